This design comes from an exercise in tuning for small area on the open sky130 flow, not from production work.
RTL that was checked went through simulation tests only; none was proved equivalent to the original.
The runs stand in the order in which they began. Some may have run side by side, so a run need not build on the results above it, and the first need not be the original design.
Some runs may be left out. An edit can pass the tests and still lose a function that they never use.
Only the layout flow was run in runs 2 to 4, 8 and 9; the RTL was not checked for function there.
The clock port is modelled as an ideal driver; clocking choices that lean on that would not hold on a real chip.
Power and IR drop assume default switching activity.

### flow/design.v
module button_pulse(clk, reset, button_in, button_out);
	input clk, reset;
	input button_in;
	output button_out;
	reg D0, D1;
	always @(posedge clk or posedge reset) begin
		if (reset) begin D0 <= 0; D1 <= 0; end
		else begin D0 <= button_in; D1 <= D0; end
	end
	assign button_out = ~D0 & D1;
endmodule
module converter(bin, bcd1, bcd0);
	input [4:0] bin;
	output [3:0] bcd1, bcd0;
	reg [3:0] bcd1, bcd0;	
        always @(bin) begin
           if (bin < 10) begin bcd1 = 10; bcd0 = bin; end
           else if (bin < 20) begin bcd1 = 1; bcd0 = bin + 6; end
           else begin bcd1 = 2; bcd0 = bin + 12; end
        end
endmodule
module counterN(clk, reset, clr, enable, qout, tc);
    parameter N=24, M=5;
    input clk, reset;
    input clr;
    input enable;
    output [M-1:0] qout;
    output tc;
    reg [M-1:0] qout;
    assign tc = (qout==N-1) & enable;
    always @(posedge clk or posedge reset) begin
        if (reset) qout <= 0;
        else if (clr) qout <= 0;
        else if (enable) begin
            if (qout==N-1) qout <= 0;
            else qout <= qout + 1;
        end
    end
endmodule
module led(data, led);
	input [3:0] data;
   output [6:0] led;
	reg [6:0]led;
    always  @(data) begin
		case (data)
			0: led=7'b100_0000;
			1: led=7'b111_1001;
			2: led=7'b010_0100;
			3: led=7'b011_0000;
			4: led=7'b001_1001;
			5: led=7'b001_0010;
			6: led=7'b000_0010;
			7: led=7'b111_1000;
			8: led=7'b000_0000;
			9: led=7'b001_0000;
			default: led = 7'b111_1111;
		endcase
   	end
endmodule
module statemachine(set_clock, alarm_set_clock, inc_hour, inc_min, stop, stop_start, stop_reset, B0, B1, clk, reset);
	input	B0, B1, clk, reset;
	output	set_clock, alarm_set_clock, inc_hour, inc_min, stop, stop_start, stop_reset;
	reg		[3:0] state;
	reg		[3:0] next_state;
	parameter  S0 = 0, S10 = 1, S11 = 3, S12 = 2, S20 = 6, S21 = 4, S22 = 5, S30 = 7, S31 = 15, S32 = 14;
	always @* begin
		next_state = state;
		case (state)
			S0: if (B0) next_state = S10;			
				else if (B1) next_state = S30;
			S10: if (B0) next_state = S20;		
		  	     else if (B1) next_state = S11;
			S11: if (B1) next_state = S12;			
			S12: if (B1) next_state = S10;			
			S20: if (B0) next_state = S0;			
			     else if (B1) next_state = S21;
			S21: if (B1) next_state = S22;		
			S22: if (B1) next_state = S20;	
			S30: if (B0) next_state = S31;		
				 else if (B1) next_state = S0;
			S31: if (B0) next_state = S32;
			S32: if (B0) next_state = S30;
				 else if (B1) next_state = S0;
			default: next_state = S0;
		endcase
	end
	always @(posedge clk or posedge reset)begin
		if(reset) state <= S0;
		else state <= next_state;
	end
	assign set_clock = (state == S10 || state == S11 || state == S12);
	assign alarm_set_clock = (state == S20 || state == S21 || state == S22);
	assign inc_hour = (state == S11 || state == S21) && B0;
	assign inc_min = (state == S12 || state == S22) && B0;
	assign stop = (state == S30 || state == S31 || state == S32);
	assign stop_start = (state == S31);
	assign stop_reset = (state == S30) || (next_state == S30);
endmodule
module project(clk, reset, button1, button0, led5, led4, led3, led2, led1, led0, alarmon, what);
	input clk, reset, button1, button0;
	output [6:0] led5, led4, led3, led2, led1, led0, alarmon, what;
	reg [3:0] num0, num1, num2, num3, num4, num5;
	reg [6:0] alarmon, what;
	wire B1, B0, inc_hour, inc_min, stop, stop_start, stop_reset;
	wire set_clock, alarm_set_clock;
	wire [3:0] h1, h10;
	wire [4:0] hour_out;
	wire en_clock, en_sec, en_sec10, en_min, en_min10, en_hour;
	wire tc, tc_sec, tc_sec10, tc_min, tc_min10;
	wire [3:0] sec, min, hour1, hour10;
	wire [2:0] sec10, min10;
	wire [4:0] hour;
	button_pulse b0 (clk, ~reset, button0, B0);		
	button_pulse b1 (clk, ~reset, button1, B1);		
	statemachine st (set_clock, alarm_set_clock, inc_hour, inc_min, stop, stop_start, stop_reset, B0, B1, clk, ~reset);
	counterN #(1000,10) u0 (clk, ~reset, 1'b0, en_clock,  , tc);   
	counterN #(10,4) u1 (clk, ~reset, 1'b0, en_sec, sec, tc_sec);
    counterN #(6,3)  u2 (clk, ~reset, 1'b0, en_sec10, sec10, tc_sec10);
    counterN #(10,4) u3 (clk, ~reset, 1'b0, en_min, min, tc_min);
    counterN #(6,3)  u4 (clk, ~reset, 1'b0, en_min10, min10, tc_min10);
    counterN #(24,5) u5 (clk, ~reset, 1'b0, en_hour, hour, );
	assign en_clock = (set_clock) ? 1'b0 : 1;
	assign en_sec = (set_clock) ? 1'b0 : tc;             
	assign en_sec10 = tc_sec;
	assign en_min = (set_clock) ? inc_min : tc_sec10;       
	assign en_min10 = tc_min;
	assign en_hour = (set_clock) ? inc_hour : tc_min10;     
	wire  alarm_en_clock, alarm_en_sec, alarm_en_sec10, alarm_en_min, alarm_en_min10, alarm_en_hour;
	wire  alarm_tc, alarm_tc_sec, alarm_tc_sec10, alarm_tc_min, alarm_tc_min10;
	assign alarm_tc = 1'b0;
	assign alarm_tc_sec = 1'b0;
	assign alarm_tc_sec10 = 1'b0;
	wire  [3:0] alarm_sec, alarm_min;
	wire  [2:0] alarm_sec10, alarm_min10;
	wire  [4:0] alarm_hour;
    counterN #(10,4) u6 (clk, ~reset, 1'b0, alarm_en_min, alarm_min, alarm_tc_min);
    counterN #(6,3)  u7 (clk, ~reset, 1'b0, alarm_en_min10, alarm_min10, alarm_tc_min10);
    counterN #(24,5) u8 (clk, ~reset, 1'b0, alarm_en_hour, alarm_hour, );
	assign alarm_en_clock = (alarm_set_clock) ? 1'b0 : 1;
	assign alarm_en_sec = (alarm_set_clock) ? 1'b0 : alarm_tc;
	assign alarm_en_sec10 = alarm_tc_sec;
	assign alarm_en_min = (alarm_set_clock) ? inc_min : alarm_tc_sec10;
	assign alarm_en_min10 = alarm_tc_min;
	assign alarm_en_hour = (alarm_set_clock) ? inc_hour : alarm_tc_min10;
	wire stop_en_clock, stop_en_msec, stop_en_msec10, stop_en_sec, stop_en_sec10, stop_en_min, stop_en_min10;
	wire stop_tc, stop_tc_msec, stop_tc_msec10, stop_tc_sec, stop_tc_sec10, stop_tc_min, stop_tc_min10;
	wire [3:0] stop_msec, stop_msec10, stop_sec, stop_min;
	wire [2:0] stop_sec10, stop_min10;
	 counterN #(10,4) u10 (clk, 1'b0, stop_reset, stop_en_clock,  , stop_tc);
	 counterN #(10,4) u11 (clk, 1'b0, stop_reset, stop_en_msec, stop_msec, stop_tc_msec);
	 counterN #(10,4) u12 (clk, 1'b0, stop_reset, stop_en_msec10, stop_msec10, stop_tc_msec10);
	 counterN #(10,4) u13 (clk, 1'b0, stop_reset, stop_en_sec, stop_sec, stop_tc_sec);
    counterN #(6,3)  u14 (clk, 1'b0, stop_reset, stop_en_sec10, stop_sec10, stop_tc_sec10);
    counterN #(10,4) u15 (clk, 1'b0, stop_reset, stop_en_min, stop_min, stop_tc_min);
    counterN #(6,3)  u16 (clk, 1'b0, stop_reset, stop_en_min10, stop_min10, stop_tc_min10);
	assign stop_en_clock = (stop) ? 1 : 1'b0;
	assign stop_en_msec = (stop_start) ? stop_tc : 1'b0;
	assign stop_en_msec10 = stop_tc_msec;
	assign stop_en_sec = stop_tc_msec10;
	assign stop_en_sec10 = stop_tc_sec;
	assign stop_en_min = stop_tc_sec10;
	assign stop_en_min10 = stop_tc_min;
	assign hour_out = (alarm_set_clock) ? alarm_hour : hour;	
	converter h0 (hour_out, h10, h1);
	always @* begin
		if (alarm_set_clock) begin	
			num5 = h10;
			num4 = h1;
			num3 = {1'b0, alarm_min10};
			num2 = alarm_min;
			num1 = 1'b0;
			num0 = 1'b0;
			what =7'b000_1000;
		end
		else if (stop) begin
			num5 = stop_min10;
			num4 = stop_min;
			num3 = stop_sec10;
			num2 = stop_sec;
			num1 = stop_msec10;
			num0 = stop_msec;
			what =7'b111_1111;
		end
		else begin
			num5 = h10;
			num4 = h1;
			num3 = {1'b0, min10};
			num2 = min;
			num1 = {1'b0, sec10};
			num0 = sec;
			what =7'b111_1111;
		end
	end
	led u31 (num0, led0);
	led u32 (num1, led1);
	led u33 (num2, led2);
	led u34 (num3, led3);
	led u35 (num4, led4);
	led u36 (num5, led5);
	always@ * begin
		if(alarm_hour == hour && alarm_min10 == min10 && alarm_min == min)
		alarmon =7'b000_1000;
		else
		alarmon =7'b111_1111; 
	end                                 
endmodule
### flow/run.sh
#!/bin/bash
# synth_recipe.tcl (not shown) runs the flow's synth.tcl, then flattens the netlist and writes it again
# the make line also repeats each setting of config.mk as NAME=value (left out here)
make -C /OpenROAD-flow-scripts/flow DESIGN_CONFIG=/design/flow/config.mk WORK_HOME=/design/flow/orfs CLKGATE_MAP_FILE= SYNTH_SCRIPT=/design/flow/synth_recipe.tcl finish
### flow/config.mk
export PLATFORM = sky130hd
export DESIGN_NAME = project
export DESIGN_NICKNAME = project
export VERILOG_FILES = /design/flow/design.v
export SDC_FILE = /design/flow/constraint.sdc
export NUM_CORES = 4
export LEC_CHECK = 0
export CAP_MARGIN = 20
export CORE_MARGIN = 2
export CORE_UTILIZATION = 40
export SLEW_MARGIN = 20
### flow/constraint.sdc
create_clock -name core_clock -period 10.0 [get_ports {clk}]
set_input_delay 2.0000 -clock core_clock [delete_from_list [all_inputs] [get_ports {clk}]]
set_output_delay 2.0000 -clock core_clock [all_outputs]
set_load 0.01 [all_outputs]
==> flow_summary.ini, run 1 <==
[grt]
grtUsageTotal_pct = 16.6
antenna_found_initial = 0
grt_max_degree = 50
grt_pass1_vias = 4229
grt_pass1_wl_mm = 19.7
overflow = 0

[cts]
clock_sinks = 75
cts_setup_buffers = 0
cts_buffers = 9
insertion_delay_ns = 0.33
cts_resized = 0
h-tree-depth = 3
clk_pin_slew_worst_paths_ns = 0.05
cts_buffer_depth = 2
postCtsHoldBufs = 0
cts_tree = yes
root_buffer = clkbuf_16

[sta]
maxSlewViolCount = 0
rsz0062_at_grt = false
slew_headroom_pct = 31.1
fin_crit_sh_pct = 73.6
hold_ws_ns = 0.394
fin_crit_ns = 7.36
layout_setup_ws_ns = 2.64
finalClockSkew_ns = 0.00736
tns_ns = 0
tightest_slew_ns = 1.02
setup_viol = 0
hold_viol_final = 0
max_freq_mhz = 136

[setup_path]
cp_top_family = compound AO/OA/AOI/OAI gates
path_cells = nand2b_4 -> a21oi_4 -> inv_2 -> mux2i_1 -> ha_1 -> or3b_2 -> o2111ai_1 -> o31ai_1 -> xor2_1 -> mux2i_1 -> ha_1 -> inv_1 -> nor4_1 -> o221ai_1 -> clkdlybuf4s50_1
crit_slowest_cell = dfrtp_1
cp_data_required_time_ns = 8.00
critical_path_buf_inv_count = 3
crit_fanout = 28
path_class = reg2out
endpoint_kind = output pin
cp-start-kind = flop
arrival_ns = 5.36
cpPeakStageDelay_ns = 0.71

[final_layout]
multiInputGateArea_sq_mm = 0.00337
nFillCells = 1287
syn_to_final_growth_pct = 15.7
finalNetCount = 738
seqCellArea_sq_mm = 0.00175
drive_gt1_share_pct = 6.06
finalNonFillerCells = 886
diodes = 0
fin_util_pct = 47.5

[synthesis]
synth_cells = 676
synth_cell_types = 69
synth_edf_count = 0
yosys.cell_count.top_type = nand2_1
yosys_warnings = 9
ys_seq_elements = 75
synthesis.area_sq_mm = 0.00544
synth_area_leaders = dfrtp_1, dfxtp_1, ha_1
synth_top_area_share_pct = 22.5
syn_avg_cell_area_sq_um = 8.04
ys_top_cells_by_count = nand2_1, nor2_1, a21oi_1, dfrtp_1, o21ai_0
ys_async_sr_fraction_pct = 65.3
ys_seq_area_share_pct = 32.1
synth_flop_cell = dfrtp_1
synth_top_area_cell = dfrtp_1

[run]
maxCapViolCount = 0

[floorplanning]
initial_core_util_pct = 41.1
rows = 42
dieArea_sq_mm = 0.0145
io_pins = 60
die_x_um = 121
die_y_um = 121
core_sq_mm = 0.0132

[pwr]
peakVddDrop_uv = 107
power.density_mw_per_mm2 = 255
p_leak_nw = 2.73

[route]
met1_length_mm = 5.61
via_per_inst = 5.28
route.detailed.drc = 0
wirelength_mm = 12.0
postRouteAntennaNets = 0
wl_met3_um = 417
drt_iter0_markers = 194
via_count = 4675
drt-pass1-iter-count = 5
wl_per_cell_um = 13.5
wl_met2_mm = 5.86
top_layer = met4

[place]
dp_hpwl_mm = 8.77
port_buffers = 57
dp_cells = 870
gp_congestion = 0.840
place_ws_ns = 3.01

[run_status]
status = complete, no violations

[hold_path]
min-delay-path-class = reg2reg
metal layers:
| metal | track usage [%] | up-vias |
|---|---|---|
| li1 | - | 2389 |
| met1 | 20.9 | 2188 |
| met2 | 28.8 | 92 |
| met3 | 2.64 | 6 |
| met4 | 5.38 | 0 |
| met5 | 0 | - |
final timing paths:
path,to,slack (ns),cells past startpoint,from
max,led4[3],2.64,15,st.state[2]$_DFF_PN0_
min,b1.D1$_DFF_PN0_,0.39,0,b1.D0$_DFF_PN0_
max reg2reg,u5.qout[3]$_DFFE_PN0P_,6.96,7,st.state[1]$_DFF_PN0_
min reg2reg,b1.D1$_DFF_PN0_,0.39,0,b1.D0$_DFF_PN0_
max in group asynchronous,u3.qout[0]$_DFFE_PN0N_,7.80,2,reset
min in group asynchronous,u0.qout[8]$_DFFE_PN0N_,1.77,2,reset
worst register-to-register path, stage by stage (launching register included):
cell	delay (ns)
dfrtp_1	0.62
or2_4	0.38
a2111oi_4	0.66
a31o_1	0.27
and2_1	0.32
a31o_4	0.24
nand4_1	0.12
mux2_4	0.31
cell families after synthesis:
kind of cell,synth area share [%]
other cells,0.0690
fa+ha+maj,6.67
compound gates,17.5
buf+inv,6.14
flops,32.1
simple gates,25.3
mux,5.43
xor+xnor,6.76
state kept, by name, indices dropped and copies added (netlist names), 4 cells and up:
register / count
u12.qout: 4
u1.qout: 4
u8.qout: 5
u15.qout: 4
u13.qout: 4
u11.qout: 4
u0.qout: 10
u5.qout: 5
u6.qout: 4
u10.qout: 4
u3.qout: 4
st.state: 4
metrics by stage:
step                total power [mW]  cell area, sq um
floorplan                      0.998              5440
global placement                1.30              6020
detailed placement              1.32              6020
CTS                             1.62              6290
global route                    1.73              6290
finish                          1.61              6290
placed cells by master (no fill, tap or decap), types with 4 or more instances in the layout:
master           instances
a211oi_1                 4
a21o_1                   7
a21oi_1                 58
and2_1                   7
clkbuf_16                9
clkdlybuf4s50_1         56
dfrtp_1                 49
dfxtp_1                 26
ha_1                    29
inv_1                   28
mux2_2                   7
mux2i_1                 19
nand2_1                 82
nand2b_1                17
nand3_1                 16
nand3b_1                 5
nand4_1                  7
nor2_1                  70
nor2b_1                 19
nor3_1                  13
nor3b_1                  4
nor4_1                   8
o211ai_1                 7
o21ai_0                 43
o22ai_1                  4
or2_2                    6
xnor2_1                 18
xor2_1                  24
power breakdown:
part	leakage [nW]	total (mW)	internal, mW	switching (mW)
registers	0.852	0.447	0.349	0.0980
clock network	0.129	0.291	0.167	0.124
logic	1.75	0.868	0.422	0.446
area by class of cell:
class | instances | share of cell area (%)
tap | 176 | 3.50
multi-input combinational | 530 | 53.5
inverter | 29 | 1.73
clock inverter | 5 | 0.497
timing repair buffer | 60 | 9.34
clock buffer | 11 | 3.70
sequential | 75 | 27.8
==> inputs of run 2 (changes only) <==
==> flow/design.v (replaced) <==
module project(clk, reset, button1, button0, led5, led4, led3, led2, led1, led0, alarmon, what);
	input clk, reset, button1, button0;
	output [6:0] led5, led4, led3, led2, led1, led0, alarmon, what;
	function [6:0] seg;
		input [3:0] d;
		case (d)
			0: seg = 7'b100_0000;
			1: seg = 7'b111_1001;
			2: seg = 7'b010_0100;
			3: seg = 7'b011_0000;
			4: seg = 7'b001_1001;
			5: seg = 7'b001_0010;
			6: seg = 7'b000_0010;
			7: seg = 7'b111_1000;
			8: seg = 7'b000_0000;
			9: seg = 7'b001_0000;
			default: seg = 7'b111_1111;
		endcase
	endfunction
	function [3:0] n10;
		input [3:0] q;
		input en;
		n10 = q ^ {en & q[0] & (q[3] | q[1] & q[2]), en & q[0] & q[1], en & q[0] & ~q[3], en};
	endfunction
	function [2:0] n6;
		input [2:0] q;
		input en;
		n6 = q ^ {en & q[0] & (q[1] | q[2]), en & q[0] & ~q[2], en};
	endfunction
	function [4:0] n24;
		input [4:0] q;
		input en;
		reg c3;
		begin
			c3 = en & q[0] & q[1] & q[2];
			n24 = q ^ {c3 & (q[3] | q[4]), c3 & ~q[4], en & q[0] & q[1], en & q[0], en};
		end
	endfunction
	function [9:0] n1000;
		input [9:0] q;
		input en;
		reg [9:0] c;
		reg e;
		integer i;
		begin
			c[0] = en;
			for (i = 1; i < 10; i = i + 1) c[i] = c[i-1] & q[i-1];
			e = c[3] & q[9] & q[8] & q[7] & q[6] & q[5];
			n1000 = q ^ {c[9:5] | {5{e}}, c[4], c[3] & ~e, c[2:0]};
		end
	endfunction
	reg b0d0, b0d1, b1d0, b1d1;
	always @(posedge clk or negedge reset)
		if (!reset) begin b0d0 <= 0; b0d1 <= 0; b1d0 <= 0; b1d1 <= 0; end
		else begin b0d0 <= button0; b0d1 <= b0d0; b1d0 <= button1; b1d1 <= b1d0; end
	wire B0 = b0d1 & ~b0d0;
	wire B1 = b1d1 & ~b1d0;
	reg [1:0] mode, sub;
	always @(posedge clk or negedge reset)
		if (!reset) begin mode <= 0; sub <= 0; end
		else case (mode)
			0: if (B0) mode <= 1; else if (B1) mode <= 3;
			1, 2: if (sub == 0) begin
					if (B0) mode <= (mode == 1) ? 2'd2 : 2'd0;
					else if (B1) sub <= 1;
				end else if (B1) sub <= (sub == 1) ? 2'd2 : 2'd0;
			3: case (sub)
					0: if (B0) sub <= 1; else if (B1) mode <= 0;
					1: if (B0) sub <= 2;
					default: if (B0) sub <= 0; else if (B1) begin mode <= 0; sub <= 0; end
				endcase
		endcase
	wire set_clock = (mode == 1);
	wire alarm_set = (mode == 2);
	wire stop = (mode == 3);
	wire inc_hour = B0 & (sub == 1);
	wire inc_min = B0 & (sub == 2);
	reg [9:0] div;
	reg [3:0] sec, min;
	reg [2:0] sec10, min10;
	reg [4:0] hour;
	wire run = ~set_clock;
	wire div_end = &{div[9:5], div[2:0]};
	wire tick = run & div_end;
	wire sec_end = sec[3] & sec[0];
	wire sec10_end = sec10[2] & sec10[0];
	wire min_end = min[3] & min[0];
	wire min10_end = min10[2] & min10[0];
	wire hour_end = hour[4] & hour[2] & hour[1] & hour[0];
	wire en_min = set_clock ? inc_min : (tick & sec_end & sec10_end);
	wire en_hour = set_clock ? inc_hour : (en_min & min_end & min10_end);
	always @(posedge clk or negedge reset)
		if (!reset) begin div <= 0; sec <= 0; sec10 <= 0; min <= 0; min10 <= 0; hour <= 0; end
		else begin
			div <= n1000(div, run);
			sec <= n10(sec, tick);
			sec10 <= n6(sec10, tick & sec_end);
			min <= n10(min, en_min);
			min10 <= n6(min10, en_min & min_end);
			hour <= n24(hour, en_hour);
		end
	reg [3:0] amin;
	reg [2:0] amin10;
	reg [4:0] ahour;
	wire amin_end = amin[3] & amin[0];
	wire amin10_end = amin10[2] & amin10[0];
	wire ahour_end = ahour[4] & ahour[2] & ahour[1] & ahour[0];
	always @(posedge clk or negedge reset)
		if (!reset) begin amin <= 0; amin10 <= 0; ahour <= 0; end
		else begin
			amin <= n10(amin, alarm_set & inc_min);
			amin10 <= n6(amin10, alarm_set & inc_min & amin_end);
			ahour <= n24(ahour, alarm_set & inc_hour);
		end
	reg [3:0] sdiv, sms, sms10, ssec, smin;
	reg [2:0] ssec10, smin10;
	wire sclr = ~((stop & sub == 1) | (stop & sub == 2 & ~B0));
	wire sdiv_end = sdiv[3] & sdiv[0];
	wire e0 = stop & (sub == 1) & sdiv_end;
	wire e1 = e0 & sms[3] & sms[0];
	wire e2 = e1 & sms10[3] & sms10[0];
	wire e3 = e2 & ssec[3] & ssec[0];
	wire e4 = e3 & ssec10[2] & ssec10[0];
	wire e5 = e4 & smin[3] & smin[0];
	always @(posedge clk)
		if (sclr) begin sdiv <= 0; sms <= 0; sms10 <= 0; ssec <= 0; ssec10 <= 0; smin <= 0; smin10 <= 0; end
		else begin
			sdiv <= n10(sdiv, 1'b1);
			sms <= n10(sms, e0);
			sms10 <= n10(sms10, e1);
			ssec <= n10(ssec, e2);
			ssec10 <= n6(ssec10, e3);
			smin <= n10(smin, e4);
			smin10 <= n6(smin10, e5);
		end
	wire [4:0] hsel = alarm_set ? ahour : hour;
	wire [3:0] h10 = (hsel < 10) ? 4'd10 : (hsel < 20) ? 4'd1 : 4'd2;
	wire [3:0] h1 = (hsel < 10) ? hsel[3:0] : (hsel < 20) ? hsel[3:0] + 4'd6 : hsel[3:0] + 4'd12;
	reg [3:0] n0, n1, n2, n3, n4, n5;
	always @* begin
		if (alarm_set) begin
			n5 = h10; n4 = h1; n3 = {1'b0, amin10}; n2 = amin; n1 = 0; n0 = 0;
		end else if (stop) begin
			n5 = {1'b0, smin10}; n4 = smin; n3 = {1'b0, ssec10}; n2 = ssec; n1 = sms10; n0 = sms;
		end else begin
			n5 = h10; n4 = h1; n3 = {1'b0, min10}; n2 = min; n1 = {1'b0, sec10}; n0 = sec;
		end
	end
	assign led0 = seg(n0);
	assign led1 = seg(n1);
	assign led2 = seg(n2);
	assign led3 = seg(n3);
	assign led4 = seg(n4);
	assign led5 = seg(n5);
	assign what = alarm_set ? 7'b000_1000 : 7'b111_1111;
	wire match = (ahour == hour) & (amin10 == min10) & (amin == min);
	assign alarmon = match ? 7'b000_1000 : 7'b111_1111;
endmodule
==> flow/flow/run.sh (new file) <==
#!/bin/bash
# Standard layout, with single-drive buffers on the ports.
set -euo pipefail
export BUFFER_PORTS_ARGS="-buffer_cell sky130_fd_sc_hd__buf_1"
bash standard.sh > standard_flow.log 2>&1
==> flow/standard.sh (new file) <==
#!/bin/bash
# synth_recipe.tcl (not shown) runs the flow's synth.tcl, then flattens the netlist and writes it again
# the make line also repeats each setting of config.mk as NAME=value (left out here)
make -C /OpenROAD-flow-scripts/flow DESIGN_CONFIG=/design/flow/config.mk WORK_HOME=/design/flow/orfs CLKGATE_MAP_FILE= SYNTH_SCRIPT=/design/flow/synth_recipe.tcl "${@:-finish}"
--- a/flow/config.mk
+++ b/flow/config.mk
@@ -5,7 +5,10 @@
 export SDC_FILE = /design/flow/constraint.sdc
 export NUM_CORES = 4
 export LEC_CHECK = 0
+export ABC_AREA = 1
 export CAP_MARGIN = 20
 export CORE_MARGIN = 2
 export CORE_UTILIZATION = 40
+export CTS_BUF_LIST = sky130_fd_sc_hd__clkbuf_4 sky130_fd_sc_hd__clkbuf_8
+export CTS_CLUSTER_SIZE = 30
 export SLEW_MARGIN = 20
removed: flow/run.sh
==> flow_summary.ini, run 2 <==
[synthesis]
ys_async_sr_fraction_pct = 65.3
yosys.cell_count.top_type = nand2_1
yosys_warnings = 1
synth_top_area_cell = dfrtp_1
synth_top_area_share_pct = 25.1
ys_seq_area_share_pct = 35.7
synth_cell_types = 32
synth_area_leaders = dfrtp_1, ha_1, dfxtp_1
synth_edf_count = 0
ys_seq_elements = 75
synthesis.area_sq_mm = 0.00489
synth_flop_cell = dfrtp_1
synth_cells = 659
syn_avg_cell_area_sq_um = 7.43
ys_top_cells_by_count = nand2_1, inv_1, nor2_1, ha_1, o21ai_0

[route]
route.detailed.drc = 0
drt_iter0_markers = 152
wirelength_mm = 9.48
drt-pass1-iter-count = 4
via_count = 4186
via_per_inst = 4.86
postRouteAntennaNets = 0
wl_per_cell_um = 11.0

[sta]
hold_viol_final = 0
layout_setup_ws_ns = 4.66
fin_crit_ns = 5.34
maxSlewViolCount = 0
slew_headroom_pct = 55.2
tns_ns = 0
setup_viol = 0
tightest_slew_ns = 0.671
rsz0062_at_grt = false
fin_crit_sh_pct = 53.4
finalClockSkew_ns = 0.00639
max_freq_mhz = 187

[floorplanning]
die_x_um = 115
rows = 40
core_sq_mm = 0.0120
io_pins = 60
initial_core_util_pct = 40.9
die_y_um = 115
dieArea_sq_mm = 0.0131

[place]
port_buffers = 57
dp_hpwl_mm = 7.30
dp_cells = 846
gp_congestion = 0.798
place_ws_ns = 5.04

[cts]
insertion_delay_ns = 0.34
clock_sinks = 75
clk_pin_slew_worst_paths_ns = 0.07
cts_resized = 0
cts_tree = yes
h-tree-depth = 3
root_buffer = clkbuf_8
postCtsHoldBufs = 0
cts_buffers = 9
cts_setup_buffers = 0
cts_buffer_depth = 2

[hold_path]
min_to = b1d1$_DFF_PN0_
min-delay-path-class = reg2reg
min_delay_path_depth = 0
hp-start = b1d0$_DFF_PN0_

[final_layout]
diodes = 0
seqCellArea_sq_mm = 0.00175
largest_reg_flops = 10
layout_common_cells = nand2_1, inv_1, nor2_1
drive_gt1_share_pct = 5.17
nFillCells = 1200
top_register = div
final_common_cell = nand2_1
multiInputGateArea_sq_mm = 0.00265
finalNetCount = 772
syn_to_final_growth_pct = 10.0
finalNonFillerCells = 862
top_regs = div (10), ahour (5), hour (5)

[grt]
antenna_found_initial = 0
grtUsageTotal_pct = 15.3
grt_pass1_vias = 3821
overflow = 0
grt_max_degree = 50
grt_pass1_wl_mm = 16.2

[setup_path]
path_cells = inv_1 -> ha_1 -> buf_4 -> o21ai_0 -> inv_1 -> ha_1 -> inv_1 -> nand3_1 -> nand2_1 -> nand2_1 -> nand2_1 -> nand3_1 -> nand2_1 -> inv_1 -> ha_1 -> nand3_1 -> nand3_1 -> nand2_1 -> buf_1
arrival_ns = 3.34
cp_data_required_time_ns = 8.00
cp-start-kind = flop
endpoint_kind = output pin
crit_path_frequent_cell = nand2_1
critical_path_buf_inv_count = 6
ff2ff_path_depth = 12
reg2reg_from = mode[1]$_DFFE_PN0P_
regToRegSetupSlack_ns = 6.89
cp_top_family = simple AND/OR/NAND/NOR gates
path_class = reg2out
cpPeakStageDelay_ns = 0.40
r2r-end = smin10[1]$_SDFF_PN0_
crit_fanout = 23
crit_slowest_cell = dfrtp_1

[run]
maxCapViolCount = 0

[run_status]
status = complete, no violations

[pwr]
peakVddDrop_uv = 119
power.density_mw_per_mm2 = 254
p_leak_nw = 2.68
[run 2: worst max-delay path by stage]
stage	from	endpoint	slack [ns]	cells past startpoint
floorplan	mode[0]$_DFFE_PN0P_	led5[1]	5.42	14
global placement	mode[0]$_DFFE_PN0P_	led4[5]	5.20	19
detailed placement	mode[0]$_DFFE_PN0P_	led4[5]	5.04	19
CTS	mode[0]$_DFFE_PN0P_	led4[5]	4.65	19
global route	mode[0]$_DFFE_PN0P_	led4[5]	4.33	19
finish	mode[0]$_DFFE_PN0P_	led4[5]	4.66	19
[run 2: metrics by stage]
stage | util, % | instance area, sq um | hold WS, ns | power (mW)
finish | 45.0 | 5390 | 0.379 | 1.37
global route | 45.0 | 5390 | 0.394 | 1.52
CTS | 45.0 | 5380 | 0.383 | 1.39
detailed placement | 43.3 | 5180 | 0.365 | 1.15
global placement | 43.3 | 5180 | 0.359 | 1.14
floorplan | - | 4900 | 0.354 | 0.967
[run 2: layout make-up]
cell class                 instances  share of cell area (%)
clock buffer                      13                    2.86
clock inverter                     3                   0.743
inverter                         102                    7.11
multi-input combinational        463                    49.2
sequential                        75                    32.4
tap                              147                    3.42
timing repair buffer              59                    4.28
[run 2: worst register-to-register path, cell delays in order (launching register included)]
cell and delay (ns):
dfrtp_1 0.40, ha_1 0.56, inv_2 0.28, nor2_1 0.28, inv_1 0.11, nor2_1 0.15, nand2_1 0.09, nor2_1 0.18
nand3_1 0.16, nor4_1 0.28, ha_1 0.26, nand3_1 0.09, nor3b_1 0.14
[run 2: cells by family after synthesis]
| family | Yosys count | share of synthesized area (%) |
|---|---|---|
| simple gates | 275 | 23.5 |
| buf+inv | 122 | 10.5 |
| compound gates | 106 | 11.5 |
| flops | 75 | 35.7 |
| fa+ha+maj | 58 | 14.8 |
| xor+xnor | 22 | 3.94 |
| other cells | 1 | 0.0766 |
[run 2: power breakdown]
part | internal (mW) | switching [mW]
Sequential | 0.342 | 0.0345
Combinational | 0.251 | 0.508
Clock | 0.126 | 0.106
Total | 0.719 | 0.648
[run 2: layer usage]
layer	wire length [um]	track usage, %	part of all wire [%]	vias up
li1	-	-	-	2185
met1	4550	18.6	48	1918
met2	4430	26.7	47	68
met3	337	3.44	3.6	15
met4	149	5.04	1.6	0
met5	0	0	0	-
==> inputs of run 3 (changes only) <==
==> flow/flow/run.sh (replaced) <==
#!/bin/bash
# Standard layout, with an area-oriented ABC script and no half-adder extraction in synthesis,
# single-drive buffers on the ports and a small clock tree.
set -euo pipefail
{ cat flow/overrides.tcl; cat synth_recipe.tcl; } > own_synth.tcl
export OWN_ABC_SCRIPT=$PWD/flow/area.abc
export BUFFER_PORTS_ARGS="-buffer_cell sky130_fd_sc_hd__buf_1"
export CTS_ARGS="-sink_clustering_enable -repair_clock_nets -root_buf sky130_fd_sc_hd__clkbuf_8 -buf_list sky130_fd_sc_hd__clkbuf_8 -sink_clustering_size 40 -sink_clustering_max_diameter 300"
bash standard.sh SYNTH_SCRIPT=$PWD/own_synth.tcl > standard_flow.log 2>&1
==> flow/flow/area.abc (new file) <==
strash
&get -n
&fraig -x
&put
scorr
dc2
strash
&get -n
&dch -f
&nf -R 1000
&put
topo
==> flow/flow/overrides.tcl (new file) <==
proc extract_fa {args} { puts "own flow: no adder extraction" }
proc abc {args} {
  set i [lsearch -exact $args -script]
  if {$i >= 0} { set args [lreplace $args $i [expr {$i + 1}] -script $::env(OWN_ABC_SCRIPT)] }
  yosys abc {*}$args
}
==> flow/config.mk (replaced) <==
export PLATFORM = sky130hd
export DESIGN_NAME = project
export DESIGN_NICKNAME = project
export VERILOG_FILES = /design/flow/design.v
export SDC_FILE = /design/flow/constraint.sdc
export NUM_CORES = 4
export LEC_CHECK = 0
export CAP_MARGIN = 20
export CORE_MARGIN = 2
export CORE_UTILIZATION = 40
export SLEW_MARGIN = 20
==> flow_summary.ini, run 3 <==
[floorplanning]
io_pins = 60
rows = 36
dieArea_sq_mm = 0.0107
die_x_um = 104
die_y_um = 104
initial_core_util_pct = 40.8
core_sq_mm = 0.00973

[place]
dp_cells = 645
port_buffers = 57
dp_hpwl_mm = 6.50
place_ws_ns = 3.59
gp_congestion = 0.778

[hold_path]
min_delay_path_depth = 0
min_to = b1d1$_DFF_PN0_
min-delay-path-class = reg2reg
hp-start = b1d0$_DFF_PN0_

[final_layout]
layout_common_cells = nand2_1, buf_1, nor2_1
drive_gt1_share_pct = 3.79
diodes = 0
finalNonFillerCells = 661
syn_to_final_growth_pct = 13.3
top_regs = div (10), ahour (5), hour (5)
largest_reg_flops = 10
finalNetCount = 527
nFillCells = 967
top_register = div
final_common_cell = nand2_1

[synthesis]
syn_avg_cell_area_sq_um = 8.58
ys_async_sr_fraction_pct = 65.3
ys_top_cells_by_count = nand2_1, nor2_1, dfrtp_1, a21oi_1, dfxtp_1
yosys_warnings = 1
synth_top_area_cell = dfrtp_1
synth_flop_cell = dfrtp_1
yosys.cell_count.top_type = nand2_1
synth_edf_count = 0
synth_top_area_share_pct = 30.9
ys_seq_area_share_pct = 44.0
synth_cell_types = 41
synth_area_leaders = dfrtp_1, dfxtp_1, xnor2_1
synthesis.area_sq_mm = 0.00397
synth_cells = 463
ys_seq_elements = 75

[setup_path]
r2r-end = hour[3]$_DFF_PN0_
path_cells = clkinv_1 -> nor2_1 -> clkinv_1 -> mux2i_1 -> a21oi_1 -> nor2b_1 -> o22ai_1 -> xor2_1 -> a21oi_1 -> nor2_1 -> or2_0 -> o21ai_0 -> buf_1
path_class = reg2out
endpoint_kind = output pin
crit_slowest_cell = dfrtp_1
cp-start-kind = flop
arrival_ns = 4.77
critical_path_buf_inv_count = 3
crit_start = mode[1]$_DFFE_PN0P_
cp_data_required_time_ns = 8.00
cp_top_family = simple AND/OR/NAND/NOR gates
crit_fanout = 15
ff2ff_path_depth = 15
cpPeakStageDelay_ns = 0.62
regToRegSetupSlack_ns = 5.58
reg2reg_from = mode[1]$_DFFE_PN0P_

[sta]
hold_ws_ns = 0.377
tns_ns = 0
layout_setup_ws_ns = 3.23
fin_crit_ns = 6.77
tightest_slew_ns = 0.760
setup_viol = 0
maxSlewViolCount = 0
slew_headroom_pct = 49.3
max_freq_mhz = 148
hold_viol_final = 0
fin_crit_sh_pct = 67.7
finalClockSkew_ns = 0.0166
rsz0062_at_grt = false

[route]
route.detailed.drc = 0
via_count = 3458
drt_iter0_markers = 182
wirelength_mm = 9.04
drt-pass1-iter-count = 4
wl_per_cell_um = 13.7
postRouteAntennaNets = 0
via_per_inst = 5.23

[pwr]
comb_power_share_pct = 50.9
seq_power_share_pct = 31.0
internal-power_mw = 0.729
total_power_mw = 1.35
power.share.clock_pct = 18.1
switchingPower_mw = 0.620
p_leak_nw = 1.95
power.density_mw_per_mm2 = 300
peakVddDrop_uv = 421
p_sw_share_pct = 46.0

[cts]
clk_pin_slew_worst_paths_ns = 0.08
cts_buffer_depth = 2
root_buffer = clkbuf_8
h-tree-depth = 3
clock_sinks = 75
postCtsHoldBufs = 0
cts_tree = yes
cts_buffers = 9
cts_resized = 0
cts_setup_buffers = 0
insertion_delay_ns = 0.35

[grt]
grtUsageTotal_pct = 17.3
grt_max_degree = 50
grt_pass1_wl_mm = 15.4
grt_pass1_vias = 3188
antenna_found_initial = 0
overflow = 0

[run_status]
status = complete, no violations

[run]
maxCapViolCount = 0
[run 3: layout make-up]
| cell class | instances | area, sq um | share of cell area (%) |
|---|---|---|---|
| well taps | 133 | 166 | 3.70 |
| flip-flops and latches | 75 | 1750 | 38.8 |
| repair buffers | 60 | 238 | 5.28 |
| clock inverters | 6 | 71.3 | 1.58 |
| multi-input cells | 368 | 2110 | 46.8 |
| inverters | 9 | 33.8 | 0.751 |
| clock buffers | 10 | 138 | 3.06 |
[run 3: power by group through the flow]
stage          Sequential (mW)  Clock (mW)  Combinational (mW)
2_1_floorplan            0.406           0               0.511
3_3_place_gp             0.421           0               0.662
3_5_place_dp             0.424           0               0.685
4_1_cts                  0.418       0.251               0.690
5_1_grt                  0.429       0.265               0.769
6_report                 0.419       0.244               0.686
[run 3: worst max path at each step]
stage	endpoint	depth (start not counted)	slack, ns
2_1_floorplan	led4[3]	12	4.53
3_3_place_gp	led4[5]	13	3.97
3_5_place_dp	led4[5]	13	3.59
4_1_cts	led4[5]	13	3.20
5_1_grt	led4[5]	13	2.68
6_report	led4[5]	13	3.23
[run 3: logic make-up after synthesis]
family | count (synthesis) | share of synthesized area, %
mux | 5 | 1.26
buf+inv | 21 | 3.12
flops | 75 | 44.0
xor+xnor | 42 | 9.26
other cells | 1 | 0.0944
simple gates | 199 | 23.6
compound gates | 120 | 18.7
[run 3: through the flow]
step | cell area [sq um] | utilization [%]
after floorplan | 3980 | -
after global placement | 4290 | 44.1
after detailed placement | 4290 | 44.1
after CTS | 4500 | 46.3
after global routing | 4500 | 46.3
final | 4500 | 46.3
[run 3: metal layers]
metal	vias up	share of wire (%)	wire length (um)	global-route usage (%)
li1	1753	-	-	-
met1	1629	51	4620	24.9
met2	69	44	4010	26.7
met3	7	3.5	320	2.64
met4	0	1.0	91	6.08
met5	-	0	0	0
==> inputs of run 4 (changes only) <==
==> flow/design.v (replaced) <==
module project(clk, reset, button1, button0, led5, led4, led3, led2, led1, led0, alarmon, what);
	input clk, reset, button1, button0;
	output [6:0] led5, led4, led3, led2, led1, led0, alarmon, what;
	function [6:0] seg10;
		input [3:0] d;
		begin
			seg10[0] = (~d[3] & ~d[2] & ~d[1] & d[0]) | (d[2] & ~d[1] & ~d[0]);
			seg10[1] = (d[2] & d[1] & ~d[0]) | (d[2] & ~d[1] & d[0]);
			seg10[2] = (~d[2] & d[1] & ~d[0]);
			seg10[3] = (d[2] & ~d[1] & ~d[0]) | (~d[3] & ~d[2] & ~d[1] & d[0]) | (d[2] & d[1] & d[0]);
			seg10[4] = (d[2] & ~d[1]) | (d[0]);
			seg10[5] = (~d[2] & d[1]) | (~d[3] & ~d[2] & d[0]) | (d[1] & d[0]);
			seg10[6] = (~d[3] & ~d[2] & ~d[1]) | (d[2] & d[1] & d[0]);
		end
	endfunction
	function [6:0] seg6;
		input [2:0] d;
		begin
			seg6[0] = (~d[2] & ~d[1] & d[0]) | (d[2] & ~d[0]);
			seg6[1] = (d[2] & d[0]);
			seg6[2] = (d[1] & ~d[0]);
			seg6[3] = (~d[2] & ~d[1] & d[0]) | (d[2] & ~d[0]);
			seg6[4] = ~((~d[2] & ~d[0]));
			seg6[5] = (~d[2] & d[0]) | (d[1]);
			seg6[6] = (~d[2] & ~d[1]);
		end
	endfunction
	function [6:0] seg6b;
		input [2:0] d;
		begin
			seg6b[0] = (~d[2] & ~d[1] & d[0]) | (d[2] & d[1]) | (d[2] & ~d[0]);
			seg6b[1] = (d[2] & d[0]);
			seg6b[2] = ~((~d[2] & d[0]) | (~d[1]));
			seg6b[3] = (~d[2] & ~d[1] & d[0]) | (d[2] & d[1]) | (d[2] & ~d[0]);
			seg6b[4] = ~((~d[2] & ~d[0]));
			seg6b[5] = (~d[2] & d[0]) | (d[1]);
			seg6b[6] = (~d[2] & ~d[1]) | (d[2] & d[1]);
		end
	endfunction
	function [3:0] n10;
		input [3:0] q;
		input en;
		n10 = q ^ {en & q[0] & (q[3] | q[1] & q[2]), en & q[0] & q[1], en & q[0] & ~q[3], en};
	endfunction
	function [2:0] n6;
		input [2:0] q;
		input en;
		n6 = q ^ {en & q[0] & (q[1] | q[2]), en & q[0] & ~q[2], en};
	endfunction
	function [4:0] n24;
		input [4:0] q;
		input en;
		reg c3;
		begin
			c3 = en & q[0] & q[1] & q[2];
			n24 = q ^ {c3 & (q[3] | q[4]), c3 & ~q[4], en & q[0] & q[1], en & q[0], en};
		end
	endfunction
	function [9:0] n1000;
		input [9:0] q;
		input en;
		reg [9:0] c;
		reg e;
		integer i;
		begin
			c[0] = en;
			for (i = 1; i < 10; i = i + 1) c[i] = c[i-1] & q[i-1];
			e = c[3] & q[9] & q[8] & q[7] & q[6] & q[5];
			n1000 = q ^ {c[9:5] | {5{e}}, c[4], c[3] & ~e, c[2:0]};
		end
	endfunction
	reg b0d0, b0d1, b1d0, b1d1;
	always @(posedge clk or negedge reset)
		if (!reset) begin b0d0 <= 0; b0d1 <= 0; b1d0 <= 0; b1d1 <= 0; end
		else begin b0d0 <= button0; b0d1 <= b0d0; b1d0 <= button1; b1d1 <= b1d0; end
	wire B0 = b0d1 & ~b0d0;
	wire B1 = b1d1 & ~b1d0;
	reg [3:0] state;
	wire ns0 = (~state[1] & ~state[0] & B0) | (state[1] & state[0] & B0) | (state[2] & state[0]) | (state[3] & ~state[1]) | (~state[1] & ~B0 & B1) | (state[0] & ~B0 & ~B1);
	wire ns1 = (state[1] & ~B0 & ~B1) | (~state[0] & ~B0 & B1) | (state[2] & state[1]) | (state[3] & state[1] & B0) | (~state[3] & ~state[2] & state[0] & B0);
	wire ns2 = (state[2] & state[1] & state[0] & ~B0) | (~state[3] & ~state[2] & state[1] & ~state[0] & ~B0 & B1) | (state[2] & ~state[0] & ~B1) | (~state[3] & ~state[2] & state[1] & state[0] & B0) | (state[2] & ~state[1] & ~B1) | (~state[3] & ~state[2] & ~state[1] & state[0] & ~B0 & B1);
	wire ns3 = (state[2] & state[1] & state[0] & B0) | (state[2] & ~state[0] & B1) | (state[2] & ~state[1] & B1) | (state[3] & ~state[0] & ~B1) | (state[3] & ~state[1] & ~B1) | (state[3] & ~B0 & ~B1);
	always @(posedge clk or negedge reset)
		if (!reset) state <= 4'd0;
		else state <= {ns3, ns2, ns1, ns0};
	wire set_clock = (~state[1] & state[0]);
	wire alarm_set = (state[1] & ~state[0]);
	wire stop = (state[1] & state[0]);
	wire hsub = (state[2] & ~state[1]) | (state[2] & ~state[0]);
	wire msub = (state[3] & ~state[1]) | (state[3] & ~state[0]);
	wire hc = (state[2] & ~state[1]);
	wire mc = (state[3] & ~state[1]);
	wire ha = (state[2] & ~state[0]);
	wire ma = (state[3] & ~state[0]);
	wire srun = (state[2] & state[1] & state[0]);
	wire spause = (state[3] & state[1] & state[0]);
	reg [9:0] div;
	reg [3:0] sec, min;
	reg [2:0] sec10, min10;
	reg [4:0] hour;
	wire run = ~set_clock;
	wire div_end = &{div[9:5], div[2:0]};
	wire tick = run & div_end;
	wire sec_end = sec[3] & sec[0];
	wire sec10_end = sec10[2] & sec10[0];
	wire min_end = min[3] & min[0];
	wire min10_end = min10[2] & min10[0];
	wire en_min = set_clock ? (B0 & mc) : (tick & sec_end & sec10_end);
	wire en_hour = set_clock ? (B0 & hc) : (en_min & min_end & min10_end);
	always @(posedge clk or negedge reset)
		if (!reset) begin div <= 0; sec <= 0; sec10 <= 0; min <= 0; min10 <= 0; hour <= 0; end
		else begin
			div <= n1000(div, run);
			sec <= n10(sec, tick);
			sec10 <= n6(sec10, tick & sec_end);
			min <= n10(min, en_min);
			min10 <= n6(min10, en_min & min_end);
			hour <= n24(hour, en_hour);
		end
	reg [3:0] amin;
	reg [2:0] amin10;
	reg [4:0] ahour;
	wire amin_end = amin[3] & amin[0];
	always @(posedge clk or negedge reset)
		if (!reset) begin amin <= 0; amin10 <= 0; ahour <= 0; end
		else begin
			amin <= n10(amin, B0 & ma);
			amin10 <= n6(amin10, B0 & ma & amin_end);
			ahour <= n24(ahour, B0 & ha);
		end
	reg [3:0] sdiv, sms, sms10, ssec, smin;
	reg [2:0] ssec10, smin10;
	wire sclr = ~(srun | (spause & ~B0));
	wire e0 = srun & sdiv[3] & sdiv[0];
	wire e1 = e0 & sms[3] & sms[0];
	wire e2 = e1 & sms10[3] & sms10[0];
	wire e3 = e2 & ssec[3] & ssec[0];
	wire e4 = e3 & ssec10[2] & ssec10[0];
	wire e5 = e4 & smin[3] & smin[0];
	always @(posedge clk)
		if (sclr) begin sdiv <= 0; sms <= 0; sms10 <= 0; ssec <= 0; ssec10 <= 0; smin <= 0; smin10 <= 0; end
		else begin
			sdiv <= n10(sdiv, 1'b1);
			sms <= n10(sms, e0);
			sms10 <= n10(sms10, e1);
			ssec <= n10(ssec, e2);
			ssec10 <= n6(ssec10, e3);
			smin <= n10(smin, e4);
			smin10 <= n6(smin10, e5);
		end
	wire [4:0] h = alarm_set ? ahour : hour;
	wire [3:0] h1;
	wire [2:0] h10;	 
	assign h1[0] = (h[0]);
	assign h1[1] = (h[3] & h[2] & ~h[1]) | (~h[4] & ~h[3] & h[1]) | (h[4] & ~h[2] & ~h[1]) | (h[4] & h[2] & h[1]);
	assign h1[2] = (~h[4] & ~h[3] & h[2]) | (h[4] & ~h[2] & ~h[1]) | (~h[4] & h[2] & h[1]);
	assign h1[3] = (h[4] & ~h[2] & h[1]) | (h[3] & ~h[2] & ~h[1]);
	assign h10[0] = (~h[4]) | (~h[2]);
	assign h10[1] = (~h[4] & ~h[3]) | (h[4] & h[2]) | (h[3] & ~h[2] & ~h[1]);
	assign h10[2] = (~h[4] & ~h[3]) | (~h[4] & ~h[2] & ~h[1]);
	wire [3:0] n0 = alarm_set ? 4'd0 : stop ? sms : sec;
	wire [3:0] n1 = alarm_set ? 4'd0 : stop ? sms10 : {1'b0, sec10};
	wire [3:0] n2 = alarm_set ? amin : stop ? ssec : min;
	wire [2:0] n3 = alarm_set ? amin10 : stop ? ssec10 : min10;
	wire [3:0] n4 = stop ? smin : h1;
	wire [2:0] n5 = stop ? smin10 : h10;
	assign led0 = seg10(n0);
	assign led1 = seg10(n1);
	assign led2 = seg10(n2);
	assign led3 = seg6(n3);
	assign led4 = seg10(n4);
	assign led5 = seg6b(n5);
	assign what = alarm_set ? 7'b000_1000 : 7'b111_1111;
	wire match = (ahour == hour) & (amin10 == min10) & (amin == min);
	assign alarmon = match ? 7'b000_1000 : 7'b111_1111;
endmodule
==> flow/flow/run.sh (replaced) <==
#!/bin/bash
# Standard layout, with an area-oriented ABC script and no half-adder extraction in synthesis,
# single-drive buffers on the ports and a small clock tree.
set -euo pipefail
{ cat flow/overrides.tcl; cat synth_recipe.tcl; } > own_synth.tcl
export OWN_ABC_SCRIPT=$PWD/flow/area.abc
export BUFFER_PORTS_ARGS="-buffer_cell sky130_fd_sc_hd__buf_1"
export CTS_ARGS="-sink_clustering_enable -repair_clock_nets -root_buf sky130_fd_sc_hd__clkbuf_8 -buf_list sky130_fd_sc_hd__clkbuf_8 -sink_clustering_size 40 -sink_clustering_max_diameter 300 -dont_use_dummy_load"
bash standard.sh SYNTH_SCRIPT=$PWD/own_synth.tcl > standard_flow.log 2>&1
--- a/flow/config.mk
+++ b/flow/config.mk
@@ -7,5 +7,5 @@
 export LEC_CHECK = 0
 export CAP_MARGIN = 20
 export CORE_MARGIN = 2
-export CORE_UTILIZATION = 40
+export CORE_UTILIZATION = 60
 export SLEW_MARGIN = 20
==> flow_summary.ini, run 4 <==
[sta]
layout_setup_ws_ns = 3.54
finalClockSkew_ns = 0.0144
tightest_slew_ns = 1.09
rsz0062_at_grt = false
hold_ws_ns = 0.379
max_freq_mhz = 155
maxSlewViolCount = 0
slew_headroom_pct = 27.2
fin_crit_ns = 6.46
fin_crit_sh_pct = 64.6
tns_ns = 0
hold_viol_final = 0
setup_viol = 0

[pwr]
comb_power_share_pct = 49.1
peakVddDrop_uv = 245
power.density_mw_per_mm2 = 280
power.share.clock_pct = 15.1
seq_power_share_pct = 35.8
p_sw_share_pct = 45.1
internal-power_mw = 0.647
p_leak_nw = 1.81
switchingPower_mw = 0.532

[synthesis]
synth_top_area_share_pct = 31.7
synthAdderAreaFrac_pct = 0
yosys.area_share.simple_pct = 22.9
synth_cell_types = 41
syn_avg_cell_area_sq_um = 8.72
synth_top_area_cell = dfrtp_1
synthesis.area_sq_mm = 0.00386
ys_top_cells_by_count = nor2_1, nand2_1, dfrtp_1, a21oi_1, o21ai_0
synth_xor_area_share_pct = 8.61
synth_edf_count = 0
synth_area_leaders = dfrtp_1, dfxtp_1, xnor2_1
synth_cells = 443
yosys_warnings = 1
yosys.cell_count.top_type = nor2_1
synth_flop_cell = dfrtp_1
ys_seq_elements = 75
yosys-mux-area-fraction_pct = 1.04
ys_seq_area_share_pct = 45.2
synth_top_family_by_area = simple AND/OR/NAND/NOR gates
ys_async_sr_fraction_pct = 65.3
synth_compound_area_share_pct = 18.8

[cts]
cts_resized = 0
insertion_delay_ns = 0.35
cts_buffer_depth = 2
postCtsHoldBufs = 0
cts_buffers = 9
h-tree-depth = 3
cts_tree = yes
root_buffer = clkbuf_8
cts_setup_buffers = 0
clk_pin_slew_worst_paths_ns = 0.07
clock_sinks = 75

[setup_path]
path_cells = clkinv_1 -> nor2_1 -> clkinv_1 -> mux2i_1 -> o21ai_0 -> a21o_1 -> nor2_1 -> nor3_1 -> nand2b_1 -> nand2_1 -> o21a_1 -> o21bai_1 -> buf_1
path_class = reg2out
cp_top_family = simple AND/OR/NAND/NOR gates
cp-start-kind = flop
cp_data_required_time_ns = 8.00
endpoint_kind = output pin
critical_path_buf_inv_count = 3
arrival_ns = 4.46
crit_fanout = 16
crit_slowest_cell = dfrtp_1
cpPeakStageDelay_ns = 0.57

[route]
via_count = 3314
wirelength_mm = 8.11
drt-pass1-iter-count = 6
drt_iter0_markers = 206
wl_per_cell_um = 14.1
route.detailed.drc = 0
via_per_inst = 5.76
postRouteAntennaNets = 0

[run]
maxCapViolCount = 0

[hold_path]
min-delay-path-class = reg2reg

[place]
gp_congestion = 0.910
port_buffers = 57
place_ws_ns = 3.97
dp_cells = 566
dp_hpwl_mm = 5.89

[final_layout]
layout_common_cells = buf_1, nor2_1, nand2_1
drive_gt1_share_pct = 2.41
top_regs = div (10), ahour (5), hour (5)
finalNonFillerCells = 575
final_common_cell = buf_1
largest_reg_flops = 10
syn_to_final_growth_pct = 9.03
nFillCells = 517
diodes = 0
finalNetCount = 504
top_register = div

[floorplanning]
rows = 29
io_pins = 60
die_y_um = 84.3
core_sq_mm = 0.00628
die_x_um = 84.3
dieArea_sq_mm = 0.00710
initial_core_util_pct = 61.6

[run_status]
status = complete, no violations

[grt]
grt_pass1_wl_mm = 13.8
grtUsageTotal_pct = 24.1
grt_max_degree = 50
overflow = 0
antenna_found_initial = 0
grt_pass1_vias = 2935
run 4: power by group through the flow:
stage / Clock [mW] / Sequential, mW / Combinational (mW)
detailed placement: 0 / 0.427 / 0.577
global placement: 0 / 0.427 / 0.565
finish: 0.178 / 0.422 / 0.579
CTS: 0.184 / 0.422 / 0.579
global route: 0.196 / 0.433 / 0.647
floorplan: 0 / 0.410 / 0.446
run 4: worst paths after layout:
| check | startpoint | end | slack [ns] | cells after the start |
|---|---|---|---|---|
| max | state[1]$_DFF_PN0_ | led4[3] | 3.54 | 13 |
| min reg2reg | b1d0$_DFF_PN0_ | b1d1$_DFF_PN0_ | 0.38 | 0 |
| min | b1d0$_DFF_PN0_ | b1d1$_DFF_PN0_ | 0.38 | 0 |
| min in group asynchronous | reset | div[5]$_DFF_PN0_ | 1.75 | 2 |
| max in group asynchronous | reset | hour[1]$_DFF_PN0_ | 7.82 | 2 |
| max reg2reg | state[1]$_DFF_PN0_ | hour[3]$_DFF_PN0_ | 5.66 | 15 |
run 4: final cells by class:
class | instances | area [sq um] | share of cell area [%]
timing repair buffer | 59 | 230 | 5.46
clock buffer | 9 | 124 | 2.94
inverter | 6 | 22.5 | 0.534
sequential | 75 | 1750 | 41.4
multi-input combinational | 349 | 1990 | 47.3
tap | 77 | 96.3 | 2.29
run 4: layer usage:
| layer | global-route usage (%) | wire length (um) |
|---|---|---|
| met5 | 0 | 0 |
| met4 | 6.45 | 51 |
| met3 | 7.37 | 329 |
| met2 | 37.3 | 3740 |
| met1 | 33.2 | 3990 |
run 4: stage by stage:
step	util (%)	area (sq um)	power [mW]
final	67.1	4210	1.18
after global placement	65.2	4090	0.991
after CTS	67.1	4210	1.18
after detailed placement	65.2	4090	1.00
after global routing	67.1	4210	1.28
after floorplan	-	3870	0.857
run 4: kinds of logic (layout without fill, tap and decap cells):
family / Yosys count / in the layout
muxes: 4 / 4
AOI/OAI and AO/OA: 116 / 116
xor gates and xnor gates: 38 / 38
and+or+nand+nor: 189 / 189
buffers and inverters: 20 / 74
other: 1 / 2
DFF: 75 / 75
==> inputs of run 5 (changes only) <==
--- a/flow/design.v
+++ b/flow/design.v
@@ -5,11 +5,11 @@
 		input [3:0] d;
 		begin
 			seg10[0] = (~d[3] & ~d[2] & ~d[1] & d[0]) | (d[2] & ~d[1] & ~d[0]);
-			seg10[1] = (d[2] & d[1] & ~d[0]) | (d[2] & ~d[1] & d[0]);
+			seg10[1] = (d[2] & ~d[1] & d[0]) | (d[2] & d[1] & ~d[0]);
 			seg10[2] = (~d[2] & d[1] & ~d[0]);
-			seg10[3] = (d[2] & ~d[1] & ~d[0]) | (~d[3] & ~d[2] & ~d[1] & d[0]) | (d[2] & d[1] & d[0]);
-			seg10[4] = (d[2] & ~d[1]) | (d[0]);
-			seg10[5] = (~d[2] & d[1]) | (~d[3] & ~d[2] & d[0]) | (d[1] & d[0]);
+			seg10[3] = (~d[3] & ~d[2] & ~d[1] & d[0]) | (d[2] & ~d[1] & ~d[0]) | (d[2] & d[1] & d[0]);
+			seg10[4] = (d[0]) | (d[2] & ~d[1]);
+			seg10[5] = (~d[3] & ~d[2] & d[0]) | (~d[2] & d[1]) | (d[1] & d[0]);
 			seg10[6] = (~d[3] & ~d[2] & ~d[1]) | (d[2] & d[1] & d[0]);
 		end
 	endfunction
@@ -28,10 +28,10 @@
 	function [6:0] seg6b;
 		input [2:0] d;
 		begin
-			seg6b[0] = (~d[2] & ~d[1] & d[0]) | (d[2] & d[1]) | (d[2] & ~d[0]);
+			seg6b[0] = (~d[2] & ~d[1] & d[0]) | (d[2] & ~d[0]) | (d[2] & d[1]);
 			seg6b[1] = (d[2] & d[0]);
-			seg6b[2] = ~((~d[2] & d[0]) | (~d[1]));
-			seg6b[3] = (~d[2] & ~d[1] & d[0]) | (d[2] & d[1]) | (d[2] & ~d[0]);
+			seg6b[2] = ~((~d[1]) | (~d[2] & d[0]));
+			seg6b[3] = (~d[2] & ~d[1] & d[0]) | (d[2] & ~d[0]) | (d[2] & d[1]);
 			seg6b[4] = ~((~d[2] & ~d[0]));
 			seg6b[5] = (~d[2] & d[0]) | (d[1]);
 			seg6b[6] = (~d[2] & ~d[1]) | (d[2] & d[1]);
@@ -76,10 +76,10 @@
 	wire B0 = b0d1 & ~b0d0;
 	wire B1 = b1d1 & ~b1d0;
 	reg [3:0] state;
-	wire ns0 = (~state[1] & ~state[0] & B0) | (state[1] & state[0] & B0) | (state[2] & state[0]) | (state[3] & ~state[1]) | (~state[1] & ~B0 & B1) | (state[0] & ~B0 & ~B1);
-	wire ns1 = (state[1] & ~B0 & ~B1) | (~state[0] & ~B0 & B1) | (state[2] & state[1]) | (state[3] & state[1] & B0) | (~state[3] & ~state[2] & state[0] & B0);
-	wire ns2 = (state[2] & state[1] & state[0] & ~B0) | (~state[3] & ~state[2] & state[1] & ~state[0] & ~B0 & B1) | (state[2] & ~state[0] & ~B1) | (~state[3] & ~state[2] & state[1] & state[0] & B0) | (state[2] & ~state[1] & ~B1) | (~state[3] & ~state[2] & ~state[1] & state[0] & ~B0 & B1);
-	wire ns3 = (state[2] & state[1] & state[0] & B0) | (state[2] & ~state[0] & B1) | (state[2] & ~state[1] & B1) | (state[3] & ~state[0] & ~B1) | (state[3] & ~state[1] & ~B1) | (state[3] & ~B0 & ~B1);
+	wire ns0 = (~state[1] & ~state[0] & B0) | (state[1] & state[0] & B0) | (state[2] & state[0]) | (~state[1] & ~B0 & B1) | (state[0] & ~B0 & ~B1) | (state[3] & ~state[1]);
+	wire ns1 = (~state[0] & ~B0 & B1) | (~state[3] & ~state[2] & state[0] & B0) | (state[2] & state[1]) | (state[1] & ~B0 & ~B1) | (state[3] & state[1] & B0);
+	wire ns2 = (~state[3] & ~state[2] & ~state[1] & state[0] & ~B0 & B1) | (~state[3] & ~state[2] & state[1] & ~state[0] & ~B0 & B1) | (~state[3] & ~state[2] & state[1] & state[0] & B0) | (state[2] & ~state[1] & ~B1) | (state[2] & ~state[0] & ~B1) | (state[2] & state[1] & state[0] & ~B0);
+	wire ns3 = (state[3] & ~state[1] & ~B1) | (state[3] & ~state[0] & ~B1) | (state[3] & ~B0 & ~B1) | (state[2] & ~state[1] & B1) | (state[2] & ~state[0] & B1) | (state[2] & state[1] & state[0] & B0);
 	always @(posedge clk or negedge reset)
 		if (!reset) state <= 4'd0;
 		else state <= {ns3, ns2, ns1, ns0};
@@ -152,11 +152,11 @@
 	wire [3:0] h1;
 	wire [2:0] h10;	 
 	assign h1[0] = (h[0]);
-	assign h1[1] = (h[3] & h[2] & ~h[1]) | (~h[4] & ~h[3] & h[1]) | (h[4] & ~h[2] & ~h[1]) | (h[4] & h[2] & h[1]);
+	assign h1[1] = (~h[4] & ~h[3] & h[1]) | (h[3] & h[2] & ~h[1]) | (h[4] & ~h[2] & ~h[1]) | (~h[3] & h[2] & h[1]);
 	assign h1[2] = (~h[4] & ~h[3] & h[2]) | (h[4] & ~h[2] & ~h[1]) | (~h[4] & h[2] & h[1]);
-	assign h1[3] = (h[4] & ~h[2] & h[1]) | (h[3] & ~h[2] & ~h[1]);
+	assign h1[3] = (h[3] & ~h[2] & ~h[1]) | (h[4] & ~h[2] & h[1]);
 	assign h10[0] = (~h[4]) | (~h[2]);
-	assign h10[1] = (~h[4] & ~h[3]) | (h[4] & h[2]) | (h[3] & ~h[2] & ~h[1]);
+	assign h10[1] = (~h[4] & ~h[3]) | (~h[4] & ~h[2] & ~h[1]) | (~h[3] & h[2]);
 	assign h10[2] = (~h[4] & ~h[3]) | (~h[4] & ~h[2] & ~h[1]);
 	wire [3:0] n0 = alarm_set ? 4'd0 : stop ? sms : sec;
 	wire [3:0] n1 = alarm_set ? 4'd0 : stop ? sms10 : {1'b0, sec10};
==> flow_summary.ini, run 5 <==
[final_layout]
drive_gt1_share_pct = 2.62
top_register = div
largest_reg_flops = 10
syn_to_final_growth_pct = 9.26
final_common_cell = nand2_1
layout_common_cells = nand2_1, buf_1, dfrtp_1
finalNetCount = 502
nFillCells = 554
top_regs = div (10), ahour (5), hour (5)
diodes = 0

[sta]
fin_crit_ns = 6.44
fin_crit_sh_pct = 64.4
finalClockSkew_ns = 0.0157
slew_headroom_pct = 42.5
maxSlewViolCount = 0
hold_viol_final = 0
max_freq_mhz = 155
tns_ns = 0
tightest_slew_ns = 0.863
setup_viol = 0
rsz0062_at_grt = false

[cts]
cts_buffers = 9
postCtsHoldBufs = 0
root_buffer = clkbuf_8
cts_tree = yes
h-tree-depth = 3
insertion_delay_ns = 0.35
clock_sinks = 75
clk_pin_slew_worst_paths_ns = 0.08
cts_buffer_depth = 2
cts_resized = 0
cts_setup_buffers = 0

[synthesis]
synth_cells = 440
synth_cell_types = 39
synth_edf_count = 0
syn_avg_cell_area_sq_um = 8.76
ys_seq_area_share_pct = 45.3
synth_top_area_cell = dfrtp_1
yosys_warnings = 1
synthesis.area_sq_mm = 0.00385
ys_seq_elements = 75
ys_async_sr_fraction_pct = 65.3
yosys.cell_count.top_type = nand2_1
synth_flop_cell = dfrtp_1
synth_top_area_share_pct = 31.8
ys_top_cells_by_count = nand2_1, dfrtp_1, nor2_1, a21oi_1, o21ai_0
synth_area_leaders = dfrtp_1, dfxtp_1, xnor2_1

[setup_path]
path_class = reg2out
cp-start-kind = flop
endpoint_kind = output pin
ff2ff_path_depth = 15
arrival_ns = 4.44
crit_fanout = 19
cp_data_required_time_ns = 8.00
regToRegSetupSlack_ns = 5.60

[hold_path]
min_delay_path_depth = 0
min-delay-path-class = reg2reg

[pwr]
seq_power_share_pct = 36.2
switchingPower_mw = 0.529
comb_power_share_pct = 48.9
peakVddDrop_uv = 253
internal-power_mw = 0.647
p_sw_share_pct = 45.0
power.density_mw_per_mm2 = 279
p_leak_nw = 1.83
total_power_mw = 1.18
power.share.clock_pct = 14.9

[place]
dp_hpwl_mm = 5.91
port_buffers = 57
gp_congestion = 0.826

[grt]
grt_pass1_wl_mm = 13.5
grt_max_degree = 34
grt_pass1_vias = 2847
grtUsageTotal_pct = 23.8
antenna_found_initial = 0
overflow = 0

[route]
wl_per_cell_um = 13.9
drt_iter0_markers = 207
via_per_inst = 5.76
wirelength_mm = 7.95
via_count = 3299
drt-pass1-iter-count = 5
postRouteAntennaNets = 0
route.detailed.drc = 0

[floorplanning]
core_sq_mm = 0.00628
dieArea_sq_mm = 0.00708
die_y_um = 84.1
initial_core_util_pct = 61.4
die_x_um = 84.1
rows = 29
io_pins = 60

[run]
maxCapViolCount = 0

[run_status]
status = complete, no violations
## run 5: final cells by class
class	count	area [sq um]	area share [%]
multi-input cells	342	1970	46.7
flip-flops and latches	75	1750	41.5
repair buffers	60	238	5.65
clock buffers	9	124	2.94
well taps	77	96.3	2.29
inverters	10	37.5	0.892
## run 5: metrics by stage
step	hold WS [ns]	instance area, sq um	setup WS [ns]	cells	util (%)
after global routing	0.409	4210	3.13	573	67.1
after global placement	0.350	4090	4.31	564	65.1
after detailed placement	0.365	4090	4.00	564	65.1
after floorplan	0.346	3860	4.54	441	-
final	0.376	4210	3.56	573	67.1
after CTS	0.384	4210	3.62	573	67.1
## run 5: cells by family after synthesis
kind of cell | count (synthesis) | share of synthesized area (%)
and+or+nand+nor | 180 | 22.0
AOI/OAI and AO/OA | 117 | 19.0
DFF | 75 | 45.3
xor gates and xnor gates | 39 | 8.87
buffers and inverters | 24 | 3.70
muxes | 4 | 1.04
other | 1 | 0.0973
## run 5: path summary, 6_finish.rpt
path,end,from
max,led4[3],state[1]$_DFF_PN0_
min,b1d1$_DFF_PN0_,b1d0$_DFF_PN0_
max reg2reg,hour[3]$_DFF_PN0_,state[1]$_DFF_PN0_
min reg2reg,b1d1$_DFF_PN0_,b1d0$_DFF_PN0_
max in group asynchronous,ahour[0]$_DFF_PN0_,reset
min in group asynchronous,div[7]$_DFF_PN0_,reset
## run 5: power groups by stage
stage	Clock (mW)	Sequential, mW	Combinational, mW
floorplan	0	0.412	0.442
global route	0.192	0.435	0.645
global placement	0	0.429	0.561
CTS	0.180	0.424	0.578
detailed placement	0	0.431	0.574
finish	0.175	0.425	0.575
## run 5: routing by layer
metal,GRT usage [%],routed length (um)
met1,35.1,3930
met2,34.8,3500
met3,4.42,390
met4,9.09,132
met5,0,0
## run 5: critical path, stage by stage (launching register included)
cell and delay (ns):
dfrtp_1 0.51, clkinv_1 0.49, nor2_1 0.53, clkinv_1 0.56, mux2i_1 0.46, and2_0 0.21, nand2b_1 0.16, xnor2_1 0.09
a22o_1 0.27, nand2b_1 0.19, nand2_1 0.11, a21boi_0 0.22, o21bai_1 0.14, buf_1 0.16
==> inputs of run 6 (changes only) <==
--- a/flow/design.v
+++ b/flow/design.v
@@ -4,13 +4,13 @@
 	function [6:0] seg10;
 		input [3:0] d;
 		begin
-			seg10[0] = (~d[3] & ~d[2] & ~d[1] & d[0]) | (d[2] & ~d[1] & ~d[0]);
-			seg10[1] = (d[2] & ~d[1] & d[0]) | (d[2] & d[1] & ~d[0]);
-			seg10[2] = (~d[2] & d[1] & ~d[0]);
-			seg10[3] = (~d[3] & ~d[2] & ~d[1] & d[0]) | (d[2] & ~d[1] & ~d[0]) | (d[2] & d[1] & d[0]);
-			seg10[4] = (d[0]) | (d[2] & ~d[1]);
-			seg10[5] = (~d[3] & ~d[2] & d[0]) | (~d[2] & d[1]) | (d[1] & d[0]);
-			seg10[6] = (~d[3] & ~d[2] & ~d[1]) | (d[2] & d[1] & d[0]);
+			seg10[0] = (~d[3] & ~d[2] & ~d[1] & d[0]) | (~d[3] & d[2] & ~d[0]);
+			seg10[1] = ~((~d[2]) | (~d[3] & ~d[0]));
+			seg10[2] = (~d[3] & d[1] & ~d[0]);
+			seg10[3] = (~d[2] & ~d[1] & d[0]) | (~d[3] & d[2] & ~d[0]);
+			seg10[4] = (d[0]) | (~d[3] & d[2]);
+			seg10[5] = (~d[3] & d[1]) | (~d[2] & ~d[1] & d[0]);
+			seg10[6] = (~d[2] & ~d[1]);
 		end
 	endfunction
 	function [6:0] seg6;
@@ -28,10 +28,10 @@
 	function [6:0] seg6b;
 		input [2:0] d;
 		begin
-			seg6b[0] = (~d[2] & ~d[1] & d[0]) | (d[2] & ~d[0]) | (d[2] & d[1]);
-			seg6b[1] = (d[2] & d[0]);
-			seg6b[2] = ~((~d[1]) | (~d[2] & d[0]));
-			seg6b[3] = (~d[2] & ~d[1] & d[0]) | (d[2] & ~d[0]) | (d[2] & d[1]);
+			seg6b[0] = (~d[2] & ~d[1] & d[0]) | (d[2] & ~d[0]);
+			seg6b[1] = ~((~d[2]) | (~d[1] & ~d[0]));
+			seg6b[2] = (d[1] & ~d[0]);
+			seg6b[3] = (~d[2] & ~d[1] & d[0]) | (d[2] & ~d[0]);
 			seg6b[4] = ~((~d[2] & ~d[0]));
 			seg6b[5] = (~d[2] & d[0]) | (d[1]);
 			seg6b[6] = (~d[2] & ~d[1]) | (d[2] & d[1]);
@@ -40,12 +40,29 @@
 	function [3:0] n10;
 		input [3:0] q;
 		input en;
-		n10 = q ^ {en & q[0] & (q[3] | q[1] & q[2]), en & q[0] & q[1], en & q[0] & ~q[3], en};
+		begin
+			n10[0] = (~q[0] & en) | (q[0] & ~en);
+			n10[1] = (~q[2] & ~q[1] & q[0] & en) | (q[1] & ~q[0]) | (q[1] & ~en);
+			n10[2] = (~q[3] & q[1] & q[0] & en) | (~q[3] & q[2]) | (q[2] & ~en);
+			n10[3] = (q[2] & q[0] & en) | (q[3] & ~q[1]) | (q[3] & ~q[0]) | (q[3] & ~en);
+		end
+	endfunction
+	function last10;
+		input [3:0] q;
+		last10 = (q[3] & q[1] & q[0]);
 	endfunction
 	function [2:0] n6;
 		input [2:0] q;
 		input en;
-		n6 = q ^ {en & q[0] & (q[1] | q[2]), en & q[0] & ~q[2], en};
+		begin
+			n6[0] = (~q[0] & en) | (q[0] & ~en);
+			n6[1] = (~q[2] & ~q[1] & q[0] & en) | (q[1] & ~q[0]) | (q[1] & ~en);
+			n6[2] = (q[2] & ~q[0]) | (q[2] & ~en) | (q[1] & q[0] & en);
+		end
+	endfunction
+	function last6;
+		input [2:0] q;
+		last6 = (q[2] & q[0]);
 	endfunction
 	function [4:0] n24;
 		input [4:0] q;
@@ -55,6 +72,10 @@
 			c3 = en & q[0] & q[1] & q[2];
 			n24 = q ^ {c3 & (q[3] | q[4]), c3 & ~q[4], en & q[0] & q[1], en & q[0], en};
 		end
+	endfunction
+	function [3:0] nsd;
+		input [3:0] q;
+		nsd = q ^ {q[0] & (q[3] | q[1] & q[2]), q[0] & q[1], q[0] & ~q[3], 1'b1};
 	endfunction
 	function [9:0] n1000;
 		input [9:0] q;
@@ -101,46 +122,41 @@
 	wire run = ~set_clock;
 	wire div_end = &{div[9:5], div[2:0]};
 	wire tick = run & div_end;
-	wire sec_end = sec[3] & sec[0];
-	wire sec10_end = sec10[2] & sec10[0];
-	wire min_end = min[3] & min[0];
-	wire min10_end = min10[2] & min10[0];
-	wire en_min = set_clock ? (B0 & mc) : (tick & sec_end & sec10_end);
-	wire en_hour = set_clock ? (B0 & hc) : (en_min & min_end & min10_end);
+	wire en_min = set_clock ? (B0 & mc) : (tick & last10(sec) & last6(sec10));
+	wire en_hour = set_clock ? (B0 & hc) : (en_min & last10(min) & last6(min10));
 	always @(posedge clk or negedge reset)
 		if (!reset) begin div <= 0; sec <= 0; sec10 <= 0; min <= 0; min10 <= 0; hour <= 0; end
 		else begin
 			div <= n1000(div, run);
 			sec <= n10(sec, tick);
-			sec10 <= n6(sec10, tick & sec_end);
+			sec10 <= n6(sec10, tick & last10(sec));
 			min <= n10(min, en_min);
-			min10 <= n6(min10, en_min & min_end);
+			min10 <= n6(min10, en_min & last10(min));
 			hour <= n24(hour, en_hour);
 		end
 	reg [3:0] amin;
 	reg [2:0] amin10;
 	reg [4:0] ahour;
-	wire amin_end = amin[3] & amin[0];
 	always @(posedge clk or negedge reset)
 		if (!reset) begin amin <= 0; amin10 <= 0; ahour <= 0; end
 		else begin
 			amin <= n10(amin, B0 & ma);
-			amin10 <= n6(amin10, B0 & ma & amin_end);
+			amin10 <= n6(amin10, B0 & ma & last10(amin));
 			ahour <= n24(ahour, B0 & ha);
 		end
 	reg [3:0] sdiv, sms, sms10, ssec, smin;
 	reg [2:0] ssec10, smin10;
 	wire sclr = ~(srun | (spause & ~B0));
 	wire e0 = srun & sdiv[3] & sdiv[0];
-	wire e1 = e0 & sms[3] & sms[0];
-	wire e2 = e1 & sms10[3] & sms10[0];
-	wire e3 = e2 & ssec[3] & ssec[0];
-	wire e4 = e3 & ssec10[2] & ssec10[0];
-	wire e5 = e4 & smin[3] & smin[0];
+	wire e1 = e0 & last10(sms);
+	wire e2 = e1 & last10(sms10);
+	wire e3 = e2 & last10(ssec);
+	wire e4 = e3 & last6(ssec10);
+	wire e5 = e4 & last10(smin);
 	always @(posedge clk)
 		if (sclr) begin sdiv <= 0; sms <= 0; sms10 <= 0; ssec <= 0; ssec10 <= 0; smin <= 0; smin10 <= 0; end
 		else begin
-			sdiv <= n10(sdiv, 1'b1);
+			sdiv <= nsd(sdiv);
 			sms <= n10(sms, e0);
 			sms10 <= n10(sms10, e1);
 			ssec <= n10(ssec, e2);
@@ -152,10 +168,10 @@
 	wire [3:0] h1;
 	wire [2:0] h10;	 
 	assign h1[0] = (h[0]);
-	assign h1[1] = (~h[4] & ~h[3] & h[1]) | (h[3] & h[2] & ~h[1]) | (h[4] & ~h[2] & ~h[1]) | (~h[3] & h[2] & h[1]);
-	assign h1[2] = (~h[4] & ~h[3] & h[2]) | (h[4] & ~h[2] & ~h[1]) | (~h[4] & h[2] & h[1]);
-	assign h1[3] = (h[3] & ~h[2] & ~h[1]) | (h[4] & ~h[2] & h[1]);
-	assign h10[0] = (~h[4]) | (~h[2]);
+	assign h1[1] = (~h[3] & ~h[2] & h[1]) | (h[3] & ~h[1]) | (h[4] & h[1]);
+	assign h1[2] = (h[4] & ~h[2] & ~h[1] & ~h[0]) | (~h[4] & ~h[3] & h[2] & ~h[1]) | (h[3] & h[2] & h[1]) | (~h[4] & ~h[3] & h[2] & ~h[0]);
+	assign h1[3] = (~h[4] & ~h[3] & h[2] & h[1]) | (h[3] & ~h[2] & ~h[1]) | (h[4] & ~h[2]);
+	assign h10[0] = (h[3] & h[1]) | (h[3] & h[2]) | (h[4] & ~h[2]);
 	assign h10[1] = (~h[4] & ~h[3]) | (~h[4] & ~h[2] & ~h[1]) | (~h[3] & h[2]);
 	assign h10[2] = (~h[4] & ~h[3]) | (~h[4] & ~h[2] & ~h[1]);
 	wire [3:0] n0 = alarm_set ? 4'd0 : stop ? sms : sec;
==> flow/flow/run.sh (replaced) <==
#!/bin/bash
# Standard layout with three changes: synthesis skips half/full-adder extraction and maps
# with each ABC script in flow/abc, keeping the smallest; the ports get single-drive
# buffers; the clock tree uses small buffers, larger only where a clock edge is slow, and no
# dummy loads.
set -euo pipefail
{ cat flow/overrides.tcl; cat synth_recipe.tcl; } > own_synth.tcl
export OWN_ABC_SCRIPTS="$(ls $PWD/flow/abc/*.abc | tr '\n' ' ')"
export BUFFER_PORTS_ARGS="-buffer_cell sky130_fd_sc_hd__buf_1"
export POST_CTS_TCL=$PWD/flow/clock_upsize.tcl
export OWN_CLOCK_SLEW_NS=0.11
export CTS_ARGS="-sink_clustering_enable -repair_clock_nets -root_buf sky130_fd_sc_hd__clkbuf_4 -buf_list sky130_fd_sc_hd__clkbuf_4 -sink_clustering_size 40 -sink_clustering_max_diameter 300 -dont_use_dummy_load"
bash standard.sh SYNTH_SCRIPT=$PWD/own_synth.tcl > standard_flow.log 2>&1
==> flow/flow/abc/a2.abc (new file) <==
strash
&get -n
&fraig -x
&put
scorr
dc2
strash
&get -n
&dch -f
&nf -R 1000
&put
topo
==> flow/flow/abc/a5.abc (new file) <==
strash
&get -n
&fraig -x
&put
scorr
dc2
strash
&get -n
&dch -f
&nf -R 1000 -p -a -F 10 -A 10
&put
topo
==> flow/flow/abc/a8.abc (new file) <==
strash
&get -n
&deepsyn -T 30
&put
&get -n
&dch -f
&nf -R 1000 -p
&put
topo
==> flow/flow/abc/b1.abc (new file) <==
strash
&get -n
&fraig -x
&put
scorr
dc2
strash
&get -n
&dch -f
&nf -R 1000
&put
strash
&get -n
&dch -f
&nf -R 1000
&put
topo
==> flow/flow/abc/b2.abc (new file) <==
strash
dc2
dc2
&get -n
&dch -f
&nf -R 1000 -F 8 -A 8 -a
&put
topo
==> flow/flow/clock_upsize.tcl (new file) <==
# POST_CTS hook: the clock tree is built from small buffers; give a larger buffer to each
# one whose loads see a slow clock edge, until every clock pin's estimated slew is below
# OWN_CLOCK_SLEW_NS.
set own_limit $::env(OWN_CLOCK_SLEW_NS)
for {set own_it 0} {$own_it < 20} {incr own_it} {
  estimate_parasitics -placement
  set own_worst 0
  set own_buf ""
  foreach own_b [get_cells clkbuf_*] {
    if {[get_property $own_b ref_name] != "sky130_fd_sc_hd__clkbuf_4"} { continue }
    set own_net [get_nets -of_objects [get_pins [get_full_name $own_b]/X]]
    foreach own_p [get_pins -of_objects $own_net -filter "direction==input"] {
      if {![string match "*__df*" [get_property [get_cells -of_objects $own_p] ref_name]]} { continue }
      set own_s [get_property $own_p slew_max]
      if {$own_s > $own_worst} { set own_worst $own_s; set own_buf $own_b }
    }
  }
  puts "own flow: worst clock slew [format %.4f $own_worst] ns after [get_full_name $own_buf]"
  if {$own_worst < $own_limit || $own_buf == ""} { break }
  puts "own flow: upsizing [get_full_name $own_buf] to sky130_fd_sc_hd__clkbuf_8"
  replace_cell $own_buf sky130_fd_sc_hd__clkbuf_8
}
detailed_placement
check_placement -verbose
estimate_parasitics -placement
==> flow/flow/overrides.tcl (replaced) <==
# Own flow: no half/full-adder extraction, and ABC mapping tried with each script in
# OWN_ABC_SCRIPTS, keeping the smallest result.
proc extract_fa {args} { puts "own flow: no adder extraction" }
proc abc {args} {
  set i [lsearch -exact $args -script]
  if {$i >= 0} { set args [lreplace $args $i [expr {$i + 1}]] }
  set lib [lindex $args [expr {[lsearch -exact $args -liberty] + 1}]]
  set stat $::env(OBJECTS_DIR)/own_abc_stat.txt
  yosys design -save own_pre_abc
  set best -1
  set best_area 1e18
  set k 0
  foreach s $::env(OWN_ABC_SCRIPTS) {
    yosys design -load own_pre_abc
    yosys abc {*}$args -script $s
    yosys tee -q -o $stat stat -liberty $lib
    set f [open $stat r]
    set txt [read $f]
    close $f
    if {[regexp {Chip area for module[^:]*:\s*([0-9.]+)} $txt -> area]} {
      puts "own flow: ABC script $s gives area $area"
      if {$area < $best_area} {
        set best_area $area
        set best $k
        yosys design -save own_best_abc
      }
    }
    incr k
  }
  puts "own flow: keeping the result of ABC script [lindex $::env(OWN_ABC_SCRIPTS) $best]"
  yosys design -load own_best_abc
}
--- a/flow/config.mk
+++ b/flow/config.mk
@@ -7,5 +7,5 @@
 export LEC_CHECK = 0
 export CAP_MARGIN = 20
 export CORE_MARGIN = 2
-export CORE_UTILIZATION = 60
+export CORE_UTILIZATION = 70
 export SLEW_MARGIN = 20
removed: flow/flow/area.abc
==> flow_summary.ini, run 6 <==
[run_status]
status = complete, no violations

[pwr]
peakVddDrop_uv = 174
p_leak_nw = 1.76
power.density_mw_per_mm2 = 236
total_power_mw = 0.948

[sta]
finalClockSkew_ns = 0.0172
layout_setup_ws_ns = 3.74
rsz0062_at_grt = false
fin_crit_ns = 6.26
hold_ws_ns = 0.382
hold_viol_final = 0
tns_ns = 0
slew_headroom_pct = 47.1
tightest_slew_ns = 0.793
fin_crit_sh_pct = 62.6
maxSlewViolCount = 0
max_freq_mhz = 160
setup_viol = 0

[floorplanning]
core_sq_mm = 0.00511
rows = 26
die_y_um = 76.9
dieArea_sq_mm = 0.00592
initial_core_util_pct = 72.9
io_pins = 60
die_x_um = 76.9

[synthesis]
ys_seq_elements = 75
synth_top_area_cell = dfrtp_1
syn_avg_cell_area_sq_um = 8.78
synthesis.area_sq_mm = 0.00372
synth_top_family_by_area = simple AND/OR/NAND/NOR gates
synth_cells = 424
yosys.cell_count.top_type = nand2_1
synthAdderAreaFrac_pct = 0
yosys.area_share.simple_pct = 22.1
synth_flop_cell = dfrtp_1
synth_top_area_share_pct = 32.9
synth_edf_count = 0
yosys-mux-area-fraction_pct = 1.41
synth_area_leaders = dfrtp_1, dfxtp_1, nand2_1
yosys_warnings = 1
ys_seq_area_share_pct = 46.9
ys_async_sr_fraction_pct = 65.3
synth_cell_types = 46
synth_compound_area_share_pct = 19.7
synth_xor_area_share_pct = 5.18
ys_top_cells_by_count = nand2_1, dfrtp_1, nor2_1, a21oi_1, o21ai_0

[final_layout]
top_register = div
diodes = 0
finalNonFillerCells = 549
finalNetCount = 485
fin_area_sq_mm = 0.00401
fin_util_pct = 78.6
largest_reg_flops = 10
layout_common_cells = nand2_1, buf_1, dfrtp_1
top_regs = div (10), ahour (5), hour (5)
syn_to_final_growth_pct = 7.80
drive_gt1_share_pct = 2.51

[place]
placed_area_sq_mm = 0.00394
dp_hpwl_mm = 5.83
gp_congestion = 0.881
port_buffers = 57
place_ws_ns = 4.21
dp_cells = 540

[grt]
busiest_layer = met2
grt_use_met3_pct = 4.71
grt_pass1_wl_mm = 13.2
grtUsageMet1_pct = 39.5
grt_max_degree = 50
antenna_found_initial = 0
overflow = 0
grt_pass1_vias = 2964
met2_usage_pct = 42.4
grtUsageTotal_pct = 27.8

[setup_path]
crit_fanout = 15
cp-start-kind = flop
arrival_ns = 4.26
path_class = reg2out
endpoint_kind = output pin
cp_data_required_time_ns = 8.00

[route]
via_per_inst = 6.04
wl_per_cell_um = 14.3
route.detailed.drc = 0
postRouteAntennaNets = 0
drt_iter0_markers = 387
drt-pass1-iter-count = 8
wirelength_mm = 7.85
via_count = 3314

[run]
maxCapViolCount = 0

[cts]
clock_sinks = 75
clk_pin_slew_worst_paths_ns = 0.10
insertion_delay_ns = 0.41
cts_tree = yes

[hold_path]
min-delay-path-class = reg2reg
## run 6: cell count changes in the layout (fill, tap and decap cells not counted), moves of 5 or more
cell / change
a22o_1: -8
a22oi_1: +5
a31oi_1: -5
clkbuf_4: +8
clkbuf_8: -8
clkinv_1: +7
nand2b_1: -12
nor2b_1: +6
xnor2_1: -12
xor2_1: -5
## run 6: kinds of logic after synthesis
group	after synthesis
compound gates	116
xor+xnor	22
buf+inv	31
flops	75
mux	5
other cells	1
simple gates	174
## run 6: layer usage
metal	vias up	share of wire (%)
li1	1606	-
met1	1549	46
met2	146	45
met3	13	7.8
met4	0	1.6
met5	-	0
## run 6: cell type report
class	count	area [sq um]
clock buffers	9	73.8
fillers	368	1090
inverters	17	63.8
multi-input cells	319	1810
flip-flops and latches	75	1750
well taps	70	87.6
repair buffers	59	230
## run 6: final timing paths
kind	from	to	slack (ns)	cells after the start
setup / recovery	state[1]$_DFF_PN0_	led4[0]	3.74	10
hold / removal	b0d0$_DFF_PN0_	b0d1$_DFF_PN0_	0.38	0
setup reg to reg	state[1]$_DFF_PN0_	hour[3]$_DFF_PN0_	5.38	15
hold reg to reg	b0d0$_DFF_PN0_	b0d1$_DFF_PN0_	0.38	0
max in group asynchronous	reset	min10[1]$_DFF_PN0_	7.92	2
min in group asynchronous	reset	b1d0$_DFF_PN0_	1.67	2
## run 6: report_power, final
group | internal (mW) | leakage [nW] | switching [mW] | total [mW]
sequential | 0.347 | 0.846 | 0.0653 | 0.412
clock | 0.0461 | 0.0440 | 0.0886 | 0.135
combinational | 0.141 | 0.868 | 0.260 | 0.401
## run 6: critical path, cell delays in order, from the launching register on
cell and delay (ns):
dfrtp_1 0.54, clkinv_1 0.42, nor2_1 0.61, clkinv_1 0.52, mux2i_1 0.50, nand2_1 0.09, a211oi_1 0.30, a211oi_1 0.11
or3_1 0.45, a21oi_1 0.16, buf_1 0.16
==> inputs of run 7 (changes only) <==
--- a/flow/config.mk
+++ b/flow/config.mk
@@ -5,7 +5,7 @@
 export SDC_FILE = /design/flow/constraint.sdc
 export NUM_CORES = 4
 export LEC_CHECK = 0
-export CAP_MARGIN = 20
+export CAP_MARGIN = 0
 export CORE_MARGIN = 2
 export CORE_UTILIZATION = 70
-export SLEW_MARGIN = 20
+export SLEW_MARGIN = 0
==> flow_summary.ini, run 7 <==
[route]
wl_per_cell_um = 14.3
drt-pass1-iter-count = 6
via_count = 3325
wirelength_mm = 7.87
postRouteAntennaNets = 0
route.detailed.drc = 0
via_per_inst = 6.06
drt_iter0_markers = 390

[pwr]
p_leak_nw = 1.76
power.density_mw_per_mm2 = 236
peakVddDrop_uv = 174

[synthesis]
ys_seq_area_share_pct = 46.9
synthesis.area_sq_mm = 0.00372
synth_area_leaders = dfrtp_1, dfxtp_1, nand2_1
yosys.area_share.simple_pct = 22.1
synth_top_family_by_area = simple AND/OR/NAND/NOR gates
ys_async_sr_fraction_pct = 65.3
synthAdderAreaFrac_pct = 0
synth_edf_count = 0
synth_top_area_share_pct = 32.9
ys_top_cells_by_count = nand2_1, dfrtp_1, nor2_1, a21oi_1, o21ai_0
syn_avg_cell_area_sq_um = 8.78
synth_cells = 424
yosys-mux-area-fraction_pct = 1.41
synth_top_area_cell = dfrtp_1
synth_flop_cell = dfrtp_1
synth_xor_area_share_pct = 5.18
synth_cell_types = 46
ys_seq_elements = 75
yosys.cell_count.top_type = nand2_1
yosys_warnings = 1
synth_compound_area_share_pct = 19.7

[final_layout]
diodes = 0
layout_common_cells = nand2_1, buf_1, dfrtp_1
syn_to_final_growth_pct = 7.80
fin_area_sq_mm = 0.00401
top_regs = div (10), ahour (5), hour (5)
drive_gt1_share_pct = 2.51
largest_reg_flops = 10
finalNetCount = 485
finalNonFillerCells = 549
top_register = div

[floorplanning]
dieArea_sq_mm = 0.00592
io_pins = 60
rows = 26
initial_core_util_pct = 72.9
die_x_um = 76.9
die_y_um = 76.9
core_sq_mm = 0.00511

[sta]
rsz0062_at_grt = false
fin_crit_ns = 6.26
max_freq_mhz = 160
hold_viol_final = 0
slew_headroom_pct = 23.1
maxSlewViolCount = 0
fin_crit_sh_pct = 62.6
tns_ns = 0
setup_viol = 0
tightest_slew_ns = 1.15
finalClockSkew_ns = 0.0172

[place]
port_buffers = 57
gp_congestion = 0.881
dp_cells = 540
dp_hpwl_mm = 5.83
placed_area_sq_mm = 0.00394

[setup_path]
endpoint_kind = output pin
crit_fanout = 15
reg2reg_from = state[1]$_DFF_PN0_
path_class = reg2out
crit_start = state[1]$_DFF_PN0_
cp-start-kind = flop
cp_data_required_time_ns = 8.00
regToRegSetupSlack_ns = 5.39
arrival_ns = 4.26
r2r-end = hour[3]$_DFF_PN0_
ff2ff_path_depth = 15
crit_end = led4[0]

[grt]
grt_max_degree = 50
grt_pass1_vias = 2964
grtUsageTotal_pct = 27.8
overflow = 0
grt_pass1_wl_mm = 13.2
antenna_found_initial = 0

[cts]
clock_sinks = 75
insertion_delay_ns = 0.41
cts_tree = yes
clk_pin_slew_worst_paths_ns = 0.10

[hold_path]
hp-start = b0d0$_DFF_PN0_
min-delay-path-class = reg2reg
min_delay_path_depth = 0

[run_status]
status = complete, no violations

[run]
maxCapViolCount = 0
==> run 7: cell count changes in the layout (fill, tap and decap cells not counted) <==
| cell | before | now |
|---|---|---|
| and2_1 | 1 | 0 |
| and2_0 | 7 | 8 |
==> run 7: how the worst min path moves through the flow <==
| stage | endpoint |
|---|---|
| finish | b0d1$_DFF_PN0_ |
| global route | b0d1$_DFF_PN0_ |
| detailed placement | b0d1$_DFF_PN0_ |
| global placement | b1d1$_DFF_PN0_ |
| floorplan | b1d1$_DFF_PN0_ |
==> run 7: routing by layer <==
metal  GRT usage, %  up-vias  wire [um]
met4           11.6        0        124
li1               -     1607          -
met2           42.4      154       3540
met1           39.5     1552       3590
met5              0        -          0
met3           4.71       12        618
==> run 7: per-stage QoR <==
| stage | power (mW) | setup WS [ns] | hold slack, ns | utilization [%] |
|---|---|---|---|---|
| floorplan | 0.716 | 4.70 | 0.346 | - |
| global placement | 0.799 | 4.48 | 0.353 | 77.1 |
| detailed placement | 0.815 | 4.21 | 0.366 | 77.1 |
| global route | 1.02 | 3.34 | 0.398 | 78.6 |
| finish | 0.948 | 3.74 | 0.382 | 78.6 |
==> run 7: kinds of logic (layout without fill, tap and decap cells) <==
family / Yosys count / count (layout)
simple gates: 174 / 174
compound gates: 116 / 116
flops: 75 / 75
buf+inv: 31 / 85
xor+xnor: 22 / 22
mux: 5 / 5
other cells: 1 / 2
==> run 7: power breakdown <==
part | leakage (nW) | internal [mW] | switching [mW] | total (mW)
Clock | 0.0440 | 0.0461 | 0.0886 | 0.135
Combinational | 0.868 | 0.141 | 0.261 | 0.401
Sequential | 0.846 | 0.347 | 0.0653 | 0.412
==> run 7: critical path, stage by stage (launching register included) <==
cell and delay, ns:
dfrtp_1 0.53, clkinv_1 0.41, nor2_1 0.61, clkinv_1 0.52
mux2i_1 0.50, nand2_1 0.09, a211oi_1 0.30, a211oi_1 0.12
or3_1 0.46, a21oi_1 0.16, buf_1 0.16
==> run 7: area by class of cell <==
type,instances,area (sq um)
Clock buffer,9,73.8
Fill cell,368,1090
Inverter,17,63.8
Multi-Input combinational cell,319,1810
Sequential cell,75,1750
Tap cell,70,87.6
Timing Repair Buffer,59,230
==> inputs of run 8 (changes only) <==
==> flow/design.v (replaced) <==
module project(clk, reset, button1, button0, led5, led4, led3, led2, led1, led0, alarmon, what);
	input clk, reset, button1, button0;
	output [6:0] led5, led4, led3, led2, led1, led0, alarmon, what;
	function [6:0] segA;
		input [3:0] d;
		begin
			segA[0] = (~d[3] & ~d[2] & ~d[1] & d[0]) | (~d[3] & d[2] & ~d[0]);
			segA[1] = ~((~d[2]) | (~d[3] & ~d[0]));
			segA[2] = (~d[3] & d[1] & ~d[0]);
			segA[3] = (~d[2] & ~d[1] & d[0]) | (~d[3] & d[2] & ~d[0]);
			segA[4] = (d[0]) | (~d[3] & d[2]);
			segA[5] = (~d[3] & d[1]) | (~d[2] & ~d[1] & d[0]);
			segA[6] = (~d[2] & ~d[1]);
		end
	endfunction
	function [6:0] segB;
		input [3:0] d;
		begin
			segB[0] = (~d[3] & ~d[2] & ~d[1] & d[0]) | (~d[3] & d[2] & ~d[0]);
			segB[1] = (~d[3] & d[2] & d[0]) | (d[3] & ~d[1] & ~d[0]);
			segB[2] = (~d[3] & d[1] & ~d[0]);
			segB[3] = (~d[2] & ~d[1] & d[0]) | (~d[3] & d[2] & ~d[0]);
			segB[4] = (d[0]) | (~d[3] & d[2]);
			segB[5] = (~d[2] & d[0]) | (~d[3] & d[1]);
			segB[6] = (~d[2] & ~d[1]);
		end
	endfunction
	function [6:0] segC;
		input [3:0] d;
		begin
			segC[0] = (~d[3] & ~d[2] & ~d[1] & d[0]) | (~d[3] & d[2] & ~d[0]);
			segC[1] = ~((~d[2]) | (~d[3] & ~d[0]));
			segC[2] = (~d[3] & d[1] & ~d[0]);
			segC[3] = (~d[2] & ~d[1] & d[0]) | (~d[3] & d[2] & ~d[0]);
			segC[4] = (d[0]) | (~d[3] & d[2]);
			segC[5] = (~d[3] & d[1]) | (~d[2] & ~d[1] & d[0]);
			segC[6] = (~d[2] & ~d[1]);
		end
	endfunction
	function [6:0] segD;
		input [2:0] d;
		begin
			segD[0] = (~d[2] & ~d[1] & d[0]) | (d[2] & ~d[0]);
			segD[1] = (d[2] & d[0]);
			segD[2] = (d[1] & ~d[0]);
			segD[3] = (~d[2] & ~d[1] & d[0]) | (d[2] & ~d[0]);
			segD[4] = ~((~d[2] & ~d[0]));
			segD[5] = (~d[2] & d[0]) | (d[1]);
			segD[6] = (~d[2] & ~d[1]);
		end
	endfunction
	function [6:0] segE;
		input [3:0] d;
		begin
			segE[0] = (~d[2] & ~d[1] & d[0]) | (~d[3] & d[2] & ~d[0]);
			segE[1] = (~d[3] & d[2] & d[0]) | (d[3] & ~d[1] & ~d[0]);
			segE[2] = (~d[3] & d[1] & ~d[0]);
			segE[3] = (~d[2] & ~d[1] & d[0]) | (~d[3] & d[2] & ~d[0]) | (d[3] & ~d[1] & d[0]);
			segE[4] = (d[0]) | (~d[3] & d[2]);
			segE[5] = ~((~d[1] & ~d[0]) | (~d[3] & d[2]) | (d[3] & ~d[2]));
			segE[6] = (~d[2] & ~d[1]) | (d[3] & ~d[1] & d[0]);
		end
	endfunction
	function [6:0] segF;
		input [2:0] d;
		begin
			segF[0] = (d[1] & d[0]) | (d[2] & ~d[0]);
			segF[1] = ~((~d[2]) | (~d[1] & ~d[0]));
			segF[2] = (d[1] & ~d[0]);
			segF[3] = (d[1] & d[0]) | (d[2] & ~d[0]);
			segF[4] = ~((~d[2] & ~d[0]));
			segF[5] = (~d[2] & d[0]) | (d[1]);
			segF[6] = (~d[2] & ~d[1] & ~d[0]) | (d[1] & d[0]) | (d[2] & d[1]);
		end
	endfunction
	function [3:0] nA;
		input [3:0] q;
		input en;
		begin
			nA[0] = (~q[0] & en) | (q[0] & ~en);
			nA[1] = (~q[2] & ~q[1] & q[0] & en) | (q[1] & ~q[0]) | (q[1] & ~en);
			nA[2] = (~q[3] & q[1] & q[0] & en) | (~q[3] & q[2]) | (q[2] & ~en);
			nA[3] = (q[2] & q[0] & en) | (q[3] & ~q[1]) | (q[3] & ~q[0]) | (q[3] & ~en);
		end
	endfunction
	function lastA;
		input [3:0] q;
		lastA = (q[3] & q[1] & q[0]);
	endfunction
	function [3:0] nB;
		input [3:0] q;
		input en;
		begin
			nB[0] = (~q[0] & en) | (q[0] & ~en);
			nB[1] = (~q[2] & ~q[1] & q[0] & en) | (~q[3] & q[1] & ~q[0]) | (q[1] & ~en);
			nB[2] = (q[1] & q[0] & en) | (~q[3] & q[2]) | (q[2] & ~en) | (q[3] & q[1] & en);
			nB[3] = (~q[3] & q[2] & q[0] & en) | (q[3] & ~q[2]) | (q[3] & ~q[0]) | (q[3] & ~en);
		end
	endfunction
	function lastB;
		input [3:0] q;
		lastB = (q[3] & q[2] & q[0]);
	endfunction
	function [2:0] nB6;
		input [2:0] q;
		input en;
		begin
			nB6[0] = (~q[0] & en) | (q[0] & ~en);
			nB6[1] = (~q[2] & ~q[1] & q[0] & en) | (q[1] & ~q[0]) | (q[1] & ~en);
			nB6[2] = (q[2] & ~q[0]) | (q[2] & ~en) | (q[1] & q[0] & en);
		end
	endfunction
	function lastB6;
		input [2:0] q;
		lastB6 = (q[2] & q[0]);
	endfunction
	function [3:0] nC;
		input [3:0] q;
		input en;
		begin
			nC[0] = (~q[0] & en) | (q[0] & ~en);
			nC[1] = (~q[2] & ~q[1] & q[0] & en) | (q[1] & ~q[0]) | (q[1] & ~en);
			nC[2] = (~q[3] & q[1] & q[0] & en) | (~q[3] & q[2]) | (q[2] & ~en);
			nC[3] = (q[2] & q[0] & en) | (q[3] & ~q[1]) | (q[3] & ~q[0]) | (q[3] & ~en);
		end
	endfunction
	function lastC;
		input [3:0] q;
		lastC = (q[3] & q[1] & q[0]);
	endfunction
	function [2:0] nD;
		input [2:0] q;
		input en;
		begin
			nD[0] = (~q[0] & en) | (q[0] & ~en);
			nD[1] = (~q[2] & ~q[1] & q[0] & en) | (q[1] & ~q[0]) | (q[1] & ~en);
			nD[2] = (q[2] & ~q[0]) | (q[2] & ~en) | (q[1] & q[0] & en);
		end
	endfunction
	function lastD;
		input [2:0] q;
		lastD = (q[2] & q[0]);
	endfunction
	function [3:0] nE;
		input [3:0] q;
		input en;
		begin
			nE[0] = (~q[0] & en) | (q[0] & ~en);
			nE[1] = (~q[2] & ~q[1] & q[0] & en) | (q[1] & ~q[0]) | (q[1] & ~en) | (q[3] & ~q[1] & q[0] & en);
			nE[2] = (~q[3] & q[1] & q[0] & en) | (~q[3] & q[2]) | (q[2] & ~q[0]) | (q[2] & ~en);
			nE[3] = (q[2] & q[0] & en) | (q[3] & ~q[0]) | (q[3] & ~en);
		end
	endfunction
	function lastE;
		input [3:0] q;
		lastE = (q[3] & ~q[2] & q[0]);
	endfunction
	function [2:0] nF;
		input [2:0] q;
		input en;
		begin
			nF[0] = (~q[0] & en) | (q[0] & ~en);
			nF[1] = (~q[2] & ~q[1] & ~q[0] & en) | (q[1] & ~en) | (q[1] & q[0]);
			nF[2] = (q[2] & ~q[0]) | (q[2] & ~en) | (~q[2] & ~q[1] & q[0] & en);
		end
	endfunction
	function lastF;
		input [2:0] q;
		lastF = (q[2] & q[0]);
	endfunction
	function [4:0] n24;
		input [4:0] q;
		input en;
		reg c3;
		begin
			c3 = en & q[0] & q[1] & q[2];
			n24 = q ^ {c3 & (q[3] | q[4]), c3 & ~q[4], en & q[0] & q[1], en & q[0], en};
		end
	endfunction
	function [3:0] nsd;
		input [3:0] q;
		nsd = q ^ {q[0] & (q[3] | q[1] & q[2]), q[0] & q[1], q[0] & ~q[3], 1'b1};
	endfunction
	function [9:0] n1000;
		input [9:0] q;
		input en;
		reg [9:0] c;
		reg e;
		integer i;
		begin
			c[0] = en;
			for (i = 1; i < 10; i = i + 1) c[i] = c[i-1] & q[i-1];
			e = c[3] & q[9] & q[8] & q[7] & q[6] & q[5];
			n1000 = q ^ {c[9:5] | {5{e}}, c[4], c[3] & ~e, c[2:0]};
		end
	endfunction
	reg b0d0, b0d1, b1d0, b1d1;
	always @(posedge clk or negedge reset)
		if (!reset) begin b0d0 <= 0; b0d1 <= 0; b1d0 <= 0; b1d1 <= 0; end
		else begin b0d0 <= button0; b0d1 <= b0d0; b1d0 <= button1; b1d1 <= b1d0; end
	wire B0 = b0d1 & ~b0d0;
	wire B1 = b1d1 & ~b1d0;
	reg [3:0] state;
	wire ns0 = (~state[1] & ~state[0] & B0) | (state[1] & state[0] & B0) | (state[2] & state[0]) | (~state[1] & ~B0 & B1) | (state[0] & ~B0 & ~B1) | (state[3] & ~state[1]);
	wire ns1 = (~state[0] & ~B0 & B1) | (~state[3] & ~state[2] & state[0] & B0) | (state[2] & state[1]) | (state[1] & ~B0 & ~B1) | (state[3] & state[1] & B0);
	wire ns2 = (~state[3] & ~state[2] & ~state[1] & state[0] & ~B0 & B1) | (~state[3] & ~state[2] & state[1] & ~state[0] & ~B0 & B1) | (~state[3] & ~state[2] & state[1] & state[0] & B0) | (state[2] & ~state[1] & ~B1) | (state[2] & ~state[0] & ~B1) | (state[2] & state[1] & state[0] & ~B0);
	wire ns3 = (state[3] & ~state[1] & ~B1) | (state[3] & ~state[0] & ~B1) | (state[3] & ~B0 & ~B1) | (state[2] & ~state[1] & B1) | (state[2] & ~state[0] & B1) | (state[2] & state[1] & state[0] & B0);
	always @(posedge clk or negedge reset)
		if (!reset) state <= 4'd0;
		else state <= {ns3, ns2, ns1, ns0};
	wire set_clock = (~state[1] & state[0]);
	wire alarm_set = (state[1] & ~state[0]);
	wire stop = (state[1] & state[0]);
	wire alm_or_stop = (state[1]);
	wire hsub = (state[2] & ~state[1]) | (state[2] & ~state[0]);
	wire msub = (state[3] & ~state[1]) | (state[3] & ~state[0]);
	wire hc = (state[2] & ~state[1]);
	wire mc = (state[3] & ~state[1]);
	wire ha = (state[2] & ~state[0]);
	wire ma = (state[3] & ~state[0]);
	wire srun = (state[2] & state[1] & state[0]);
	wire spause = (state[3] & state[1] & state[0]);
	reg [9:0] div;
	reg [3:0] sec, min;
	reg [2:0] sec10, min10;
	reg [4:0] hour;
	wire run = ~set_clock;
	wire div_end = &{div[9:5], div[2:0]};
	wire tick = run & div_end;
	wire en_min = set_clock ? (B0 & mc) : (tick & lastA(sec) & lastB6(sec10));
	wire en_hour = set_clock ? (B0 & hc) : (en_min & lastC(min) & lastD(min10));
	always @(posedge clk or negedge reset)
		if (!reset) begin div <= 0; sec <= 0; sec10 <= 0; min <= 0; min10 <= 0; hour <= 0; end
		else begin
			div <= n1000(div, run);
			sec <= nA(sec, tick);
			sec10 <= nB6(sec10, tick & lastA(sec));
			min <= nC(min, en_min);
			min10 <= nD(min10, en_min & lastC(min));
			hour <= n24(hour, en_hour);
		end
	reg [3:0] amin;
	reg [2:0] amin10;
	reg [4:0] ahour;
	always @(posedge clk or negedge reset)
		if (!reset) begin amin <= 0; amin10 <= 0; ahour <= 0; end
		else begin
			amin <= nC(amin, B0 & ma);
			amin10 <= nD(amin10, B0 & ma & lastC(amin));
			ahour <= n24(ahour, B0 & ha);
		end
	reg [3:0] sdiv, sms, sms10, ssec, smin;
	reg [2:0] ssec10, smin10;
	wire sclr = ~(srun | (spause & ~B0));
	wire e0 = srun & sdiv[3] & sdiv[0];
	wire e1 = e0 & lastA(sms);
	wire e2 = e1 & lastB(sms10);
	wire e3 = e2 & lastC(ssec);
	wire e4 = e3 & lastD(ssec10);
	wire e5 = e4 & lastE(smin);
	always @(posedge clk)
		if (sclr) begin sdiv <= 0; sms <= 0; sms10 <= 0; ssec <= 0; ssec10 <= 0; smin <= 0; smin10 <= 0; end
		else begin
			sdiv <= nsd(sdiv);
			sms <= nA(sms, e0);
			sms10 <= nB(sms10, e1);
			ssec <= nC(ssec, e2);
			ssec10 <= nD(ssec10, e3);
			smin <= nE(smin, e4);
			smin10 <= nF(smin10, e5);
		end
	wire [4:0] h = alarm_set ? ahour : hour;
	wire [3:0] h1;
	wire [2:0] h10;	 
	assign h1[0] = (h[0]);
	assign h1[1] = (~h[3] & ~h[2] & h[1]) | (h[3] & ~h[1]) | (h[4] & h[1]);
	assign h1[2] = (~h[4] & ~h[3] & h[2]) | (h[4] & ~h[2] & ~h[1]) | (~h[4] & h[2] & h[1]);
	assign h1[3] = (~h[4] & ~h[3] & h[2] & h[1]) | (h[3] & ~h[2] & ~h[1]) | (h[4] & ~h[2]);
	assign h10[0] = (h[3] & h[1]) | (h[3] & h[2]) | (h[4] & ~h[2]);
	assign h10[1] = 1'b1;
	assign h10[2] = (~h[4] & ~h[3]) | (~h[4] & ~h[2] & ~h[1]);
	wire [3:0] n0 = alarm_set ? 4'd0 : stop ? sms : sec;
	wire [3:0] n1 = alarm_set ? 4'd0 : stop ? sms10 : {1'b0, sec10};
	wire [3:0] n2 = alarm_set ? amin : stop ? ssec : min;
	wire [2:0] n3 = alarm_set ? amin10 : stop ? ssec10 : min10;
	wire [3:0] n4 = stop ? smin : h1;
	wire [2:0] n5 = stop ? smin10 : h10;
	assign led0 = segA(n0);
	assign led1 = segB(n1);
	assign led2 = segC(n2);
	assign led3 = segD(n3);
	assign led4 = segE(n4);
	assign led5 = segF(n5);
	assign what = alarm_set ? 7'b000_1000 : 7'b111_1111;
	wire match = (ahour == hour) & (amin10 == min10) & (amin == min);
	assign alarmon = match ? 7'b000_1000 : 7'b111_1111;
endmodule
--- a/flow/config.mk
+++ b/flow/config.mk
@@ -5,7 +5,7 @@
 export SDC_FILE = /design/flow/constraint.sdc
 export NUM_CORES = 4
 export LEC_CHECK = 0
-export CAP_MARGIN = 0
+export CAP_MARGIN = 20
 export CORE_MARGIN = 2
 export CORE_UTILIZATION = 70
-export SLEW_MARGIN = 0
+export SLEW_MARGIN = 20
==> flow_summary.ini, run 8 <==
[run_status]
status = complete, no violations

[setup_path]
cp_data_required_time_ns = 8.00
cp-start-kind = flop
crit_start = state[1]$_DFF_PN0_
path_class = reg2out
crit_fanout = 28
arrival_ns = 3.92
reg2reg_from = state[1]$_DFF_PN0_
endpoint_kind = output pin

[route]
via_per_inst = 5.90
drt-pass1-iter-count = 5
wirelength_mm = 7.97
route.detailed.drc = 0
wl_per_cell_um = 14.1
drt_iter0_markers = 208
via_count = 3335
postRouteAntennaNets = 0

[sta]
rsz0062_at_grt = false
setup_viol = 0
finalClockSkew_ns = 0.0319
max_freq_mhz = 169
fin_crit_ns = 5.92
tightest_slew_ns = 0.774
maxSlewViolCount = 0
tns_ns = 0
slew_headroom_pct = 48.4
hold_viol_final = 0
fin_crit_sh_pct = 59.2

[synthesis]
synth_area_leaders = dfrtp_1, dfxtp_1, a21oi_1
ys_async_sr_fraction_pct = 65.3
ys_seq_elements = 75
synth_edf_count = 0
synth_top_area_cell = dfrtp_1
ys_seq_area_share_pct = 46.3
synth_top_area_share_pct = 32.5
synthesis.area_sq_mm = 0.00377
synth_flop_cell = dfrtp_1
synth_cell_types = 44
syn_avg_cell_area_sq_um = 8.58
ys_top_cells_by_count = nor2_1, dfrtp_1, nand2_1, a21oi_1, dfxtp_1
yosys.cell_count.top_type = nor2_1
synth_cells = 440
yosys_warnings = 1

[pwr]
power.density_mw_per_mm2 = 268
p_leak_nw = 1.76
peakVddDrop_uv = 202
total_power_mw = 1.09

[grt]
overflow = 0
antenna_found_initial = 0
grtUsageTotal_pct = 28.7
grt_pass1_vias = 3121
grt_pass1_wl_mm = 13.8
grt_max_degree = 50

[place]
gp_congestion = 0.936
placed_area_sq_mm = 0.00399
dp_hpwl_mm = 5.90
port_buffers = 57

[final_layout]
top_regs = div (10), ahour (5), hour (5)
drive_gt1_share_pct = 2.42
layout_common_cells = nor2_1, buf_1, nand2_1, dfrtp_1, a21oi_1
diodes = 0
syn_to_final_growth_pct = 7.89
finalNetCount = 501
fin_area_sq_mm = 0.00407
nFillCells = 382
top_register = div
largest_reg_flops = 10

[floorplanning]
core_sq_mm = 0.00514
dieArea_sq_mm = 0.00599
die_y_um = 77.4
rows = 26
initial_core_util_pct = 73.4
die_x_um = 77.4
io_pins = 60

[run]
maxCapViolCount = 0

[cts]
clk_pin_slew_worst_paths_ns = 0.09
cts_tree = yes
insertion_delay_ns = 0.43
clock_sinks = 75

[hold_path]
min-delay-path-class = reg2reg
hp-start = b1d0$_DFF_PN0_
[run 8: critical path, cell delays in order, from the launching register on]
cell       delay [ns]
dfrtp_1          0.85
nor2b_1          0.40
clkinv_1         0.42
nor2_1           0.23
nor2_1           0.09
nand2_1          0.09
nor3_1           0.05
a2111oi_1        0.67
nand2_1          0.14
a21boi_0         0.26
nand2b_1         0.13
buf_1            0.15
[run 8: area by class of cell]
| type | count | area, sq um | share of cell area, % |
|---|---|---|---|
| clock buffers | 9 | 80.1 | 1.97 |
| inverters | 14 | 52.6 | 1.29 |
| multi-input cells | 338 | 1870 | 46.0 |
| flip-flops and latches | 75 | 1750 | 42.9 |
| well taps | 70 | 87.6 | 2.15 |
| repair buffers | 59 | 230 | 5.65 |
[run 8: cells by family (layout without fill, tap and decap cells)]
family / count (synthesis) / in the layout / share of synthesized area (%)
AND/OR/NAND/NOR: 199 / 199 / 25.3
AO/OA/AOI/OAI: 110 / 110 / 17.7
flip-flops: 75 / 75 / 46.3
buffers and inverters: 28 / 82 / 4.18
XOR/XNOR: 24 / 24 / 5.57
multiplexers: 3 / 3 / 0.829
other: 1 / 2 / 0.0994
[run 8: report_power, final]
group,total [mW],internal [mW],switching [mW]
combinational,0.520,0.191,0.328
sequential,0.429,0.351,0.0783
clock,0.141,0.0503,0.0912
total,1.09,0.592,0.498
[run 8: stage by stage]
step	hold WS [ns]	setup slack, ns	utilization (%)	instances
floorplan	0.346	4.88	-	441
global placement	0.357	4.67	77.6	556
detailed placement	0.361	4.40	77.6	556
global route	0.403	3.60	79.2	565
finish	0.377	4.08	79.2	565
[run 8: final timing paths]
path | to | slack, ns | cells past startpoint
setup / recovery | led4[3] | 4.08 | 11
hold / removal | b1d1$_DFF_PN0_ | 0.38 | 0
setup reg to reg | hour[3]$_DFF_PN0_ | 5.53 | 14
hold reg to reg | b1d1$_DFF_PN0_ | 0.38 | 0
max in group asynchronous | state[0]$_DFF_PN0_ | 7.91 | 2
min in group asynchronous | sec[3]$_DFF_PN0_ | 1.67 | 2
[run 8: layer usage]
metal | part of all wire (%) | wire (um) | vias up | global-route usage [%]
li1 | - | - | 1640 | -
met1 | 42 | 3380 | 1567 | 36.2
met2 | 50 | 3970 | 110 | 49.5
met3 | 6.0 | 480 | 18 | 6.74
met4 | 1.8 | 143 | 0 | 8.21
met5 | 0 | 0 | - | 0
==> inputs of run 9 (changes only) <==
--- a/flow/design.v
+++ b/flow/design.v
@@ -17,11 +17,11 @@
 		input [3:0] d;
 		begin
 			segB[0] = (~d[3] & ~d[2] & ~d[1] & d[0]) | (~d[3] & d[2] & ~d[0]);
-			segB[1] = (~d[3] & d[2] & d[0]) | (d[3] & ~d[1] & ~d[0]);
+			segB[1] = ~((~d[2]) | (~d[3] & ~d[0]));
 			segB[2] = (~d[3] & d[1] & ~d[0]);
 			segB[3] = (~d[2] & ~d[1] & d[0]) | (~d[3] & d[2] & ~d[0]);
 			segB[4] = (d[0]) | (~d[3] & d[2]);
-			segB[5] = (~d[2] & d[0]) | (~d[3] & d[1]);
+			segB[5] = (~d[3] & d[1]) | (~d[2] & ~d[1] & d[0]);
 			segB[6] = (~d[2] & ~d[1]);
 		end
 	endfunction
@@ -52,25 +52,25 @@
 	function [6:0] segE;
 		input [3:0] d;
 		begin
-			segE[0] = (~d[2] & ~d[1] & d[0]) | (~d[3] & d[2] & ~d[0]);
-			segE[1] = (~d[3] & d[2] & d[0]) | (d[3] & ~d[1] & ~d[0]);
+			segE[0] = (~d[3] & ~d[2] & ~d[1] & d[0]) | (~d[3] & d[2] & ~d[0]);
+			segE[1] = ~((~d[2]) | (~d[3] & ~d[0]));
 			segE[2] = (~d[3] & d[1] & ~d[0]);
-			segE[3] = (~d[2] & ~d[1] & d[0]) | (~d[3] & d[2] & ~d[0]) | (d[3] & ~d[1] & d[0]);
+			segE[3] = (~d[2] & ~d[1] & d[0]) | (~d[3] & d[2] & ~d[0]);
 			segE[4] = (d[0]) | (~d[3] & d[2]);
-			segE[5] = ~((~d[1] & ~d[0]) | (~d[3] & d[2]) | (d[3] & ~d[2]));
-			segE[6] = (~d[2] & ~d[1]) | (d[3] & ~d[1] & d[0]);
+			segE[5] = (~d[3] & d[1]) | (~d[2] & ~d[1] & d[0]);
+			segE[6] = (~d[2] & ~d[1]);
 		end
 	endfunction
 	function [6:0] segF;
 		input [2:0] d;
 		begin
-			segF[0] = (d[1] & d[0]) | (d[2] & ~d[0]);
+			segF[0] = (~d[2] & ~d[1] & d[0]) | (d[2] & ~d[0]);
 			segF[1] = ~((~d[2]) | (~d[1] & ~d[0]));
 			segF[2] = (d[1] & ~d[0]);
-			segF[3] = (d[1] & d[0]) | (d[2] & ~d[0]);
+			segF[3] = (~d[2] & ~d[1] & d[0]) | (d[2] & ~d[0]);
 			segF[4] = ~((~d[2] & ~d[0]));
 			segF[5] = (~d[2] & d[0]) | (d[1]);
-			segF[6] = (~d[2] & ~d[1] & ~d[0]) | (d[1] & d[0]) | (d[2] & d[1]);
+			segF[6] = (~d[2] & ~d[1]) | (d[2] & d[1]);
 		end
 	endfunction
 	function [3:0] nA;
@@ -92,14 +92,14 @@
 		input en;
 		begin
 			nB[0] = (~q[0] & en) | (q[0] & ~en);
-			nB[1] = (~q[2] & ~q[1] & q[0] & en) | (~q[3] & q[1] & ~q[0]) | (q[1] & ~en);
-			nB[2] = (q[1] & q[0] & en) | (~q[3] & q[2]) | (q[2] & ~en) | (q[3] & q[1] & en);
-			nB[3] = (~q[3] & q[2] & q[0] & en) | (q[3] & ~q[2]) | (q[3] & ~q[0]) | (q[3] & ~en);
+			nB[1] = (~q[2] & ~q[1] & q[0] & en) | (q[1] & ~q[0]) | (q[1] & ~en);
+			nB[2] = (~q[3] & q[1] & q[0] & en) | (~q[3] & q[2]) | (q[2] & ~en);
+			nB[3] = (q[2] & q[0] & en) | (q[3] & ~q[1]) | (q[3] & ~q[0]) | (q[3] & ~en);
 		end
 	endfunction
 	function lastB;
 		input [3:0] q;
-		lastB = (q[3] & q[2] & q[0]);
+		lastB = (q[3] & q[1] & q[0]);
 	endfunction
 	function [2:0] nB6;
 		input [2:0] q;
@@ -146,22 +146,22 @@
 		input en;
 		begin
 			nE[0] = (~q[0] & en) | (q[0] & ~en);
-			nE[1] = (~q[2] & ~q[1] & q[0] & en) | (q[1] & ~q[0]) | (q[1] & ~en) | (q[3] & ~q[1] & q[0] & en);
-			nE[2] = (~q[3] & q[1] & q[0] & en) | (~q[3] & q[2]) | (q[2] & ~q[0]) | (q[2] & ~en);
-			nE[3] = (q[2] & q[0] & en) | (q[3] & ~q[0]) | (q[3] & ~en);
+			nE[1] = (~q[2] & ~q[1] & q[0] & en) | (q[1] & ~q[0]) | (q[1] & ~en);
+			nE[2] = (~q[3] & q[1] & q[0] & en) | (~q[3] & q[2]) | (q[2] & ~en);
+			nE[3] = (q[2] & q[0] & en) | (q[3] & ~q[1]) | (q[3] & ~q[0]) | (q[3] & ~en);
 		end
 	endfunction
 	function lastE;
 		input [3:0] q;
-		lastE = (q[3] & ~q[2] & q[0]);
+		lastE = (q[3] & q[1] & q[0]);
 	endfunction
 	function [2:0] nF;
 		input [2:0] q;
 		input en;
 		begin
 			nF[0] = (~q[0] & en) | (q[0] & ~en);
-			nF[1] = (~q[2] & ~q[1] & ~q[0] & en) | (q[1] & ~en) | (q[1] & q[0]);
-			nF[2] = (q[2] & ~q[0]) | (q[2] & ~en) | (~q[2] & ~q[1] & q[0] & en);
+			nF[1] = (~q[2] & ~q[1] & q[0] & en) | (q[1] & ~q[0]) | (q[1] & ~en);
+			nF[2] = (q[2] & ~q[0]) | (q[2] & ~en) | (q[1] & q[0] & en);
 		end
 	endfunction
 	function lastF;
@@ -201,10 +201,10 @@
 	wire B0 = b0d1 & ~b0d0;
 	wire B1 = b1d1 & ~b1d0;
 	reg [3:0] state;
-	wire ns0 = (~state[1] & ~state[0] & B0) | (state[1] & state[0] & B0) | (state[2] & state[0]) | (~state[1] & ~B0 & B1) | (state[0] & ~B0 & ~B1) | (state[3] & ~state[1]);
-	wire ns1 = (~state[0] & ~B0 & B1) | (~state[3] & ~state[2] & state[0] & B0) | (state[2] & state[1]) | (state[1] & ~B0 & ~B1) | (state[3] & state[1] & B0);
-	wire ns2 = (~state[3] & ~state[2] & ~state[1] & state[0] & ~B0 & B1) | (~state[3] & ~state[2] & state[1] & ~state[0] & ~B0 & B1) | (~state[3] & ~state[2] & state[1] & state[0] & B0) | (state[2] & ~state[1] & ~B1) | (state[2] & ~state[0] & ~B1) | (state[2] & state[1] & state[0] & ~B0);
-	wire ns3 = (state[3] & ~state[1] & ~B1) | (state[3] & ~state[0] & ~B1) | (state[3] & ~B0 & ~B1) | (state[2] & ~state[1] & B1) | (state[2] & ~state[0] & B1) | (state[2] & state[1] & state[0] & B0);
+	wire ns0 = (~state[1] & ~state[0] & B0) | (state[1] & state[0] & B0) | (~state[3] & state[2] & state[0]) | (~state[1] & ~B0 & B1) | (state[0] & ~B0 & ~B1) | (state[3] & ~state[1]);
+	wire ns1 = (~state[0] & ~B0 & B1) | (~state[3] & ~state[2] & state[0] & B0) | (~state[3] & state[2] & state[1]) | (state[1] & ~B0 & ~B1) | (state[3] & state[1] & B0);
+	wire ns2 = (~state[3] & ~state[2] & ~state[1] & state[0] & ~B0 & B1) | (~state[3] & ~state[2] & state[1] & ~state[0] & ~B0 & B1) | (~state[3] & state[2] & state[1] & state[0]) | (~state[3] & state[1] & state[0] & B0) | (~state[3] & state[2] & ~B1) | (state[2] & ~B0 & ~B1);
+	wire ns3 = (state[2] & ~state[1] & B1) | (state[2] & ~state[0] & B1) | (state[3] & ~B0 & ~B1) | (~state[3] & state[2] & state[1] & state[0] & B0) | (state[3] & ~state[2] & ~B1);
 	always @(posedge clk or negedge reset)
 		if (!reset) state <= 4'd0;
 		else state <= {ns3, ns2, ns1, ns0};
@@ -213,13 +213,13 @@
 	wire stop = (state[1] & state[0]);
 	wire alm_or_stop = (state[1]);
 	wire hsub = (state[2] & ~state[1]) | (state[2] & ~state[0]);
-	wire msub = (state[3] & ~state[1]) | (state[3] & ~state[0]);
+	wire msub = (state[3] & ~state[2]);
 	wire hc = (state[2] & ~state[1]);
 	wire mc = (state[3] & ~state[1]);
 	wire ha = (state[2] & ~state[0]);
 	wire ma = (state[3] & ~state[0]);
-	wire srun = (state[2] & state[1] & state[0]);
-	wire spause = (state[3] & state[1] & state[0]);
+	wire srun = (~state[3] & state[2] & state[1] & state[0]);
+	wire spause = (state[3] & state[2]);
 	reg [9:0] div;
 	reg [3:0] sec, min;
 	reg [2:0] sec10, min10;
@@ -274,10 +274,10 @@
 	wire [2:0] h10;	 
 	assign h1[0] = (h[0]);
 	assign h1[1] = (~h[3] & ~h[2] & h[1]) | (h[3] & ~h[1]) | (h[4] & h[1]);
-	assign h1[2] = (~h[4] & ~h[3] & h[2]) | (h[4] & ~h[2] & ~h[1]) | (~h[4] & h[2] & h[1]);
+	assign h1[2] = (h[4] & ~h[2] & ~h[1] & ~h[0]) | (~h[4] & ~h[3] & h[2] & ~h[1]) | (h[3] & h[2] & h[1]) | (~h[4] & ~h[3] & h[2] & ~h[0]);
 	assign h1[3] = (~h[4] & ~h[3] & h[2] & h[1]) | (h[3] & ~h[2] & ~h[1]) | (h[4] & ~h[2]);
 	assign h10[0] = (h[3] & h[1]) | (h[3] & h[2]) | (h[4] & ~h[2]);
-	assign h10[1] = 1'b1;
+	assign h10[1] = (~h[4] & ~h[3]) | (~h[4] & ~h[2] & ~h[1]) | (~h[3] & h[2]);
 	assign h10[2] = (~h[4] & ~h[3]) | (~h[4] & ~h[2] & ~h[1]);
 	wire [3:0] n0 = alarm_set ? 4'd0 : stop ? sms : sec;
 	wire [3:0] n1 = alarm_set ? 4'd0 : stop ? sms10 : {1'b0, sec10};
==> flow_summary.ini, run 9 <==
[synthesis]
yosys.cell_count.top_type = nand2_1
synth_top_area_cell = dfrtp_1
synth_cell_types = 39
ys_async_sr_fraction_pct = 65.3
synth_top_area_share_pct = 33.0
ys_seq_elements = 75
synth_area_leaders = dfrtp_1, dfxtp_1, nand2_1
synthesis.area_sq_mm = 0.00371
ys_seq_area_share_pct = 47.0
syn_avg_cell_area_sq_um = 8.93
ys_top_cells_by_count = nand2_1, dfrtp_1, a21oi_1, nor2_1, dfxtp_1
synth_cells = 416
yosys_warnings = 1
synth_flop_cell = dfrtp_1
synth_edf_count = 0

[final_layout]
layout_common_cells = buf_1, nand2_1, dfrtp_1
final_common_cell = buf_1
largest_reg_flops = 10
top_register = div
top_regs = div (10), ahour (5), hour (5)
drive_gt1_share_pct = 2.55
syn_to_final_growth_pct = 7.82
diodes = 0
finalNetCount = 477

[sta]
layout_setup_ws_ns = 4.07
finalClockSkew_ns = 0.0270
tightest_slew_ns = 0.780
maxSlewViolCount = 0
slew_headroom_pct = 48.0
fin_crit_sh_pct = 59.3
fin_crit_ns = 5.93
max_freq_mhz = 169
hold_viol_final = 0
setup_viol = 0
tns_ns = 0
rsz0062_at_grt = false

[pwr]
power.density_mw_per_mm2 = 240
p_leak_nw = 1.78
peakVddDrop_uv = 172

[cts]
cts_tree = yes
clk_pin_slew_worst_paths_ns = 0.10
insertion_delay_ns = 0.40
clock_sinks = 75

[route]
wirelength_mm = 7.73
postRouteAntennaNets = 0
via_per_inst = 5.92
drt_iter0_markers = 252
via_count = 3202
route.detailed.drc = 0
wl_per_cell_um = 14.3
drt-pass1-iter-count = 5

[setup_path]
cp_data_required_time_ns = 8.00
endpoint_kind = output pin
arrival_ns = 3.93
path_cells = clkinv_1 -> nor2_1 -> clkinv_1 -> mux2i_1 -> o21ai_0 -> a211oi_1 -> o22ai_1 -> and2_0 -> nand2b_1 -> o21ai_0 -> buf_1
crit_fanout = 13
cp-start-kind = flop
crit_slowest_cell = dfrtp_1
cpPeakStageDelay_ns = 0.56
path_class = reg2out

[floorplanning]
initial_core_util_pct = 72.7
dieArea_sq_mm = 0.00590
core_sq_mm = 0.00511
rows = 26
die_y_um = 76.8
io_pins = 60
die_x_um = 76.8

[place]
gp_congestion = 0.831
port_buffers = 57
place_ws_ns = 4.55
dp_hpwl_mm = 5.74

[run_status]
status = complete, no violations

[run]
maxCapViolCount = 0

[grt]
grt_pass1_vias = 2954
grt_pass1_wl_mm = 13.3
overflow = 0
grtUsageTotal_pct = 27.8
grt_max_degree = 50
antenna_found_initial = 0

[hold_path]
min-delay-path-class = reg2reg
==> run 9: cell count changes after synthesis, sizes merged, moves of 7 or more <==
| cell | change |
|---|---|
| xor2 | -8 |
| a21oi | -7 |
| nor2 | -20 |
| a22oi | +9 |
| xnor2 | +9 |
==> run 9: cell families after synthesis <==
logic type / Yosys count / synth area share, %
and+or+nand+nor: 166 / 21.4
AOI/OAI and AO/OA: 110 / 18.8
DFF: 75 / 47.0
buffers and inverters: 31 / 4.55
xor gates and xnor gates: 25 / 5.90
muxes: 8 / 2.22
other: 1 / 0.101
==> run 9: worst paths after layout <==
kind,start,end,slack (ns),depth (start not counted)
worst max register to register,state[1]$_DFF_PN0_,hour[3]$_DFF_PN0_,5.58,14
worst min-delay path,b1d0$_DFF_PN0_,b1d1$_DFF_PN0_,0.38,0
worst max-delay path,state[1]$_DFF_PN0_,led4[5],4.07,11
max in group asynchronous,reset,state[0]$_DFF_PN0_,7.89,2
min in group asynchronous,reset,div[6]$_DFF_PN0_,1.67,2
worst min register to register,b1d0$_DFF_PN0_,b1d1$_DFF_PN0_,0.38,0
==> run 9: through the flow <==
stage                     area, sq um  hold slack, ns  power [mW]  util [%]  cells
after floorplan                  3720           0.346       0.731         -    417
after global placement           3930           0.365       0.819      76.9    532
after detailed placement         3930           0.364       0.831      76.9    532
after global routing             4000           0.407        1.03      78.4    541
final                            4000           0.382       0.961      78.4    541
==> run 9: cell type report <==
class,instances,area (sq um)
Sequential cell,75,1750
Fill cell,359,1100
Clock buffer,9,73.8
Multi-Input combinational cell,311,1800
Timing Repair Buffer,59,230
Inverter,17,63.8
Tap cell,70,87.6
==> run 9: critical path, delay by kind of cell (launching register included) <==
kind	cells	cell delay [ns]
AOI/OAI and AO/OA	4	0.74
buffers and inverters	3	0.98
DFF	1	0.56
muxes	1	0.49
and+or+nand+nor	3	0.77
==> run 9: where the power goes <==
part / internal [mW] / switching (mW) / leakage [nW] / total [mW]
sequential: 0.348 / 0.0614 / 0.848 / 0.410
clock: 0.0461 / 0.0864 / 0.0440 / 0.132
combinational: 0.148 / 0.270 / 0.883 / 0.418
total: 0.542 / 0.418 / 1.78 / 0.961
==> run 9: per-layer routing <==
| layer | track usage, % | share of wire (%) | vias to the layer above |
|---|---|---|---|
| li1 | - | - | 1574 |
| met1 | 37.5 | 45 | 1519 |
| met2 | 46.6 | 49 | 103 |
| met3 | 4.12 | 5.8 | 6 |
| met4 | 8.91 | 0.59 | 0 |
| met5 | 0 | 0 | - |
==> inputs of run 10 (changes only) <==
--- a/flow/design.v
+++ b/flow/design.v
@@ -211,7 +211,6 @@
 	wire set_clock = (~state[1] & state[0]);
 	wire alarm_set = (state[1] & ~state[0]);
 	wire stop = (state[1] & state[0]);
-	wire alm_or_stop = (state[1]);
 	wire hsub = (state[2] & ~state[1]) | (state[2] & ~state[0]);
 	wire msub = (state[3] & ~state[2]);
 	wire hc = (state[2] & ~state[1]);
==> flow_summary.ini, run 10 <==
[synthesis]
synth_flop_cell = dfrtp_1
synth_top_area_share_pct = 33.0
ys_seq_elements = 75
yosys.cell_count.top_type = nand2_1
synth_top_area_cell = dfrtp_1
synthesis.area_sq_mm = 0.00371
ys_async_sr_fraction_pct = 65.3
syn_avg_cell_area_sq_um = 8.93
synth_cell_types = 39
synth_cells = 416
synth_edf_count = 0
ys_top_cells_by_count = nand2_1, dfrtp_1, a21oi_1, nor2_1, dfxtp_1
synth_area_leaders = dfrtp_1, dfxtp_1, nand2_1
ys_seq_area_share_pct = 47.0
yosys_warnings = 1

[sta]
hold_ws_ns = 0.375
hold_viol_final = 0
fin_crit_sh_pct = 60.0
rsz0062_at_grt = false
fin_crit_ns = 6.00
max_freq_mhz = 167
finalClockSkew_ns = 0.0279
slew_headroom_pct = 48.0
maxSlewViolCount = 0
tightest_slew_ns = 0.780
tns_ns = 0
layout_setup_ws_ns = 4.00
setup_viol = 0

[place]
dp_cells = 532
dp_hpwl_mm = 5.75
gp_congestion = 0.831
place_ws_ns = 4.55
port_buffers = 57

[grt]
grtUsageTotal_pct = 28.8
overflow = 0
busiest_layer = met2
grt_max_degree = 50
grt_pass1_vias = 2988
grt_pass1_wl_mm = 13.6
met2_usage_pct = 46.2
grt_use_met3_pct = 4.00
antenna_found_initial = 0
grtUsageMet1_pct = 39.0

[cts]
insertion_delay_ns = 0.43
cts_tree = yes
clk_pin_slew_worst_paths_ns = 0.10
clock_sinks = 75

[route]
via_per_inst = 5.96
postRouteAntennaNets = 0
wl_per_cell_um = 14.6
drt-pass1-iter-count = 5
wirelength_mm = 7.90
drt_iter0_markers = 283
route.detailed.drc = 0
via_count = 3224

[floorplanning]
initial_core_util_pct = 72.7
io_pins = 60
die_y_um = 76.8
rows = 26
core_sq_mm = 0.00511
die_x_um = 76.8
dieArea_sq_mm = 0.00590

[final_layout]
top_register = div
nFillCells = 361
drive_gt1_share_pct = 2.55
finalNonFillerCells = 541
largest_reg_flops = 10
diodes = 0
layout_common_cells = buf_1, nand2_1, dfrtp_1
top_regs = div (10), ahour (5), hour (5)
final_common_cell = buf_1
syn_to_final_growth_pct = 8.15
finalNetCount = 477

[setup_path]
path_class = reg2out
ff2ff_path_depth = 14
crit_start = state[1]$_DFF_PN0_
reg2reg_from = state[1]$_DFF_PN0_
endpoint_kind = output pin
cp-start-kind = flop
arrival_ns = 4.00
cp_data_required_time_ns = 8.00
crit_fanout = 13

[pwr]
power.density_mw_per_mm2 = 243
p_leak_nw = 1.78
peakVddDrop_uv = 172

[hold_path]
min-delay-path-class = reg2reg
hp-start = b1d0$_DFF_PN0_
min_delay_path_depth = 0

[run_status]
status = complete, no violations

[run]
maxCapViolCount = 0
==> run 10: cell families (layout without fill, tap and decap cells) <==
| logic type | count (synthesis) | in the layout | synth area share [%] |
|---|---|---|---|
| other | 1 | 2 | 0.101 |
| buffers and inverters | 31 | 85 | 4.55 |
| multiplexers | 8 | 8 | 2.22 |
| flip-flops | 75 | 75 | 47.0 |
| AO/OA/AOI/OAI | 110 | 110 | 18.8 |
| XOR/XNOR | 25 | 25 | 5.90 |
| AND/OR/NAND/NOR | 166 | 166 | 21.4 |
==> run 10: worst max-delay path, stage by stage (launching register included) <==
cell and delay [ns]:
dfrtp_1 0.58, clkinv_1 0.41, nor2_1 0.45, clkinv_1 0.43
mux2i_1 0.48, o21ai_0 0.16, a211oi_1 0.30, o22ai_1 0.17
and2_0 0.22, nand2b_1 0.12, o21ai_0 0.11, buf_1 0.15
==> run 10: cell type report <==
cell class | count | area [sq um] | share of cell area (%)
multi-input combinational | 311 | 1800 | 44.9
sequential | 75 | 1750 | 43.5
timing repair buffer | 59 | 230 | 5.73
tap | 70 | 87.6 | 2.18
clock buffer | 9 | 86.3 | 2.15
inverter | 17 | 63.8 | 1.59
==> run 10: worst paths after layout <==
kind	slack (ns)	endpoint
min reg2reg	0.37	b1d1$_DFF_PN0_
max in group asynchronous	7.91	sec[2]$_DFF_PN0_
max	4.00	led4[5]
min in group asynchronous	1.67	div[2]$_DFF_PN0_
max reg2reg	5.44	hour[3]$_DFF_PN0_
min	0.37	b1d1$_DFF_PN0_
==> run 10: per-stage QoR <==
step | utilization [%] | instance area [sq um] | total power [mW]
after floorplan | - | 3720 | 0.731
after global placement | 76.9 | 3930 | 0.819
after detailed placement | 76.9 | 3930 | 0.831
after global routing | 78.6 | 4020 | 1.04
final | 78.6 | 4020 | 0.976
==> run 10: layer usage <==
layer,routed length [um],vias to the layer above
li1,-,1572
met3,486,13
met4,136,0
met1,3540,1509
met2,3740,130
met5,0,-
==> run 10: power by group <==
| group | switching, mW | internal (mW) | total (mW) |
|---|---|---|---|
| combinational | 0.272 | 0.148 | 0.420 |
| sequential | 0.0624 | 0.348 | 0.411 |
| clock | 0.0910 | 0.0544 | 0.145 |
| total | 0.425 | 0.551 | 0.976 |
==> inputs of run 11 (changes only) <==
==> flow/design.v: back to that of run 6 <==
--- a/flow/config.mk
+++ b/flow/config.mk
@@ -7,5 +7,5 @@
 export LEC_CHECK = 0
 export CAP_MARGIN = 20
 export CORE_MARGIN = 2
-export CORE_UTILIZATION = 70
+export CORE_UTILIZATION = 80
 export SLEW_MARGIN = 20
==> flow_summary.ini, run 11 <==
[setup_path]
path_class = reg2out
cp_data_required_time_ns = 8.00
cp_top_family = simple AND/OR/NAND/NOR gates
crit_fanout = 15
cpPeakStageDelay_ns = 0.73
crit_slowest_cell = nor2_1
arrival_ns = 4.47
cp-start-kind = flop
critical_path_buf_inv_count = 3
path_cells = clkinv_1 -> nor2_1 -> clkinv_1 -> mux2i_1 -> nand2_1 -> a211oi_1 -> a211oi_1 -> or3_1 -> a21oi_1 -> buf_1
endpoint_kind = output pin

[cts]
clock_sinks = 75
clk_pin_slew_worst_paths_ns = 0.11
cts_tree = yes
insertion_delay_ns = 0.42

[grt]
antenna_found_initial = 0
grt_pass1_wl_mm = 15.2
grt_pass1_vias = 3171
grt_max_degree = 50
overflow = 0
grtUsageTotal_pct = 38.0

[final_layout]
largest_reg_flops = 10
drive_gt1_share_pct = 2.71
layout_common_cells = nand2_1, buf_1, dfrtp_1
top_register = div
fin_util_pct = 90.6
finalNonFillerCells = 532
syn_to_final_growth_pct = 7.39
finalNetCount = 486
diodes = 0
top_regs = div (10), ahour (5), hour (5)

[sta]
layout_setup_ws_ns = 3.53
setup_viol = 0
hold_viol_final = 0
maxSlewViolCount = 0
tns_ns = 0
slew_headroom_pct = 50.0
rsz0062_at_grt = false
fin_crit_sh_pct = 64.7
finalClockSkew_ns = 0.0263
tightest_slew_ns = 0.748
fin_crit_ns = 6.47
max_freq_mhz = 155

[route]
drt_iter0_markers = 732
postRouteAntennaNets = 0
wirelength_mm = 9.42
via_per_inst = 6.77
route.detailed.drc = 0
wl_per_cell_um = 17.7
drt-pass1-iter-count = 6
via_count = 3601

[place]
place_ws_ns = 4.16
dp_cells = 523
gp_congestion = 0.888
port_buffers = 57
dp_hpwl_mm = 6.80

[synthesis]
yosys.area_share.simple_pct = 22.1
synthesis.area_sq_mm = 0.00372
synth_edf_count = 0
synth_cells = 424
ys_async_sr_fraction_pct = 65.3
synth_top_area_cell = dfrtp_1
yosys-mux-area-fraction_pct = 1.41
ys_seq_area_share_pct = 46.9
ys_top_cells_by_count = nand2_1, dfrtp_1, nor2_1, a21oi_1, o21ai_0
ys_seq_elements = 75
synth_area_leaders = dfrtp_1, dfxtp_1, nand2_1
synth_flop_cell = dfrtp_1
yosys_warnings = 1
synth_top_area_share_pct = 32.9
synth_xor_area_share_pct = 5.18
synth_cell_types = 46
yosys.cell_count.top_type = nand2_1
syn_avg_cell_area_sq_um = 8.78
synth_top_family_by_area = simple AND/OR/NAND/NOR gates
synthAdderAreaFrac_pct = 0
synth_compound_area_share_pct = 19.7

[run_status]
status = complete, no violations

[pwr]
power.density_mw_per_mm2 = 246
p_leak_nw = 1.76
peakVddDrop_uv = 157

[floorplanning]
initial_core_util_pct = 84.3
dieArea_sq_mm = 0.00521
io_pins = 60
core_sq_mm = 0.00441
die_x_um = 72.2
rows = 24
die_y_um = 72.2

[hold_path]
min-delay-path-class = reg2reg

[run]
maxCapViolCount = 0
==> run 11: cell types whose count changed after synthesis, sizes merged, moves of 3 or more <==
cell    before  now
mux2i        6    3
nand2       53   56
nand2b      11    7
nor2        36   43
o211a        5    2
o211ai       4    1
o21ai       24   30
xnor2       17   13
==> run 11: cell type report <==
type	count	area [sq um]
Inverter	17	63.8
Multi-Input combinational cell	319	1810
Clock buffer	9	73.8
Timing Repair Buffer	60	238
Tap cell	52	65.1
Sequential cell	75	1750
Fill cell	208	417
==> run 11: per-stage QoR <==
stage	area [sq um]	hold slack [ns]	total power [mW]
global placement	3920	0.352	0.800
floorplan	3730	0.346	0.716
global route	4000	0.409	1.04
detailed placement	3920	0.358	0.838
finish	4000	0.396	0.983
==> run 11: kinds of logic after synthesis <==
logic type,Yosys count
AND/OR/NAND/NOR,174
other,1
buffers and inverters,31
XOR/XNOR,22
flip-flops,75
multiplexers,5
AO/OA/AOI/OAI,116
==> run 11: final timing paths <==
path                                     from            endpoint  slack (ns)  cells after the start
min                            b0d0$_DFF_PN0_      b0d1$_DFF_PN0_        0.40                      0
max in group asynchronous               reset  state[2]$_DFF_PN0_        7.91                      2
max reg2reg                state[1]$_DFF_PN0_   hour[3]$_DFF_PN0_        5.05                     15
min in group asynchronous               reset    div[4]$_DFF_PN0_        1.66                      2
min reg2reg                    b0d0$_DFF_PN0_      b0d1$_DFF_PN0_        0.40                      0
max                        state[1]$_DFF_PN0_             led4[0]        3.53                     10
==> run 11: per-layer routing <==
layer	part of all wire, %	GRT usage, %
met2	49	62.5
met4	2.1	14.0
met3	9.9	6.94
met5	0	0
met1	39	50.7
==> run 11: power breakdown <==
group	total (mW)	internal [mW]	switching [mW]	leakage, nW
Sequential	0.416	0.347	0.0688	0.846
Clock	0.138	0.0461	0.0922	0.0440
Combinational	0.429	0.144	0.285	0.873
Total	0.983	0.537	0.446	1.76
==> inputs of run 12 (changes only) <==
--- a/flow/config.mk
+++ b/flow/config.mk
@@ -7,5 +7,5 @@
 export LEC_CHECK = 0
 export CAP_MARGIN = 20
 export CORE_MARGIN = 2
-export CORE_UTILIZATION = 80
+export CORE_UTILIZATION = 55
 export SLEW_MARGIN = 20
==> flow_summary.ini, run 12 <==
[final_layout]
syn_to_final_growth_pct = 8.37
top_regs = div (10), ahour (5), hour (5)
finalNetCount = 485
top_register = div
seqCellArea_sq_mm = 0.00175
diodes = 0
multiInputGateArea_sq_mm = 0.00181
largest_reg_flops = 10
layout_common_cells = nand2_1, buf_1, dfrtp_1
nFillCells = 579
drive_gt1_share_pct = 2.51
fin_area_sq_mm = 0.00403

[cts]
cts_tree = yes
insertion_delay_ns = 0.42
clk_pin_slew_worst_paths_ns = 0.07
clock_sinks = 75

[place]
placed_area_sq_mm = 0.00395
gp_congestion = 0.890
port_buffers = 57
dp_hpwl_mm = 5.87

[synthesis]
synth_flop_cell = dfrtp_1
synth_edf_count = 0
yosys_warnings = 1
synth_area_leaders = dfrtp_1, dfxtp_1, nand2_1
yosys.cell_count.top_type = nand2_1
synth_top_area_share_pct = 32.9
ys_seq_elements = 75
synth_top_area_cell = dfrtp_1
synth_cell_types = 46
synth_cells = 424
synthesis.area_sq_mm = 0.00372
ys_top_cells_by_count = nand2_1, dfrtp_1, nor2_1, a21oi_1, o21ai_0
ys_async_sr_fraction_pct = 65.3
syn_avg_cell_area_sq_um = 8.78
ys_seq_area_share_pct = 46.9

[grt]
met2_usage_pct = 32.3
antenna_found_initial = 0
busiest_layer = met1
grt_pass1_wl_mm = 13.3
grtUsageTotal_pct = 22.8
grt_pass1_vias = 2775
overflow = 0
grt_use_met3_pct = 5.71
grt_max_degree = 50
grtUsageMet1_pct = 33.6

[sta]
hold_viol_final = 0
tns_ns = 0
slew_headroom_pct = 44.8
rsz0062_at_grt = false
max_freq_mhz = 157
setup_viol = 0
tightest_slew_ns = 0.828
finalClockSkew_ns = 0.0276
fin_crit_sh_pct = 63.7
maxSlewViolCount = 0
fin_crit_ns = 6.37

[route]
postRouteAntennaNets = 0
wirelength_mm = 7.96
wl_per_cell_um = 14.3
via_per_inst = 5.79
route.detailed.drc = 0
via_count = 3220
drt_iter0_markers = 246
drt-pass1-iter-count = 4

[floorplanning]
io_pins = 60
dieArea_sq_mm = 0.00744
rows = 29
initial_core_util_pct = 57.6
die_x_um = 86.3
die_y_um = 86.3
core_sq_mm = 0.00646

[setup_path]
arrival_ns = 4.37
crit_slowest_cell = nor2_1
endpoint_kind = output pin
cp_top_family = simple AND/OR/NAND/NOR gates
critical_path_buf_inv_count = 3
cp_data_required_time_ns = 8.00
cpPeakStageDelay_ns = 0.66
path_class = reg2out
path_cells = clkinv_1 -> nor2_1 -> clkinv_1 -> mux2i_1 -> nand3_1 -> a21oi_1 -> a211oi_1 -> or3_1 -> a21oi_1 -> buf_1
crit_fanout = 15
cp-start-kind = flop

[hold_path]
min-delay-path-class = reg2reg

[run_status]
status = complete, no violations

[pwr]
peakVddDrop_uv = 105
p_leak_nw = 1.76
power.density_mw_per_mm2 = 237

[run]
maxCapViolCount = 0
-- run 12: cell counts after synthesis --
No cell type changed its count.
-- run 12: path summary, 6_finish.rpt --
path / end / cells past startpoint / from / slack, ns
max: led4[0] / 10 / state[1]$_DFF_PN0_ / 3.63
min: b0d1$_DFF_PN0_ / 0 / b0d0$_DFF_PN0_ / 0.39
max reg2reg: hour[3]$_DFF_PN0_ / 15 / state[1]$_DFF_PN0_ / 5.44
min reg2reg: b0d1$_DFF_PN0_ / 0 / b0d0$_DFF_PN0_ / 0.39
max in group asynchronous: min10[0]$_DFF_PN0_ / 2 / reset / 7.91
min in group asynchronous: div[6]$_DFF_PN0_ / 2 / reset / 1.65
-- run 12: report_power, final --
part	leakage [nW]	switching [mW]	total, mW	internal (mW)
logic	0.868	0.260	0.401	0.141
clock network	0.0492	0.0893	0.144	0.0544
registers	0.846	0.0641	0.411	0.347
total	1.76	0.413	0.956	0.542
-- run 12: per-stage QoR --
step           util [%]  hold WS (ns)  total power, mW  setup WS, ns  std cells
2_1_floorplan         -         0.346            0.716          4.70        425
5_1_grt            62.5         0.418             1.03          3.09        556
3_3_place_gp       61.1         0.353            0.806          4.43        547
3_5_place_dp       61.1         0.364            0.817          4.09        547
6_report           62.5         0.391            0.956          3.63        556
-- run 12: layout make-up --
type	count	area share, %
Inverter	17	1.58
Multi-Input combinational cell	319	44.9
Clock buffer	9	2.14
Tap cell	77	2.39
Timing Repair Buffer	59	5.71
Sequential cell	75	43.3
-- run 12: kinds of logic after synthesis --
group / share of synthesized area (%)
simple gates: 22.1
compound gates: 19.7
flops: 46.9
buf+inv: 4.54
xor+xnor: 5.18
mux: 1.41
other cells: 0.101
-- run 12: per-layer routing --
metal	vias up	share of wire, %
li1	1614	-
met2	101	43
met1	1497	51
met4	0	0.90
met3	8	5.1
met5	-	0
-- run 12: worst reg2reg max path: stages (launching register included) --
cell and delay [ns]:
dfrtp_1 0.54, clkinv_1 0.45, nand2_1 0.39, nand3_1 0.18, nor2b_1 0.23, and2_0 0.39
and3_1 0.29, and3_1 0.27, a21oi_1 0.17, nor3_1 0.41, and3_1 0.34, nand3_1 0.09
o21ai_0 0.23, nand4_1 0.19, nor2_1 0.18, xor2_1 0.16

==> re-timing with driven ports <==
The results above use ideal ports. As a check the final layouts listed here were re-extracted and re-timed, cells and wires unchanged.
Step 1 sets driving cells, clkbuf_16 on the clock port and buf_2 on the other inputs (assumed; they add their load-dependent delay and slew).
Step 2, shift: input delay + t, output delay - t, t = (earliest + latest rising clock arrival at the registers) / 2. This alone moves slack from input paths to output paths.
a / b / c = no drivers / after step 1 / after step 2; a / b = the first two.
run | shift t [ns] | slack for setup (ns) | worst setup path at the end | worst data-port slew with drivers (ns) | cell pins on the clock port's net
run 1 | 0.366 | 2.637 / 2.600 / 2.967 | register to output | 0.03 | 1
run 2 | 0.371 | 4.663 / 4.632 / 5.004 | register to output | 0.03 | 1
run 3 | 0.375 | 3.232 / 3.200 / 3.575 | register to output | 0.03 | 1
run 4 | 0.375 | 3.539 / 3.508 / 3.883 | register to output | 0.03 | 1
run 5 | 0.375 | 3.561 / 3.529 / 3.904 | register to output | 0.03 | 1
run 6 | 0.432 | 3.736 / 3.709 / 4.141 | register to output | 0.03 | 1
run 7 | 0.433 | 3.736 / 3.708 / 4.141 | register to output | 0.03 | 1
run 8 | 0.439 | 4.084 / 4.056 / 4.495 | register to output | 0.03 | 1
run 9 | 0.417 | 4.068 / 4.039 / 4.457 | register to output | 0.03 | 1
run 10 | 0.442 | 3.996 / 3.968 / 4.410 | register to output | 0.03 | 1
run 11 | 0.434 | 3.528 / 3.499 / 3.934 | register to output | 0.03 | 1
run 12 | 0.439 | 3.631 / 3.601 / 4.040 | register to output | 0.03 | 1
After both steps every run listed still meets setup and hold.
